From an optimization exercise on the open Yosys and OpenROAD flow, aimed at small area; shortcuts taken in it are not production practice.
At most, simulation tests tie the RTL to the original design; equivalence was not proved.
The runs stand in the order in which they began. Some may have run side by side, so a run need not build on the results above it, and the first need not be the original design.
Some runs may be left out. An edit can pass the tests and still lose a function that they never use.
Function not checked in runs 3, 4 and 6: the RTL went through the layout flow alone.
Power and IR drop assume default switching activity.

==> flow/constraint.sdc <==
create_clock -name core_clock -period 10.0 [get_ports {clk}]
set_input_delay 2.0000 -clock core_clock [delete_from_list [all_inputs] [get_ports {clk}]]
set_output_delay 2.0000 -clock core_clock [all_outputs]
set_load 0.01 [all_outputs]
==> flow/run.sh <==
#!/bin/bash
# synth_recipe.tcl (not shown) runs the flow's synth.tcl, then flattens the netlist and writes it again
# the make line also repeats each setting of config.mk as NAME=value (left out here)
make -C /OpenROAD-flow-scripts/flow DESIGN_CONFIG=/design/flow/config.mk WORK_HOME=/design/flow/orfs CLKGATE_MAP_FILE= SYNTH_SCRIPT=/design/flow/synth_recipe.tcl finish
==> flow/design.v <==
module multiplier ( input logic clk,
input logic signed  [7:0] a, b, 
output logic signed [7:0] out);
	logic signed [15:0] mult_out;
	assign mult_out = a * b;
        assign out = mult_out[7:0];  
endmodule
module alu #(parameter n =8) (
input logic clk,
input logic [n-1:0] a, b,  
input logic [2:0] func,  
output logic [3:0] flags,  
output logic signed [n-1:0] result  
);
logic[n-1:0] ar,b1;  
logic[3:0] mulOut;
multiplier mul(.clk(clk),.a(a[3:0]),.b(b[3:0]),.out(mulOut));
always_comb
begin
      if(func==3'b011)
	    b1 = ~b + 1'b1;  
       else b1 = b;
		ar = a+b1;  
end  
always_comb
begin
	flags = 3'b0;
	result = a;  
	case(func)
		3'b000 : result = a;
		3'b001 : result = b;
		3'b010 : begin
			result = ar;  
			flags[3] = a[7] & b[7] & ~result[7] | ~a[7] & ~b[7] & result[7];  
			flags[0] = a[7] & b[7] | a[7] & ~result[7] | b[7] & ~result[7];  
		end
		3'b011 : begin
			result = ar;  
			flags[3] = a[7] & ~b[7] & ~result[7] | ~a[7] & b[7] & result[7];  
			flags[0] = ~a[7] & b[7] | ~a[7] & result[7] | b[7] & result[7];
		end
		3'b100 : result = a & b;
		3'b101 : result  = a | b;
		3'b110 : result = a ^ b;
		3'b111 : result = mulOut;
endcase
flags[1] = result == {n{1'b0}};  
flags[2] = result[n-1];  
end  
endmodule  
module decoder
( input logic [5:0] opcode,  
input [3:0] flags,  
output logic PCincr,PCabsbranch,PCrelbranch,
output logic [2:0] ALUfunc, 
output logic imm,
output logic w
  );
logic takeBranch;  
always_comb 
begin
   PCincr = 1'b1;  
   PCabsbranch = 1'b0; PCrelbranch = 1'b0;
   ALUfunc = opcode[2:0]; 
   imm=1'b0; w=1'b0; 
   takeBranch =  1'b0; 
   case(opcode[5:3])         
      3'b000 : begin  
	        w = 1'b1;  
	      end
      3'b001 : begin  
	        w = 1'b1;  
		  imm = 1'b1;  
	      end
      3'b010:;  
      3'b011: begin  
		takeBranch = flags[1];
	      end
      3'b100: begin   
		takeBranch = ~flags[1];
	      end
	default:
	    ;  
  endcase  
   if(takeBranch)  
   begin
      PCincr = 1'b0;
	  PCrelbranch = 1'b1; 
   end
end  
endmodule  
module registers #(parameter n = 8)  
(input logic clk, w, reset,  
 input logic [n-1:0] Wdata, 
 input logic [9:0] switches,
 input logic [4:0] Raddr1, Raddr2,
 output logic [n-1:0] Rdata1, Rdata2);
	logic [n-1:0] gpr [31:0];
	always_ff @ (posedge clk)
	begin
	gpr[1] <= switches[7:0];      
	gpr[2] <= switches [8];         
	if(reset) 
			for(int i =3; i<32;i++)
				gpr[i] <= 0;                   
		else if (w)
            gpr[Raddr1] <= Wdata;
	end
	always_comb
	begin
	   if (Raddr1==5'd0)
	         Rdata1 =  {n{1'b0}};
        else  Rdata1 = gpr[Raddr1];
        if (Raddr2==5'd0)
	        Rdata2 =  {n{1'b0}};
	  else  Rdata2 = gpr[Raddr2];
	end	
endmodule  
module pc #(parameter Psize = 6)  
(input logic clk, reset, PCincr,PCrelbranch,
 input logic [Psize-1:0] Branchaddr,
 output logic [Psize-1 : 0]PCout
);
logic[Psize-1:0] Rbranch;  
always_comb begin
  if (PCincr)
       Rbranch = { {(Psize-1){1'b0}}, 1'b1};
  else Rbranch =  Branchaddr + 1;
end
always_ff @ ( posedge clk )  
  if (reset)  
     PCout <= {Psize{1'b0}};
  else if (PCincr | PCrelbranch)  
     PCout <= PCout + Rbranch;  
endmodule  
module cpu #( parameter n = 8, Isize = 24, Psize = 6)  
(input logic clk,
  input logic reset,                
  input logic [n:0] SW,             
  input logic [Isize-1:0] I,        
  output logic [Psize-1:0] PC,      
  output logic [n-1:0] LED);  
logic [3:0] flags;
logic [5:0] opcode;  
logic [2:0] ALUfunc;
logic PCincr,PCabsbranch,PCrelbranch,imm,w;
logic [n-1:0] Rdata1, Rdata2, Alub, Wdata;
logic [4:0] Raddr1, Raddr2;
logic [Psize-1:0] Memaddress;
alu alu(.clk(clk),.a(Rdata1),.b(Alub),.func(ALUfunc),.flags(flags),.result(Wdata));
registers r(.clk(clk),.w(w),.reset(reset),.Wdata(Wdata),.switches({reset,SW}),.Raddr1(Raddr1),.Raddr2(Raddr2),.Rdata1(Rdata1),.Rdata2(Rdata2));
decoder d(.opcode(opcode),.flags(flags),.PCincr(PCincr),.PCabsbranch(PCabsbranch),.PCrelbranch(PCrelbranch),.imm(imm),.w(w),.ALUfunc(ALUfunc));
pc p(.clk(clk),.reset(reset),.PCincr(PCincr),.PCrelbranch(PCrelbranch),.Branchaddr(I[Psize-1:0]),.PCout(Memaddress));
always_comb
	begin
	opcode = I[Isize-1:Isize-6];
	Raddr1 = I[n+9:n+5];
	Raddr2 = I[n+4:n];
end
assign Alub = (imm ? I[n-1:0] : Rdata2);
assign LED = Wdata;
assign PC = Memaddress;
endmodule  
==> flow/config.mk <==
export PLATFORM = sky130hd
export DESIGN_NAME = cpu
export DESIGN_NICKNAME = cpu
export VERILOG_FILES = /design/flow/design.v
export SDC_FILE = /design/flow/constraint.sdc
export NUM_CORES = 4
export LEC_CHECK = 0
export CAP_MARGIN = 20
export CORE_MARGIN = 2
export CORE_UTILIZATION = 40
export SLEW_MARGIN = 20
==> results of run 1 <==
## path summary, 6_finish.rpt
| check | from | endpoint | slack (ns) | cells past startpoint |
|---|---|---|---|---|
| setup / recovery | I[11] | LED[7] | 0.45 | 22 |
| hold reg to reg | p.PCout[0] | p.PCout[0] | 0.62 | 2 |
| hold / removal | p.PCout[0] | p.PCout[0] | 0.62 | 2 |
| setup reg to reg | r.gpr[20][0] | p.PCout[5] | 2.65 | 30 |
## state kept, by name (all words and copies together), names as in the netlist
register and count:
p.PCout 6, r.gpr 256
## tightest hold or removal path: stages (launching register included)
cell	delay, ns
dfxtp_1	0.34
ha_1	0.14
nor2b_1	0.11
## metrics by stage
step,worst slack [ns],cell area [um2],util [%],hold slack [ns]
2_1_floorplan,1.88,15300,-,0.622
3_3_place_gp,0.540,16400,43.5,0.595
3_5_place_dp,0.547,16400,43.5,0.616
4_1_cts,0.545,17400,46.2,0.629
5_1_grt,0.157,17400,46.2,0.668
6_report,0.453,17400,46.2,0.616
## final cells by class
type	instances	share of cell area, %
sequential	262	44.0
multi-input combinational	940	41.0
timing repair buffer	96	4.89
clock buffer	34	4.83
tap	511	3.68
clock inverter	18	1.02
inverter	28	0.619
## layout by cell type, fill, tap and decap left out, drive strengths merged, types with 6 or more instances in the layout
cell type and instances:
nor2 273, edfxtp 240, mux2i 128, nand2 80, mux4 60, o22ai 60, buf 53, clkdlybuf4s50 43
nand2b 36, clkbuf 34, ha 33, inv 30, mux2 26, o21ai 24, a21oi 22, dfxtp 22
xnor2 15, nor4 14, clkinv 13, nand3 12, nor2b 11, xor2 10, nor3 9, a31oi 7
a211oi 7, and2 6, nand4 6, a21o 6, nor3b 6
## power by group through the flow
| stage | Clock [mW] | Combinational, mW | Sequential [mW] |
|---|---|---|---|
| 2_1_floorplan | 0 | 0.342 | 1.27 |
| 3_3_place_gp | 0 | 0.570 | 1.29 |
| 3_5_place_dp | 0 | 0.571 | 1.29 |
| 4_1_cts | 1.14 | 0.573 | 1.26 |
| 5_1_grt | 1.18 | 0.614 | 1.27 |
| 6_report | 1.14 | 0.581 | 1.27 |
## layer usage
metal / wire, um / part of all wire (%)
met1: 23400 / 41
met2: 25600 / 45
met4: 2120 / 3.7
met3: 5590 / 9.8
met5: 0 / 0
## logic make-up after synthesis
group | synth area share [%]
AO/OA/AOI/OAI | 7.95
XOR/XNOR | 1.58
adder cells (fa/ha/maj) | 2.96
buffers and inverters | 3.67
flip-flops | 50.0
multiplexers | 19.1
AND/OR/NAND/NOR | 14.7
==> impl_metrics.csv, run 1 <==
group,metric,value,unit
global_route,use_met1,41.1,%
route,via_per_inst,6.23,
setup_path,crit_path_max_incr_delay,0.54,ns
global_route,grt_use_total,29.0,%
route,ant_nets,0,
pwr,p_seq_share,42.5,%
floorplanning,num_rows,71,
route,drt_pass1_iterations,7,
cts,cts_buffers,28,
route,drcViolationCount,0,
placement,place.gp.congestion,1.01,
sta,finalHoldViolCount,0,
global_route,antenna_found_initial,1,
setup_path,arrival,7.55,ns
cts,cts_hold_buf,0,
cts,post_cts_buffers,0,
layout,final_layout_size_suffix_gt1_share,15.1,%
sta,worst_pin_slew,0.826,ns
yosys,ys_async_sr_fraction,0,%
global_route,grt_max_degree,54,
cts,cts_root_buf,"clkbuf_16",
layout,final_nets,1426,
yosys,synth_edf_count,240,
status,status,"finished clean",
floorplanning,fp.dieH,199,um
yosys,synth_commonest_cells,"nor2_1 (273), edfxtp_1 (240), mux2i_1 (128)",
setup_path,cp.required,8.00,ns
cts,clk_latency,0.56,ns
sta,fin_skew,0.0160,ns
layout,multi_input_area,7130,um2
floorplanning,ios,49,
global_route,grt_remaining_overflow,0,
cts,clockBufferDepth,3,
route,wl_per_cell,30.0,um
global_route,grt_pass1_vias,11300,
layout,area.sequential,7650,um2
cts,clkTransAtPathRegs,0.07,ns
yosys,ys_types,79,
yosys,synth_area,15300,um2
yosys,seq_area_frac_synth,50.0,%
setup_path,path_max_fanout,30,
cts,cts_tree,"built",
setup_path,crit_buf_inv,5,
layout,num-fill-cells,3501,
placement,dpl.cell_count,1837,
floorplanning,die_area,39800,um2
global_route,grt_pass1_wl,81.2,mm
floorplanning,core-area,37700,um2
yosys,synth_area_leaders,"edfxtp_1 (47%), mux4_2 (8.8%), mux2i_1 (8.4%), nor2_1 (6.7%), dfxtp_1 (2.9%)",
floorplanning,start_util,40.6,%
yosys,ys_seq_elements,262,
yosys,yosysTopAreaCell,"edfxtp_1",
layout,diodes,0,
placement,port_buffers,48,
pwr,power_frac_clock,38.1,%
global_route,met2_usage,45.3,%
job,max-cap-violations,0,
global_route,busiest_layer,"met2",
layout,synthToLayoutAreaGrowth,13.8,%
sta,setup_violations,0,
sta,min_period_over_period,95.5,%
sta,maxSlewViolCount,0,
sta,timing.final.crit_period,9.55,ns
cts,cts.sinks,262,
setup_path,crit_family,"buffers and inverters",
route,drt-initial-drc-count,1445,
sta,slew_headroom,44.0,%
pwr,p_int,2.11,mW
sta,rsz0062_at_grt,"no",
sta,max_freq,105,MHz
yosys,syn_avg_cell_area,11.5,um2
pwr,pwr-share-comb,19.5,%
yosys,ys_warn_count,8,
worst_hold_path,hold_class,"flip-flop to flip-flop",
placement,dpl.hpwl,42.8,mm
pwr,p_sw_share,29.1,%
pwr,p_leak,6.63,nW
pwr,powerDensity,172,nW/um2
yosys,synthCells,1329,
sta,fin_setup_tns,0,ns
setup_path,crit_chain,"buf_2 > buf_4 > nor4_1 > or3_1 > nor4_1 > or3_1 > or2_1 > inv_1 > ha_1 > nor2_1 > a21oi_1 > ha_1 > a211oi_1 > o21ai_0 > a31oi_1 > nand2b_1 > nand4_1 > xor2_1 > xnor2_1 > o22a_2 > inv_1 > clkdlybuf4s50_1",
setup_path,cp-start-kind,"primary input",
pwr,power_switching,869,uW
cts,cts.repair.resized,0,
setup_path,cp_slowest_cell,"buf_2",
yosys,yosysMostFrequentCell,"nor2_1",
route,via_count,11800,
route,drt-total-wl,56.7,mm
global_route,met3_usage,4.73,%
cts,cts_max_level,1,
layout,fin_cells,1889,
setup_path,endpoint_kind,"output pin",
yosys,synth_flop_cell,"edfxtp_1",
pwr,vdd_ir_drop_max,0.128,mV
setup_path,worstSetupPathType,"primary input to output pin",
pwr,p_total,2.98,mW
yosys,synth.top_cell.area_share,47.2,%
floorplanning,die_w,199,um
==> run 2, diff against run 1 <==
==> flow/design.v (replaced) <==
module multiplier (
input logic [3:0] a, b,
output logic [3:0] out);
assign out = a * b;
endmodule
module alu #(parameter n = 8) (
input logic [n-1:0] a, b,       
input logic [2:0] func,         
output logic [n-1:0] result,    
output logic zero               
);
logic [3:0] t;                  
logic sub, isadd, ismul;
logic [n-1:0] k;                
logic [3:0] mulOut;
aluctl ctl(.func(func), .t(t), .sub(sub), .isadd(isadd), .ismul(ismul));
multiplier mul(.a(a[3:0]), .b(b[3:0]), .out(mulOut));
assign k[0] = 1'b0;
genvar i;
generate for (i = 0; i < n; i++) begin : bits
  logic lu;
  lumux m(.t(t), .a(a[i]), .b(b[i]), .y(lu));
  if (i < n - 1) begin : cy
    carry c(.a(a[i]), .b(b[i]), .k(k[i]), .sub(sub), .isadd(isadd), .ko(k[i+1]));
  end
  if (i < 4) begin : lo
    assign result[i] = (lu ^ k[i]) | (ismul & mulOut[i]);
  end else begin : hi
    assign result[i] = lu ^ k[i];
  end
end endgenerate
assign zero = ~|result;
endmodule  
module aluctl (
input logic [2:0] func,
output logic [3:0] t,
output logic sub, isadd, ismul);
always_comb begin
  case (func)
    3'b000   : t = 4'b1100;
    3'b001   : t = 4'b1010;
    3'b010 : t = 4'b0110;
    3'b011 : t = 4'b0110;
    3'b100 : t = 4'b1000;
    3'b101  : t = 4'b1110;
    3'b110 : t = 4'b0110;
    default : t = 4'b0000;
  endcase
  isadd = (func[2:1] == 2'b01);
  sub   = func[0];
  ismul = (func == 3'b111);
end
endmodule
module lumux (input logic [3:0] t, input logic a, b, output logic y);
  assign y = t[{a, b}];
endmodule
module carry (input logic a, b, k, sub, isadd, output logic ko);
  logic ax, bg;
  assign ax = a ^ sub;
  assign bg = b & isadd;
  assign ko = ax & bg | ax & k | bg & k;
endmodule
module decoder #(parameter n = 8)
( input logic [23:0] I,
  input logic reset,
  input logic [n-1:0] result,
  output logic w, imm,
  output logic [31:1] selA, selB,
  output logic [31:3] en,
  output logic wr1, wr2,
  output logic [n-1:0] wd
);
logic [3:0] loAn, loBn, loWn;
logic [7:0] hiAn, hiBn, hiWn;
predecode pa(.I(I), .reset(reset), .w(w), .imm(imm),
             .loAn(loAn), .hiAn(hiAn), .loBn(loBn), .hiBn(hiBn),
             .loWn(loWn), .hiWn(hiWn), .wr1(wr1), .wr2(wr2));
nor2grid #(.K0(1)) ga(.lon(loAn), .hin(hiAn), .y(selA));
nor2grid #(.K0(1)) gb(.lon(loBn), .hin(hiBn), .y(selB));
nor2grid #(.K0(3)) gw(.lon(loWn), .hin(hiWn), .y(en));
assign wd = reset ? {n{1'b0}} : result;
endmodule  
module predecode
( input logic [23:0] I,
  input logic reset,
  output logic w, imm,
  output logic [3:0] loAn, loBn, loWn,
  output logic [7:0] hiAn, hiBn, hiWn,
  output logic wr1, wr2
);
logic [4:0] rd, rs;
assign rd = I[17:13];
assign rs = I[12:8];
assign w   = (I[23:22] == 2'b00);    
assign imm = (I[23:21] == 3'b001);   
always_comb begin
  for (int j = 0; j < 4; j++) begin
    loAn[j] = ~(rd[1:0] == j[1:0]);
    loBn[j] = ~(rs[1:0] == j[1:0]);
    loWn[j] = ~(reset | w & (rd[1:0] == j[1:0]));
  end
  for (int i = 0; i < 8; i++) begin
    hiAn[i] = ~(rd[4:2] == i[2:0]);
    hiBn[i] = ~((rs[4:2] == i[2:0]) & ~imm);
    hiWn[i] = ~(reset | (rd[4:2] == i[2:0]));
  end
end
assign wr1 = w & ~reset & (rd == 5'd1);
assign wr2 = w & ~reset & (rd == 5'd2);
endmodule
module nor2grid #(parameter K0 = 1)
( input logic [3:0] lon,
  input logic [7:0] hin,
  output logic [31:K0] y
);
always_comb
  for (int k = K0; k < 32; k++)
    y[k] = ~(lon[k % 4] | hin[k / 4]);
endmodule
module regread #(parameter n = 8, N = 31)
(input logic [N-1:0] sel,
 input logic [N-1:0][n-1:0] d,
 output logic [n-1:0] y);
genvar b;
generate for (b = 0; b < n; b++) begin : bits
  logic [N-1:0] col;
  for (genvar k = 0; k < N; k++) begin : c
    assign col[k] = d[k][b];
  end
  rdbit #(.N(N)) rb(.sel(sel), .d(col), .y(y[b]));
end endgenerate
endmodule
module rdbit #(parameter N = 31)
(input logic [N-1:0] sel, d,
 output logic y);
localparam G = N / 3;          
localparam R = N - 3 * G;      
logic [G-1:0] x;
genvar k;
generate for (k = 0; k < G; k++) begin : g
  aoi222 a(.a1(sel[3*k]), .a2(d[3*k]), .b1(sel[3*k+1]), .b2(d[3*k+1]),
           .c1(sel[3*k+2]), .c2(d[3*k+2]), .y(x[k]));
end endgenerate
rdcombine #(.G(G), .R(R)) cmb(.x(x), .sel(sel[N-1:3*G]), .d(d[N-1:3*G]), .y(y));
endmodule
module aoi222 (input logic a1, a2, b1, b2, c1, c2, output logic y);
  assign y = ~(a1 & a2 | b1 & b2 | c1 & c2);
endmodule
module rdcombine #(parameter G = 10, R = 1)
(input logic [G-1:0] x,
 input logic [R-1:0] sel, d,
 output logic y);
  assign y = ~(&x) | (|(sel & d));
endmodule
module pc #(parameter Psize = 6)
(input logic [Psize-1:0] PC,
 input logic [23:0] I,
 input logic zero, reset,
 output logic [Psize-1:0] PCnext
);
logic take;
assign take = (I[23:21] == 3'b011 & zero) | (I[23:21] == 3'b100 & ~zero);
assign PCnext = reset ? {Psize{1'b0}}
                      : PC + (take ? I[Psize-1:0] : {Psize{1'b0}}) + 1'b1;
endmodule
module cpu #( parameter n = 8, Isize = 24, Psize = 6)
(input logic clk,
  input logic reset,                
  input logic [n:0] SW,             
  input logic [Isize-1:0] I,        
  output logic [Psize-1:0] PC,      
  output logic [n-1:0] LED);        
logic w, imm, zero;
logic [n-1:0] A, B, result, wd;
logic [31:1] selA, selB;
logic [31:3] en;
logic wr1, wr2;
logic [Psize-1:0] PCnext;
logic [n-1:0] gpr1, gpr2;
logic [31:3][n-1:0] gpr;
decoder d(.I(I), .reset(reset), .result(result), .w(w), .imm(imm),
          .selA(selA), .selB(selB), .en(en), .wr1(wr1), .wr2(wr2), .wd(wd));
always_ff @(posedge clk) begin
  gpr1 <= wr1 ? result : SW[7:0];
  gpr2 <= wr2 ? result : {7'b0, SW[8]};
end
genvar g;
generate for (g = 3; g < 32; g++) begin : file
  always_ff @(posedge clk)
    if (en[g]) gpr[g] <= wd;
end endgenerate
regread #(.N(31)) ra(.sel(selA), .d({gpr, gpr2, gpr1}), .y(A));
regread #(.N(32)) rb(.sel({imm, selB}), .d({I[n-1:0], gpr, gpr2, gpr1}), .y(B));
alu alu(.a(A), .b(B), .func(I[20:18]), .result(result), .zero(zero));
pc p(.PC(PC), .I(I), .zero(zero), .reset(reset), .PCnext(PCnext));
always_ff @(posedge clk)
  PC <= PCnext;
assign LED = result;
endmodule
--- a/flow/config.mk
+++ b/flow/config.mk
@@ -9,3 +9,4 @@
 export CORE_MARGIN = 2
 export CORE_UTILIZATION = 40
 export SLEW_MARGIN = 20
+export SYNTH_HIERARCHICAL = 1
==> run 2 against run 1 <==
First-iteration DRC count increased by 13%; die area decreased by 24%; core utilization increased by 1.2 points; final cell count decreased by 32%; design area decreased by 22%; clock skew increased by 0.0046 ns; combinational power decreased by about 20%; critical path type unchanged.
==> impl_metrics.csv, run 2 <==
group,metric,value,unit
floorplanning,die_w,174,um
setup_path,r2r_start,"gpr[128]",
cts,cts_tree,"built",
route,wl_per_cell,28.9,um
worst_hold_path,hold_class,"flip-flop to flip-flop",
layout,synthToLayoutAreaGrowth,17.5,%
yosys,syn_avg_cell_area,14.6,um2
yosys,synth_commonest_cells,"edfxtp_1 (232), a222oi_1 (160), nor2_1 (106)",
sta,fin_ws,0.344,ns
sta,setup_violations,0,
sta,timing.final.crit_period,9.66,ns
sta,max_freq,104,MHz
placement,post-place-ws,0.460,ns
route,via_count,8669,
sta,finalHoldViolCount,0,
yosys,seq_area_frac_synth,64.4,%
worst_hold_path,whs_endpoint,"PC[0]",
cts,cts_max_level,1,
route,drcViolationCount,0,
yosys,yosysMostFrequentCell,"edfxtp_1",
cts,cts.sinks,254,
yosys,ys_types,51,
yosys,synthCells,787,
setup_path,endpoint_kind,"output pin",
route,via_per_inst,6.73,
pwr,p_total,2.91,mW
floorplanning,start_util,40.3,%
setup_path,arrival,7.66,ns
yosys,synth.top_cell.area_share,60.5,%
cts,clockBufferDepth,3,
floorplanning,die_area,30100,um2
global_route,antenna_found_initial,1,
placement,dpl.hpwl,25.8,mm
global_route,grt_use_total,24.1,%
global_route,met3_usage,4.82,%
pwr,powerDensity,215,nW/um2
route,drt_pass1_iterations,13,
layout,diodes,0,
layout,stdcell_area,13500,um2
global_route,grt_remaining_overflow,0,
layout,reg_top3,"gpr: 232 flops, gpr1: 8 flops, gpr2: 8 flops",
job,max-cap-violations,0,
floorplanning,core-area,28500,um2
layout,layout_common_cells,"edfxtp_1 (232), a222oi_1 (160), nor2_1 (106)",
setup_path,cp-start-kind,"primary input",
sta,min_period_over_period,96.6,%
floorplanning,ios,49,
yosys,synth_area,11500,um2
yosys,synth_flop_cell,"edfxtp_1",
setup_path,cp.required,8.00,ns
setup_path,r2r-end,"PC[4]",
setup_path,worstSetupPathType,"primary input to output pin",
cts,cts_hold_buf,0,
cts,cts_root_buf,"clkbuf_16",
yosys,ys_async_sr_fraction,0,%
yosys,synth_area_leaders,"edfxtp_1 (61%), a222oi_1 (14%), dfxtp_1 (3.8%), nor2_1 (3.5%), nand4_1 (1.8%)",
setup_path,path_max_fanout,9,
sta,slew_headroom,25.2,%
layout,largest_register_ffs,232,
placement,port_buffers,48,
setup_path,cp_slowest_cell,"or3b_2",
worst_hold_path,whs_path_depth,3,
global_route,busiest_layer,"met2",
setup_path,r2r_setup_slack,3.34,ns
cts,clk_latency,0.55,ns
setup_path,rr_worst_depth,31,
floorplanning,fp.dieH,174,um
cts,cts_buffers,28,
yosys,ys_seq_elements,254,
layout,largest-register,"gpr",
pwr,vdd_ir_drop_max,0.123,mV
global_route,grt_pass1_wl,54.1,mm
sta,maxSlewViolCount,0,
placement,placed_area,12600,um2
layout,final_common_cell,"edfxtp_1",
global_route,met2_usage,37.3,%
sta,worst_pin_slew,1.12,ns
setup_path,crit_path_max_incr_delay,0.67,ns
route,drt-initial-drc-count,1628,
route,drt-total-wl,37.2,mm
floorplanning,num_rows,62,
placement,place.gp.congestion,0.960,
worst_hold_path,worstHoldStart,"PC[0]",
global_route,grt_max_degree,30,
setup_path,crit_chain,"clkdlybuf4s50_1 > or3b_2 > nand4b_1 > nor2_1 > a222oi_1 > nand4_1 > or4_4 > a21oi_1 > o21ai_1 > a21oi_1 > o21ai_1 > a21oi_1 > o21ai_1 > a21oi_1 > o21ai_1 > a21oi_1 > o21ai_1 > a21oi_1 > o21ai_1 > a21oi_1 > o21ai_1 > xor2_1 > clkdlybuf4s50_1",
status,status,"finished clean",
yosys,synth_edf_count,232,
sta,rsz0062_at_grt,"no",
layout,final_nets,929,
yosys,yosysTopAreaCell,"edfxtp_1",
layout,num-fill-cells,2529,
yosys,ys_warn_count,11,
sta,fin_setup_tns,0,ns
cts,clkTransAtPathRegs,0.06,ns
route,ant_nets,0,
global_route,use_met1,34.0,%
layout,final_layout_size_suffix_gt1_share,14.0,%
global_route,grt_pass1_vias,8187,
sta,fin_skew,0.0207,ns
pwr,p_leak,4.61,nW
==> run 2: cell count changes after synthesis, moves of 31 or more <==
cell / delta
a222oi_1: +158
mux4_2: -52
nand2b_1: -31
o22ai_1: -60
nand2_1: -46
mux2i_1: -128
nor2_1: -167
clkbuf_1: -54
==> run 2: layout make-up <==
class | instances | area (um2) | share of cell area, %
clock buffer | 39 | 773 | 5.72
clock inverter | 12 | 123 | 0.907
inverter | 8 | 30.0 | 0.222
multi-input combinational | 511 | 3980 | 29.4
sequential | 254 | 7410 | 54.8
tap | 384 | 480 | 3.55
timing repair buffer | 81 | 728 | 5.39
==> run 2: worst max-delay path: cells and delay by family <==
family	cells	cell delay, ns
compound gates	15	2.47
xor+xnor	1	0.21
buf+inv	2	1.12
simple gates	5	1.83
==> run 2: repair_timing <==
| action | in CTS | in global routing |
|---|---|---|
| setup endpoints to repair | 0 | 1 |
| buffers inserted | 0 | 0 |
| resized for setup | 0 | 1 |
==> run 2: modules after synthesis, one instance, submodules excluded, a selection <==
module	cells	flip-flops and latches	cell area, um2
pc	40	0	289
alu	19	0	123
predecode	53	0	337
carry	4	0	23.8
lumux	1	0	22.5
cpu	271	254	7590
decoder	8	0	50.0
multiplier	19	0	174
aluctl	11	0	62.6
aoi222	1	0	10.0
==> run 2: worst max path at each step <==
stage / from / to
after detailed placement: I[13] / LED[7]
after CTS: I[13] / LED[7]
after global routing: I[23] / LED[7]
after global placement: I[13] / LED[7]
final: I[23] / LED[7]
after floorplan: I[23] / PC[4]
==> run 2: power by group <==
| part | internal (mW) | switching [mW] | total [mW] |
|---|---|---|---|
| clock network | 0.591 | 0.410 | 1.00 |
| registers | 1.37 | 0.0697 | 1.44 |
| logic | 0.168 | 0.298 | 0.466 |
==> run 2: metal layers <==
layer  vias to the layer above  part of all wire [%]
met3                        70                    12
met4                         0                   3.4
met5                         -                     0
met1                      4294                    40
li1                       3673                     -
met2                       632                    45
==> run 2: cells by family (layout without fill, tap and decap cells) <==
family | after synthesis | in the layout | share of synthesized area (%)
DFF | 254 | 254 | 64.4
and+or+nand+nor | 251 | 251 | 11.4
AOI/OAI and AO/OA | 206 | 206 | 16.8
xor gates and xnor gates | 24 | 24 | 2.08
buffers and inverters | 23 | 140 | 1.42
muxes | 17 | 17 | 2.71
adders and majority gates | 10 | 10 | 1.15
other | 2 | 3 | 0.0653
==> run 2: metrics by stage <==
stage / hold WS [ns] / std cells / utilization (%)
after floorplan: 0.557 / 788 / -
after global placement: 0.529 / 1238 / 44.2
after detailed placement: 0.542 / 1238 / 44.2
after CTS: 0.555 / 1289 / 47.3
after global routing: 0.585 / 1289 / 47.4
final: 0.543 / 1289 / 47.4
==> run 3, diff against run 2 <==
--- a/flow/design.v
+++ b/flow/design.v
@@ -159,9 +159,17 @@
  output logic [Psize-1:0] PCnext
 );
 logic take;
+logic [Psize-1:0] t, s;
+logic [Psize:0] c;
 assign take = (I[23:21] == 3'b011 & zero) | (I[23:21] == 3'b100 & ~zero);
-assign PCnext = reset ? {Psize{1'b0}}
-                      : PC + (take ? I[Psize-1:0] : {Psize{1'b0}}) + 1'b1;
+assign t = take ? I[Psize-1:0] : {Psize{1'b0}};
+assign c[0] = 1'b1;
+always_comb
+  for (int i = 0; i < Psize; i++) begin
+    s[i]   = PC[i] ^ t[i] ^ c[i];
+    c[i+1] = PC[i] & t[i] | PC[i] & c[i] | t[i] & c[i];
+  end
+assign PCnext = reset ? {Psize{1'b0}} : s;
 endmodule
 module cpu #( parameter n = 8, Isize = 24, Psize = 6)
 (input logic clk,
==> flow/flow/run.sh (new file) <==
#!/bin/bash
# Layout flow: the standard ORFS flow, with a smaller clock tree
# (clkbuf_8/16 buffers on larger sink clusters, no dummy loads) and
# port buffers of the smallest buffer cell.
set -euo pipefail
export CTS_ARGS="-sink_clustering_enable -repair_clock_nets -dont_use_dummy_load -buf_list {sky130_fd_sc_hd__clkbuf_8 sky130_fd_sc_hd__clkbuf_16} -sink_clustering_size 30 -sink_clustering_max_diameter 100"
export BUFFER_PORTS_ARGS="-buffer_cell sky130_fd_sc_hd__buf_1"
bash standard.sh > standard.log 2>&1
==> flow/standard.sh (new file) <==
#!/bin/bash
# synth_recipe.tcl (not shown) runs the flow's synth.tcl, then flattens the netlist and writes it again
# the make line also repeats each setting of config.mk as NAME=value (left out here)
make -C /OpenROAD-flow-scripts/flow DESIGN_CONFIG=/design/flow/config.mk WORK_HOME=/design/flow/orfs CLKGATE_MAP_FILE= SYNTH_SCRIPT=/design/flow/synth_recipe.tcl "${@:-finish}"
removed: flow/run.sh
==> run 3 against run 2 <==
Synthesized cell count is 1.3% lower; setup slack better by 0.24 ns; combinational power is 6.0% lower; routed wire length is 5.9% lower; total power is 18% lower; non-clock buffer count is 17 higher; register-to-register slack worse by 0.75 ns; design area is 6.1% lower; worst hold slack worse by 0.0019 ns; largest power group unchanged; highest routed layer unchanged.
==> impl_metrics.csv, run 3 <==
group,metric,value,unit
setup_path,cp-start-kind,"primary input",
cts,clockBufferDepth,3,
yosys,synth.top_cell.area_share,60.9,%
route,via_count,8536,
global_route,antenna_found_initial,1,
sta,maxSlewViolCount,0,
yosys,synth_commonest_cells,"edfxtp_1 (232), a222oi_1 (160), nor2_1 (102)",
floorplanning,num_rows,61,
sta,setup_violations,0,
route,drcViolationCount,0,
yosys,synth_top_family_by_area,"compound AO/OA/AOI/OAI gates",
job,max-cap-violations,0,
route,drt-initial-drc-count,2071,
layout,final_layout_size_suffix_gt1_share,12.9,%
setup_path,path_max_fanout,9,
cts,cts_root_buf,"clkbuf_16",
pwr,p_leak,4.21,nW
yosys,seq_area_frac_synth,64.7,%
yosys,synth_xor_area_share,1.79,%
placement,dpl.hpwl,25.3,mm
yosys,yosysTopAreaCell,"edfxtp_1",
route,drt-total-wl,35.1,mm
sta,rsz0062_at_grt,"no",
yosys,synthCells,777,
yosys,synth_edf_count,232,
cts,cts.sinks,254,
yosys,ys_warn_count,12,
yosys,ys_seq_elements,254,
floorplanning,ios,49,
status,status,"finished clean",
global_route,grt_pass1_vias,7954,
yosys,synthMuxAreaShare,2.72,%
placement,post-place-ws,0.0445,ns
setup_path,crit_buf_inv,3,
yosys,synth_area_leaders,"edfxtp_1 (61%), a222oi_1 (14%), dfxtp_1 (3.8%), nor2_1 (3.3%), nand4_1 (1.9%)",
pwr,powerDensity,189,nW/um2
layout,layout_common_cells,"edfxtp_1 (232), a222oi_1 (160), nor2_1 (102)",
layout,final_common_cell,"edfxtp_1",
layout,reg_top3,"gpr: 232 flops, gpr1: 8 flops, gpr2: 8 flops",
yosys,ys_types,48,
cts,cts_buffers,12,
sta,max_freq,106,MHz
placement,place.gp.congestion,0.940,
layout,synthToLayoutAreaGrowth,10.8,%
floorplanning,die_area,30000,um2
layout,largest-register,"gpr",
global_route,grt_use_total,22.6,%
route,ant_nets,0,
cts,clk_latency,0.49,ns
pwr,vdd_ir_drop_max,0.0880,mV
sta,fin_skew,0.0237,ns
sta,min_period_over_period,94.2,%
global_route,grt_remaining_overflow,0,
floorplanning,fp.dieH,173,um
sta,timing.final.crit_period,9.42,ns
setup_path,arrival,9.84,ns
layout,final_nets,919,
yosys,synth_flop_cell,"edfxtp_1",
sta,slew_headroom,23.0,%
yosys,synth_area,11400,um2
cts,cts_max_level,1,
placement,placed_area,12400,um2
layout,stdcell_area,12700,um2
cts,clkTransAtPathRegs,0.10,ns
setup_path,worstSetupPathType,"primary input to flip-flop",
sta,fin_setup_tns,0,ns
route,wl_per_cell,28.0,um
layout,largest_register_ffs,232,
route,drt_pass1_iterations,13,
yosys,synthAdderAreaFrac,1.25,%
route,via_per_inst,6.82,
cts,cts_tree,"built",
global_route,grt_pass1_wl,51.2,mm
setup_path,crit_path_max_incr_delay,0.59,ns
sta,fin_ws,0.580,ns
sta,worst_pin_slew,1.15,ns
floorplanning,die_w,173,um
floorplanning,core-area,28000,um2
pwr,p_total,2.39,mW
yosys,syn_avg_cell_area,14.7,um2
yosys,yosysMostFrequentCell,"edfxtp_1",
sta,holdWs,0.541,ns
placement,port_buffers,48,
setup_path,cp_slowest_cell,"or4_4",
floorplanning,start_util,40.9,%
global_route,grt_max_degree,31,
setup_path,crit_family,"compound AO/OA/AOI/OAI gates",
yosys,ys_async_sr_fraction,0,%
yosys,synth_compound_area_share,16.7,%
yosys,synth-simple-area-share,11.3,%
setup_path,endpoint_kind,"flip-flop",
sta,finalHoldViolCount,0,
setup_path,cp.required,10.42,ns
worst_hold_path,hold_class,"flip-flop to flip-flop",
-- run 3: cell types whose count changed in the layout (fill, tap and decap cells not counted), moves of 4 or more --
cell and delta:
clkinv_2 -5, buf_1 +47, clkbuf_16 -17, buf_4 +17, clkdlybuf4s50_1 -48, ha_1 -4
clkbuf_1 -9, nor2_1 -4
-- run 3: path summary, 6_finish.rpt --
path / from / to / slack (ns) / cells past startpoint
min reg2reg: PC[0] / PC[0] / 0.54 / 3
max reg2reg: gpr[128] / PC[5] / 2.59 / 33
min: PC[0] / PC[0] / 0.54 / 3
max: I[23] / PC[5] / 0.58 / 37
-- run 3: logic make-up (layout without fill, tap and decap cells) --
group,Yosys count,in the layout
xor+xnor,21,21
other cells,2,4
fa+ha+maj,9,9
simple gates,247,247
mux,17,17
compound gates,201,201
flops,254,254
buf+inv,26,121
-- run 3: modules after synthesis, one instance, submodules excluded, excerpt --
| module | times used | flip-flops and latches | area [um2] | cells inside |
|---|---|---|---|---|
| multiplier | 1 | 0 | 174 | 19 |
| predecode | 1 | 0 | 337 | 53 |
| alu | 1 | 0 | 123 | 19 |
| aoi222 | 160 | 0 | 10.0 | 1 |
| carry | 7 | 0 | 23.8 | 4 |
| cpu | 1 | 254 | 7590 | 271 |
| pc | 1 | 0 | 230 | 30 |
| lumux | 8 | 0 | 22.5 | 1 |
| decoder | 1 | 0 | 50.0 | 8 |
| aluctl | 1 | 0 | 62.6 | 11 |
-- run 3: power by group --
group,internal [mW],total [mW],leakage (nW),switching (mW)
clock,0.218,0.524,0.148,0.306
combinational,0.142,0.438,1.63,0.297
sequential,1.36,1.43,2.44,0.0670
total,1.72,2.39,4.21,0.670
-- run 3: cell type report --
class / instances / area (um2)
Sequential cell: 254 / 7410
Clock buffer: 12 / 300
Antenna cell: 1 / 2.50
Fill cell: 2510 / 15300
Inverter: 11 / 41.3
Tap cell: 378 / 473
Timing Repair Buffer: 98 / 557
Multi-Input combinational cell: 498 / 3910
-- run 3: stage by stage --
stage          std cells  util (%)
2_1_floorplan        778         -
3_5_place_dp        1238      44.2
5_1_grt             1251      45.3
3_3_place_gp        1238      44.2
4_1_cts             1250      45.2
6_report            1252      45.3
-- run 3: repair_timing --
| item | CTS | global route |
|---|---|---|
| hold buffers | 0 | 0 |
| gates resized for setup | 0 | 1 |
| endpoints found under the setup margin | 0 | 1 |
| setup buffers | 0 | 1 |
-- run 3: layer usage --
metal | GRT usage [%] | part of all wire [%]
met1 | 32.8 | 42
met3 | 3.25 | 9.6
met5 | 0 | 0
met4 | 6.11 | 2.7
met2 | 35.6 | 46
-- run 3: worst reg2reg max path, delay by kind of cell (launching register included) --
family | cells | cell delay [ns]
buffers and inverters | 2 | 0.13
XOR/XNOR | 3 | 0.49
AND/OR/NAND/NOR | 6 | 1.27
AO/OA/AOI/OAI | 17 | 3.46
adder cells (fa/ha/maj) | 5 | 1.58
flip-flops | 1 | 0.40
==> run 4, diff against run 3 <==
==> flow/design.v (replaced) <==
module multiplier (
input logic [3:0] a, b,
output logic [3:0] out);
logic [3:0][3:0] p;    
logic c1, s2, c2;
always_comb
  for (int i = 0; i < 4; i++)
    for (int j = 0; j < 4; j++)
      p[i][j] = a[i] & b[j];
assign out[0] = p[0][0];
assign out[1] = p[1][0] ^ p[0][1];
assign c1     = p[1][0] & p[0][1];
assign s2     = p[2][0] ^ p[1][1] ^ p[0][2];
assign c2     = p[2][0] & p[1][1] | p[2][0] & p[0][2] | p[1][1] & p[0][2];
assign out[2] = s2 ^ c1;
assign out[3] = p[3][0] ^ p[2][1] ^ p[1][2] ^ p[0][3] ^ c2 ^ (s2 & c1);
endmodule
module alu #(parameter n = 8) (
input logic [n-1:0] a, b,       
input logic [2:0] func,         
output logic [n-1:0] result,    
output logic zero               
);
logic [3:0] t;                  
logic sub, isadd, ismul;
logic [n-1:0] k;                
logic [3:0] mulOut;
aluctl ctl(.func(func), .t(t), .sub(sub), .isadd(isadd), .ismul(ismul));
multiplier mul(.a(a[3:0]), .b(b[3:0]), .out(mulOut));
assign k[0] = 1'b0;
genvar i;
generate for (i = 0; i < n; i++) begin : bits
  logic lu;
  lumux m(.t(t), .a(a[i]), .b(b[i]), .y(lu));
  if (i < n - 1) begin : cy
    carry c(.a(a[i]), .b(b[i]), .k(k[i]), .sub(sub), .isadd(isadd), .ko(k[i+1]));
  end
  if (i < 4) begin : lo
    assign result[i] = (lu ^ k[i]) | (ismul & mulOut[i]);
  end else begin : hi
    assign result[i] = lu ^ k[i];
  end
end endgenerate
assign zero = ~|result;
endmodule  
module aluctl (
input logic [2:0] func,
output logic [3:0] t,
output logic sub, isadd, ismul);
always_comb begin
  case (func)
    3'b000   : t = 4'b1100;
    3'b001   : t = 4'b1010;
    3'b010 : t = 4'b0110;
    3'b011 : t = 4'b0110;
    3'b100 : t = 4'b1000;
    3'b101  : t = 4'b1110;
    3'b110 : t = 4'b0110;
    default : t = 4'b0000;
  endcase
  isadd = (func[2:1] == 2'b01);
  sub   = func[0];
  ismul = (func == 3'b111);
end
endmodule
module lumux (input logic [3:0] t, input logic a, b, output logic y);
  assign y = t[{a, b}];
endmodule
module carry (input logic a, b, k, sub, isadd, output logic ko);
  logic ax, bg;
  assign ax = a ^ sub;
  assign bg = b & isadd;
  assign ko = ax & bg | ax & k | bg & k;
endmodule
module decoder #(parameter n = 8)
( input logic [23:0] I,
  input logic reset,
  input logic [n-1:0] result,
  output logic w, nimm,
  output logic [31:1] selAn, selBn,
  output logic sel0A, sel0B,            
  output logic [31:3] en,
  output logic wr1, wr2,
  output logic [n-1:0] wd
);
logic [3:0] loA, loB, loWn;
logic [7:0] hiA, hiB, hiWn;
predecode pa(.I(I), .reset(reset), .w(w), .nimm(nimm),
             .loA(loA), .hiA(hiA), .loB(loB), .hiB(hiB),
             .loWn(loWn), .hiWn(hiWn), .wr1(wr1), .wr2(wr2));
nand2grid ga(.lo(loA), .hi(hiA), .y(selAn));
nand2grid gb(.lo(loB), .hi(hiB), .y(selBn));
gand2 z0a(.a(loA[0]), .b(hiA[0]), .y(sel0A));
gand2 z0b(.a(loB[0]), .b(hiB[0]), .y(sel0B));
nor2grid #(.K0(3)) gw(.lon(loWn), .hin(hiWn), .y(en));
assign wd = reset ? {n{1'b0}} : result;
endmodule  
module predecode
( input logic [23:0] I,
  input logic reset,
  output logic w, nimm,
  output logic [3:0] loA, loB, loWn,
  output logic [7:0] hiA, hiB, hiWn,
  output logic wr1, wr2
);
logic [4:0] rd, rs;
logic nw, imm, wres;
logic [4:0][1:0] dl, sl;             
assign rd = I[17:13];
assign rs = I[12:8];
gnor2 gw(.a(I[23]), .b(I[22]), .y(w));           
ginv  gnw(.a(w), .y(nw));
gnand2 gni(.a(w), .b(I[21]), .y(nimm));          
ginv  gim(.a(nimm), .y(imm));
gnor2 gwr(.a(nw), .b(reset), .y(wres));          
genvar b, j, i;
generate
  for (b = 0; b < 5; b++) begin : inv
    assign dl[b][1] = rd[b];
    assign sl[b][1] = rs[b];
    ginv gd(.a(rd[b]), .y(dl[b][0]));
    ginv gs(.a(rs[b]), .y(sl[b][0]));
  end
  for (j = 0; j < 4; j++) begin : lo
    gnor2 ga(.a(dl[1][1-j/2]), .b(dl[0][1-j%2]), .y(loA[j]));
    gnor2 gb(.a(sl[1][1-j/2]), .b(sl[0][1-j%2]), .y(loB[j]));
    ga31oi gw(.a1(w), .a2(dl[1][j/2]), .a3(dl[0][j%2]), .b1(reset), .y(loWn[j]));
  end
  for (i = 0; i < 8; i++) begin : hi
    gnor3 ga(.a(dl[4][1-i/4]), .b(dl[3][1-(i/2)%2]), .c(dl[2][1-i%2]), .y(hiA[i]));
    gnor4 gb(.a(sl[4][1-i/4]), .b(sl[3][1-(i/2)%2]), .c(sl[2][1-i%2]), .d(imm), .y(hiB[i]));
    ga31oi gw(.a1(dl[4][i/4]), .a2(dl[3][(i/2)%2]), .a3(dl[2][i%2]), .b1(reset), .y(hiWn[i]));
  end
endgenerate
gand3 g1(.a(wres), .b(loA[1]), .c(hiA[0]), .y(wr1));
gand3 g2(.a(wres), .b(loA[2]), .c(hiA[0]), .y(wr2));
endmodule
module nand2grid
( input logic [3:0] lo,
  input logic [7:0] hi,
  output logic [31:1] y
);
genvar k;
generate for (k = 1; k < 32; k++) begin : g
  gnand2 n(.a(lo[k % 4]), .b(hi[k / 4]), .y(y[k]));
end endgenerate
endmodule
module ginv (input logic a, output logic y);
  assign y = ~a;
endmodule
module gnor2 (input logic a, b, output logic y);
  assign y = ~(a | b);
endmodule
module gnor3 (input logic a, b, c, output logic y);
  assign y = ~(a | b | c);
endmodule
module gand3 (input logic a, b, c, output logic y);
  assign y = a & b & c;
endmodule
module gnor4 (input logic a, b, c, d, output logic y);
  assign y = ~(a | b | c | d);
endmodule
module gnand2 (input logic a, b, output logic y);
  assign y = ~(a & b);
endmodule
module gnand3 (input logic a, b, c, output logic y);
  assign y = ~(a & b & c);
endmodule
module gnand4 (input logic a, b, c, d, output logic y);
  assign y = ~(a & b & c & d);
endmodule
module ga31oi (input logic a1, a2, a3, b1, output logic y);
  assign y = ~(a1 & a2 & a3 | b1);
endmodule
module nor2grid #(parameter K0 = 1)
( input logic [3:0] lon,
  input logic [7:0] hin,
  output logic [31:K0] y
);
always_comb
  for (int k = K0; k < 32; k++)
    y[k] = ~(lon[k % 4] | hin[k / 4]);
endmodule
module regread #(parameter n = 8, N = 31)
(input logic [N-1:0] seln,
 input logic sel0,             
 input logic [N-1:0][n-1:0] d,
 output logic [n-1:0] y);
genvar b;
generate for (b = 0; b < n; b++) begin : bits
  logic [N-1:0] col;
  for (genvar k = 0; k < N; k++) begin : c
    assign col[k] = d[k][b];
  end
  rdbit #(.N(N)) rb(.seln(seln), .sel0(sel0), .d(col), .y(y[b]));
end endgenerate
endmodule
module rdbit #(parameter N = 31)
(input logic [N-1:0] seln, d,
 input logic sel0,
 output logic y);
localparam P = N / 2;          
logic [P-1:0] o;
logic [3:0] q;
genvar k;
generate for (k = 0; k < P; k++) begin : g
  goai22 a(.a1(seln[2*k]), .a2(d[2*k]), .b1(seln[2*k+1]), .b2(d[2*k+1]), .y(o[k]));
end endgenerate
generate if (N == 32) begin : even
  gnor4 n0(.a(o[0]),  .b(o[1]),  .c(o[2]),  .d(o[3]),  .y(q[0]));
  gnor4 n1(.a(o[4]),  .b(o[5]),  .c(o[6]),  .d(o[7]),  .y(q[1]));
  gnor4 n2(.a(o[8]),  .b(o[9]),  .c(o[10]), .d(o[11]), .y(q[2]));
  gnor4 n3(.a(o[12]), .b(o[13]), .c(o[14]), .d(o[15]), .y(q[3]));
end else begin : odd    
  logic x;
  gnor2 nx(.a(seln[30]), .b(d[30]), .y(x));
  gnor4 n0(.a(o[0]),  .b(o[1]),  .c(o[2]),  .d(o[3]),  .y(q[0]));
  gnor4 n1(.a(o[4]),  .b(o[5]),  .c(o[6]),  .d(o[7]),  .y(q[1]));
  gnor4 n2(.a(o[8]),  .b(o[9]),  .c(o[10]), .d(o[11]), .y(q[2]));
  gnor4 n3(.a(o[12]), .b(o[13]), .c(o[14]), .d(x),     .y(q[3]));
end endgenerate
logic yn;
gnand4 an(.a(q[0]), .b(q[1]), .c(q[2]), .d(q[3]), .y(yn));
gnor2 z(.a(yn), .b(sel0), .y(y));
endmodule
module goai22 (input logic a1, a2, b1, b2, output logic y);
  assign y = ~((a1 | a2) & (b1 | b2));
endmodule
module swload #(parameter n = 8)
(input logic wr1, wr2,
 input logic [n-1:0] result,
 input logic [8:0] SW,
 output logic [n-1:0] gpr1d, gpr2d);
  logic nwr1, nwr2;
  ginv i1(.a(wr1), .y(nwr1));
  ginv i2(.a(wr2), .y(nwr2));
  genvar b;
  generate for (b = 0; b < n; b++) begin : bits
    ga22o m1(.a1(wr1), .a2(result[b]), .b1(nwr1), .b2(SW[b]), .y(gpr1d[b]));
    if (b == 0) begin : b0
      ga22o m2(.a1(wr2), .a2(result[b]), .b1(nwr2), .b2(SW[8]), .y(gpr2d[b]));
    end else begin : bn
      gand2 m2(.a(wr2), .b(result[b]), .y(gpr2d[b]));
    end
  end endgenerate
endmodule
module ga22o (input logic a1, a2, b1, b2, output logic y);
  assign y = a1 & a2 | b1 & b2;
endmodule
module gand2 (input logic a, b, output logic y);
  assign y = a & b;
endmodule
module pc #(parameter Psize = 6)
(input logic [Psize-1:0] PC,
 input logic [23:0] I,
 input logic zero, reset,
 output logic [Psize-1:0] PCnext
);
logic take;
logic [Psize-1:0] t, s;
logic [Psize:0] c;
assign take = (I[23:21] == 3'b011 & zero) | (I[23:21] == 3'b100 & ~zero);
assign t = take ? I[Psize-1:0] : {Psize{1'b0}};
assign c[0] = 1'b1;
always_comb
  for (int i = 0; i < Psize; i++) begin
    s[i]   = PC[i] ^ t[i] ^ c[i];
    c[i+1] = PC[i] & t[i] | PC[i] & c[i] | t[i] & c[i];
  end
assign PCnext = reset ? {Psize{1'b0}} : s;
endmodule
module cpu #( parameter n = 8, Isize = 24, Psize = 6)
(input logic clk,
  input logic reset,                
  input logic [n:0] SW,             
  input logic [Isize-1:0] I,        
  output logic [Psize-1:0] PC,      
  output logic [n-1:0] LED);        
logic w, nimm, zero;
logic [n-1:0] A, B, result, wd;
logic [31:1] selAn, selBn;
logic sel0A, sel0B;
logic [31:3] en;
logic wr1, wr2;
logic [Psize-1:0] PCnext;
logic [n-1:0] gpr1, gpr2;
logic [31:3][n-1:0] gpr;
decoder d(.I(I), .reset(reset), .result(result), .w(w), .nimm(nimm),
          .selAn(selAn), .selBn(selBn), .sel0A(sel0A), .sel0B(sel0B), .en(en), .wr1(wr1), .wr2(wr2), .wd(wd));
logic [n-1:0] gpr1d, gpr2d;
swload sl(.wr1(wr1), .wr2(wr2), .result(result), .SW(SW), .gpr1d(gpr1d), .gpr2d(gpr2d));
always_ff @(posedge clk) begin
  gpr1 <= gpr1d;
  gpr2 <= gpr2d;
end
genvar g;
generate for (g = 3; g < 32; g++) begin : file
  always_ff @(posedge clk)
    if (en[g]) gpr[g] <= wd;
end endgenerate
regread #(.N(31)) ra(.seln(selAn), .sel0(sel0A), .d({gpr, gpr2, gpr1}), .y(A));
regread #(.N(32)) rb(.seln({nimm, selBn}), .sel0(sel0B), .d({I[n-1:0], gpr, gpr2, gpr1}), .y(B));
alu alu(.a(A), .b(B), .func(I[20:18]), .result(result), .zero(zero));
pc p(.PC(PC), .I(I), .zero(zero), .reset(reset), .PCnext(PCnext));
always_ff @(posedge clk)
  PC <= PCnext;
assign LED = result;
endmodule
==> flow/flow/run.sh (replaced) <==
#!/bin/bash
# Layout flow: the standard ORFS flow (standard.sh) with
#  - a smaller clock tree: clkbuf_8/16 buffers on larger sink clusters, no dummy loads
#  - port buffers of the smallest buffer cell
#  - after floorplan, every combinational gate set to its smallest drive
#    strength (downsize.tcl); repair steps then size up what timing needs
#  - power recovery after global routing, which downsizes gates that synthesis
#    sized up but that have timing slack
# The make output goes to standard.log; ORFS writes each step's log under orfs/logs.
set -euo pipefail
export CTS_ARGS="-sink_clustering_enable -repair_clock_nets -dont_use_dummy_load -buf_list {sky130_fd_sc_hd__clkbuf_8 sky130_fd_sc_hd__clkbuf_16} -sink_clustering_size 30 -sink_clustering_max_diameter 100"
export BUFFER_PORTS_ARGS="-buffer_cell sky130_fd_sc_hd__buf_1"
export RECOVER_POWER=100
export POST_FLOORPLAN_TCL="$PWD/flow/downsize.tcl"
bash standard.sh > standard.log 2>&1
==> flow/flow/downsize.tcl (new file) <==
# Post-floorplan hook: synthesis (ABC) sizes gates for a far tighter delay target
# than the clock needs; put every combinational gate back to its smallest drive
# strength of the same function.  Later repair steps (repair_design, repair_timing)
# size up or buffer what the real loads and timing need.
set block [ord::get_db_block]
set db [ord::get_db]
set count 0
set saved 0.0
foreach inst [$block getInsts] {
  set m [$inst getMaster]
  set name [$m getName]
  if {![regexp {^(sky130_fd_sc_hd__[a-z0-9]+)_([0-9]+)$} $name -> base size]} { continue }
  if {$size <= 1} { continue }
  # keep flip-flops, tie cells and anything clock-specific as they are
  if {[regexp {df|dl|edf|sdf|conb|clk|tap|fill|decap|diode} $base]} { continue }
  set small [$db findMaster ${base}_1]
  if {$small == "NULL" || $small == ""} { continue }
  set da [expr {[$m getWidth] - [$small getWidth]}]
  if {$da <= 0} { continue }
  replace_cell [$inst getName] ${base}_1
  incr count
  set saved [expr {$saved + $da * [$m getHeight] / 1e6}]
}
puts "downsize: $count instances set to drive strength 1, [format %.1f $saved] um^2 saved"
==> run 4 against run 3 <==
The layout now fails its checks (max-capacitance violations, max-slew violations); critical path type unchanged; critical endpoint unchanged; largest cell class unchanged; worst hold slack improved by 0.022 ns; sequential share of layout area fell by 0.80 points; final cell count rose by 15%; largest power group unchanged; sequential power rose by 3%.
==> impl_metrics.csv, run 4 <==
group,metric,value,unit
status,status,"complete, but fails checks",
status,so_faults,"max-capacitance violations, max-slew violations",
setup_path,endpoint_kind,"flip-flop",
yosys,synth_edf_count,232,
setup_path,r2r-end,"PC[5]",
route,wl_per_cell,26.5,um
setup_path,cp.required,10.42,ns
yosys,synth_xor_area_share,1.61,%
global_route,grt_remaining_overflow,0,
cts,clkTransAtPathRegs,0.11,ns
yosys,synth.top_cell.area_share,59.3,%
setup_path,path_max_fanout,9,
worst_hold_path,worstHoldStart,"PC[0]",
yosys,synthAdderAreaFrac,1.17,%
layout,largest_register_ffs,232,
route,drt_pass1_iterations,5,
setup_path,r2r_setup_slack,2.55,ns
global_route,grt_max_degree,31,
sta,fin_setup_tns,0,ns
yosys,synth-simple-area-share,16.2,%
layout,largest-register,"gpr",
yosys,synth_commonest_cells,"o22ai_1 (248), edfxtp_1 (232), nand2_1 (81)",
setup_path,crit_buf_inv,6,
cts,cts_root_buf,"clkbuf_16",
route,ant_nets,0,
route,via_per_inst,6.41,
setup_path,path_depth,38,
route,drcViolationCount,0,
floorplanning,die_w,175,um
sta,rsz0062_at_grt,"no",
yosys,yosysMostFrequentCell,"o22ai_1",
yosys,ys_types,37,
yosys,synth_area,11800,um2
sta,fin_skew,0.0368,ns
setup_path,crit_path_max_incr_delay,0.59,ns
placement,place.gp.congestion,1.02,
sta,max_freq,107,MHz
setup_path,cp-start-kind,"primary input",
pwr,vdd_ir_drop_max,0.0869,mV
yosys,synth_area_leaders,"edfxtp_1 (59%), o22ai_1 (13%), nor4_2 (7.7%), dfxtp_1 (3.7%), nand2_1 (2.6%)",
floorplanning,num_rows,62,
cts,cts_tree,"built",
layout,final_layout_size_suffix_gt1_share,9.75,%
global_route,antenna_found_initial,3,
placement,dpl.cell_count,1418,
cts,cts_max_level,1,
global_route,grt_use_total,24.4,%
floorplanning,start_util,40.7,%
setup_path,crit_top_cell,"o21ai_1",
placement,dpl.hpwl,27.7,mm
cts,clk_latency,0.51,ns
layout,fin_cells,1435,
yosys,ys_seq_elements,254,
yosys,ys_warn_count,11,
sta,maxSlewViolCount,210,
cts,cts_buffers,12,
route,drt-total-wl,38.0,mm
yosys,synth_compound_area_share,15.4,%
route,via_count,9204,
job,max-cap-violations,7,
global_route,grt_pass1_vias,8735,
worst_hold_path,whs_endpoint,"PC[0]",
setup_path,cp_slowest_cell,"or4b_1",
layout,fin_util,44.6,%
cts,cts.sinks,254,
floorplanning,fp.dieH,175,um
yosys,synth_top_family_by_area,"simple AND/OR/NAND/NOR gates",
worst_hold_path,hold_class,"flip-flop to flip-flop",
layout,final_common_cell,"o22ai_1",
yosys,synthMuxAreaShare,1.53,%
route,drt-initial-drc-count,1178,
sta,setup_violations,0,
pwr,p_leak,4.18,nW
worst_hold_path,whs_path_depth,3,
setup_path,rr_worst_depth,34,
yosys,seq_area_frac_synth,63.0,%
pwr,powerDensity,195,nW/um2
yosys,synth_flop_cell,"edfxtp_1",
layout,synthToLayoutAreaGrowth,9.42,%
floorplanning,ios,49,
yosys,ys_async_sr_fraction,0,%
floorplanning,core-area,28900,um2
layout,layout_common_cells,"o22ai_1 (248), edfxtp_1 (232), nand2_1 (81)",
cts,post_cts_buffers,0,
layout,num-fill-cells,2650,
sta,worst_pin_slew,2.33,ns
cts,cts_hold_buf,0,
setup_path,arrival,9.80,ns
sta,min_period_over_period,93.8,%
setup_path,crit_family,"compound AO/OA/AOI/OAI gates",
sta,slew_headroom,-55.4,%
sta,timing.final.crit_period,9.38,ns
floorplanning,die_area,30800,um2
layout,reg_top3,"gpr: 232 flops, gpr1: 8 flops, gpr2: 8 flops",
sta,finalHoldViolCount,0,
setup_path,r2r_start,"gpr[184]",
placement,port_buffers,48,
yosys,syn_avg_cell_area,13.2,um2
cts,cts.repair.resized,0,
setup_path,worstSetupPathType,"primary input to flip-flop",
yosys,yosysTopAreaCell,"edfxtp_1",
cts,clockBufferDepth,3,
global_route,grt_pass1_wl,56.1,mm
layout,final_nets,1091,
yosys,synthCells,893,
[run 4: cell count changes after synthesis, sizes merged, moves of 9 or more]
cell / before / now
o22ai: 0 / 248
nand2: 37 / 81
buf: 14 / 3
nor4: 2 / 72
nor2: 102 / 71
mux2: 9 / 0
nand4: 34 / 17
or4: 9 / 0
a222oi: 160 / 0
inv: 11 / 23
[run 4: cells by family after synthesis]
group,after synthesis
AND/OR/NAND/NOR,287
other,2
adder cells (fa/ha/maj),8
buffers and inverters,26
flip-flops,254
multiplexers,8
XOR/XNOR,20
AO/OA/AOI/OAI,288
[run 4: worst max path at each step]
stage	from	endpoint
3_3_place_gp	I[16]	PC[5]
2_1_floorplan	I[22]	PC[5]
5_1_grt	I[16]	PC[5]
6_report	I[16]	PC[5]
4_1_cts	I[16]	PC[5]
3_5_place_dp	I[16]	PC[5]
[run 4: routing by layer]
metal	part of all wire, %	GRT usage, %
met1	42	34.3
met2	44	37.9
met3	9.8	5.04
met4	3.9	8.30
met5	0	0
[run 4: per-module statistics from Yosys, one instance, submodules excluded, excerpt]
module / copies in the design / flops+latches / cells / area [um2]
decoder: 1 / 0 / 8 / 50.0
ginv: 14 / 0 / 1 / 3.75
goai22: 248 / 0 / 1 / 6.26
ga31oi: 12 / 0 / 1 / 6.26
cpu: 1 / 254 / 254 / 7410
gand3: 2 / 0 / 1 / 6.26
gnand4: 16 / 0 / 1 / 6.26
gnor4: 72 / 0 / 1 / 12.5
lumux: 8 / 0 / 1 / 22.5
gand2: 9 / 0 / 1 / 6.26
gnand2: 63 / 0 / 1 / 3.75
alu: 1 / 0 / 19 / 123
carry: 7 / 0 / 4 / 23.8
multiplier: 1 / 0 / 18 / 145
pc: 1 / 0 / 30 / 230
[run 4: layout make-up]
class,instances,area [um2],area share (%)
flip-flops and latches,254,7410,57.6
multi-input cells,614,3750,29.1
repair buffers,143,830,6.45
well taps,384,480,3.74
clock buffers,12,300,2.33
inverters,23,86.3,0.671
diodes,5,12.5,0.0973
[run 4: through the flow]
| stage | instance area, um2 | hold WS [ns] | power, mW | setup WS [ns] |
|---|---|---|---|---|
| detailed placement | 12600 | 0.552 | 2.00 | 0.268 |
| finish | 12900 | 0.564 | 2.51 | 0.619 |
| CTS | 12900 | 0.567 | 2.53 | 0.758 |
| global placement | 12600 | 0.553 | 2.00 | 0.556 |
| global route | 12900 | 0.588 | 2.61 | 0.0960 |
| floorplan | 11800 | 0.572 | 1.75 | 0.447 |
[run 4: power by group]
group          leakage [nW]  switching, mW  internal (mW)
Sequential             2.42         0.0770           1.40
Combinational          1.61          0.349          0.151
Clock                 0.148          0.318          0.218
Total                  4.18          0.744           1.77
[run 4: tightest hold or removal path, stage by stage (launching register included)]
cell and delay [ns]:
dfxtp_1 0.32, inv_1 0.05, ha_1 0.12, nor2_1 0.04
==> run 5, diff against run 4 <==
--- a/flow/design.v
+++ b/flow/design.v
@@ -76,43 +76,39 @@
 ( input logic [23:0] I,
   input logic reset,
   input logic [n-1:0] result,
-  output logic w, nimm,
-  output logic [31:1] selAn, selBn,
-  output logic sel0A, sel0B,            
+  output logic w, imm,
+  output logic [31:1] selA, selB,
   output logic [31:3] en,
   output logic wr1, wr2,
   output logic [n-1:0] wd
 );
-logic [3:0] loA, loB, loWn;
-logic [7:0] hiA, hiB, hiWn;
-predecode pa(.I(I), .reset(reset), .w(w), .nimm(nimm),
-             .loA(loA), .hiA(hiA), .loB(loB), .hiB(hiB),
+logic [3:0] loAn, loBn, loWn;
+logic [7:0] hiAn, hiBn, hiWn;
+predecode pa(.I(I), .reset(reset), .w(w), .imm(imm),
+             .loAn(loAn), .hiAn(hiAn), .loBn(loBn), .hiBn(hiBn),
              .loWn(loWn), .hiWn(hiWn), .wr1(wr1), .wr2(wr2));
-nand2grid ga(.lo(loA), .hi(hiA), .y(selAn));
-nand2grid gb(.lo(loB), .hi(hiB), .y(selBn));
-gand2 z0a(.a(loA[0]), .b(hiA[0]), .y(sel0A));
-gand2 z0b(.a(loB[0]), .b(hiB[0]), .y(sel0B));
+nor2grid #(.K0(1)) ga(.lon(loAn), .hin(hiAn), .y(selA));
+nor2grid #(.K0(1)) gb(.lon(loBn), .hin(hiBn), .y(selB));
 nor2grid #(.K0(3)) gw(.lon(loWn), .hin(hiWn), .y(en));
 assign wd = reset ? {n{1'b0}} : result;
 endmodule  
 module predecode
 ( input logic [23:0] I,
   input logic reset,
-  output logic w, nimm,
-  output logic [3:0] loA, loB, loWn,
-  output logic [7:0] hiA, hiB, hiWn,
+  output logic w, imm,
+  output logic [3:0] loAn, loBn, loWn,
+  output logic [7:0] hiAn, hiBn, hiWn,
   output logic wr1, wr2
 );
 logic [4:0] rd, rs;
-logic nw, imm, wres;
+logic nw, nimm;
 logic [4:0][1:0] dl, sl;             
 assign rd = I[17:13];
 assign rs = I[12:8];
 gnor2 gw(.a(I[23]), .b(I[22]), .y(w));           
 ginv  gnw(.a(w), .y(nw));
-gnand2 gni(.a(w), .b(I[21]), .y(nimm));          
+gnand2 gni(.a(w), .b(I[21]), .y(nimm));  
 ginv  gim(.a(nimm), .y(imm));
-gnor2 gwr(.a(nw), .b(reset), .y(wres));          
 genvar b, j, i;
 generate
   for (b = 0; b < 5; b++) begin : inv
@@ -122,40 +118,24 @@
     ginv gs(.a(rs[b]), .y(sl[b][0]));
   end
   for (j = 0; j < 4; j++) begin : lo
-    gnor2 ga(.a(dl[1][1-j/2]), .b(dl[0][1-j%2]), .y(loA[j]));
-    gnor2 gb(.a(sl[1][1-j/2]), .b(sl[0][1-j%2]), .y(loB[j]));
+    gnand2 ga(.a(dl[1][j/2]), .b(dl[0][j%2]), .y(loAn[j]));
+    gnand2 gb(.a(sl[1][j/2]), .b(sl[0][j%2]), .y(loBn[j]));
     ga31oi gw(.a1(w), .a2(dl[1][j/2]), .a3(dl[0][j%2]), .b1(reset), .y(loWn[j]));
   end
   for (i = 0; i < 8; i++) begin : hi
-    gnor3 ga(.a(dl[4][1-i/4]), .b(dl[3][1-(i/2)%2]), .c(dl[2][1-i%2]), .y(hiA[i]));
-    gnor4 gb(.a(sl[4][1-i/4]), .b(sl[3][1-(i/2)%2]), .c(sl[2][1-i%2]), .d(imm), .y(hiB[i]));
+    gnand3 ga(.a(dl[4][i/4]), .b(dl[3][(i/2)%2]), .c(dl[2][i%2]), .y(hiAn[i]));
+    gnand4 gb(.a(sl[4][i/4]), .b(sl[3][(i/2)%2]), .c(sl[2][i%2]), .d(nimm), .y(hiBn[i]));
     ga31oi gw(.a1(dl[4][i/4]), .a2(dl[3][(i/2)%2]), .a3(dl[2][i%2]), .b1(reset), .y(hiWn[i]));
   end
 endgenerate
-gand3 g1(.a(wres), .b(loA[1]), .c(hiA[0]), .y(wr1));
-gand3 g2(.a(wres), .b(loA[2]), .c(hiA[0]), .y(wr2));
-endmodule
-module nand2grid
-( input logic [3:0] lo,
-  input logic [7:0] hi,
-  output logic [31:1] y
-);
-genvar k;
-generate for (k = 1; k < 32; k++) begin : g
-  gnand2 n(.a(lo[k % 4]), .b(hi[k / 4]), .y(y[k]));
-end endgenerate
+gnor4 g1(.a(reset), .b(nw), .c(loAn[1]), .d(hiAn[0]), .y(wr1));
+gnor4 g2(.a(reset), .b(nw), .c(loAn[2]), .d(hiAn[0]), .y(wr2));
 endmodule
 module ginv (input logic a, output logic y);
   assign y = ~a;
 endmodule
 module gnor2 (input logic a, b, output logic y);
   assign y = ~(a | b);
-endmodule
-module gnor3 (input logic a, b, c, output logic y);
-  assign y = ~(a | b | c);
-endmodule
-module gand3 (input logic a, b, c, output logic y);
-  assign y = a & b & c;
 endmodule
 module gnor4 (input logic a, b, c, d, output logic y);
   assign y = ~(a | b | c | d);
@@ -182,8 +162,7 @@
     y[k] = ~(lon[k % 4] | hin[k / 4]);
 endmodule
 module regread #(parameter n = 8, N = 31)
-(input logic [N-1:0] seln,
- input logic sel0,             
+(input logic [N-1:0] sel,
  input logic [N-1:0][n-1:0] d,
  output logic [n-1:0] y);
 genvar b;
@@ -192,39 +171,30 @@
   for (genvar k = 0; k < N; k++) begin : c
     assign col[k] = d[k][b];
   end
-  rdbit #(.N(N)) rb(.seln(seln), .sel0(sel0), .d(col), .y(y[b]));
+  rdbit #(.N(N)) rb(.sel(sel), .d(col), .y(y[b]));
 end endgenerate
 endmodule
 module rdbit #(parameter N = 31)
-(input logic [N-1:0] seln, d,
- input logic sel0,
+(input logic [N-1:0] sel, d,
  output logic y);
-localparam P = N / 2;          
-logic [P-1:0] o;
-logic [3:0] q;
+localparam G = N / 3;          
+localparam R = N - 3 * G;      
+logic [G-1:0] x;
 genvar k;
-generate for (k = 0; k < P; k++) begin : g
-  goai22 a(.a1(seln[2*k]), .a2(d[2*k]), .b1(seln[2*k+1]), .b2(d[2*k+1]), .y(o[k]));
-end endgenerate
-generate if (N == 32) begin : even
-  gnor4 n0(.a(o[0]),  .b(o[1]),  .c(o[2]),  .d(o[3]),  .y(q[0]));
-  gnor4 n1(.a(o[4]),  .b(o[5]),  .c(o[6]),  .d(o[7]),  .y(q[1]));
-  gnor4 n2(.a(o[8]),  .b(o[9]),  .c(o[10]), .d(o[11]), .y(q[2]));
-  gnor4 n3(.a(o[12]), .b(o[13]), .c(o[14]), .d(o[15]), .y(q[3]));
-end else begin : odd    
-  logic x;
-  gnor2 nx(.a(seln[30]), .b(d[30]), .y(x));
-  gnor4 n0(.a(o[0]),  .b(o[1]),  .c(o[2]),  .d(o[3]),  .y(q[0]));
-  gnor4 n1(.a(o[4]),  .b(o[5]),  .c(o[6]),  .d(o[7]),  .y(q[1]));
-  gnor4 n2(.a(o[8]),  .b(o[9]),  .c(o[10]), .d(o[11]), .y(q[2]));
-  gnor4 n3(.a(o[12]), .b(o[13]), .c(o[14]), .d(x),     .y(q[3]));
-end endgenerate
-logic yn;
-gnand4 an(.a(q[0]), .b(q[1]), .c(q[2]), .d(q[3]), .y(yn));
-gnor2 z(.a(yn), .b(sel0), .y(y));
-endmodule
-module goai22 (input logic a1, a2, b1, b2, output logic y);
-  assign y = ~((a1 | a2) & (b1 | b2));
+generate for (k = 0; k < G; k++) begin : g
+  aoi222 a(.a1(sel[3*k]), .a2(d[3*k]), .b1(sel[3*k+1]), .b2(d[3*k+1]),
+           .c1(sel[3*k+2]), .c2(d[3*k+2]), .y(x[k]));
+end endgenerate
+rdcombine #(.G(G), .R(R)) cmb(.x(x), .sel(sel[N-1:3*G]), .d(d[N-1:3*G]), .y(y));
+endmodule
+module aoi222 (input logic a1, a2, b1, b2, c1, c2, output logic y);
+  assign y = ~(a1 & a2 | b1 & b2 | c1 & c2);
+endmodule
+module rdcombine #(parameter G = 10, R = 1)
+(input logic [G-1:0] x,
+ input logic [R-1:0] sel, d,
+ output logic y);
+  assign y = ~(&x) | (|(sel & d));
 endmodule
 module swload #(parameter n = 8)
 (input logic wr1, wr2,
@@ -276,17 +246,16 @@
   input logic [Isize-1:0] I,        
   output logic [Psize-1:0] PC,      
   output logic [n-1:0] LED);        
-logic w, nimm, zero;
+logic w, imm, zero;
 logic [n-1:0] A, B, result, wd;
-logic [31:1] selAn, selBn;
-logic sel0A, sel0B;
+logic [31:1] selA, selB;
 logic [31:3] en;
 logic wr1, wr2;
 logic [Psize-1:0] PCnext;
 logic [n-1:0] gpr1, gpr2;
 logic [31:3][n-1:0] gpr;
-decoder d(.I(I), .reset(reset), .result(result), .w(w), .nimm(nimm),
-          .selAn(selAn), .selBn(selBn), .sel0A(sel0A), .sel0B(sel0B), .en(en), .wr1(wr1), .wr2(wr2), .wd(wd));
+decoder d(.I(I), .reset(reset), .result(result), .w(w), .imm(imm),
+          .selA(selA), .selB(selB), .en(en), .wr1(wr1), .wr2(wr2), .wd(wd));
 logic [n-1:0] gpr1d, gpr2d;
 swload sl(.wr1(wr1), .wr2(wr2), .result(result), .SW(SW), .gpr1d(gpr1d), .gpr2d(gpr2d));
 always_ff @(posedge clk) begin
@@ -298,8 +267,8 @@
   always_ff @(posedge clk)
     if (en[g]) gpr[g] <= wd;
 end endgenerate
-regread #(.N(31)) ra(.seln(selAn), .sel0(sel0A), .d({gpr, gpr2, gpr1}), .y(A));
-regread #(.N(32)) rb(.seln({nimm, selBn}), .sel0(sel0B), .d({I[n-1:0], gpr, gpr2, gpr1}), .y(B));
+regread #(.N(31)) ra(.sel(selA), .d({gpr, gpr2, gpr1}), .y(A));
+regread #(.N(32)) rb(.sel({imm, selB}), .d({I[n-1:0], gpr, gpr2, gpr1}), .y(B));
 alu alu(.a(A), .b(B), .func(I[20:18]), .result(result), .zero(zero));
 pc p(.PC(PC), .I(I), .zero(zero), .reset(reset), .PCnext(PCnext));
 always_ff @(posedge clk)
==> flow/flow/run.sh (replaced) <==
#!/bin/bash
# Layout flow: the standard ORFS flow, with a smaller clock tree
# (clkbuf_8/16 buffers on larger sink clusters, no dummy loads) and
# port buffers of the smallest buffer cell.
set -euo pipefail
export CTS_ARGS="-sink_clustering_enable -repair_clock_nets -dont_use_dummy_load -buf_list {sky130_fd_sc_hd__clkbuf_8 sky130_fd_sc_hd__clkbuf_16} -sink_clustering_size 30 -sink_clustering_max_diameter 100"
export BUFFER_PORTS_ARGS="-buffer_cell sky130_fd_sc_hd__buf_1"
bash standard.sh > standard.log 2>&1
removed: flow/flow/downsize.tcl
==> run 5 against run 4 <==
Now clean on timing, DRC and antenna; register-to-register slack worse by 0.14 ns; final cell count down 14%; critical path depth down 1; synthesized cell count down 13%; critical path type unchanged; critical endpoint unchanged; highest routed layer is now met5.
==> impl_metrics.csv, run 5 <==
group,metric,value,unit
status,status,"finished clean",
yosys,syn_avg_cell_area,14.6,um2
pwr,power_switching,687,uW
layout,num-fill-cells,2546,
yosys,ys_warn_count,12,
layout,stdcell_area,12500,um2
layout,fin_util,44.8,%
setup_path,path_max_fanout,9,
yosys,synth_compound_area_share,17.9,%
layout,fin_cells,1238,
yosys,ys_async_sr_fraction,0,%
yosys,synthAdderAreaFrac,1.22,%
global_route,grt_max_degree,31,
sta,min_period_over_period,95.8,%
placement,dpl.hpwl,25.1,mm
yosys,synth_flop_cell,"edfxtp_1",
layout,final_common_cell,"edfxtp_1",
pwr,p_int,1.73,mW
placement,placed_area,12100,um2
global_route,grt_pass1_wl,50.3,mm
yosys,synthCells,775,
route,drt-total-wl,35.5,mm
global_route,grt_remaining_overflow,0,
sta,rsz0062_at_grt,"no",
placement,port_buffers,48,
route,drt_pass1_iterations,13,
layout,largest-register,"gpr",
yosys,synthMuxAreaShare,1.60,%
setup_path,worstSetupPathType,"primary input to flip-flop",
yosys,synth_xor_area_share,1.67,%
job,max-cap-violations,0,
yosys,synth_area,11300,um2
layout,final_layout_size_suffix_gt1_share,9.32,%
setup_path,r2r_setup_slack,2.41,ns
sta,slew_headroom,25.9,%
cts,cts.sinks,254,
yosys,synth_commonest_cells,"edfxtp_1 (232), a222oi_1 (160), nor2_1 (100)",
yosys,synth_edf_count,232,
sta,fin_setup_tns,0,ns
cts,cts_max_level,1,
placement,dpl.cell_count,1223,
layout,final_nets,903,
sta,setup_violations,0,
cts,cts_root_buf,"clkbuf_16",
route,via_per_inst,6.94,
floorplanning,die_w,172,um
sta,max_freq,104,MHz
yosys,seq_area_frac_synth,65.6,%
yosys,ys_types,36,
pwr,power_frac_clock,22.8,%
sta,timing.final.crit_period,9.58,ns
layout,layout_common_cells,"edfxtp_1 (232), a222oi_1 (160), nor2_1 (100)",
yosys,synth_top_family_by_area,"compound AO/OA/AOI/OAI gates",
cts,cts.repair.resized,0,
placement,post-place-ws,0.0859,ns
route,wl_per_cell,28.7,um
global_route,grt_use_total,23.3,%
sta,maxSlewViolCount,0,
pwr,p_seq_share,59.3,%
cts,cts_buffers,13,
layout,reg_top3,"gpr: 232 flops, gpr1: 8 flops, gpr2: 8 flops",
yosys,yosysMostFrequentCell,"edfxtp_1",
cts,clk_latency,0.51,ns
route,drcViolationCount,0,
layout,largest_register_ffs,232,
sta,finalHoldViolCount,0,
route,via_count,8592,
cts,clkTransAtPathRegs,0.07,ns
worst_hold_path,hold_class,"flip-flop to flip-flop",
floorplanning,ios,49,
setup_path,crit_path_max_incr_delay,0.60,ns
global_route,grt_pass1_vias,7706,
layout,synthToLayoutAreaGrowth,10.3,%
route,drt-initial-drc-count,2331,
cts,cts_hold_buf,0,
floorplanning,core-area,27800,um2
setup_path,cp-start-kind,"primary input",
sta,worst_pin_slew,1.11,ns
yosys,synth.top_cell.area_share,61.7,%
pwr,powerDensity,194,nW/um2
sta,fin_skew,0.0502,ns
floorplanning,fp.dieH,172,um
sta,holdWs,0.554,ns
route,ant_nets,0,
yosys,synth-simple-area-share,10.3,%
setup_path,endpoint_kind,"flip-flop",
setup_path,cp_slowest_cell,"a222oi_1",
global_route,antenna_found_initial,3,
yosys,ys_seq_elements,254,
cts,clockBufferDepth,3,
pwr,vdd_ir_drop_max,0.107,mV
placement,place.gp.congestion,0.955,
setup_path,cp.required,10.40,ns
pwr,pwr-share-comb,17.9,%
sta,fin_ws,0.423,ns
yosys,yosysTopAreaCell,"edfxtp_1",
cts,cts_tree,"built",
pwr,p_leak,4.12,nW
floorplanning,num_rows,61,
floorplanning,die_area,29600,um2
cts,post_cts_buffers,0,
pwr,p_total,2.42,mW
yosys,synth_area_leaders,"edfxtp_1 (62%), a222oi_1 (14%), dfxtp_1 (3.9%), nor2_1 (3.3%), nand4_1 (2.3%)",
setup_path,arrival,9.98,ns
floorplanning,start_util,40.7,%
pwr,p_sw_share,28.4,%
[run 5: cell types whose count changed in the layout (fill, tap and decap cells not counted), moves of 19 or more]
cell | previous run | this run
o22ai_1 | 248 | 0
a222oi_1 | 0 | 160
nor4_1 | 72 | 0
buf_4 | 75 | 30
nand2_1 | 81 | 40
nor2_1 | 70 | 100
nand4_1 | 17 | 41
clkbuf_1 | 19 | 0
[run 5: cells by family after synthesis]
| group | count (synthesis) |
|---|---|
| flops | 254 |
| simple gates | 235 |
| compound gates | 216 |
| buf+inv | 32 |
| xor+xnor | 20 |
| fa+ha+maj | 8 |
| mux | 8 |
| other cells | 2 |
[run 5: area by class of cell]
class / instances / area, um2 / share of cell area (%)
Antenna cell: 2 / 5.00 / 0.0402
Clock buffer: 13 / 325 / 2.61
Inverter: 23 / 86.3 / 0.693
Multi-Input combinational cell: 490 / 3750 / 30.1
Sequential cell: 254 / 7410 / 59.5
Tap cell: 378 / 473 / 3.80
Timing Repair Buffer: 78 / 407 / 3.26
[run 5: path summary, 6_finish.rpt]
path	startpoint	to	cells after the start
setup / recovery	I[14]	PC[5]	37
hold / removal	PC[0]	PC[0]	3
hold reg to reg	PC[0]	PC[0]	3
setup reg to reg	gpr[128]	PC[5]	33
[run 5: worst max-delay path: cells and delay by family]
kind,cells,cell delay (ns)
AO/OA/AOI/OAI,17,3.58
AND/OR/NAND/NOR,8,1.84
adder cells (fa/ha/maj),5,1.56
XOR/XNOR,3,0.52
buffers and inverters,4,0.47
[run 5: layer usage]
metal	GRT usage [%]	vias to the layer above	wire length (um)
met5	0	-	14
met4	7.60	2	1370
met3	4.03	89	3990
met2	35.2	648	15300
met1	34.3	4251	14800
li1	-	3602	-
[run 5: power by group through the flow]
stage,registers [mW],logic (mW),clock network [mW]
global placement,1.45,0.420,0
floorplan,1.43,0.236,0
CTS,1.43,0.424,0.561
detailed placement,1.45,0.424,0
finish,1.43,0.432,0.552
global route,1.45,0.458,0.594
[run 5: per-module statistics from Yosys, one instance, submodules excluded, excerpt]
module	cell area (um2)	flops+latches	times used	cells inside
aluctl	58.8	0	1	10
cpu	7410	254	1	254
multiplier	145	0	1	18
alu	123	0	1	19
ginv	3.75	0	14	1
decoder	50.0	0	1	8
gnand3	5.00	0	8	1
ga31oi	6.26	0	12	1
gnor4	12.5	0	2	1
carry	23.8	0	7	4
gnor2	3.75	0	1	1
gnand4	6.26	0	8	1
==> run 6, diff against run 5 <==
--- a/flow/design.v
+++ b/flow/design.v
@@ -76,39 +76,43 @@
 ( input logic [23:0] I,
   input logic reset,
   input logic [n-1:0] result,
-  output logic w, imm,
-  output logic [31:1] selA, selB,
+  output logic w, nimm,
+  output logic [31:1] selAn, selBn,
+  output logic sel0A, sel0B,            
   output logic [31:3] en,
   output logic wr1, wr2,
   output logic [n-1:0] wd
 );
-logic [3:0] loAn, loBn, loWn;
-logic [7:0] hiAn, hiBn, hiWn;
-predecode pa(.I(I), .reset(reset), .w(w), .imm(imm),
-             .loAn(loAn), .hiAn(hiAn), .loBn(loBn), .hiBn(hiBn),
+logic [3:0] loA, loB, loWn;
+logic [7:0] hiA, hiB, hiWn;
+predecode pa(.I(I), .reset(reset), .w(w), .nimm(nimm),
+             .loA(loA), .hiA(hiA), .loB(loB), .hiB(hiB),
              .loWn(loWn), .hiWn(hiWn), .wr1(wr1), .wr2(wr2));
-nor2grid #(.K0(1)) ga(.lon(loAn), .hin(hiAn), .y(selA));
-nor2grid #(.K0(1)) gb(.lon(loBn), .hin(hiBn), .y(selB));
+nand2grid ga(.lo(loA), .hi(hiA), .y(selAn));
+nand2grid gb(.lo(loB), .hi(hiB), .y(selBn));
+gand2 z0a(.a(loA[0]), .b(hiA[0]), .y(sel0A));
+gand2 z0b(.a(loB[0]), .b(hiB[0]), .y(sel0B));
 nor2grid #(.K0(3)) gw(.lon(loWn), .hin(hiWn), .y(en));
 assign wd = reset ? {n{1'b0}} : result;
 endmodule  
 module predecode
 ( input logic [23:0] I,
   input logic reset,
-  output logic w, imm,
-  output logic [3:0] loAn, loBn, loWn,
-  output logic [7:0] hiAn, hiBn, hiWn,
+  output logic w, nimm,
+  output logic [3:0] loA, loB, loWn,
+  output logic [7:0] hiA, hiB, hiWn,
   output logic wr1, wr2
 );
 logic [4:0] rd, rs;
-logic nw, nimm;
+logic nw, imm, wres;
 logic [4:0][1:0] dl, sl;             
 assign rd = I[17:13];
 assign rs = I[12:8];
 gnor2 gw(.a(I[23]), .b(I[22]), .y(w));           
 ginv  gnw(.a(w), .y(nw));
-gnand2 gni(.a(w), .b(I[21]), .y(nimm));  
-ginv  gim(.a(nimm), .y(imm));
+gnor3b gim(.a(I[23]), .b(I[22]), .cn(I[21]), .y(imm));   
+ginv  gni(.a(imm), .y(nimm));
+gnor2 gwr(.a(nw), .b(reset), .y(wres));          
 genvar b, j, i;
 generate
   for (b = 0; b < 5; b++) begin : inv
@@ -118,24 +122,43 @@
     ginv gs(.a(rs[b]), .y(sl[b][0]));
   end
   for (j = 0; j < 4; j++) begin : lo
-    gnand2 ga(.a(dl[1][j/2]), .b(dl[0][j%2]), .y(loAn[j]));
-    gnand2 gb(.a(sl[1][j/2]), .b(sl[0][j%2]), .y(loBn[j]));
+    gnor2 ga(.a(dl[1][1-j/2]), .b(dl[0][1-j%2]), .y(loA[j]));
+    gnor2 gb(.a(sl[1][1-j/2]), .b(sl[0][1-j%2]), .y(loB[j]));
     ga31oi gw(.a1(w), .a2(dl[1][j/2]), .a3(dl[0][j%2]), .b1(reset), .y(loWn[j]));
   end
   for (i = 0; i < 8; i++) begin : hi
-    gnand3 ga(.a(dl[4][i/4]), .b(dl[3][(i/2)%2]), .c(dl[2][i%2]), .y(hiAn[i]));
-    gnand4 gb(.a(sl[4][i/4]), .b(sl[3][(i/2)%2]), .c(sl[2][i%2]), .d(nimm), .y(hiBn[i]));
+    gnor3 ga(.a(dl[4][1-i/4]), .b(dl[3][1-(i/2)%2]), .c(dl[2][1-i%2]), .y(hiA[i]));
+    gnor4 gb(.a(sl[4][1-i/4]), .b(sl[3][1-(i/2)%2]), .c(sl[2][1-i%2]), .d(imm), .y(hiB[i]));
     ga31oi gw(.a1(dl[4][i/4]), .a2(dl[3][(i/2)%2]), .a3(dl[2][i%2]), .b1(reset), .y(hiWn[i]));
   end
 endgenerate
-gnor4 g1(.a(reset), .b(nw), .c(loAn[1]), .d(hiAn[0]), .y(wr1));
-gnor4 g2(.a(reset), .b(nw), .c(loAn[2]), .d(hiAn[0]), .y(wr2));
+gand3 g1(.a(wres), .b(loA[1]), .c(hiA[0]), .y(wr1));
+gand3 g2(.a(wres), .b(loA[2]), .c(hiA[0]), .y(wr2));
+endmodule
+module nand2grid
+( input logic [3:0] lo,
+  input logic [7:0] hi,
+  output logic [31:1] y
+);
+genvar k;
+generate for (k = 1; k < 32; k++) begin : g
+  gnand2 n(.a(lo[k % 4]), .b(hi[k / 4]), .y(y[k]));
+end endgenerate
 endmodule
 module ginv (input logic a, output logic y);
   assign y = ~a;
 endmodule
 module gnor2 (input logic a, b, output logic y);
   assign y = ~(a | b);
+endmodule
+module gnor3 (input logic a, b, c, output logic y);
+  assign y = ~(a | b | c);
+endmodule
+module gand3 (input logic a, b, c, output logic y);
+  assign y = a & b & c;
+endmodule
+module gnor3b (input logic a, b, cn, output logic y);
+  assign y = ~(a | b | ~cn);
 endmodule
 module gnor4 (input logic a, b, c, d, output logic y);
   assign y = ~(a | b | c | d);
@@ -162,7 +185,8 @@
     y[k] = ~(lon[k % 4] | hin[k / 4]);
 endmodule
 module regread #(parameter n = 8, N = 31)
-(input logic [N-1:0] sel,
+(input logic [N-1:0] seln,
+ input logic sel0,             
  input logic [N-1:0][n-1:0] d,
  output logic [n-1:0] y);
 genvar b;
@@ -171,30 +195,39 @@
   for (genvar k = 0; k < N; k++) begin : c
     assign col[k] = d[k][b];
   end
-  rdbit #(.N(N)) rb(.sel(sel), .d(col), .y(y[b]));
+  rdbit #(.N(N)) rb(.seln(seln), .sel0(sel0), .d(col), .y(y[b]));
 end endgenerate
 endmodule
 module rdbit #(parameter N = 31)
-(input logic [N-1:0] sel, d,
+(input logic [N-1:0] seln, d,
+ input logic sel0,
  output logic y);
-localparam G = N / 3;          
-localparam R = N - 3 * G;      
-logic [G-1:0] x;
+localparam P = N / 2;          
+logic [P-1:0] o;
+logic [3:0] q;
 genvar k;
-generate for (k = 0; k < G; k++) begin : g
-  aoi222 a(.a1(sel[3*k]), .a2(d[3*k]), .b1(sel[3*k+1]), .b2(d[3*k+1]),
-           .c1(sel[3*k+2]), .c2(d[3*k+2]), .y(x[k]));
-end endgenerate
-rdcombine #(.G(G), .R(R)) cmb(.x(x), .sel(sel[N-1:3*G]), .d(d[N-1:3*G]), .y(y));
-endmodule
-module aoi222 (input logic a1, a2, b1, b2, c1, c2, output logic y);
-  assign y = ~(a1 & a2 | b1 & b2 | c1 & c2);
-endmodule
-module rdcombine #(parameter G = 10, R = 1)
-(input logic [G-1:0] x,
- input logic [R-1:0] sel, d,
- output logic y);
-  assign y = ~(&x) | (|(sel & d));
+generate for (k = 0; k < P; k++) begin : g
+  goai22 a(.a1(seln[2*k]), .a2(d[2*k]), .b1(seln[2*k+1]), .b2(d[2*k+1]), .y(o[k]));
+end endgenerate
+generate if (N == 32) begin : even
+  gnor4 n0(.a(o[0]),  .b(o[1]),  .c(o[2]),  .d(o[3]),  .y(q[0]));
+  gnor4 n1(.a(o[4]),  .b(o[5]),  .c(o[6]),  .d(o[7]),  .y(q[1]));
+  gnor4 n2(.a(o[8]),  .b(o[9]),  .c(o[10]), .d(o[11]), .y(q[2]));
+  gnor4 n3(.a(o[12]), .b(o[13]), .c(o[14]), .d(o[15]), .y(q[3]));
+end else begin : odd    
+  logic x;
+  gnor2 nx(.a(seln[30]), .b(d[30]), .y(x));
+  gnor4 n0(.a(o[0]),  .b(o[1]),  .c(o[2]),  .d(o[3]),  .y(q[0]));
+  gnor4 n1(.a(o[4]),  .b(o[5]),  .c(o[6]),  .d(o[7]),  .y(q[1]));
+  gnor4 n2(.a(o[8]),  .b(o[9]),  .c(o[10]), .d(o[11]), .y(q[2]));
+  gnor4 n3(.a(o[12]), .b(o[13]), .c(o[14]), .d(x),     .y(q[3]));
+end endgenerate
+logic yn;
+gnand4 an(.a(q[0]), .b(q[1]), .c(q[2]), .d(q[3]), .y(yn));
+gnor2 z(.a(yn), .b(sel0), .y(y));
+endmodule
+module goai22 (input logic a1, a2, b1, b2, output logic y);
+  assign y = ~((a1 | a2) & (b1 | b2));
 endmodule
 module swload #(parameter n = 8)
 (input logic wr1, wr2,
@@ -227,17 +260,23 @@
  output logic [Psize-1:0] PCnext
 );
 logic take;
-logic [Psize-1:0] t, s;
-logic [Psize:0] c;
+logic [Psize-1:0] inc, br, off;
+logic [Psize:0] c, ci;
 assign take = (I[23:21] == 3'b011 & zero) | (I[23:21] == 3'b100 & ~zero);
-assign t = take ? I[Psize-1:0] : {Psize{1'b0}};
+assign off = I[Psize-1:0];
 assign c[0] = 1'b1;
 always_comb
   for (int i = 0; i < Psize; i++) begin
-    s[i]   = PC[i] ^ t[i] ^ c[i];
-    c[i+1] = PC[i] & t[i] | PC[i] & c[i] | t[i] & c[i];
-  end
-assign PCnext = reset ? {Psize{1'b0}} : s;
+    br[i]  = PC[i] ^ off[i] ^ c[i];
+    c[i+1] = PC[i] & off[i] | PC[i] & c[i] | off[i] & c[i];
+  end
+assign ci[0] = 1'b1;
+always_comb
+  for (int i = 0; i < Psize; i++) begin
+    inc[i]  = PC[i] ^ ci[i];
+    ci[i+1] = PC[i] & ci[i];
+  end
+assign PCnext = reset ? {Psize{1'b0}} : (take ? br : inc);
 endmodule
 module cpu #( parameter n = 8, Isize = 24, Psize = 6)
 (input logic clk,
@@ -246,16 +285,17 @@
   input logic [Isize-1:0] I,        
   output logic [Psize-1:0] PC,      
   output logic [n-1:0] LED);        
-logic w, imm, zero;
+logic w, nimm, zero;
 logic [n-1:0] A, B, result, wd;
-logic [31:1] selA, selB;
+logic [31:1] selAn, selBn;
+logic sel0A, sel0B;
 logic [31:3] en;
 logic wr1, wr2;
 logic [Psize-1:0] PCnext;
 logic [n-1:0] gpr1, gpr2;
 logic [31:3][n-1:0] gpr;
-decoder d(.I(I), .reset(reset), .result(result), .w(w), .imm(imm),
-          .selA(selA), .selB(selB), .en(en), .wr1(wr1), .wr2(wr2), .wd(wd));
+decoder d(.I(I), .reset(reset), .result(result), .w(w), .nimm(nimm),
+          .selAn(selAn), .selBn(selBn), .sel0A(sel0A), .sel0B(sel0B), .en(en), .wr1(wr1), .wr2(wr2), .wd(wd));
 logic [n-1:0] gpr1d, gpr2d;
 swload sl(.wr1(wr1), .wr2(wr2), .result(result), .SW(SW), .gpr1d(gpr1d), .gpr2d(gpr2d));
 always_ff @(posedge clk) begin
@@ -267,8 +307,8 @@
   always_ff @(posedge clk)
     if (en[g]) gpr[g] <= wd;
 end endgenerate
-regread #(.N(31)) ra(.sel(selA), .d({gpr, gpr2, gpr1}), .y(A));
-regread #(.N(32)) rb(.sel({imm, selB}), .d({I[n-1:0], gpr, gpr2, gpr1}), .y(B));
+regread #(.N(31)) ra(.seln(selAn), .sel0(sel0A), .d({gpr, gpr2, gpr1}), .y(A));
+regread #(.N(32)) rb(.seln({nimm, selBn}), .sel0(sel0B), .d({I[n-1:0], gpr, gpr2, gpr1}), .y(B));
 alu alu(.a(A), .b(B), .func(I[20:18]), .result(result), .zero(zero));
 pc p(.PC(PC), .I(I), .zero(zero), .reset(reset), .PCnext(PCnext));
 always_ff @(posedge clk)
==> flow/flow/run.sh (replaced) <==
#!/bin/bash
# Layout flow: the standard ORFS flow (standard.sh) with
#  - a smaller clock tree: clkbuf_8/16 buffers on larger sink clusters, no dummy loads
#  - port buffers of the smallest buffer cell
#  - after floorplan, every combinational gate set to its smallest drive
#    strength (downsize.tcl); repair steps then size up what timing needs
# The make output goes to standard.log; ORFS writes each step's log under orfs/logs.
set -euo pipefail
export CTS_ARGS="-sink_clustering_enable -repair_clock_nets -dont_use_dummy_load -buf_list {sky130_fd_sc_hd__clkbuf_8 sky130_fd_sc_hd__clkbuf_16} -sink_clustering_size 30 -sink_clustering_max_diameter 100"
export BUFFER_PORTS_ARGS="-buffer_cell sky130_fd_sc_hd__buf_1"
export POST_FLOORPLAN_TCL="$PWD/flow/downsize.tcl"
bash standard.sh > standard.log 2>&1
==> flow/flow/downsize.tcl (new file) <==
# Post-floorplan hook: synthesis (ABC) sizes gates for a far tighter delay target
# than the clock needs; put every combinational gate back to its smallest drive
# strength of the same function.  Later repair steps (repair_design, repair_timing)
# size up or buffer what the real loads and timing need.
set block [ord::get_db_block]
set db [ord::get_db]
set count 0
set saved 0.0
foreach inst [$block getInsts] {
  set m [$inst getMaster]
  set name [$m getName]
  if {![regexp {^(sky130_fd_sc_hd__[a-z0-9]+)_([0-9]+)$} $name -> base size]} { continue }
  if {$size <= 1} { continue }
  # keep flip-flops, tie cells and anything clock-specific as they are
  if {[regexp {df|dl|edf|sdf|conb|clk|tap|fill|decap|diode} $base]} { continue }
  set small [$db findMaster ${base}_1]
  if {$small == "NULL" || $small == ""} { continue }
  set da [expr {[$m getWidth] - [$small getWidth]}]
  if {$da <= 0} { continue }
  replace_cell [$inst getName] ${base}_1
  incr count
  set saved [expr {$saved + $da * [$m getHeight] / 1e6}]
}
puts "downsize: $count instances set to drive strength 1, [format %.1f $saved] um^2 saved"
==> run 6 against run 5 <==
Still clean; clock power fell by 0.7%; combinational power rose by 16%; clock-buffer cell count did not move; synthesized area increased by 5.7%; setup slack better by 0.48 ns; design area grew 0.19%; global-route usage up 1.3 points; sequential power up 3%; maximum frequency increased by 5.2%; critical path depth shrank 13; routed wire length rose by 8.6%; largest cell class unchanged; highest routed layer is now met4.
==> impl_metrics.csv, run 6 <==
group,metric,value,unit
cts,cts.sinks,254,
yosys,synth_edf_count,232,
pwr,p_leak,4.00,nW
cts,cts_max_level,1,
route,drcViolationCount,0,
route,drt-total-wl,38.6,mm
yosys,synth_area_leaders,"edfxtp_1 (58%), o22ai_1 (13%), nor4_2 (7.5%), dfxtp_1 (3.7%), nand2_1 (2.4%)",
sta,maxSlewViolCount,0,
sta,setup_violations,0,
sta,fin_setup_tns,0,ns
sta,worst_pin_slew,1.19,ns
layout,layout_common_cells,"o22ai_1 (248), edfxtp_1 (232), nand2_1 (75)",
cts,clk_latency,0.51,ns
setup_path,crit_top_cell,"o21ai_1",
setup_path,crit_path_max_incr_delay,0.61,ns
setup_path,endpoint_kind,"output pin",
sta,timing.final.crit_period,9.10,ns
setup_path,path_max_fanout,9,
sta,holdWs,0.654,ns
global_route,antenna_found_initial,0,
route,wl_per_cell,28.2,um
route,ant_nets,0,
layout,synthToLayoutAreaGrowth,4.57,%
pwr,vdd_ir_drop_max,0.0820,mV
setup_path,cp.required,8.00,ns
setup_path,path_depth,24,
placement,dpl.hpwl,28.4,mm
setup_path,rr_worst_depth,25,
setup_path,crit_chain,"buf_1 > inv_1 > nor3_1 > nand2_1 > o22ai_1 > nor4_1 > nand4_1 > nor2_1 > xnor2_1 > o21ai_1 > a21oi_1 > o21ai_1 > a21oi_1 > o21ai_1 > a21oi_1 > o21ai_1 > a21oi_1 > o21ai_1 > a21oi_1 > o21ai_1 > a21oi_1 > o21ai_1 > xor2_1 > buf_1",
layout,fin_cells,1367,
yosys,ys_types,41,
global_route,grt_use_total,24.6,%
route,drt-initial-drc-count,1194,
global_route,grt_remaining_overflow,0,
sta,max_freq,110,MHz
yosys,seq_area_frac_synth,62.1,%
placement,port_buffers,48,
floorplanning,fp.dieH,177,um
sta,finalHoldViolCount,0,
route,via_per_inst,6.54,
yosys,synth_flop_cell,"edfxtp_1",
setup_path,r2r-end,"PC[3]",
layout,largest_register_ffs,232,
layout,final_layout_size_suffix_gt1_share,4.91,%
placement,place.gp.congestion,0.981,
yosys,synth_commonest_cells,"o22ai_1 (248), edfxtp_1 (232), nand2_1 (75)",
setup_path,cp_slowest_cell,"nor4_1",
setup_path,cp-start-kind,"primary input",
yosys,ys_async_sr_fraction,0,%
floorplanning,die_area,31200,um2
yosys,ys_seq_elements,254,
sta,fin_skew,0.0439,ns
cts,clkTransAtPathRegs,0.11,ns
layout,largest-register,"gpr",
yosys,synth.top_cell.area_share,58.4,%
floorplanning,die_w,177,um
route,drt_pass1_iterations,5,
worst_hold_path,worstHoldStart,"PC[0]",
layout,final_nets,1026,
worst_hold_path,hold_class,"flip-flop to flip-flop",
status,status,"finished clean",
setup_path,crit_buf_inv,3,
floorplanning,ios,49,
cts,cts_hold_buf,0,
layout,final_common_cell,"o22ai_1",
cts,post_cts_buffers,0,
setup_path,worstSetupPathType,"primary input to output pin",
cts,cts.repair.resized,0,
layout,num-fill-cells,2715,
route,via_count,8936,
worst_hold_path,whs_endpoint,"PC[0]",
setup_path,r2r_start,"gpr[184]",
cts,cts_buffers,13,
setup_path,arrival,7.10,ns
floorplanning,start_util,40.5,%
yosys,ys_warn_count,11,
worst_hold_path,whs_path_depth,3,
job,max-cap-violations,0,
sta,rsz0062_at_grt,"no",
cts,cts_tree,"built",
cts,cts_root_buf,"clkbuf_16",
global_route,grt_pass1_vias,8473,
floorplanning,core-area,29500,um2
cts,clockBufferDepth,3,
yosys,syn_avg_cell_area,13.2,um2
yosys,synth_area,11900,um2
yosys,yosysMostFrequentCell,"o22ai_1",
setup_path,r2r_setup_slack,4.17,ns
yosys,synthCells,905,
floorplanning,num_rows,63,
layout,diodes,0,
sta,slew_headroom,20.0,%
global_route,grt_max_degree,31,
pwr,powerDensity,202,nW/um2
yosys,yosysTopAreaCell,"edfxtp_1",
global_route,grt_pass1_wl,56.3,mm
placement,dpl.cell_count,1354,
setup_path,crit_family,"compound AO/OA/AOI/OAI gates",
layout,reg_top3,"gpr: 232 flops, gpr1: 8 flops, gpr2: 8 flops",
sta,min_period_over_period,91.0,%
==> run 6: worst max-delay path by stage <==
stage / startpoint / to / slack (ns)
2_1_floorplan: I[22] / LED[7] / 1.93
3_3_place_gp: I[17] / LED[7] / 1.20
3_5_place_dp: I[16] / LED[7] / 1.01
4_1_cts: I[16] / LED[7] / 1.00
5_1_grt: I[21] / LED[7] / 0.35
6_report: I[16] / LED[7] / 0.90
==> run 6: modules after synthesis (local to each module, per instance), a selection <==
module | area, um2 | cells inside | copies in the design
alu | 123 | 19 | 1
carry | 23.8 | 4 | 7
cpu | 7410 | 254 | 1
decoder | 50.0 | 8 | 1
gand2 | 6.26 | 1 | 9
gnand2 | 3.75 | 1 | 62
gnor3 | 10.0 | 1 | 8
gnor3b | 12.5 | 1 | 1
goai22 | 6.26 | 1 | 248
lumux | 22.5 | 1 | 8
multiplier | 145 | 18 | 1
==> run 6: per-layer routing <==
metal  GRT usage (%)  part of all wire (%)  vias up
li1                -                     -     3903
met1            34.4                    42     4420
met2            37.8                    44      525
met3            5.63                    10       88
met4            8.44                   3.7        0
met5               0                     0        -
==> run 6: logic make-up (layout without fill, tap and decap cells) <==
| group | Yosys count | in the layout | synth area share [%] |
|---|---|---|---|
| other | 2 | 3 | 0.0629 |
| multiplexers | 8 | 8 | 1.51 |
| flip-flops | 254 | 254 | 62.1 |
| AND/OR/NAND/NOR | 283 | 283 | 16.2 |
| XOR/XNOR | 20 | 20 | 1.58 |
| AO/OA/AOI/OAI | 293 | 293 | 15.7 |
| buffers and inverters | 33 | 104 | 1.32 |
| adder cells (fa/ha/maj) | 12 | 12 | 1.57 |
==> run 6: per-stage QoR <==
step           utilization [%]  power [mW]  worst slack (ns)  instance area, um2
2_1_floorplan                -        1.76              1.93               11900
3_3_place_gp              41.2        1.98              1.20               12100
3_5_place_dp              41.2        1.98              1.01               12100
4_1_cts                   42.3        2.51              1.00               12500
5_1_grt                   42.3        2.61             0.353               12500
6_report                  42.3        2.52             0.899               12500
==> run 6: worst reg2reg max path: stages, from the launching register on <==
cell and delay (ns):
edfxtp_1 0.39, o22ai_1 0.09, nor4_1 0.59, nand4_1 0.16, nor2_1 0.35, xnor2_1 0.11, o21ai_1 0.26, a21oi_1 0.07
o21ai_1 0.29, a21oi_1 0.07, o21ai_1 0.28, a21oi_1 0.07, o21ai_1 0.27, a21oi_1 0.07, o21ai_1 0.27, a21oi_1 0.07
o21ai_1 0.28, a21oi_1 0.07, o21ai_1 0.20, xor2_1 0.35, nor2_1 0.07, and4bb_2 0.30, nor4b_1 0.32, buf_4 0.21
or2_0 0.33, a211oi_1 0.14
==> run 6: final cells by class <==
class | count | area, um2 | share of cell area [%]
multi-input cells | 619 | 3860 | 30.9
well taps | 390 | 488 | 3.91
clock buffers | 13 | 325 | 2.61
inverters | 27 | 101 | 0.812
repair buffers | 64 | 300 | 2.41
flip-flops and latches | 254 | 7410 | 59.3
==> run 6: power breakdown <==
group | switching [mW] | internal, mW | total (mW) | leakage [nW]
logic | 0.353 | 0.146 | 0.499 | 1.42
registers | 0.0793 | 1.39 | 1.47 | 2.42
clock network | 0.313 | 0.235 | 0.548 | 0.160
total | 0.745 | 1.77 | 2.52 | 4.00
==> run 7, diff against run 6 <==
--- a/flow/design.v
+++ b/flow/design.v
@@ -76,43 +76,39 @@
 ( input logic [23:0] I,
   input logic reset,
   input logic [n-1:0] result,
-  output logic w, nimm,
-  output logic [31:1] selAn, selBn,
-  output logic sel0A, sel0B,            
+  output logic w, imm,
+  output logic [31:1] selA, selB,
   output logic [31:3] en,
   output logic wr1, wr2,
   output logic [n-1:0] wd
 );
-logic [3:0] loA, loB, loWn;
-logic [7:0] hiA, hiB, hiWn;
-predecode pa(.I(I), .reset(reset), .w(w), .nimm(nimm),
-             .loA(loA), .hiA(hiA), .loB(loB), .hiB(hiB),
+logic [3:0] loAn, loBn, loWn;
+logic [7:0] hiAn, hiBn, hiWn;
+predecode pa(.I(I), .reset(reset), .w(w), .imm(imm),
+             .loAn(loAn), .hiAn(hiAn), .loBn(loBn), .hiBn(hiBn),
              .loWn(loWn), .hiWn(hiWn), .wr1(wr1), .wr2(wr2));
-nand2grid ga(.lo(loA), .hi(hiA), .y(selAn));
-nand2grid gb(.lo(loB), .hi(hiB), .y(selBn));
-gand2 z0a(.a(loA[0]), .b(hiA[0]), .y(sel0A));
-gand2 z0b(.a(loB[0]), .b(hiB[0]), .y(sel0B));
+nor2grid #(.K0(1)) ga(.lon(loAn), .hin(hiAn), .y(selA));
+nor2grid #(.K0(1)) gb(.lon(loBn), .hin(hiBn), .y(selB));
 nor2grid #(.K0(3)) gw(.lon(loWn), .hin(hiWn), .y(en));
 assign wd = reset ? {n{1'b0}} : result;
 endmodule  
 module predecode
 ( input logic [23:0] I,
   input logic reset,
-  output logic w, nimm,
-  output logic [3:0] loA, loB, loWn,
-  output logic [7:0] hiA, hiB, hiWn,
+  output logic w, imm,
+  output logic [3:0] loAn, loBn, loWn,
+  output logic [7:0] hiAn, hiBn, hiWn,
   output logic wr1, wr2
 );
 logic [4:0] rd, rs;
-logic nw, imm, wres;
+logic nw, nimm;
 logic [4:0][1:0] dl, sl;             
 assign rd = I[17:13];
 assign rs = I[12:8];
 gnor2 gw(.a(I[23]), .b(I[22]), .y(w));           
 ginv  gnw(.a(w), .y(nw));
-gnor3b gim(.a(I[23]), .b(I[22]), .cn(I[21]), .y(imm));   
-ginv  gni(.a(imm), .y(nimm));
-gnor2 gwr(.a(nw), .b(reset), .y(wres));          
+gor3b gni(.a(I[23]), .b(I[22]), .cn(I[21]), .y(nimm));  
+ginv  gim(.a(nimm), .y(imm));
 genvar b, j, i;
 generate
   for (b = 0; b < 5; b++) begin : inv
@@ -122,28 +118,18 @@
     ginv gs(.a(rs[b]), .y(sl[b][0]));
   end
   for (j = 0; j < 4; j++) begin : lo
-    gnor2 ga(.a(dl[1][1-j/2]), .b(dl[0][1-j%2]), .y(loA[j]));
-    gnor2 gb(.a(sl[1][1-j/2]), .b(sl[0][1-j%2]), .y(loB[j]));
+    gnand2 ga(.a(dl[1][j/2]), .b(dl[0][j%2]), .y(loAn[j]));
+    gnand2 gb(.a(sl[1][j/2]), .b(sl[0][j%2]), .y(loBn[j]));
     ga31oi gw(.a1(w), .a2(dl[1][j/2]), .a3(dl[0][j%2]), .b1(reset), .y(loWn[j]));
   end
   for (i = 0; i < 8; i++) begin : hi
-    gnor3 ga(.a(dl[4][1-i/4]), .b(dl[3][1-(i/2)%2]), .c(dl[2][1-i%2]), .y(hiA[i]));
-    gnor4 gb(.a(sl[4][1-i/4]), .b(sl[3][1-(i/2)%2]), .c(sl[2][1-i%2]), .d(imm), .y(hiB[i]));
+    gnand3 ga(.a(dl[4][i/4]), .b(dl[3][(i/2)%2]), .c(dl[2][i%2]), .y(hiAn[i]));
+    gnand4 gb(.a(sl[4][i/4]), .b(sl[3][(i/2)%2]), .c(sl[2][i%2]), .d(nimm), .y(hiBn[i]));
     ga31oi gw(.a1(dl[4][i/4]), .a2(dl[3][(i/2)%2]), .a3(dl[2][i%2]), .b1(reset), .y(hiWn[i]));
   end
 endgenerate
-gand3 g1(.a(wres), .b(loA[1]), .c(hiA[0]), .y(wr1));
-gand3 g2(.a(wres), .b(loA[2]), .c(hiA[0]), .y(wr2));
-endmodule
-module nand2grid
-( input logic [3:0] lo,
-  input logic [7:0] hi,
-  output logic [31:1] y
-);
-genvar k;
-generate for (k = 1; k < 32; k++) begin : g
-  gnand2 n(.a(lo[k % 4]), .b(hi[k / 4]), .y(y[k]));
-end endgenerate
+gnor4 g1(.a(reset), .b(nw), .c(loAn[1]), .d(hiAn[0]), .y(wr1));
+gnor4 g2(.a(reset), .b(nw), .c(loAn[2]), .d(hiAn[0]), .y(wr2));
 endmodule
 module ginv (input logic a, output logic y);
   assign y = ~a;
@@ -151,14 +137,8 @@
 module gnor2 (input logic a, b, output logic y);
   assign y = ~(a | b);
 endmodule
-module gnor3 (input logic a, b, c, output logic y);
-  assign y = ~(a | b | c);
-endmodule
-module gand3 (input logic a, b, c, output logic y);
-  assign y = a & b & c;
-endmodule
-module gnor3b (input logic a, b, cn, output logic y);
-  assign y = ~(a | b | ~cn);
+module gor3b (input logic a, b, cn, output logic y);
+  assign y = a | b | ~cn;
 endmodule
 module gnor4 (input logic a, b, c, d, output logic y);
   assign y = ~(a | b | c | d);
@@ -185,8 +165,7 @@
     y[k] = ~(lon[k % 4] | hin[k / 4]);
 endmodule
 module regread #(parameter n = 8, N = 31)
-(input logic [N-1:0] seln,
- input logic sel0,             
+(input logic [N-1:0] sel,
  input logic [N-1:0][n-1:0] d,
  output logic [n-1:0] y);
 genvar b;
@@ -195,39 +174,30 @@
   for (genvar k = 0; k < N; k++) begin : c
     assign col[k] = d[k][b];
   end
-  rdbit #(.N(N)) rb(.seln(seln), .sel0(sel0), .d(col), .y(y[b]));
+  rdbit #(.N(N)) rb(.sel(sel), .d(col), .y(y[b]));
 end endgenerate
 endmodule
 module rdbit #(parameter N = 31)
-(input logic [N-1:0] seln, d,
- input logic sel0,
+(input logic [N-1:0] sel, d,
  output logic y);
-localparam P = N / 2;          
-logic [P-1:0] o;
-logic [3:0] q;
+localparam G = N / 3;          
+localparam R = N - 3 * G;      
+logic [G-1:0] x;
 genvar k;
-generate for (k = 0; k < P; k++) begin : g
-  goai22 a(.a1(seln[2*k]), .a2(d[2*k]), .b1(seln[2*k+1]), .b2(d[2*k+1]), .y(o[k]));
-end endgenerate
-generate if (N == 32) begin : even
-  gnor4 n0(.a(o[0]),  .b(o[1]),  .c(o[2]),  .d(o[3]),  .y(q[0]));
-  gnor4 n1(.a(o[4]),  .b(o[5]),  .c(o[6]),  .d(o[7]),  .y(q[1]));
-  gnor4 n2(.a(o[8]),  .b(o[9]),  .c(o[10]), .d(o[11]), .y(q[2]));
-  gnor4 n3(.a(o[12]), .b(o[13]), .c(o[14]), .d(o[15]), .y(q[3]));
-end else begin : odd    
-  logic x;
-  gnor2 nx(.a(seln[30]), .b(d[30]), .y(x));
-  gnor4 n0(.a(o[0]),  .b(o[1]),  .c(o[2]),  .d(o[3]),  .y(q[0]));
-  gnor4 n1(.a(o[4]),  .b(o[5]),  .c(o[6]),  .d(o[7]),  .y(q[1]));
-  gnor4 n2(.a(o[8]),  .b(o[9]),  .c(o[10]), .d(o[11]), .y(q[2]));
-  gnor4 n3(.a(o[12]), .b(o[13]), .c(o[14]), .d(x),     .y(q[3]));
+generate for (k = 0; k < G; k++) begin : g
+  aoi222 a(.a1(sel[3*k]), .a2(d[3*k]), .b1(sel[3*k+1]), .b2(d[3*k+1]),
+           .c1(sel[3*k+2]), .c2(d[3*k+2]), .y(x[k]));
 end endgenerate
-logic yn;
-gnand4 an(.a(q[0]), .b(q[1]), .c(q[2]), .d(q[3]), .y(yn));
-gnor2 z(.a(yn), .b(sel0), .y(y));
+rdcombine #(.G(G), .R(R)) cmb(.x(x), .sel(sel[N-1:3*G]), .d(d[N-1:3*G]), .y(y));
 endmodule
-module goai22 (input logic a1, a2, b1, b2, output logic y);
-  assign y = ~((a1 | a2) & (b1 | b2));
+module aoi222 (input logic a1, a2, b1, b2, c1, c2, output logic y);
+  assign y = ~(a1 & a2 | b1 & b2 | c1 & c2);
+endmodule
+module rdcombine #(parameter G = 10, R = 1)
+(input logic [G-1:0] x,
+ input logic [R-1:0] sel, d,
+ output logic y);
+  assign y = ~(&x) | (|(sel & d));
 endmodule
 module swload #(parameter n = 8)
 (input logic wr1, wr2,
@@ -285,17 +255,16 @@
   input logic [Isize-1:0] I,        
   output logic [Psize-1:0] PC,      
   output logic [n-1:0] LED);        
-logic w, nimm, zero;
+logic w, imm, zero;
 logic [n-1:0] A, B, result, wd;
-logic [31:1] selAn, selBn;
-logic sel0A, sel0B;
+logic [31:1] selA, selB;
 logic [31:3] en;
 logic wr1, wr2;
 logic [Psize-1:0] PCnext;
 logic [n-1:0] gpr1, gpr2;
 logic [31:3][n-1:0] gpr;
-decoder d(.I(I), .reset(reset), .result(result), .w(w), .nimm(nimm),
-          .selAn(selAn), .selBn(selBn), .sel0A(sel0A), .sel0B(sel0B), .en(en), .wr1(wr1), .wr2(wr2), .wd(wd));
+decoder d(.I(I), .reset(reset), .result(result), .w(w), .imm(imm),
+          .selA(selA), .selB(selB), .en(en), .wr1(wr1), .wr2(wr2), .wd(wd));
 logic [n-1:0] gpr1d, gpr2d;
 swload sl(.wr1(wr1), .wr2(wr2), .result(result), .SW(SW), .gpr1d(gpr1d), .gpr2d(gpr2d));
 always_ff @(posedge clk) begin
@@ -307,8 +276,8 @@
   always_ff @(posedge clk)
     if (en[g]) gpr[g] <= wd;
 end endgenerate
-regread #(.N(31)) ra(.seln(selAn), .sel0(sel0A), .d({gpr, gpr2, gpr1}), .y(A));
-regread #(.N(32)) rb(.seln({nimm, selBn}), .sel0(sel0B), .d({I[n-1:0], gpr, gpr2, gpr1}), .y(B));
+regread #(.N(31)) ra(.sel(selA), .d({gpr, gpr2, gpr1}), .y(A));
+regread #(.N(32)) rb(.sel({imm, selB}), .d({I[n-1:0], gpr, gpr2, gpr1}), .y(B));
 alu alu(.a(A), .b(B), .func(I[20:18]), .result(result), .zero(zero));
 pc p(.PC(PC), .I(I), .zero(zero), .reset(reset), .PCnext(PCnext));
 always_ff @(posedge clk)
==> run 7 against run 6 <==
Critical path type unchanged; highest routed layer is now met5; routed wire length decreased by 8.1%; core utilization increased by 1.2 points; combinational power decreased by 18%; sequential power decreased by 3%; worst hold slack got worse by 0.030 ns; still clean on timing, DRC and antenna; final cell count decreased by 9.1%.
==> impl_metrics.csv, run 7 <==
group,metric,value,unit
yosys,yosysTopAreaCell,"edfxtp_1",
floorplanning,start_util,40.3,%
job,max-cap-violations,0,
cts,cts_tree,"built",
setup_path,r2r-end,"PC[4]",
yosys,synth-simple-area-share,10.4,%
setup_path,cp.required,8.00,ns
setup_path,cp-start-kind,"primary input",
yosys,ys_types,40,
placement,port_buffers,48,
setup_path,endpoint_kind,"output pin",
yosys,synth_area,11500,um2
yosys,seq_area_frac_synth,64.6,%
yosys,synth_top_family_by_area,"compound AO/OA/AOI/OAI gates",
sta,max_freq,108,MHz
sta,worst_pin_slew,0.980,ns
route,ant_nets,0,
global_route,grt_pass1_vias,7947,
setup_path,worstSetupPathType,"primary input to output pin",
setup_path,crit_buf_inv,3,
layout,largest-register,"gpr",
setup_path,path_max_fanout,9,
yosys,synth_commonest_cells,"edfxtp_1 (232), a222oi_1 (160), nor2_1 (96)",
yosys,ys_async_sr_fraction,0,%
floorplanning,die_area,30100,um2
cts,cts.sinks,254,
setup_path,crit_top_cell,"o21ai_1",
floorplanning,fp.dieH,173,um
cts,cts_max_level,1,
yosys,synth_edf_count,232,
pwr,p_leak,4.12,nW
yosys,synthCells,788,
worst_hold_path,whs_endpoint,"PC[0]",
setup_path,r2r_start,"gpr[128]",
route,drt-total-wl,35.5,mm
yosys,ys_warn_count,12,
pwr,powerDensity,193,nW/um2
yosys,synth_flop_cell,"edfxtp_1",
global_route,grt_remaining_overflow,0,
layout,layout_common_cells,"edfxtp_1 (232), a222oi_1 (160), nor2_1 (96)",
placement,dpl.hpwl,25.4,mm
yosys,synthMuxAreaShare,1.57,%
route,drt-initial-drc-count,1889,
yosys,synth_area_leaders,"edfxtp_1 (61%), a222oi_1 (14%), dfxtp_1 (3.8%), nor2_1 (3.1%), nand4_1 (2.2%)",
placement,place.gp.congestion,0.960,
sta,min_period_over_period,93.0,%
setup_path,rr_worst_depth,24,
route,via_count,8599,
global_route,grt_use_total,23.0,%
setup_path,crit_chain,"buf_1 > inv_1 > nand3_1 > nor2_1 > a222oi_1 > nand4_1 > a2111o_1 > xnor2_1 > o21ai_1 > a21oi_1 > o21ai_1 > a21oi_1 > o21ai_1 > a21oi_1 > o21ai_1 > a21oi_1 > o21ai_1 > a21oi_1 > o21ai_1 > a21oi_1 > o21ai_1 > xor2_1 > buf_1",
sta,timing.final.crit_period,9.30,ns
yosys,synth.top_cell.area_share,60.7,%
cts,cts_hold_buf,0,
cts,clk_latency,0.51,ns
worst_hold_path,worstHoldStart,"PC[0]",
cts,clkTransAtPathRegs,0.07,ns
global_route,grt_max_degree,32,
setup_path,crit_family,"compound AO/OA/AOI/OAI gates",
sta,finalHoldViolCount,0,
layout,final_layout_size_suffix_gt1_share,5.50,%
cts,cts_root_buf,"clkbuf_16",
yosys,ys_seq_elements,254,
layout,reg_top3,"gpr: 232 flops, gpr1: 8 flops, gpr2: 8 flops",
global_route,antenna_found_initial,6,
floorplanning,ios,49,
floorplanning,num_rows,62,
route,drcViolationCount,0,
global_route,grt_pass1_wl,51.9,mm
pwr,p_total,2.40,mW
placement,dpl.cell_count,1225,
yosys,synth_xor_area_share,1.65,%
cts,clockBufferDepth,3,
placement,placed_area,12100,um2
yosys,synth_compound_area_share,18.2,%
layout,fin_cells,1242,
route,via_per_inst,6.92,
yosys,synthAdderAreaFrac,1.64,%
yosys,syn_avg_cell_area,14.6,um2
cts,cts.repair.resized,0,
sta,rsz0062_at_grt,"no",
status,status,"finished clean",
layout,stdcell_area,12400,um2
cts,cts_buffers,13,
sta,fin_skew,0.0488,ns
sta,maxSlewViolCount,0,
floorplanning,core-area,28500,um2
cts,post_cts_buffers,0,
layout,final_common_cell,"edfxtp_1",
worst_hold_path,whs_path_depth,3,
setup_path,r2r_setup_slack,4.02,ns
setup_path,crit_path_max_incr_delay,0.56,ns
layout,synthToLayoutAreaGrowth,8.12,%
sta,slew_headroom,34.4,%
route,drt_pass1_iterations,9,
setup_path,cp_slowest_cell,"a222oi_1",
layout,largest_register_ffs,232,
layout,final_nets,903,
yosys,yosysMostFrequentCell,"edfxtp_1",
floorplanning,die_w,173,um
sta,setup_violations,0,
route,wl_per_cell,28.5,um
worst_hold_path,hold_class,"flip-flop to flip-flop",
pwr,vdd_ir_drop_max,0.122,mV
setup_path,arrival,7.30,ns
sta,fin_setup_tns,0,ns
run 7: kinds of logic after synthesis:
| group | Yosys count |
|---|---|
| AO/OA/AOI/OAI | 221 |
| flip-flops | 254 |
| other | 2 |
| adder cells (fa/ha/maj) | 12 |
| XOR/XNOR | 20 |
| buffers and inverters | 39 |
| AND/OR/NAND/NOR | 232 |
| multiplexers | 8 |
run 7: per-layer routing:
metal	vias up	wire length [um]	global-route usage (%)
met4	4	1320	8.05
met5	-	27	0
li1	3631	-	-
met2	641	15800	35.3
met3	81	4150	5.18
met1	4242	14200	32.4
run 7: Yosys stat by module (local to each module, per instance), a selection:
module | copies in the design | cells inside
gor3b | 1 | 1
gnor2 | 1 | 1
ga22o | 9 | 1
lumux | 8 | 1
ga31oi | 12 | 1
pc | 1 | 43
ginv | 14 | 1
alu | 1 | 19
multiplier | 1 | 18
cpu | 1 | 254
decoder | 1 | 8
run 7: tightest hold or removal path: stages (launching register included):
cell	delay, ns
dfxtp_1	0.32
inv_1	0.08
ha_1	0.12
a211oi_1	0.05
run 7: power by group:
group	total, mW	internal, mW	switching (mW)	leakage, nW
logic	0.411	0.118	0.292	1.52
clock network	0.555	0.235	0.319	0.160
registers	1.43	1.36	0.0697	2.44
run 7: cell type report:
type                    count  area (um2)
fillers                  2572       16100
flip-flops and latches    254        7410
multi-input cells         496        3780
well taps                 384         480
clock buffers              13         325
repair buffers             64         300
inverters                  27         101
diodes                      4        10.0
run 7: stage by stage:
step	util [%]	setup WS [ns]	hold slack, ns
after floorplan	-	2.25	0.636
after global placement	42.4	1.06	0.606
after global routing	43.6	0.353	0.698
final	43.6	0.704	0.624
after CTS	43.5	0.890	0.632
after detailed placement	42.4	0.939	0.622
run 7: how the worst max path moves through the flow:
| stage | start | to | slack (ns) | depth (start not counted) |
|---|---|---|---|---|
| finish | I[15] | LED[7] | 0.70 | 23 |
| global route | I[13] | LED[7] | 0.35 | 23 |
| floorplan | I[22] | LED[7] | 2.25 | 21 |
| global placement | I[15] | LED[7] | 1.06 | 23 |
| detailed placement | I[15] | LED[7] | 0.94 | 23 |
| CTS | I[15] | LED[7] | 0.89 | 23 |
==> run 8, diff against run 7 <==
==> flow/flow/run.sh (replaced) <==
#!/bin/bash
# Layout flow: the standard ORFS flow (standard.sh) with
#  - a smaller clock tree: clkbuf_8 buffers on clusters of up to 18 sinks, no dummy loads
#  - port buffers of the smallest buffer cell
#  - after floorplan, every combinational gate set to its smallest drive
#    strength (downsize.tcl); repair steps then size up what timing needs
# The make output goes to standard.log; ORFS writes each step's log under orfs/logs.
set -euo pipefail
export CTS_ARGS="-sink_clustering_enable -repair_clock_nets -dont_use_dummy_load -buf_list {sky130_fd_sc_hd__clkbuf_8} -sink_clustering_size 18 -sink_clustering_max_diameter 70"
export BUFFER_PORTS_ARGS="-buffer_cell sky130_fd_sc_hd__buf_1"
export POST_FLOORPLAN_TCL="$PWD/flow/downsize.tcl"
bash standard.sh > standard.log 2>&1
--- a/flow/config.mk
+++ b/flow/config.mk
@@ -7,6 +7,6 @@
 export LEC_CHECK = 0
 export CAP_MARGIN = 20
 export CORE_MARGIN = 2
-export CORE_UTILIZATION = 40
+export CORE_UTILIZATION = 55
 export SLEW_MARGIN = 20
 export SYNTH_HIERARCHICAL = 1
==> run 8 against run 7 <==
Combinational power is 1% higher; non-clock buffer count fell by 5; still clean; global-route usage increased by 10 points; clock-buffer cell count is 5 higher; die area is 27% lower; register-to-register slack worse by 0.04 ns; clock skew up 0.021 ns; total power is 3.0% lower; final cell count fell by 9.5%.
==> impl_metrics.csv, run 8 <==
group,metric,value,unit
sta,max_freq,107,MHz
layout,largest_register_ffs,232,
yosys,syn_avg_cell_area,14.6,um2
layout,diodes,0,
placement,dpl.cell_count,1105,
layout,reg_top3,"gpr: 232 flops, gpr1: 8 flops, gpr2: 8 flops",
layout,stdcell_area,12100,um2
layout,final_layout_size_suffix_gt1_share,5.62,%
placement,place.gp.congestion,0.966,
sta,setup_violations,0,
yosys,ys_warn_count,12,
layout,final_nets,903,
route,drcViolationCount,0,
placement,port_buffers,48,
route,drt-initial-drc-count,2040,
worst_hold_path,hold_class,"flip-flop to flip-flop",
cts,cts_tree,"built",
layout,fin_util,59.6,%
placement,placed_area,11900,um2
sta,worst_pin_slew,1.16,ns
floorplanning,ios,49,
route,drt_pass1_iterations,11,
global_route,grt_pass1_wl,53.4,mm
floorplanning,start_util,56.3,%
cts,clk_latency,0.55,ns
sta,fin_skew,0.0702,ns
cts,cts_hold_buf,0,
yosys,ys_async_sr_fraction,0,%
route,ant_nets,0,
route,drt-total-wl,37.0,mm
setup_path,cp_slowest_cell,"a222oi_1",
yosys,ys_seq_elements,254,
layout,fin_cells,1124,
setup_path,worstSetupPathType,"primary input to output pin",
route,via_per_inst,7.80,
sta,timing.final.crit_period,9.31,ns
route,via_count,8767,
yosys,synth_area_leaders,"edfxtp_1 (61%), a222oi_1 (14%), dfxtp_1 (3.8%), nor2_1 (3.1%), nand4_1 (2.2%)",
yosys,yosysMostFrequentCell,"edfxtp_1",
cts,cts_root_buf,"clkbuf_8",
global_route,grt_pass1_vias,8093,
job,max-cap-violations,0,
global_route,grt_use_total,33.1,%
cts,cts_max_level,1,
pwr,p_leak,4.06,nW
layout,final_common_cell,"edfxtp_1",
cts,cts.repair.resized,0,
setup_path,crit_chain,"buf_1 > inv_1 > nand3_1 > nor2_1 > a222oi_1 > nand4_1 > a2111o_1 > xnor2_1 > o21ai_1 > a21oi_1 > o21ai_1 > a21oi_1 > o21ai_1 > a21oi_1 > o21ai_1 > a21oi_1 > o21ai_1 > a21oi_1 > o21ai_1 > a21oi_1 > o21ai_1 > xor2_1 > buf_1",
cts,clockBufferDepth,3,
cts,clkTransAtPathRegs,0.07,ns
yosys,synth_area,11500,um2
setup_path,arrival,7.31,ns
layout,layout_common_cells,"edfxtp_1 (232), a222oi_1 (160), nor2_1 (96)",
cts,cts_buffers,18,
setup_path,cp-start-kind,"primary input",
floorplanning,fp.dieH,148,um
setup_path,endpoint_kind,"output pin",
yosys,seq_area_frac_synth,64.6,%
cts,cts.sinks,254,
setup_path,cp.required,8.00,ns
sta,min_period_over_period,93.1,%
yosys,synth_edf_count,232,
setup_path,crit_path_max_incr_delay,0.60,ns
floorplanning,num_rows,52,
sta,slew_headroom,22.5,%
setup_path,crit_top_cell,"o21ai_1",
yosys,synth_flop_cell,"edfxtp_1",
sta,finalHoldViolCount,0,
pwr,powerDensity,192,nW/um2
floorplanning,die_area,22000,um2
layout,largest-register,"gpr",
yosys,synth_commonest_cells,"edfxtp_1 (232), a222oi_1 (160), nor2_1 (96)",
route,wl_per_cell,32.9,um
yosys,yosysTopAreaCell,"edfxtp_1",
floorplanning,core-area,20400,um2
setup_path,path_max_fanout,9,
global_route,grt_max_degree,32,
yosys,synth.top_cell.area_share,60.7,%
global_route,grt_remaining_overflow,0,
cts,post_cts_buffers,0,
sta,rsz0062_at_grt,"no",
sta,fin_ws,0.688,ns
sta,maxSlewViolCount,0,
pwr,p_total,2.33,mW
sta,holdWs,0.649,ns
sta,fin_setup_tns,0,ns
yosys,ys_types,40,
yosys,synthCells,788,
placement,dpl.hpwl,26.6,mm
floorplanning,die_w,148,um
placement,post-place-ws,0.876,ns
pwr,vdd_ir_drop_max,0.135,mV
global_route,antenna_found_initial,2,
layout,synthToLayoutAreaGrowth,5.84,%
status,status,"finished clean",
run 8: cell counts after synthesis:
No cell type changed its count.
run 8: power by group:
| group | leakage, nW | total (mW) | switching, mW | internal [mW] |
|---|---|---|---|---|
| registers | 2.44 | 1.44 | 0.0773 | 1.37 |
| logic | 1.49 | 0.416 | 0.297 | 0.119 |
| clock network | 0.129 | 0.469 | 0.306 | 0.163 |
run 8: worst max-delay path: cells and delay by family:
family / cells / cell delay [ns]
AO/OA/AOI/OAI: 15 / 3.44
XOR/XNOR: 2 / 0.49
buffers and inverters: 3 / 0.72
AND/OR/NAND/NOR: 3 / 0.68
run 8: area by class of cell:
cell class | count | area, um2
inverter | 27 | 101
tap | 270 | 338
clock buffer | 18 | 248
fill | 1587 | 8220
timing repair buffer | 59 | 263
sequential | 254 | 7410
multi-input combinational | 496 | 3790
run 8: Yosys stat by module, one instance, submodules excluded, a selection:
module | flip-flops and latches | copies in the design
alu | 0 | 1
aoi222 | 0 | 160
cpu | 254 | 1
gand2 | 0 | 7
ginv | 0 | 14
gnand3 | 0 | 8
gor3b | 0 | 1
run 8: path summary, 6_finish.rpt:
| check | startpoint | to | slack [ns] | cells after the start |
|---|---|---|---|---|
| hold reg to reg | PC[0] | PC[0] | 0.65 | 3 |
| setup / recovery | I[15] | LED[7] | 0.69 | 23 |
| hold / removal | PC[0] | PC[0] | 0.65 | 3 |
| setup reg to reg | gpr[128] | PC[1] | 3.98 | 24 |
run 8: logic make-up (layout without fill, tap and decap cells):
group | count (synthesis) | count (layout) | share of synthesized area, %
AOI/OAI and AO/OA | 221 | 221 | 18.2
muxes | 8 | 8 | 1.57
buffers and inverters | 39 | 104 | 1.96
DFF | 254 | 254 | 64.6
adders and majority gates | 12 | 12 | 1.64
and+or+nand+nor | 232 | 232 | 10.4
other | 2 | 3 | 0.0654
xor gates and xnor gates | 20 | 20 | 1.65
run 8: layer usage:
metal / GRT usage (%) / wire length [um] / part of all wire (%)
met4: 9.00 / 1130 / 3.1
met1: 48.7 / 14300 / 39
met2: 52.2 / 17000 / 46
met5: 0 / 24 / 0.065
met3: 4.97 / 4540 / 12
==> run 9, diff against run 8 <==
--- a/flow/config.mk
+++ b/flow/config.mk
@@ -7,6 +7,6 @@
 export LEC_CHECK = 0
 export CAP_MARGIN = 20
 export CORE_MARGIN = 2
-export CORE_UTILIZATION = 55
+export CORE_UTILIZATION = 40
 export SLEW_MARGIN = 20
 export SYNTH_HIERARCHICAL = 1
==> run 9 against run 8 <==
Via count is 1.5% lower; highest routed layer unchanged; design area grew 1.7%; critical path type unchanged; critical endpoint unchanged; sequential power is essentially flat; first-iteration DRC count rose by 5.1%; synthesized area stayed put; clock-buffer cell count is 2 higher; total power is 1.1% higher; global-route usage down 10 points; core utilization decreased by 16 points; combinational power about the same.
==> impl_metrics.csv, run 9 <==
group,metric,value,unit
cts,cts.repair.resized,0,
global_route,grt_max_degree,32,
global_route,grt_remaining_overflow,0,
setup_path,r2r-end,"PC[1]",
floorplanning,core-area,28500,um2
placement,place.gp.congestion,0.960,
pwr,powerDensity,190,nW/um2
cts,cts_tree,"built",
yosys,ys_seq_elements,254,
yosys,syn_avg_cell_area,14.6,um2
yosys,synth_area_leaders,"edfxtp_1 (61%), a222oi_1 (14%), dfxtp_1 (3.8%), nor2_1 (3.1%), nand4_1 (2.2%)",
cts,cts_hold_buf,0,
floorplanning,num_rows,62,
global_route,antenna_found_initial,4,
status,status,"finished clean",
sta,fin_setup_tns,0,ns
layout,synthToLayoutAreaGrowth,7.64,%
yosys,synth_flop_cell,"edfxtp_1",
global_route,grt_pass1_vias,8021,
sta,slew_headroom,32.7,%
sta,fin_ws,0.696,ns
cts,clk_latency,0.56,ns
sta,rsz0062_at_grt,"no",
global_route,use_met1,33.5,%
setup_path,cp.required,8.00,ns
placement,post-place-ws,0.939,ns
yosys,synthCells,788,
sta,timing.final.crit_period,9.30,ns
sta,fin_skew,0.0488,ns
setup_path,cp-start-kind,"primary input",
setup_path,r2r_setup_slack,4.04,ns
layout,largest-register,"gpr",
worst_hold_path,whs_endpoint,"PC[0]",
cts,post_cts_buffers,0,
layout,final_common_cell,"edfxtp_1",
placement,dpl.hpwl,25.4,mm
sta,finalHoldViolCount,0,
setup_path,worstSetupPathType,"primary input to output pin",
floorplanning,start_util,40.3,%
sta,maxSlewViolCount,0,
yosys,yosysMostFrequentCell,"edfxtp_1",
sta,max_freq,107,MHz
global_route,met2_usage,35.5,%
route,drt-total-wl,35.7,mm
setup_path,endpoint_kind,"output pin",
cts,cts.sinks,254,
yosys,ys_types,40,
worst_hold_path,worstHoldStart,"PC[0]",
route,ant_nets,0,
yosys,synth.top_cell.area_share,60.7,%
route,drcViolationCount,0,
floorplanning,die_w,173,um
placement,port_buffers,48,
job,max-cap-violations,0,
layout,num-fill-cells,2583,
yosys,ys_warn_count,12,
pwr,vdd_ir_drop_max,0.0903,mV
floorplanning,ios,49,
yosys,yosysTopAreaCell,"edfxtp_1",
sta,worst_pin_slew,1.00,ns
global_route,grt_pass1_wl,52.4,mm
pwr,p_leak,4.10,nW
cts,clkTransAtPathRegs,0.05,ns
cts,cts_max_level,1,
sta,setup_violations,0,
worst_hold_path,whs_path_depth,3,
setup_path,path_max_fanout,9,
layout,final_layout_size_suffix_gt1_share,6.27,%
route,via_per_inst,6.93,
layout,reg_top3,"gpr: 232 flops, gpr1: 8 flops, gpr2: 8 flops",
layout,layout_common_cells,"edfxtp_1 (232), a222oi_1 (160), nor2_1 (96)",
worst_hold_path,hold_class,"flip-flop to flip-flop",
global_route,busiest_layer,"met2",
cts,cts_root_buf,"clkbuf_8",
floorplanning,fp.dieH,173,um
cts,cts_buffers,20,
floorplanning,die_area,30100,um2
sta,min_period_over_period,93.0,%
yosys,ys_async_sr_fraction,0,%
global_route,grt_use_total,23.1,%
setup_path,r2r_start,"gpr[128]",
yosys,synth_edf_count,232,
layout,largest_register_ffs,232,
global_route,met3_usage,4.34,%
route,drt-initial-drc-count,2145,
layout,final_nets,910,
yosys,synth_area,11500,um2
route,via_count,8638,
setup_path,rr_worst_depth,24,
setup_path,arrival,7.30,ns
yosys,synth_commonest_cells,"edfxtp_1 (232), a222oi_1 (160), nor2_1 (96)",
yosys,seq_area_frac_synth,64.6,%
route,drt_pass1_iterations,8,
route,wl_per_cell,28.7,um
cts,clockBufferDepth,3,
-- run 9: layout make-up --
cell class | count | area, um2 | share of cell area [%]
flip-flops and latches | 254 | 7410 | 60.0
multi-input cells | 496 | 3780 | 30.6
well taps | 384 | 480 | 3.89
repair buffers | 64 | 300 | 2.43
clock buffers | 20 | 275 | 2.23
inverters | 27 | 101 | 0.821
diodes | 2 | 5.00 | 0.0405
-- run 9: worst max path at each step --
stage | start | endpoint | slack (ns) | cells after the start
floorplan | I[22] | LED[7] | 2.25 | 21
global placement | I[15] | LED[7] | 1.06 | 23
detailed placement | I[15] | LED[7] | 0.94 | 23
CTS | I[15] | LED[7] | 0.91 | 23
global route | I[15] | LED[7] | 0.38 | 23
finish | I[15] | LED[7] | 0.70 | 23
-- run 9: metrics by stage --
stage	util (%)	instances	power [mW]	area (um2)	hold WS, ns
final	43.4	1247	2.35	12400	0.621
after global placement	42.4	1225	1.86	12100	0.606
after floorplan	-	789	1.68	11500	0.636
after CTS	43.4	1245	2.35	12300	0.630
after global routing	43.4	1245	2.43	12300	0.696
after detailed placement	42.4	1225	1.87	12100	0.622
-- run 9: routing by layer --
metal / vias up / wire length (um)
met3: 83 / 4210
met5: - / 40
li1: 3638 / -
met2: 650 / 15800
met4: 6 / 1290
met1: 4261 / 14400
-- run 9: per-module statistics from Yosys, one instance, submodules excluded, a selection --
module | times used | area (um2)
ginv | 14 | 3.75
cpu | 1 | 7410
aoi222 | 160 | 10.0
pc | 1 | 404
gand2 | 7 | 6.26
ga31oi | 12 | 6.26
-- run 9: logic make-up after synthesis --
kind of cell / Yosys count / synth area share [%]
AO/OA/AOI/OAI: 221 / 18.2
XOR/XNOR: 20 / 1.65
adder cells (fa/ha/maj): 12 / 1.64
buffers and inverters: 39 / 1.96
flip-flops: 254 / 64.6
multiplexers: 8 / 1.57
other: 2 / 0.0654
AND/OR/NAND/NOR: 232 / 10.4
-- run 9: worst max-delay path: stages --
cell	delay, ns
buf_1	0.29
inv_1	0.21
nand3_1	0.25
nor2_1	0.20
a222oi_1	0.56
nand4_1	0.28
a2111o_1	0.53
xnor2_1	0.16
o21ai_1	0.26
a21oi_1	0.07
o21ai_1	0.27
a21oi_1	0.07
o21ai_1	0.28
a21oi_1	0.07
o21ai_1	0.28
a21oi_1	0.07
o21ai_1	0.28
a21oi_1	0.07
o21ai_1	0.27
a21oi_1	0.07
o21ai_1	0.21
xor2_1	0.37
buf_1	0.19
-- run 9: power breakdown --
| group | internal, mW | switching (mW) | total, mW |
|---|---|---|---|
| registers | 1.36 | 0.0700 | 1.43 |
| logic | 0.118 | 0.294 | 0.413 |
| clock network | 0.180 | 0.324 | 0.504 |
==> run 10, diff against run 9 <==
--- a/flow/design.v
+++ b/flow/design.v
@@ -27,15 +27,18 @@
 logic [3:0] mulOut;
 aluctl ctl(.func(func), .t(t), .sub(sub), .isadd(isadd), .ismul(ismul));
 multiplier mul(.a(a[3:0]), .b(b[3:0]), .out(mulOut));
-assign k[0] = 1'b0;
 genvar i;
 generate for (i = 0; i < n; i++) begin : bits
   logic lu;
   lumux m(.t(t), .a(a[i]), .b(b[i]), .y(lu));
-  if (i < n - 1) begin : cy
+  if (i == 0) begin : cy0
+    carry0 c(.a(a[i]), .b(b[i]), .sub(sub), .isadd(isadd), .ko(k[i+1]));
+  end else if (i < n - 1) begin : cy
     carry c(.a(a[i]), .b(b[i]), .k(k[i]), .sub(sub), .isadd(isadd), .ko(k[i+1]));
   end
-  if (i < 4) begin : lo
+  if (i == 0) begin : b0
+    assign result[i] = lu | (ismul & mulOut[i]);
+  end else if (i < 4) begin : lo
     assign result[i] = (lu ^ k[i]) | (ismul & mulOut[i]);
   end else begin : hi
     assign result[i] = lu ^ k[i];
@@ -66,6 +69,9 @@
 module lumux (input logic [3:0] t, input logic a, b, output logic y);
   assign y = t[{a, b}];
 endmodule
+module carry0 (input logic a, b, sub, isadd, output logic ko);
+  assign ko = (a ^ sub) & b & isadd;
+endmodule
 module carry (input logic a, b, k, sub, isadd, output logic ko);
   logic ax, bg;
   assign ax = a ^ sub;
@@ -232,21 +238,58 @@
 logic take;
 logic [Psize-1:0] inc, br, off;
 logic [Psize:0] c, ci;
-assign take = (I[23:21] == 3'b011 & zero) | (I[23:21] == 3'b100 & ~zero);
+branch bt(.cls(I[23:21]), .zero(zero), .take(take));
 assign off = I[Psize-1:0];
-assign c[0] = 1'b1;
-always_comb
-  for (int i = 0; i < Psize; i++) begin
-    br[i]  = PC[i] ^ off[i] ^ c[i];
-    c[i+1] = PC[i] & off[i] | PC[i] & c[i] | off[i] & c[i];
+gxnor2 b0(.a(PC[0]), .b(off[0]), .y(br[0]));
+gor2   c0(.a(PC[0]), .b(off[0]), .y(c[1]));
+genvar i;
+generate for (i = 1; i < Psize; i++) begin : fa
+  if (i < Psize - 1) begin : full
+    gfa f(.a(PC[i]), .b(off[i]), .ci(c[i]), .s(br[i]), .co(c[i+1]));
+  end else begin : top
+    gxor3 x(.a(PC[i]), .b(off[i]), .c(c[i]), .y(br[i]));
   end
-assign ci[0] = 1'b1;
-always_comb
-  for (int i = 0; i < Psize; i++) begin
-    inc[i]  = PC[i] ^ ci[i];
-    ci[i+1] = PC[i] & ci[i];
+end endgenerate
+ginv i0(.a(PC[0]), .y(inc[0]));
+assign ci[1] = PC[0];
+generate for (i = 1; i < Psize; i++) begin : ha
+  if (i < Psize - 1) begin : half
+    gha h(.a(PC[i]), .b(ci[i]), .s(inc[i]), .co(ci[i+1]));
+  end else begin : top
+    gxor2 x(.a(PC[i]), .b(ci[i]), .y(inc[i]));
   end
-assign PCnext = reset ? {Psize{1'b0}} : (take ? br : inc);
+end endgenerate
+generate for (i = 0; i < Psize; i++) begin : sel
+  logic m;
+  gmux2i mx(.s(take), .a1(br[i]), .a0(inc[i]), .y(m));
+  gnor2 r(.a(m), .b(reset), .y(PCnext[i]));
+end endgenerate
+endmodule
+module branch (input logic [2:0] cls, input logic zero, output logic take);
+  assign take = (cls == 3'b011 & zero) | (cls == 3'b100 & ~zero);
+endmodule
+module gfa (input logic a, b, ci, output logic s, co);
+  assign s  = a ^ b ^ ci;
+  assign co = a & b | a & ci | b & ci;
+endmodule
+module gha (input logic a, b, output logic s, co);
+  assign s  = a ^ b;
+  assign co = a & b;
+endmodule
+module gxor2 (input logic a, b, output logic y);
+  assign y = a ^ b;
+endmodule
+module gxnor2 (input logic a, b, output logic y);
+  assign y = ~(a ^ b);
+endmodule
+module gxor3 (input logic a, b, c, output logic y);
+  assign y = a ^ b ^ c;
+endmodule
+module gor2 (input logic a, b, output logic y);
+  assign y = a | b;
+endmodule
+module gmux2i (input logic s, a1, a0, output logic y);
+  assign y = ~(s ? a1 : a0);
 endmodule
 module cpu #( parameter n = 8, Isize = 24, Psize = 6)
 (input logic clk,
--- a/flow/config.mk
+++ b/flow/config.mk
@@ -7,6 +7,6 @@
 export LEC_CHECK = 0
 export CAP_MARGIN = 20
 export CORE_MARGIN = 2
-export CORE_UTILIZATION = 40
+export CORE_UTILIZATION = 65
 export SLEW_MARGIN = 20
 export SYNTH_HIERARCHICAL = 1
==> run 10 against run 9 <==
Core utilization is 27 points higher; sequential power barely moved; clock-buffer cell count is 2 lower; global-route usage increased by 15 points; final cell count fell by 15%; design area down 2.8%; setup slack better by 0.25 ns; synthesized area down 1.1%; sequential share of layout area rose by 1.7 points; combinational power is 9.4% lower; largest cell class unchanged.
==> impl_metrics.csv, run 10 <==
group,metric,value,unit
layout,num-fill-cells,1160,
pwr,powerDensity,187,nW/um2
global_route,grt_pass1_wl,51.3,mm
layout,largest-register,"gpr",
pwr,p_leak,4.01,nW
global_route,grt_pass1_vias,8062,
sta,holdWs,0.597,ns
layout,synthToLayoutAreaGrowth,5.84,%
sta,timing.final.crit_period,9.06,ns
layout,final_nets,883,
cts,clockBufferDepth,3,
sta,setup_violations,0,
setup_path,arrival,7.06,ns
yosys,synth.top_cell.area_share,61.4,%
floorplanning,die_w,136,um
yosys,ys_types,39,
sta,worst_pin_slew,1.19,ns
yosys,yosysTopAreaCell,"edfxtp_1",
status,status,"finished clean",
route,drt-initial-drc-count,3070,
yosys,synth_area_leaders,"edfxtp_1 (61%), a222oi_1 (14%), dfxtp_1 (3.9%), nor2_1 (3.4%), nand4_1 (2.3%)",
route,drt_pass1_iterations,14,
yosys,yosysMostFrequentCell,"edfxtp_1",
yosys,synthCells,771,
yosys,ys_async_sr_fraction,0,%
cts,cts_root_buf,"clkbuf_8",
layout,reg_top3,"gpr: 232 flops, gpr1: 8 flops, gpr2: 8 flops",
pwr,vdd_ir_drop_max,0.155,mV
global_route,antenna_found_initial,0,
sta,rsz0062_at_grt,"no",
placement,placed_area,11800,um2
yosys,synth_edf_count,232,
setup_path,path_max_fanout,9,
placement,place.gp.congestion,1.01,
sta,min_period_over_period,90.6,%
cts,post_cts_buffers,0,
sta,finalHoldViolCount,0,
yosys,synth_flop_cell,"edfxtp_1",
worst_hold_path,hold_class,"flip-flop to flip-flop",
yosys,ys_warn_count,11,
sta,fin_ws,0.944,ns
cts,cts_buffers,18,
global_route,grt_max_degree,30,
yosys,synth_area,11300,um2
floorplanning,die_area,18500,um2
route,drt-total-wl,35.5,mm
setup_path,endpoint_kind,"output pin",
layout,fin_cells,1060,
layout,final_layout_size_suffix_gt1_share,5.15,%
route,wl_per_cell,33.5,um
layout,fin_util,69.9,%
global_route,grt_use_total,38.6,%
cts,cts_hold_buf,0,
cts,clkTransAtPathRegs,0.11,ns
cts,cts.sinks,254,
floorplanning,ios,49,
layout,diodes,0,
sta,maxSlewViolCount,0,
sta,fin_setup_tns,0,ns
setup_path,worstSetupPathType,"primary input to output pin",
pwr,p_total,2.25,mW
yosys,synth_commonest_cells,"edfxtp_1 (232), a222oi_1 (160), nor2_1 (102)",
placement,post-place-ws,1.14,ns
global_route,grt_remaining_overflow,0,
sta,max_freq,110,MHz
job,max-cap-violations,0,
floorplanning,start_util,66.1,%
floorplanning,core-area,17200,um2
cts,cts_tree,"built",
yosys,seq_area_frac_synth,65.3,%
placement,dpl.hpwl,25.2,mm
yosys,ys_seq_elements,254,
cts,cts_max_level,1,
floorplanning,num_rows,48,
yosys,syn_avg_cell_area,14.7,um2
route,drcViolationCount,0,
route,ant_nets,0,
route,via_count,8805,
floorplanning,fp.dieH,136,um
setup_path,r2r_setup_slack,4.08,ns
cts,clk_latency,0.53,ns
cts,cts.repair.resized,0,
worst_hold_path,whs_path_depth,3,
route,via_per_inst,8.31,
placement,dpl.cell_count,1042,
sta,fin_skew,0.0430,ns
layout,layout_common_cells,"edfxtp_1 (232), a222oi_1 (160), nor2_1 (102)",
layout,stdcell_area,12000,um2
placement,port_buffers,48,
setup_path,cp-start-kind,"primary input",
layout,largest_register_ffs,232,
layout,final_common_cell,"edfxtp_1",
sta,slew_headroom,20.1,%
setup_path,cp.required,8.00,ns
setup_path,rr_worst_depth,24,
[run 10: final cells by class]
| cell class | instances | area, um2 | share of cell area [%] |
|---|---|---|---|
| Timing Repair Buffer | 55 | 233 | 1.94 |
| Inverter | 17 | 63.8 | 0.531 |
| Tap cell | 225 | 282 | 2.34 |
| Clock buffer | 18 | 248 | 2.06 |
| Multi-Input combinational cell | 491 | 3780 | 31.5 |
| Sequential cell | 254 | 7410 | 61.7 |
[run 10: final timing paths]
check | startpoint | to
hold / removal | PC[0] | PC[0]
setup / recovery | I[15] | LED[7]
hold reg to reg | PC[0] | PC[0]
setup reg to reg | gpr[128] | PC[3]
[run 10: critical path: stages]
cell and delay (ns):
buf_1 0.29, inv_1 0.22, nand3_1 0.20, nor2_1 0.15, a222oi_1 0.53, nand4_1 0.26
a2111o_1 0.50, xor2_1 0.16, and3_1 0.22, a21oi_1 0.05, o21ai_1 0.29, a21oi_1 0.07
o21ai_1 0.27, a21oi_1 0.07, o21ai_1 0.26, a21oi_1 0.07, o21ai_1 0.28, a21oi_1 0.08
o21ai_1 0.29, a21oi_1 0.07, o21ai_1 0.21, xor2_1 0.31, buf_1 0.20
[run 10: cells by family (layout without fill, tap and decap cells)]
| group | count (synthesis) | count (layout) | share of synthesized area, % |
|---|---|---|---|
| AOI/OAI and AO/OA | 211 | 211 | 17.5 |
| xor gates and xnor gates | 22 | 22 | 1.95 |
| adders and majority gates | 11 | 11 | 1.54 |
| buffers and inverters | 26 | 90 | 1.39 |
| DFF | 254 | 254 | 65.3 |
| muxes | 14 | 14 | 2.12 |
| other | 1 | 1 | 0.0330 |
| and+or+nand+nor | 232 | 232 | 10.2 |
[run 10: power by group]
group / internal [mW] / total [mW] / switching (mW) / leakage (nW)
Sequential: 1.34 / 1.41 / 0.0714 / 2.44
Clock: 0.163 / 0.464 / 0.301 / 0.129
Combinational: 0.109 / 0.374 / 0.265 / 1.45
Total: 1.61 / 2.25 / 0.637 / 4.01
[run 10: per-layer routing]
metal	GRT usage, %	part of all wire [%]	up-vias
met4	12.8	4.5	0
met3	7.05	15	125
li1	-	-	3559
met5	0	0	-
met2	60.2	45	925
met1	55.6	36	4196
[run 10: per-module statistics from Yosys (local to each module, per instance), excerpt]
module | cells | area, um2 | flops+latches | copies in the design
alu | 18 | 119 | 0 | 1
aluctl | 11 | 62.6 | 0 | 1
carry | 4 | 23.8 | 0 | 6
lumux | 1 | 22.5 | 0 | 8
carry0 | 2 | 15.0 | 0 | 1
gmux2i | 1 | 10.0 | 0 | 6
gor3b | 1 | 8.76 | 0 | 1
gand2 | 1 | 6.26 | 0 | 7
gnand4 | 1 | 6.26 | 0 | 8
ga31oi | 1 | 6.26 | 0 | 12
gor2 | 1 | 6.26 | 0 | 1
gnand2 | 1 | 3.75 | 0 | 8
==> run 11, diff against run 10 <==
==> flow/flow/run.sh (replaced) <==
#!/bin/bash
# Layout flow: the standard ORFS flow (standard.sh) with
#  - a smaller clock tree: clkbuf_8 buffers on clusters of up to 16 sinks, no dummy loads
#  - port buffers of the smallest buffer cell
#  - after floorplan, every combinational gate set to its smallest drive
#    strength (downsize.tcl); repair steps then size up what timing needs
# The make output goes to standard.log; ORFS writes each step's log under orfs/logs.
set -euo pipefail
export CTS_ARGS="-sink_clustering_enable -repair_clock_nets -dont_use_dummy_load -buf_list {sky130_fd_sc_hd__clkbuf_8} -sink_clustering_size 16 -sink_clustering_max_diameter 70"
export BUFFER_PORTS_ARGS="-buffer_cell sky130_fd_sc_hd__buf_1"
export POST_FLOORPLAN_TCL="$PWD/flow/downsize.tcl"
bash standard.sh > standard.log 2>&1
--- a/flow/config.mk
+++ b/flow/config.mk
@@ -7,6 +7,6 @@
 export LEC_CHECK = 0
 export CAP_MARGIN = 20
 export CORE_MARGIN = 2
-export CORE_UTILIZATION = 65
+export CORE_UTILIZATION = 55
 export SLEW_MARGIN = 20
 export SYNTH_HIERARCHICAL = 1
==> run 11 against run 10 <==
Global-route usage down 5.2 points; clock skew about the same; die area up 18%; synthesized cell count unchanged; clock power up 4%; critical path type unchanged; sequential share of layout area down 0.43 points; maximum frequency down 1.6%.
==> impl_metrics.csv, run 11 <==
group,metric,value,unit
status,status,"finished clean",
sta,max_freq,109,MHz
floorplanning,die_area,21800,um2
layout,largest-register,"gpr",
global_route,grt_pass1_vias,8147,
setup_path,path_depth,23,
setup_path,crit_chain,"buf_1 > inv_1 > nand3_1 > nor2_1 > a222oi_1 > nand4_1 > a2111o_1 > xor2_1 > and3_1 > a21oi_1 > o21ai_1 > a21oi_1 > o21ai_1 > a21oi_1 > o21ai_1 > a21oi_1 > o21ai_1 > a21oi_1 > o21ai_1 > a21oi_1 > o21ai_1 > xor2_1 > buf_1",
pwr,vdd_ir_drop_max,0.121,mV
sta,timing.final.crit_period,9.20,ns
yosys,seq_area_frac_synth,65.3,%
placement,place.gp.congestion,0.944,
yosys,synth_flop_cell,"edfxtp_1",
sta,fin_setup_tns,0,ns
layout,diodes,0,
setup_path,endpoint_kind,"output pin",
yosys,syn_avg_cell_area,14.7,um2
cts,clk_latency,0.56,ns
setup_path,path_max_fanout,9,
cts,cts.repair.resized,0,
sta,fin_skew,0.0430,ns
layout,layout_common_cells,"edfxtp_1 (232), a222oi_1 (160), nor2_1 (102)",
pwr,p_leak,4.03,nW
floorplanning,num_rows,52,
yosys,ys_warn_count,11,
sta,holdWs,0.596,ns
yosys,synth_area_leaders,"edfxtp_1 (61%), a222oi_1 (14%), dfxtp_1 (3.9%), nor2_1 (3.4%), nand4_1 (2.3%)",
yosys,synth.top_cell.area_share,61.4,%
global_route,grt_use_total,33.4,%
yosys,synth_commonest_cells,"edfxtp_1 (232), a222oi_1 (160), nor2_1 (102)",
cts,cts_buffers,19,
route,drt-initial-drc-count,2298,
layout,final_common_cell,"edfxtp_1",
sta,worst_pin_slew,1.20,ns
route,via_count,8736,
setup_path,rr_worst_depth,24,
cts,clkTransAtPathRegs,0.10,ns
sta,rsz0062_at_grt,"no",
cts,cts.sinks,254,
floorplanning,die_w,148,um
cts,clockBufferDepth,3,
yosys,yosysTopAreaCell,"edfxtp_1",
route,wl_per_cell,33.1,um
yosys,ys_types,39,
floorplanning,fp.dieH,148,um
floorplanning,start_util,56.1,%
setup_path,crit_family,"compound AO/OA/AOI/OAI gates",
floorplanning,ios,49,
yosys,yosysMostFrequentCell,"edfxtp_1",
setup_path,cp.required,8.00,ns
layout,fin_util,59.8,%
yosys,synthCells,771,
placement,placed_area,11800,um2
layout,largest_register_ffs,232,
yosys,ys_seq_elements,254,
setup_path,cp_slowest_cell,"a222oi_1",
global_route,grt_pass1_wl,53.4,mm
global_route,antenna_found_initial,0,
job,max-cap-violations,0,
yosys,ys_async_sr_fraction,0,%
cts,cts_hold_buf,0,
cts,cts_max_level,1,
global_route,grt_remaining_overflow,0,
sta,maxSlewViolCount,0,
setup_path,worstSetupPathType,"primary input to output pin",
floorplanning,core-area,20200,um2
layout,synthToLayoutAreaGrowth,6.58,%
sta,fin_ws,0.799,ns
route,ant_nets,0,
sta,setup_violations,0,
setup_path,cp-start-kind,"primary input",
layout,stdcell_area,12100,um2
cts,cts_tree,"built",
placement,port_buffers,48,
cts,cts_root_buf,"clkbuf_8",
setup_path,crit_path_max_incr_delay,0.58,ns
pwr,powerDensity,188,nW/um2
setup_path,startpoint,"I[15]",
worst_hold_path,hold_class,"flip-flop to flip-flop",
setup_path,crit_buf_inv,3,
route,via_per_inst,7.87,
sta,finalHoldViolCount,0,
global_route,grt_max_degree,30,
sta,min_period_over_period,92.0,%
yosys,synth_edf_count,232,
placement,dpl.hpwl,26.4,mm
layout,final_layout_size_suffix_gt1_share,5.60,%
route,drt_pass1_iterations,10,
worst_hold_path,worstHoldStart,"PC[0]",
route,drcViolationCount,0,
yosys,synth_area,11300,um2
layout,final_nets,888,
sta,slew_headroom,19.7,%
layout,reg_top3,"gpr: 232 flops, gpr1: 8 flops, gpr2: 8 flops",
setup_path,arrival,7.20,ns
setup_path,r2r_start,"gpr[128]",
worst_hold_path,whs_path_depth,3,
route,drt-total-wl,36.8,mm
placement,post-place-ws,1.06,ns
cts,post_cts_buffers,0,
run 11: cell counts after synthesis:
Identical to the previous run, type by type.
run 11: cells by family after synthesis:
kind of cell | synth area share (%)
flops | 65.3
compound gates | 17.5
xor+xnor | 1.95
other cells | 0.0330
fa+ha+maj | 1.54
mux | 2.12
buf+inv | 1.39
simple gates | 10.2
run 11: final timing paths:
check,end,slack (ns)
max,LED[7],0.80
max reg2reg,PC[2],3.83
min reg2reg,PC[0],0.60
min,PC[0],0.60
run 11: Yosys stat by module, one instance, submodules excluded, a selection:
module | times used | cells | flops+latches | area (um2)
gand2 | 7 | 1 | 0 | 6.26
carry0 | 1 | 2 | 0 | 15.0
gxor2 | 1 | 1 | 0 | 8.76
gfa | 4 | 1 | 0 | 20.0
gha | 4 | 1 | 0 | 12.5
gnor4 | 2 | 1 | 0 | 12.5
gor2 | 1 | 1 | 0 | 6.26
gnand2 | 8 | 1 | 0 | 3.75
decoder | 1 | 8 | 0 | 50.0
lumux | 8 | 1 | 0 | 22.5
run 11: cell type report:
| type | count | area (um2) |
|---|---|---|
| sequential | 254 | 7410 |
| timing repair buffer | 59 | 263 |
| inverter | 17 | 63.8 |
| fill | 1621 | 8140 |
| clock buffer | 19 | 262 |
| tap | 270 | 338 |
| multi-input combinational | 491 | 3760 |
run 11: per-layer routing:
layer	part of all wire [%]	track usage, %	wire, um	up-vias
met1	38	48.1	13900	4340
met2	46	52.7	16900	733
met5	0	0	0	-
met4	3.8	10.9	1390	0
met3	13	5.43	4600	91
li1	-	-	-	3572
run 11: where the power goes:
group | leakage, nW | switching, mW | internal [mW]
Combinational | 1.46 | 0.269 | 0.109
Sequential | 2.44 | 0.0667 | 1.34
Clock | 0.137 | 0.311 | 0.172
Total | 4.03 | 0.647 | 1.62
run 11: stage by stage:
step	cells	power (mW)
after CTS	1110	2.27
after floorplan	771	1.62
after detailed placement	1091	1.80
after global routing	1110	2.35
after global placement	1091	1.78
final	1110	2.27
run 11: worst reg2reg max path, stage by stage, from the launching register on:
cell and delay [ns]:
edfxtp_1 0.42, a222oi_1 0.54, nand4_1 0.29, a2111o_1 0.51, xor2_1 0.15, and3_1 0.23, a21oi_1 0.07, o21ai_1 0.31
a21oi_1 0.08, o21ai_1 0.30, a21oi_1 0.07, o21ai_1 0.27, a21oi_1 0.07, o21ai_1 0.28, a21oi_1 0.07, o21ai_1 0.27
a21oi_1 0.07, o21ai_1 0.19, xor2_1 0.32, nor2_1 0.07, and4bb_2 0.29, or4b_1 0.47, nand2_1 0.34, mux2i_1 0.27
nor2_1 0.06

## re-timing with driven ports
The flow's constraints put no driver on any port. The routed layouts listed below were extracted and timed again, unchanged, in two steps. Step 1, drivers: a clkbuf_16 drives clk and a buf_2 each remaining input, both assumed. Step 2, shift: input delay + t, output delay - t, t = (earliest + latest rising clock arrival at the registers) / 2. This alone moves slack from input paths to output paths. a / b / c = ideal / step 1 / step 2; a / b = the first two.
run	shift t [ns]	setup WS [ns]	clock arrival spread, ns	worst data-port slew with drivers (ns)	pins driven straight from the clock port
run 1	0.609	0.453 / 0.430 / 0.417	0.016 / 0.016	0.07	1
run 2	0.587	0.344 / 0.317 / 0.317	0.021 / 0.021	0.07	1
run 3	0.530	0.580 / 0.604 / 0.075	0.023 / 0.023	0.08	1
run 4	0.544	0.619 / 0.585 / 0.041	0.037 / 0.037	0.10	1
run 5	0.536	0.423 / 0.379 / -0.157	0.050 / 0.050	0.09	1
run 6	0.536	0.899 / 0.873 / 0.873	0.044 / 0.044	0.04	1
run 7	0.530	0.704 / 0.608 / 0.608	0.049 / 0.049	0.09	1
run 8	0.562	0.688 / 0.617 / 0.617	0.070 / 0.070	0.08	1
run 9	0.585	0.696 / 0.600 / 0.600	0.049 / 0.049	0.09	1
run 10	0.556	0.944 / 0.897 / 0.897	0.043 / 0.043	0.06	1
run 11	0.580	0.799 / 0.728 / 0.728	0.043 / 0.043	0.07	1
Met with ideal ports but missed after step 2: setup timing in run 5. The setup slack of run 5, which loses most, moves by -0.044 ns with the drivers and by -0.580 ns with both steps.
